This is an optimization exercise on Yosys and OpenROAD, whose aim is small area, not a production implementation. Only simulation tests tie the RTL to the original design; equivalence was not proved. Runs are listed by start time; runs that overlapped did not see each other's results, and the first one shown may already differ from the original design. Some runs may be left out. An edit can pass the tests and still lose a function that they never use. In runs 5 to 7, 9 and 12 to 18 the design's own scripts or RTL, not TritonCTS, make the clock network. The clock port is modelled as an ideal driver, which makes a skipped or thinned clock tree look cheaper than it is; a real chip needs a root buffer or a tree. Power and IR drop assume default switching activity.

### flow/run.sh
#!/bin/bash
# synth_recipe.tcl (not shown) runs the flow's synth.tcl, then flattens the netlist and writes it again
# the make line also repeats each setting of config.mk as NAME=value (left out here)
make -C /OpenROAD-flow-scripts/flow DESIGN_CONFIG=/design/flow/config.mk WORK_HOME=/design/flow/orfs CLKGATE_MAP_FILE= SYNTH_SCRIPT=/design/flow/synth_recipe.tcl finish
### flow/config.mk
export PLATFORM = sky130hd
export DESIGN_NAME = led_show
export DESIGN_NICKNAME = led_show
export VERILOG_FILES = /design/flow/design.v
export SDC_FILE = /design/flow/constraint.sdc
export NUM_CORES = 4
export LEC_CHECK = 0
export CAP_MARGIN = 20
export CORE_MARGIN = 2
export CORE_UTILIZATION = 40
export SLEW_MARGIN = 20
### flow/constraint.sdc
create_clock -name core_clock -period 20.0 [get_ports {clk}]
set_input_delay 4.0000 -clock core_clock [delete_from_list [all_inputs] [get_ports {clk}]]
set_output_delay 4.0000 -clock core_clock [all_outputs]
set_load 0.01 [all_outputs]
### flow/design.v
`timescale 1ns / 1ps
module led_show(
    input clk,
    input rst,  
    output reg red,
    output reg green,
    output reg blue
);
reg [2:0] red_dir;
reg [2:0] green_dir;
reg [2:0] blue_dir;
reg [25:0] counter;
wire slow_clk;
assign slow_clk = counter[20];
reg [25:0] slow_counter;
reg [31:0] six_colors_counter;
wire change_dir_clk;
assign change_dir_clk = counter[25];
reg [18:0] pw_counter;
reg [7:0] pwm_percentage_red;  
reg [7:0] pwm_percentage_green;
reg [7:0] pwm_percentage_blue;
always@(posedge clk)
begin
    counter <= counter + 1;
end
always@(posedge clk)
begin
  if (rst) begin
    pw_counter <= 0;
    pwm_percentage_red <= 50;
    pwm_percentage_green <= 0;
    pwm_percentage_blue <= 0;
    slow_counter <= 0;
    six_colors_counter <= 0;
    red <= 0;
    green <= 0;
    blue <= 0;
  end
  else begin
    pw_counter <= pw_counter + 1;
    if (pwm_percentage_red == 0) begin          
        red <= 0;
    end
    else begin
        if (pw_counter >= (pwm_percentage_red * 1000)) begin
            red <= 0;
        end        
        else begin
            red <= 1;
        end
    end
    if (pwm_percentage_green == 0) begin          
        green <= 0;
    end
    else begin
        if (pw_counter >= (pwm_percentage_green * 1000)) begin
            green <= 0;
        end        
        else begin
            green <= 1;
        end
    end
    if (pwm_percentage_blue == 0) begin          
        blue <= 0;
    end
    else begin
        if (pw_counter >= (pwm_percentage_blue * 1000)) begin
            blue <= 0;
        end        
        else begin
            blue <= 1;
        end
    end
    if (pw_counter >= 100000) begin
        pw_counter <= 0;
    end
    slow_counter <= (slow_counter + 1) % 23277;
    six_colors_counter <= six_colors_counter + 1;
    if (six_colors_counter < 698322) begin
        if (slow_counter == 23275) begin
            pwm_percentage_red <= (pwm_percentage_red == 0) ? 0 : pwm_percentage_red - 1;  
            pwm_percentage_green <= (pwm_percentage_green == 50) ? 50 : pwm_percentage_green + 1;  
            pwm_percentage_blue <= 0;
        end
    end
    else if (six_colors_counter < 1396644) begin
        if (slow_counter == 23275) begin
            pwm_percentage_red <= 0;
            pwm_percentage_green <= (pwm_percentage_green == 0) ? 0 : pwm_percentage_green - 1;
            pwm_percentage_blue <= (pwm_percentage_blue == 50) ? 50 : pwm_percentage_blue + 1;
        end
    end
    else if (six_colors_counter < 2094966) begin
        if (slow_counter == 23275) begin
            pwm_percentage_red <= (pwm_percentage_red == 50) ? 50 : pwm_percentage_red + 1;
            pwm_percentage_green <= 0;
            pwm_percentage_blue <= (pwm_percentage_blue == 0) ? 0 : pwm_percentage_blue - 1;
        end
    end
    else begin
        six_colors_counter <= 0;
    end
  end
end
endmodule
==> impl_metrics.toml, run 1 <==
[critical_path]
cp-end-kind = "flip-flop"
r2r_end = "slow_counter[2]"
startpoint_type = "flip-flop"
worst-path-max-fanout = 16
timing.critical_path.slowest_cell_delay_ns = 0.63
signal_arrival_time_at_the_worst_endpoint_ns = 18.95
slowest_stage = "sky130_fd_sc_hd__or4_4"
worst_r2r_startpoint = "slow_counter[0]"
path_class = "flip-flop to flip-flop"
critPathMostFrequentCell = "sky130_fd_sc_hd__a21oi_2"
r2r_setup_slk_ns = 1.29
worst-r2r-cell-count = 55
worst_ep_required_time_ns = 20.24

[hold_path]
timing.hold.worst_endpoint = "six_colors_counter[0]"
timing.hold.worst_path_depth = 1
worst_hold_path_type = "flip-flop to flip-flop"
hold_path.startpoint = "six_colors_counter[0]"

[clock_tree]
postCtsSetupRepairBufs = 0
hold_buffers = 0
numClockSinks = 104
cts_root_buffer = "sky130_fd_sc_hd__clkbuf_16"
max-clock-path-buffers = 2
cts.htree.levels = 3
path_clk_slew_ns = 0.08
ctsResizeCount = 0
cts-buffers-inserted = 9
cts_tree = "yes"
insertion_delay_ns = 0.36

[synth]
most_used_flip_flop_cell_after_synthesis = "sky130_fd_sc_hd__dfxtp_1"
synth_compound_area_frac = 0.283
synth_cell_types = 132
synth_xor_area_frac = 0.111
yosys.area.top_type = "sky130_fd_sc_hd__ha_1"
ys_ff_latch = 104
avgSynthCellArea_sq_um = 7.68
synth_seq_area_share = 0.109
synth-simple-area-share = 0.232
synth_top_cell_area_share = 0.126
yosys.area_share.adder = 0.197
synthArstFlopShare = 0
synth_edf_count = 0
share_of_cell_area_taken_by_muxes_after_synthesis = 0.0189
ys.warnings.count = 1
synth_top_family_by_area = "compound AO/OA/AOI/OAI gates"
synthesis.instances = 2489
synth_top_cells_by_area = "sky130_fd_sc_hd__ha_1, sky130_fd_sc_hd__dfxtp_1, sky130_fd_sc_hd__fa_1"
post_synth_instance_area_sq_um = 19100

[die]
die_x_um = 223
floorplan.initialDensity = 0.403
die_h_um = 223
floorplan.rows = 80
top_level_ports = 5
core_sq_um = 47400
dieArea_sq_um = 49500

[timing]
relSlewSlack = 0.240
rsz0062_at_grt = "no"
finalSetupViolCount = 0
setup_total_negative_slack_ns = 0
timing_worst_slew_pin_value_ns = 1.13
finalHoldViolations = 0
finalWorstSetupSlack_ns = 1.29
final_max_slew_viol_count = 0
min_period_ns = 18.71
layout_worst_path_cycle_share = 0.936
fin_worst_skew_ns = 0.0166
clock.fmax_mhz = 53.4

[place]
post-place-cells = 3037
dp_hpwl_um = 42700
placement.setup.worst_slack_ns = 0.380
place.port_buffers = 4
place_congestion = 0.926

[cells_and_area]
layout.area.seq_sq_um = 2080
post_layout_nonfiller_instances = 3053
inserted_diodes = 0
area_growth_pct = 4.48
multi_input_area_sq_um = 16200
final_net_count = 2694
share_of_post_route_cells_with_drive_strength_above_1 = 0.0673
fill_cells = 4810

[global_route]
globalRouteTotalUtil = 0.215
gr-total-overflow = 0
vias_in_the_first_global_route = 17700
global_route_wire_length_before_repair_um = 90600
antenna_found_initial = 0
largest_net_degree_at_the_start_of_global_routing = 53

[status]
outcome = "timing/DRC/antenna clean"

[drt]
antenna_violating_nets_remaining = 0
vias_per_cell = 6.06
detail_route.wl_per_cell_um = 17.6
drt-total-wl_um = 53800
drc = 0
route.vias.total = 18500
detail_route.iter0.violations = 1528
first_pass_iters = 6

[flow_run]
cap_viol_max_count = 0
[critical path, delay by kind of cell, from the launching register on]
family,cells,cell delay (ns)
DFF,1,0.44
AOI/OAI and AO/OA,32,10.43
and+or+nand+nor,16,5.65
adders and majority gates,2,0.54
muxes,1,0.35
xor gates and xnor gates,4,1.12
[cells by family (layout without fill, tap and decap cells)]
logic type / Yosys count / after routing
mux: 34 / 34
flops: 104 / 104
fa+ha+maj: 261 / 261
other cells: 1 / 13
compound gates: 757 / 757
buf+inv: 227 / 164
xor+xnor: 234 / 234
simple gates: 871 / 871
[how the worst max path moves through the flow]
stage	endpoint	start
final	slow_counter[2]	slow_counter[0]
after global routing	slow_counter[2]	slow_counter[0]
after CTS	slow_counter[2]	slow_counter[2]
after detailed placement	slow_counter[2]	slow_counter[2]
after global placement	slow_counter[7]	slow_counter[2]
after floorplan	slow_counter[7]	slow_counter[0]
[state kept, by name (all words and copies together), names as in the netlist]
register,count
red,1
slow_counter,26
pw_counter,19
six_colors_counter,32
green,1
pwm_percentage_green,8
pwm_percentage_red,8
blue,1
pwm_percentage_blue,8
[cells in the mapped netlist, types with 35 or more instances]
cell type and count:
sky130_fd_sc_hd__nor2_1 231, sky130_fd_sc_hd__a21oi_1 165, sky130_fd_sc_hd__ha_1 193, sky130_fd_sc_hd__xnor2_1 147
sky130_fd_sc_hd__nand2_1 216, sky130_fd_sc_hd__o21ai_0 123, sky130_fd_sc_hd__inv_1 131, sky130_fd_sc_hd__a21o_1 38
sky130_fd_sc_hd__xor2_1 78, sky130_fd_sc_hd__a211oi_1 35, sky130_fd_sc_hd__nand3_1 80, sky130_fd_sc_hd__dfxtp_1 104
sky130_fd_sc_hd__fa_1 66, sky130_fd_sc_hd__nor3_1 74, sky130_fd_sc_hd__clkbuf_1 47
[per-stage QoR]
step,instance area (sq um),hold slack [ns],util
floorplan,19200,0.418,-
global placement,19600,0.431,0.413
detailed placement,19600,0.445,0.413
CTS,19900,0.457,0.419
global route,20000,0.480,0.421
finish,20000,0.457,0.421
[layer usage]
metal | vias up | routed length, um | GRT usage
met5 | - | 0 | 0
met4 | 0 | 780 | 0.0444
met3 | 69 | 2600 | 0.0229
met2 | 585 | 24200 | 0.346
met1 | 8808 | 26200 | 0.311
li1 | 9030 | - | -
[layout make-up]
cell class | instances | share of cell area
multi-input cells | 2170 | 0.812
flip-flops and latches | 104 | 0.104
well taps | 615 | 0.0385
inverters | 131 | 0.0246
clock buffers | 9 | 0.0113
repair buffers | 17 | 0.00664
clock inverters | 7 | 0.00276
[placed cells by master, fill, tap and decap left out, drive strengths merged, types with 22 or more instances in the layout]
cell    instances
a211oi         42
a21o           39
a21oi         173
a31oi          34
and2           30
and3           28
dfxtp         104
fa             66
ha            193
inv           133
mux2i          26
nand2         217
nand2b         34
nand3          83
nand4          38
nor2          234
nor2b          22
nor3           76
o211ai         34
o21ai         153
o22ai          24
o31ai          26
or2            23
xnor2         154
xor2           80
Power of run 1 is left out: the tool's default activity adds up to more than one toggle a clock period on the data nets, which glitch-free logic cannot reach.
==> run 2: changes to the inputs <==
==> flow/design.v (replaced) <==
module led_show(
    input clk,
    input rst,  
    output red,
    output green,
    output blue
);
reg [9:0]  r;
reg [6:0]  q;
reg [14:0] s;
reg [19:0] c;
reg [1:0]  ph;
reg        pend;
reg [4:0]  up;
reg        d0f;    
reg        d0b;    
wire r_tc  = r[9] & ~r[8] & ~r[7] & r[6] & r[5] & ~r[4] & r[3] & r[2] & r[1] & ~r[0];
wire q_top = q[6] & q[5] & q[2];    
wire s_tc  = s[14] & ~s[13] & ~s[12] & s[11] & ~s[9] & ~s[8] & ~s[6] & s[5] & s[4] & s[3] & s[2] & ~s[1] & ~s[0];
wire c_tc  = ~c[19] & c[17] & c[16] & ~c[15] & c[13] & ~c[12] & ~c[11] & ~c[10] & c[9] & ~c[8] & c[7] & c[6] & ~c[5] & ~c[4] & ~c[3] & ~c[2] & ~c[1] & c[0];
wire ph3   = ph[1] & ~ph[0];
wire ev    = s_tc & ~ph3;
wire r_ld = rst | r_tc | q_top;
wire s_ld = rst | s_tc;
wire c_ld = rst | c_tc | ph3;
always @(posedge clk) begin
    r <= ~({r[8:0], r[9] ^ r[6]} | {10{r_ld}});
    s <= ~({s[13:0], s[14] ^ s[13]} | {15{s_ld}});
    c <= ~({c[18:0], c[19] ^ c[16]} | {20{c_ld}});
    if (rst) q <= 7'd100;
    else if (q_top) q <= 7'd0;
    else if (r_tc) q <= q + 7'd1;
    if (rst) ph <= 2'b10;
    else if (c_tc | ph3) ph <= {ph[0], ~ph[1]};
    if (rst) pend <= 1'b0;
    else pend <= c_tc | (pend & ~ev);
    if (rst) begin
        up <= 5'd0;
        d0f <= 1'b1;
        d0b <= 1'b0;
    end else if (ev) begin
        if (pend) begin
            up <= 5'd1;
            d0f <= 1'b0;
            d0b <= up[0];
        end else begin
            up <= up + 5'd1;
        end
    end
end
wire p0 = ph == 2'b00, p1 = ph == 2'b01, p2 = ph == 2'b11;
wire r0 = pend ? p1 : p0;
wire r1 = pend ? p2 : p1;
wire r2 = pend ? (p0 | ph3) : (p2 | ph3);
wire [5:0] d0 = d0f ? 6'd50 : {5'b01111, d0b};
wire cu = q < {2'b00, up};
wire cd = ~q[6] & ({1'b0, q[5:0]} + {2'b00, up} < {1'b0, d0});
assign red   = (r0 & cd) | (r2 & cu);
assign green = (r0 & cu) | (r1 & cd);
assign blue  = (r1 & cu) | (r2 & cd);
endmodule
==> run 2 against run 1 <==
Still clean. Register-to-register slack better by 17 ns. Area after synthesis down 87%. Maximum frequency up 150%. Sequential cell count down 42. Final cell count down 89%. Critical path depth down 42. Cell area down 86%. Sequential share of layout area up 34 points. Global-route usage down 7.8 points. Routed wire length down 92%. Worst setup slack better by 11 ns. Non-clock buffer count down 12. Critical path type is now flip-flop to primary output.
==> impl_metrics.toml, run 2 <==
[power_and_ir_drop]
share_clk_of_total_power = 0.384
leakage_nw = 1.13
seq_power_share = 0.555
switching_power_uw = 64.1
p_per_area_nw_per_um2 = 89.6
power_switching_share = 0.258
power_report.internal_total_uw = 184
worst_ir_drop_vdd_mv = 0.0436
p_comb_frac = 0.061

[synth]
synthesis.instances = 261
synth_top_cells_by_area = "sky130_fd_sc_hd__dfxtp_1, sky130_fd_sc_hd__nor2_1, sky130_fd_sc_hd__ha_1"
synth.top_cells.by_count = "sky130_fd_sc_hd__dfxtp_1, sky130_fd_sc_hd__nor2_1, sky130_fd_sc_hd__ha_1"
synth_edf_count = 0
avgSynthCellArea_sq_um = 9.52
yosys.area.top_type = "sky130_fd_sc_hd__dfxtp_1"
synth_top_cell_area_share = 0.499
synthArstFlopShare = 0
most_used_flip_flop_cell_after_synthesis = "sky130_fd_sc_hd__dfxtp_1"
synth_seq_area_share = 0.499
post_synth_instance_area_sq_um = 2480
ys_ff_latch = 62
synth_cell_types = 46
ys.warnings.count = 1
yosys.cell_count.top_type = "sky130_fd_sc_hd__dfxtp_1"

[cells_and_area]
final_cell_mix = "sky130_fd_sc_hd__dfxtp_1, sky130_fd_sc_hd__nor2_1, sky130_fd_sc_hd__ha_1"
multi_input_area_sq_um = 1170
fill_cells = 593
most_flop_heavy_register = "c"
largest_register_ff_count = 20
final_net_count = 289
layout.area.seq_sq_um = 1240
mostFrequentLayoutCell = "sky130_fd_sc_hd__dfxtp_1"
inserted_diodes = 0
area_growth_pct = 11.5
biggestRegsByFlops = "c x20, s x15, r x10"
share_of_post_route_cells_with_drive_strength_above_1 = 0.0945

[clock_tree]
path_clk_slew_ns = 0.07
insertion_delay_ns = 0.34
cts-buffers-inserted = 9
postCtsSetupRepairBufs = 0
cts_tree = "yes"
cts_root_buffer = "sky130_fd_sc_hd__clkbuf_8"
max-clock-path-buffers = 2
hold_buffers = 0
ctsResizeCount = 0
numClockSinks = 62
cts.htree.levels = 3

[die]
floorplan.rows = 28
floorplan.initialDensity = 0.417
top_level_ports = 5
dieArea_sq_um = 6860
die_h_um = 82.8
die_x_um = 82.8
core_sq_um = 5960

[timing]
setup_total_negative_slack_ns = 0
rsz0062_at_grt = "no"
finalHoldViolations = 0
timing_worst_slew_pin_value_ns = 0.765
hold-worst-slack_ns = 0.385
layout_worst_path_cycle_share = 0.374
final_max_slew_viol_count = 0
clock.fmax_mhz = 134
fin_worst_skew_ns = 0.0105
finalSetupViolCount = 0
relSlewSlack = 0.477
min_period_ns = 7.49

[global_route]
gr-total-overflow = 0
globalRouteTotalUtil = 0.137
vias_in_the_first_global_route = 1689
largest_net_degree_at_the_start_of_global_routing = 21
global_route_wire_length_before_repair_um = 7590
antenna_found_initial = 0

[drt]
detail_route.wl_per_cell_um = 12.4
vias_per_cell = 4.98
first_pass_iters = 4
route.vias.total = 1743
antenna_violating_nets_remaining = 0
drc = 0
drt-total-wl_um = 4330
detail_route.iter0.violations = 96

[flow_run]
cap_viol_max_count = 0

[critical_path]
path_class = "flip-flop to primary output"
startpoint_type = "flip-flop"
signal_arrival_time_at_the_worst_endpoint_ns = 3.49
worst_ep_required_time_ns = 16.00
worst-path-max-fanout = 6
cp-end-kind = "primary output"

[place]
dp_hpwl_um = 3030
place_congestion = 0.787
place.port_buffers = 4

[hold_path]
worst_hold_path_type = "flip-flop to flip-flop"

[status]
outcome = "timing/DRC/antenna clean"
run 2: cell count changes after synthesis, moves of 37 or more:
cell	change
sky130_fd_sc_hd__nand2_1	-206
sky130_fd_sc_hd__dfxtp_1	-42
sky130_fd_sc_hd__nor3_1	-73
sky130_fd_sc_hd__a21o_1	-37
sky130_fd_sc_hd__fa_1	-65
sky130_fd_sc_hd__clkbuf_1	-41
sky130_fd_sc_hd__a21oi_1	-153
sky130_fd_sc_hd__xnor2_1	-143
sky130_fd_sc_hd__xor2_1	-73
sky130_fd_sc_hd__nor2_1	-171
sky130_fd_sc_hd__inv_1	-118
sky130_fd_sc_hd__ha_1	-177
sky130_fd_sc_hd__nand3_1	-73
sky130_fd_sc_hd__o21ai_0	-115
run 2: routing by layer:
layer | up-vias | global-route usage | wire (um)
li1 | 911 | - | -
met1 | 810 | 0.185 | 2230
met2 | 16 | 0.205 | 1910
met3 | 6 | 0.0427 | 126
met4 | 0 | 0.0581 | 62
met5 | - | 0 | 0
run 2: worst max-delay path: stages, from the launching register on:
cell,delay [ns]
sky130_fd_sc_hd__dfxtp_1,0.45
sky130_fd_sc_hd__inv_1,0.07
sky130_fd_sc_hd__ha_1,0.28
sky130_fd_sc_hd__nand2b_1,0.15
sky130_fd_sc_hd__a21oi_1,0.14
sky130_fd_sc_hd__nor2_1,0.08
sky130_fd_sc_hd__xor2_1,0.14
sky130_fd_sc_hd__ha_1,0.29
sky130_fd_sc_hd__a21o_1,0.17
sky130_fd_sc_hd__o21ai_0,0.26
sky130_fd_sc_hd__o2111ai_1,0.20
sky130_fd_sc_hd__o211ai_1,0.24
sky130_fd_sc_hd__a22o_1,0.15
sky130_fd_sc_hd__clkdlybuf4s50_1,0.53
run 2: area by class of cell:
| cell class | instances | area share |
|---|---|---|
| Clock buffer | 9 | 0.0447 |
| Tap cell | 75 | 0.0339 |
| Inverter | 13 | 0.0176 |
| Clock inverter | 7 | 0.0176 |
| Timing Repair Buffer | 5 | 0.0172 |
| Sequential cell | 62 | 0.448 |
| Multi-Input combinational cell | 179 | 0.421 |
run 2: cells by family after synthesis:
logic type	share of synthesized area
mux	0.00806
flops	0.499
simple gates	0.230
fa+ha+maj	0.0886
buf+inv	0.0307
compound gates	0.112
xor+xnor	0.0317
run 2: worst paths after layout:
check | startpoint | to | slack [ns] | cells past startpoint
min reg2reg | c[18] | c[19] | 0.38 | 1
min | c[18] | c[19] | 0.38 | 1
max reg2reg | s[12] | d0b | 18.24 | 6
max | up[1] | green | 12.51 | 13
run 2: power by group through the flow:
stage / combinational [mW] / sequential [mW] / clock [mW]
detailed placement: 0.0154 / 0.141 / 0
global placement: 0.0151 / 0.141 / 0
global route: 0.0176 / 0.139 / 0.104
CTS: 0.0155 / 0.138 / 0.0981
finish: 0.0151 / 0.138 / 0.0953
floorplan: 0.0124 / 0.139 / 0
run 2: metrics by stage:
step	utilization	area, sq um	power [mW]	setup slack, ns	instances
floorplan	-	2480	0.151	13.55	261
CTS	0.465	2770	0.251	12.51	350
detailed placement	0.436	2600	0.156	12.91	334
global placement	0.436	2600	0.156	12.94	334
finish	0.465	2770	0.248	12.51	350
global route	0.465	2770	0.260	12.27	350
==> run 3: changes to the inputs <==
==> flow/config.mk (replaced) <==
export PLATFORM = sky130hd
export DESIGN_NAME = led_show
export DESIGN_NICKNAME = led_show
export VERILOG_FILES = /design/flow/design.v
export SDC_FILE = /design/flow/constraint.sdc
export NUM_CORES = 4
export LEC_CHECK = 0
export CAP_MARGIN = 0
export CORE_MARGIN = 2
export CORE_UTILIZATION = 60
export CTS_BUF_LIST = sky130_fd_sc_hd__clkbuf_4
export CTS_CLUSTER_DIAMETER = 100
export CTS_CLUSTER_SIZE = 30
export SLEW_MARGIN = 0
==> run 3 against run 2 <==
Worst setup slack got worse by 0.074 ns. Combinational power about the same. Total power shrank 4.0%. Sequential share of layout area increased by 1.1 points. Critical path depth is 1 lower. Cell area is 2.4% lower. Synthesized cell count unchanged. Clock power shrank about 10%. Final cell count shrank 7.1%. Area after synthesis unchanged. Routed wire length shrank 3.6%. Via count hardly changed.
==> impl_metrics.toml, run 3 <==
[power_and_ir_drop]
total_power_uw = 238
worst_ir_drop_vdd_mv = 0.0733
leakage_nw = 1.12
p_per_area_nw_per_um2 = 88.1

[clock_tree]
cts-buffers-inserted = 9
postCtsSetupRepairBufs = 0
numClockSinks = 62
insertion_delay_ns = 0.41
ctsResizeCount = 0
cts_tree = "yes"
cts_root_buffer = "sky130_fd_sc_hd__clkbuf_4"
max-clock-path-buffers = 2
cts.htree.levels = 3
path_clk_slew_ns = 0.10
hold_buffers = 0

[critical_path]
slowest_stage = "sky130_fd_sc_hd__clkdlybuf4s50_1"
startpoint_type = "flip-flop"
timing.critical_path.slowest_cell_delay_ns = 0.60
timing.critical_path.cells = "inv_1 > ha_1 > nand2b_1 > a21oi_1 > nor2_1 > xor2_1 > ha_1 > a21o_1 > o21ai_0 > o211ai_1 > o31ai_1 > clkdlybuf4s50_1"
critPathMostFrequentCell = "sky130_fd_sc_hd__ha_1"
worst_path_depth = 12
critPathTopFamily = "compound AO/OA/AOI/OAI gates"
worst_ep_required_time_ns = 16.00
critical_path.n_buffers_inverters = 2
r2r_setup_slk_ns = 18.23
worst_r2r_startpoint = "s[12]"
path_class = "flip-flop to primary output"
r2r_end = "d0b"
worst-path-max-fanout = 6
crit_path_end = "red"
critPathLaunch = "up[1]"
cp-end-kind = "primary output"
worst-r2r-cell-count = 6
signal_arrival_time_at_the_worst_endpoint_ns = 3.56

[synth]
ys_ff_latch = 62
synth_edf_count = 0
yosys.cell_count.top_type = "sky130_fd_sc_hd__dfxtp_1"
avgSynthCellArea_sq_um = 9.52
synth_seq_area_share = 0.499
most_used_flip_flop_cell_after_synthesis = "sky130_fd_sc_hd__dfxtp_1"
synth_cell_types = 46
post_synth_instance_area_sq_um = 2480
yosys.area.top_type = "sky130_fd_sc_hd__dfxtp_1"
ys.warnings.count = 1
synthesis.instances = 261
synth_top_cells_by_area = "sky130_fd_sc_hd__dfxtp_1, sky130_fd_sc_hd__nor2_1, sky130_fd_sc_hd__ha_1"
synth_top_cell_area_share = 0.499
synth.top_cells.by_count = "sky130_fd_sc_hd__dfxtp_1, sky130_fd_sc_hd__nor2_1, sky130_fd_sc_hd__ha_1"
synthArstFlopShare = 0

[cells_and_area]
multi_input_area_sq_um = 1170
mostFrequentLayoutCell = "sky130_fd_sc_hd__dfxtp_1"
share_of_post_route_cells_with_drive_strength_above_1 = 0.0909
largest_register_ff_count = 20
layout.area.seq_sq_um = 1240
most_flop_heavy_register = "c"
inserted_diodes = 0
area_growth_pct = 8.81
final_net_count = 289
biggestRegsByFlops = "c x20, s x15, r x10"
fill_cells = 324
final_cell_mix = "sky130_fd_sc_hd__dfxtp_1, sky130_fd_sc_hd__nor2_1, sky130_fd_sc_hd__ha_1"
post_layout_nonfiller_instances = 325

[timing]
setup_total_negative_slack_ns = 0
rsz0062_at_grt = "no"
final_max_slew_viol_count = 0
hold-worst-slack_ns = 0.385
clock.fmax_mhz = 132
finalWorstSetupSlack_ns = 12.44
finalHoldViolations = 0
min_period_ns = 7.56
relSlewSlack = 0.429
layout_worst_path_cycle_share = 0.378
timing_worst_slew_pin_value_ns = 0.835
finalSetupViolCount = 0
fin_worst_skew_ns = 0.0139

[drt]
detail_route.iter0.violations = 112
drt-total-wl_um = 4170
first_pass_iters = 4
antenna_violating_nets_remaining = 0
route.vias.total = 1744
vias_per_cell = 5.37
drc = 0
detail_route.wl_per_cell_um = 12.8

[die]
die_x_um = 68.4
die_h_um = 68.4
floorplan.initialDensity = 0.621
floorplan.rows = 23
top_level_ports = 5
dieArea_sq_um = 4670
core_sq_um = 4000

[global_route]
gr-usage-met3 = 0.0543
antenna_found_initial = 0
global_route_wire_length_before_repair_um = 6740
vias_in_the_first_global_route = 1534
globalRouteTotalUtil = 0.203
grt_use_met1 = 0.262
gr-usage-met2 = 0.301
largest_net_degree_at_the_start_of_global_routing = 21
busiest_layer = "met2"
gr-total-overflow = 0

[flow_run]
cap_viol_max_count = 0

[place]
placement.setup.worst_slack_ns = 12.93
place.port_buffers = 4
place_congestion = 0.803
dp_hpwl_um = 2940
post-place-cells = 309

[status]
outcome = "timing/DRC/antenna clean"

[hold_path]
worst_hold_path_type = "flip-flop to flip-flop"
[run 3: cell families (layout without fill, tap and decap cells)]
family	count (synthesis)	after routing	share of synthesized area
AOI/OAI and AO/OA	41	41	0.112
xor gates and xnor gates	9	9	0.0317
adders and majority gates	17	17	0.0886
buffers and inverters	20	34	0.0307
DFF	62	62	0.499
muxes	2	2	0.00806
and+or+nand+nor	110	110	0.230
[run 3: worst min-delay path by stage]
stage                from  slack (ns)     to  cells past startpoint
global placement     s[7]        0.37   s[8]                      1
global route         s[7]        0.39   s[8]                      1
detailed placement  c[18]        0.37  c[19]                      1
CTS                  s[7]        0.38   s[8]                      1
floorplan           c[14]        0.37  c[15]                      1
finish               s[7]        0.39   s[8]                      1
[run 3: metal layers]
metal	part of all wire	up-vias
met5	0	-
met1	0.51	784
met2	0.44	25
met3	0.029	9
li1	-	926
met4	0.024	0
[run 3: report_power, final]
part / internal (mW) / leakage [nW] / switching [mW]
logic: 0.00693 / 0.525 / 0.00821
registers: 0.132 / 0.513 / 0.00580
clock network: 0.0394 / 0.0782 / 0.0461
[run 3: area by class of cell]
type,count,share of cell area
Clock inverter,6,0.0227
Timing Repair Buffer,5,0.0176
Multi-Input combinational cell,179,0.432
Clock buffer,10,0.0278
Tap cell,50,0.0231
Sequential cell,62,0.459
Inverter,13,0.0180
[run 3: stage by stage]
stage	util	area (sq um)
6_report	0.676	2700
5_1_grt	0.676	2700
4_1_cts	0.676	2700
3_5_place_dp	0.642	2570
3_3_place_gp	0.642	2570
2_1_floorplan	-	2480
==> run 4: changes to the inputs <==
--- a/flow/config.mk
+++ b/flow/config.mk
@@ -8,7 +8,7 @@
 export CAP_MARGIN = 0
 export CORE_MARGIN = 2
 export CORE_UTILIZATION = 60
-export CTS_BUF_LIST = sky130_fd_sc_hd__clkbuf_4
-export CTS_CLUSTER_DIAMETER = 100
-export CTS_CLUSTER_SIZE = 30
+export CTS_BUF_LIST = sky130_fd_sc_hd__clkbuf_8
+export CTS_CLUSTER_DIAMETER = 500
+export CTS_CLUSTER_SIZE = 64
 export SLEW_MARGIN = 0
==> run 4 against run 3 <==
Hold slack worse by 0.0044 ns. Worst setup slack improved by 0.084 ns. Sequential power hardly changed. Area after synthesis unchanged. Sequential cell count is the same. Critical endpoint is now blue. Combinational power is essentially flat. Core utilization grew 1.6 points.
==> impl_metrics.toml, run 4 <==
[drt]
drt-total-wl_um = 4220
detail_route.iter0.violations = 105
antenna_violating_nets_remaining = 0
drc = 0
detail_route.wl_per_cell_um = 13.0
first_pass_iters = 4
vias_per_cell = 5.39
route.vias.total = 1752

[synth]
synth_top_cells_by_area = "sky130_fd_sc_hd__dfxtp_1, sky130_fd_sc_hd__nor2_1, sky130_fd_sc_hd__ha_1"
synth.top_cells.by_count = "sky130_fd_sc_hd__dfxtp_1, sky130_fd_sc_hd__nor2_1, sky130_fd_sc_hd__ha_1"
synth_top_family_by_area = "simple AND/OR/NAND/NOR gates"
synth_edf_count = 0
synthesis.instances = 261
synthArstFlopShare = 0
yosys.area_share.adder = 0.0886
synth_seq_area_share = 0.499
yosys.area.top_type = "sky130_fd_sc_hd__dfxtp_1"
synth_cell_types = 46
post_synth_instance_area_sq_um = 2480
share_of_cell_area_taken_by_muxes_after_synthesis = 0.00806
synth-simple-area-share = 0.230
most_used_flip_flop_cell_after_synthesis = "sky130_fd_sc_hd__dfxtp_1"
ys_ff_latch = 62
yosys.cell_count.top_type = "sky130_fd_sc_hd__dfxtp_1"
avgSynthCellArea_sq_um = 9.52
ys.warnings.count = 1
synth_top_cell_area_share = 0.499
synth_compound_area_frac = 0.112
synth_xor_area_frac = 0.0317

[clock_tree]
hold_buffers = 0
cts-buffers-inserted = 9
max-clock-path-buffers = 2
cts.htree.levels = 3
cts_root_buffer = "sky130_fd_sc_hd__clkbuf_8"
postCtsSetupRepairBufs = 0
ctsResizeCount = 0
path_clk_slew_ns = 0.07
cts_tree = "yes"
numClockSinks = 62
insertion_delay_ns = 0.34

[power_and_ir_drop]
leakage_nw = 1.15
worst_ir_drop_vdd_mv = 0.0837
p_per_area_nw_per_um2 = 94.7
total_power_uw = 262

[die]
floorplan.rows = 23
core_sq_um = 4000
die_x_um = 68.4
die_h_um = 68.4
dieArea_sq_um = 4670
top_level_ports = 5
floorplan.initialDensity = 0.621

[place]
place_congestion = 0.803
place.port_buffers = 4
dp_hpwl_um = 2940

[flow_run]
cap_viol_max_count = 0

[timing]
relSlewSlack = 0.373
rsz0062_at_grt = "no"
finalSetupViolCount = 0
fin_worst_skew_ns = 0.00613
finalHoldViolations = 0
final_max_slew_viol_count = 0
min_period_ns = 7.48
timing_worst_slew_pin_value_ns = 0.917
clock.fmax_mhz = 134
setup_total_negative_slack_ns = 0
layout_worst_path_cycle_share = 0.374

[global_route]
gr-total-overflow = 0
vias_in_the_first_global_route = 1604
globalRouteTotalUtil = 0.210
global_route_wire_length_before_repair_um = 6930
largest_net_degree_at_the_start_of_global_routing = 21
antenna_found_initial = 0

[status]
outcome = "timing/DRC/antenna clean"

[cells_and_area]
biggestRegsByFlops = "c x20, s x15, r x10"
share_of_post_route_cells_with_drive_strength_above_1 = 0.0909
area_growth_pct = 11.3
largest_register_ff_count = 20
inserted_diodes = 0
utilization = 0.692
final_cell_mix = "sky130_fd_sc_hd__dfxtp_1, sky130_fd_sc_hd__nor2_1, sky130_fd_sc_hd__ha_1"
fill_cells = 311
final_net_count = 289
most_flop_heavy_register = "c"
mostFrequentLayoutCell = "sky130_fd_sc_hd__dfxtp_1"

[hold_path]
worst_hold_path_type = "flip-flop to flip-flop"

[critical_path]
path_class = "flip-flop to primary output"
signal_arrival_time_at_the_worst_endpoint_ns = 3.48
worst_ep_required_time_ns = 16.00
worst-path-max-fanout = 6
startpoint_type = "flip-flop"
cp-end-kind = "primary output"
[run 4: cell count changes in the layout (fill, tap and decap cells not counted)]
cell	previous run	this run
sky130_fd_sc_hd__clkinv_1	1	0
sky130_fd_sc_hd__inv_1	13	14
sky130_fd_sc_hd__clkbuf_4	10	0
sky130_fd_sc_hd__clkbuf_8	0	10
[run 4: final cells by class]
class | instances | area [sq um] | area share
multi-input cells | 179 | 1170 | 0.422
repair buffers | 5 | 47.5 | 0.0172
clock inverters | 6 | 61.3 | 0.0222
well taps | 50 | 62.6 | 0.0226
clock buffers | 10 | 138 | 0.0498
inverters | 13 | 48.8 | 0.0176
flip-flops and latches | 62 | 1240 | 0.449
[run 4: cells by family after synthesis]
family                     after synthesis
xor gates and xnor gates                 9
AOI/OAI and AO/OA                       41
adders and majority gates               17
muxes                                    2
buffers and inverters                   20
and+or+nand+nor                        110
DFF                                     62
[run 4: worst paths after layout]
kind              depth (start not counted)   from    end  slack, ns
setup reg to reg                          6  s[12]    d0b      18.24
hold reg to reg                           1  s[10]  s[11]       0.38
setup / recovery                         13  up[1]   blue      12.52
hold / removal                            1  s[10]  s[11]       0.38
[run 4: metal layers]
| layer | wire (um) | vias to the layer above | global-route usage | part of all wire |
|---|---|---|---|---|
| li1 | - | 919 | - | - |
| met4 | 131 | 0 | 0.145 | 0.031 |
| met1 | 2100 | 805 | 0.258 | 0.50 |
| met5 | 0 | - | 0 | 0 |
| met2 | 1900 | 16 | 0.318 | 0.45 |
| met3 | 84 | 12 | 0.0559 | 0.020 |
[run 4: power breakdown]
group | leakage (nW) | switching (mW) | internal [mW]
clock network | 0.108 | 0.0485 | 0.0607
logic | 0.525 | 0.00823 | 0.00693
registers | 0.513 | 0.00584 | 0.132
total | 1.15 | 0.0626 | 0.200
[run 4: worst max-delay path: stages, from the launching register on]
cell and delay (ns):
sky130_fd_sc_hd__dfxtp_1 0.45, sky130_fd_sc_hd__inv_1 0.08, sky130_fd_sc_hd__ha_1 0.28, sky130_fd_sc_hd__nand2b_1 0.14, sky130_fd_sc_hd__a21oi_1 0.14, sky130_fd_sc_hd__nor2_1 0.07, sky130_fd_sc_hd__xor2_1 0.14, sky130_fd_sc_hd__ha_1 0.29
sky130_fd_sc_hd__a21o_1 0.18, sky130_fd_sc_hd__o21ai_0 0.28, sky130_fd_sc_hd__o211ai_1 0.18, sky130_fd_sc_hd__o21a_1 0.20, sky130_fd_sc_hd__o221ai_1 0.15, sky130_fd_sc_hd__clkdlybuf4s50_1 0.56
[run 4: per-stage QoR]
step,instance area [sq um],worst slack (ns),hold WS [ns],instances
4_1_cts,2770,12.51,0.380,325
3_5_place_dp,2570,12.93,0.371,309
3_3_place_gp,2570,12.95,0.369,309
5_1_grt,2770,12.24,0.385,325
2_1_floorplan,2480,13.55,0.368,261
6_report,2770,12.52,0.381,325
==> run 5: changes to the inputs <==
==> flow/flow/run.sh (new file) <==
#!/bin/bash
# Own layout flow: the standard ORFS flow (standard.sh) with
#  - synthesis through flow/synth.tcl: synth_recipe.tcl unchanged, but ABC maps
#    with the area-oriented flow/abc_area.script, and adders are left to ABC
#    (no ha/fa extraction);
#  - port buffers of the smallest buffer (buf_1);
#  - a one-level clock tree built by flow/cts_pre.tcl (a few clkbuf cells fed
#    by the clock port, one per group of nearby flip-flops) in place of
#    TritonCTS's H-tree.
# Each tool's full output is in orfs/logs/ (ORFS's per-step logs) and make.log.
set -euo pipefail
W=$PWD
F=$W/flow
bash "$W/standard.sh" \
  "SYNTH_SCRIPT=$F/synth.tcl" \
  "ADDER_MAP_FILE=" \
  "BUFFER_PORTS_ARGS=-buffer_cell sky130_fd_sc_hd__buf_1" \
  "PRE_CTS_TCL=$F/cts_pre.tcl" \
  finish > "$W/make.log" 2>&1
==> flow/flow/abc_area.script (new file) <==
strash
&get -n
&st
&dch -f
&nf -R 1000
&put
topo
==> flow/flow/cts_pre.tcl (new file) <==
# Clock tree: split the clock port's flip-flops into NGROUP groups of
# neighbours (quarters: halves by x, then by y; else slices by x) and give each group one
# clock buffer at its centre, driven by the clock port. TritonCTS is then
# skipped; the rest of ORFS's CTS step (legalisation, timing repair) runs.
set own_buf sky130_fd_sc_hd__clkbuf_8
set own_ngroup 3
set block [ord::get_db_block]
set master [[ord::get_db] findMaster $own_buf]
set clknet [[$block findBTerm clk] getNet]
proc own_x {it} { return [lindex [[$it getInst] getLocation] 0] }
proc own_y {it} { return [lindex [[$it getInst] getLocation] 1] }
proc own_slices {items key n} {
  set s [lsort -command [list apply [list {k a b} {expr {[$k $a] - [$k $b]}}] $key] $items]
  set m [llength $s]
  set out {}
  for {set g 0} {$g < $n} {incr g} {
    lappend out [lrange $s [expr {$g * $m / $n}] [expr {($g + 1) * $m / $n - 1}]]
  }
  return $out
}
set sinks [$clknet getITerms]
if { $own_ngroup == 4 } {
  set groups {}
  foreach half [own_slices $sinks own_x 2] {
    lappend groups {*}[own_slices $half own_y 2]
  }
} else {
  set groups [own_slices $sinks own_x $own_ngroup]
}
set gi 0
foreach grp $groups {
  set inst [odb::dbInst_create $block $master "clkbuf_own_$gi"]
  set net [odb::dbNet_create $block "clknet_own_$gi"]
  $net setSigType CLOCK
  set sx 0
  set sy 0
  foreach it $grp {
    $it disconnect
    $it connect $net
    set sx [expr {$sx + [own_x $it]}]
    set sy [expr {$sy + [own_y $it]}]
  }
  set k [llength $grp]
  $inst setLocation [expr {$sx / $k}] [expr {$sy / $k}]
  $inst setPlacementStatus PLACED
  [$inst findITerm A] connect $clknet
  [$inst findITerm X] connect $net
  incr gi
}
puts "own clock tree: $gi x $own_buf for [llength $sinks] sinks"
set_propagated_clock [all_clocks]
proc clock_tree_synthesis {args} {
  puts "clock_tree_synthesis skipped: clock tree built by cts_pre.tcl"
}
==> flow/flow/synth.tcl (new file) <==
# synth_recipe.tcl (the standard synthesis) with ABC's mapping script swapped
# for flow/abc_area.script. Registers are mapped before ABC runs, so they
# are the standard synthesis's.
set ::own_abc_script [file join [file dirname [file normalize [info script]]] abc_area.script]
proc abc {args} {
  set i [lsearch -exact $args -script]
  if { $i >= 0 } {
    lset args [expr { $i + 1 }] $::own_abc_script
  }
  yosys abc {*}$args
}
source [file join [file dirname [file dirname $::own_abc_script]] synth_recipe.tcl]
==> flow/standard.sh (new file) <==
#!/bin/bash
# synth_recipe.tcl (not shown) runs the flow's synth.tcl, then flattens the netlist and writes it again
# the make line also repeats each setting of config.mk as NAME=value (left out here)
make -C /OpenROAD-flow-scripts/flow DESIGN_CONFIG=/design/flow/config.mk WORK_HOME=/design/flow/orfs CLKGATE_MAP_FILE= SYNTH_SCRIPT=/design/flow/synth_recipe.tcl "${@:-finish}"
==> flow/config.mk (replaced) <==
export PLATFORM = sky130hd
export DESIGN_NAME = led_show
export DESIGN_NICKNAME = led_show
export VERILOG_FILES = /design/flow/design.v
export SDC_FILE = /design/flow/constraint.sdc
export NUM_CORES = 4
export LEC_CHECK = 0
export CAP_MARGIN = 20
export CORE_MARGIN = 2
export CORE_UTILIZATION = 40
export SLEW_MARGIN = 20
removed: flow/run.sh
==> run 5 against run 4 <==
Maximum frequency increased by 15%. Global-route usage decreased by 9.2 points. Combinational power decreased by 5%. Largest cell class unchanged. Core utilization decreased by 24 points. Area after synthesis decreased by 13%. Critical path depth decreased by 3.
==> impl_metrics.toml, run 5 <==
[critical_path]
r2r_end = "q[6]"
worst_path_depth = 10
worst_r2r_startpoint = "r[8]"
path_class = "flip-flop to primary output"
critPathTopFamily = "compound AO/OA/AOI/OAI gates"
worst-r2r-cell-count = 7
startpoint_type = "flip-flop"
worst-path-max-fanout = 6
signal_arrival_time_at_the_worst_endpoint_ns = 2.49
r2r_setup_slk_ns = 17.53
timing.critical_path.slowest_cell_delay_ns = 0.42
timing.critical_path.cells = "xnor2_1 > o21ai_0 > maj3_1 > nand2b_1 > a21oi_1 > a221oi_1 > nor2_1 > a211o_1 > o22ai_1 > buf_1"
slowest_stage = "sky130_fd_sc_hd__maj3_1"
cp-end-kind = "primary output"
worst_ep_required_time_ns = 16.00
critical_path.n_buffers_inverters = 1

[timing]
relSlewSlack = 0.541
clock.fmax_mhz = 154
finalHoldViolations = 0
finalSetupViolCount = 0
timing_worst_slew_pin_value_ns = 0.679
setup_total_negative_slack_ns = 0
final_max_slew_viol_count = 0
hold-worst-slack_ns = 0.387
rsz0062_at_grt = "no"
min_period_ns = 6.49
fin_worst_skew_ns = 0.0149
layout_worst_path_cycle_share = 0.325

[die]
die_h_um = 77.4
floorplan.rows = 26
core_sq_um = 5140
dieArea_sq_um = 5990
top_level_ports = 5
die_x_um = 77.4
floorplan.initialDensity = 0.419

[synth]
synth_edf_count = 0
most_used_flip_flop_cell_after_synthesis = "sky130_fd_sc_hd__dfxtp_1"
ys_ff_latch = 62
ys.warnings.count = 1
synth_top_cell_area_share = 0.576
synthesis.instances = 236
synth.top_cells.by_count = "sky130_fd_sc_hd__dfxtp_1, sky130_fd_sc_hd__nor2_1, sky130_fd_sc_hd__nand2_1"
synthArstFlopShare = 0
synth_seq_area_share = 0.576
yosys.cell_count.top_type = "sky130_fd_sc_hd__dfxtp_1"
post_synth_instance_area_sq_um = 2160
synth_top_cells_by_area = "sky130_fd_sc_hd__dfxtp_1, sky130_fd_sc_hd__nor2_1, sky130_fd_sc_hd__nand2_1"
avgSynthCellArea_sq_um = 9.13
yosys.area.top_type = "sky130_fd_sc_hd__dfxtp_1"
synth_cell_types = 35

[flow_run]
cap_viol_max_count = 0

[hold_path]
hold_path.startpoint = "s[7]"
worst_hold_path_type = "flip-flop to flip-flop"
timing.hold.worst_endpoint = "s[8]"
timing.hold.worst_path_depth = 1

[clock_tree]
ctsResizeCount = 0
insertion_delay_ns = 0.17
path_clk_slew_ns = 0.11
postCtsSetupRepairBufs = 0
hold_buffers = 0

[power_and_ir_drop]
leakage_nw = 0.876
worst_ir_drop_vdd_mv = 0.0492
p_per_area_nw_per_um2 = 85.7

[cells_and_area]
final_net_count = 247
mostFrequentLayoutCell = "sky130_fd_sc_hd__dfxtp_1"
final_cell_mix = "sky130_fd_sc_hd__dfxtp_1, sky130_fd_sc_hd__nor2_1, sky130_fd_sc_hd__nand2_1"
most_flop_heavy_register = "c"
area_growth_pct = 6.67
inserted_diodes = 0
largest_register_ff_count = 20
post_layout_nonfiller_instances = 313
share_of_post_route_cells_with_drive_strength_above_1 = 0.0123
biggestRegsByFlops = "c x20, s x15, r x10"

[drt]
first_pass_iters = 4
detail_route.wl_per_cell_um = 11.1
dr_wl_met2_um = 1490
detail_route.iter0.violations = 47
antenna_violating_nets_remaining = 0
uppermost_signal_routing_layer_after_detailed_routing = "met4"
vias_per_cell = 4.81
route.vias.total = 1506
route.met3.wl_um = 68
drc = 0
m1WireLength_um = 1880
drt-total-wl_um = 3470

[global_route]
global_route_wire_length_before_repair_um = 6140
gr-total-overflow = 0
globalRouteTotalUtil = 0.118
antenna_found_initial = 0
largest_net_degree_at_the_start_of_global_routing = 22
vias_in_the_first_global_route = 1402

[status]
outcome = "timing/DRC/antenna clean"

[place]
place_congestion = 0.773
dp_hpwl_um = 2510
post-place-cells = 310
place.port_buffers = 4
## run 5: cell count changes after synthesis, sizes merged, moves of 4 or more
cell,delta
ha,-16
a21oi,-5
o211ai,-5
nor4b,+4
nor2b,+5
nor3,+8
inv,-13
clkinv,+7
nand2,+6
nor2,-4
clkbuf,-6
## run 5: layer usage
layer / GRT usage / up-vias
met3: 0.00930 / 2
met4: 0.0107 / 0
met5: 0 / -
met1: 0.173 / 671
li1: - / 823
met2: 0.199 / 10
## run 5: through the flow
| step | util | worst slack (ns) | area (sq um) | total power, mW |
|---|---|---|---|---|
| 6_report | 0.447 | 13.51 | 2300 | 0.197 |
| 4_1_cts | 0.447 | 13.51 | 2300 | 0.200 |
| 5_1_grt | 0.447 | 13.30 | 2300 | 0.207 |
| 2_1_floorplan | - | 13.91 | 2160 | 0.152 |
| 3_5_place_dp | 0.439 | 13.73 | 2260 | 0.157 |
| 3_3_place_gp | 0.439 | 13.76 | 2260 | 0.157 |
## run 5: power breakdown
part	leakage [nW]	switching, mW	internal (mW)
Clock	0.0216	0.0291	0.0141
Combinational	0.341	0.00810	0.00634
Sequential	0.513	0.00646	0.133
## run 5: area by class of cell
class                           count  area (sq um)
Buffer                              3          41.3
Timing Repair Buffer                4          15.0
Inverter                            7          26.3
Sequential cell                    62          1240
Fill cell                         546          2840
Multi-Input combinational cell    167           888
Tap cell                           70          87.6
## run 5: worst max path at each step
stage / startpoint / endpoint
final: up[1] / blue
after global routing: up[1] / blue
after CTS: up[1] / blue
after detailed placement: up[1] / blue
after global placement: up[1] / blue
after floorplan: up[1] / blue
## run 5: cell families after synthesis
group                    share of synthesized area
XOR/XNOR                                    0.0325
AO/OA/AOI/OAI                               0.0871
adder cells (fa/ha/maj)                    0.00464
AND/OR/NAND/NOR                              0.288
flip-flops                                   0.576
buffers and inverters                       0.0122
==> run 6: changes to the inputs <==
--- a/flow/flow/cts_pre.tcl
+++ b/flow/flow/cts_pre.tcl
@@ -3,7 +3,7 @@
 # clock buffer at its centre, driven by the clock port. TritonCTS is then
 # skipped; the rest of ORFS's CTS step (legalisation, timing repair) runs.
 set own_buf sky130_fd_sc_hd__clkbuf_8
-set own_ngroup 3
+set own_ngroup 4
 set block [ord::get_db_block]
 set master [[ord::get_db] findMaster $own_buf]
 set clknet [[$block findBTerm clk] getNet]
==> run 6 against run 5 <==
Still clean on timing, DRC and antenna. Sequential cell count is the same. Clock skew is essentially flat. Cell area grew 0.60%. Clock power grew 13%. Largest power group unchanged.
==> impl_metrics.toml, run 6 <==
[clock_tree]
ctsResizeCount = 0
insertion_delay_ns = 0.16
hold_buffers = 0
postCtsSetupRepairBufs = 0
path_clk_slew_ns = 0.09

[synth]
ys.warnings.count = 1
synthesis.instances = 236
synth_xor_area_frac = 0.0325
synth_top_cells_by_area = "sky130_fd_sc_hd__dfxtp_1, sky130_fd_sc_hd__nor2_1, sky130_fd_sc_hd__nand2_1"
synth_top_family_by_area = "simple AND/OR/NAND/NOR gates"
most_used_flip_flop_cell_after_synthesis = "sky130_fd_sc_hd__dfxtp_1"
synth.top_cells.by_count = "sky130_fd_sc_hd__dfxtp_1, sky130_fd_sc_hd__nor2_1, sky130_fd_sc_hd__nand2_1"
synth_compound_area_frac = 0.0871
synthArstFlopShare = 0
ys_ff_latch = 62
synth_cell_types = 35
post_synth_instance_area_sq_um = 2160
synth_seq_area_share = 0.576
avgSynthCellArea_sq_um = 9.13
synth-simple-area-share = 0.288
yosys.area_share.adder = 0.00464
synth_top_cell_area_share = 0.576
yosys.area.top_type = "sky130_fd_sc_hd__dfxtp_1"
yosys.cell_count.top_type = "sky130_fd_sc_hd__dfxtp_1"
share_of_cell_area_taken_by_muxes_after_synthesis = 0
synth_edf_count = 0

[place]
dp_hpwl_um = 2510
place.port_buffers = 4
place_congestion = 0.773
postPlaceCellArea_sq_um = 2260

[drt]
antenna_violating_nets_remaining = 0
detail_route.wl_per_cell_um = 11.3
first_pass_iters = 4
drc = 0
detail_route.iter0.violations = 49
drt-total-wl_um = 3560
vias_per_cell = 4.86
route.vias.total = 1525

[cells_and_area]
most_flop_heavy_register = "c"
final_net_count = 248
mostFrequentLayoutCell = "sky130_fd_sc_hd__dfxtp_1"
share_of_post_route_cells_with_drive_strength_above_1 = 0.0164
inserted_diodes = 0
biggestRegsByFlops = "c x20, s x15, r x10"
final_cell_mix = "sky130_fd_sc_hd__dfxtp_1, sky130_fd_sc_hd__nor2_1, sky130_fd_sc_hd__nand2_1"
utilization = 0.450
area_growth_pct = 7.31
design_area_sq_um = 2310
largest_register_ff_count = 20

[timing]
rsz0062_at_grt = "no"
clock.fmax_mhz = 155
finalSetupViolCount = 0
min_period_ns = 6.46
relSlewSlack = 0.550
fin_worst_skew_ns = 0.0147
setup_total_negative_slack_ns = 0
hold-worst-slack_ns = 0.385
final_max_slew_viol_count = 0
finalHoldViolations = 0
layout_worst_path_cycle_share = 0.323
timing_worst_slew_pin_value_ns = 0.665

[hold_path]
worst_hold_path_type = "flip-flop to flip-flop"
timing.hold.worst_path_depth = 1

[critical_path]
startpoint_type = "flip-flop"
cp-end-kind = "primary output"
worst-path-max-fanout = 6
critPathTopFamily = "compound AO/OA/AOI/OAI gates"
timing.critical_path.cells = "xnor2_1 > o21ai_0 > maj3_1 > nand2b_1 > a21oi_1 > a221oi_1 > nor2_1 > a211o_1 > o22ai_1 > buf_1"
timing.critical_path.slowest_cell_delay_ns = 0.42
critical_path.n_buffers_inverters = 1
path_class = "flip-flop to primary output"
signal_arrival_time_at_the_worst_endpoint_ns = 2.46
slowest_stage = "sky130_fd_sc_hd__maj3_1"
worst-r2r-cell-count = 7
worst_path_depth = 10
worst_ep_required_time_ns = 16.00

[power_and_ir_drop]
worst_ir_drop_vdd_mv = 0.0448
total_power_uw = 203
p_per_area_nw_per_um2 = 87.6
leakage_nw = 0.883

[global_route]
largest_net_degree_at_the_start_of_global_routing = 21
globalRouteTotalUtil = 0.120
global_route_wire_length_before_repair_um = 6240
vias_in_the_first_global_route = 1408
antenna_found_initial = 0
gr-total-overflow = 0

[die]
core_sq_um = 5140
top_level_ports = 5
dieArea_sq_um = 5990
die_h_um = 77.4
floorplan.rows = 26
floorplan.initialDensity = 0.419
die_x_um = 77.4

[flow_run]
cap_viol_max_count = 0

[status]
outcome = "timing/DRC/antenna clean"
[run 6: through the flow]
| stage | std cells | worst slack (ns) |
|---|---|---|
| after CTS | 314 | 13.55 |
| final | 314 | 13.54 |
| after global placement | 310 | 13.76 |
| after floorplan | 236 | 13.91 |
| after global routing | 314 | 13.34 |
| after detailed placement | 310 | 13.73 |
[run 6: cell type report]
class                      instances  area (sq um)
fill                             550          2830
tap                               70          87.6
timing repair buffer               4          15.0
sequential                        62          1240
multi-input combinational        167           888
inverter                           7          26.3
buffer                             4          55.1
[run 6: where the power goes]
| group | switching, mW | internal [mW] |
|---|---|---|
| registers | 0.00652 | 0.133 |
| logic | 0.00813 | 0.00634 |
| clock network | 0.0302 | 0.0185 |
[run 6: cell families after synthesis]
| logic type | Yosys count |
|---|---|
| DFF | 62 |
| buffers and inverters | 7 |
| and+or+nand+nor | 128 |
| adders and majority gates | 1 |
| xor gates and xnor gates | 8 |
| AOI/OAI and AO/OA | 30 |
[run 6: worst paths after layout]
check	start	slack [ns]	endpoint
setup / recovery	up[1]	13.54	blue
hold / removal	s[7]	0.39	s[8]
setup reg to reg	r[8]	17.53	q[6]
hold reg to reg	s[7]	0.39	s[8]
[run 6: per-layer routing]
metal  vias up  global-route usage  routed length (um)
met5         -                   0                   0
met4         0              0.0107                  42
met3         6              0.0140                  93
met2         8               0.196                1530
met1       686               0.179                1900
li1        825                   -                   -
==> run 7: changes to the inputs <==
--- a/flow/flow/cts_pre.tcl
+++ b/flow/flow/cts_pre.tcl
@@ -2,8 +2,8 @@
 # neighbours (quarters: halves by x, then by y; else slices by x) and give each group one
 # clock buffer at its centre, driven by the clock port. TritonCTS is then
 # skipped; the rest of ORFS's CTS step (legalisation, timing repair) runs.
-set own_buf sky130_fd_sc_hd__clkbuf_8
-set own_ngroup 4
+set own_buf sky130_fd_sc_hd__clkbuf_16
+set own_ngroup 2
 set block [ord::get_db_block]
 set master [[ord::get_db] findMaster $own_buf]
 set clknet [[$block findBTerm clk] getNet]
==> run 7 against run 6 <==
Combinational power is essentially flat. Sequential share of layout area grew 0.12 points. Worst setup slack got worse by 0.020 ns. Critical endpoint unchanged. Largest power group unchanged. Highest routed layer unchanged.
==> impl_metrics.toml, run 7 <==
[status]
outcome = "timing/DRC/antenna clean"

[global_route]
gr-total-overflow = 0
antenna_found_initial = 0
globalRouteTotalUtil = 0.118
global_route_wire_length_before_repair_um = 6150
busiest_layer = "met2"
gr-usage-met3 = 0.00698
gr-usage-met2 = 0.201
grt_use_met1 = 0.174
vias_in_the_first_global_route = 1400
largest_net_degree_at_the_start_of_global_routing = 32

[critical_path]
path_class = "flip-flop to primary output"
timing.critical_path.cells = "xnor2_1 > o21ai_0 > maj3_1 > nand2b_1 > a21oi_1 > a221oi_1 > nor2_1 > a211o_1 > o22ai_1 > buf_1"
critical_path.n_buffers_inverters = 1
critPathTopFamily = "compound AO/OA/AOI/OAI gates"
cp-end-kind = "primary output"
startpoint_type = "flip-flop"
signal_arrival_time_at_the_worst_endpoint_ns = 2.48
timing.critical_path.slowest_cell_delay_ns = 0.42
worst_ep_required_time_ns = 16.00
worst-path-max-fanout = 6
slowest_stage = "sky130_fd_sc_hd__maj3_1"

[synth]
synth.top_cells.by_count = "sky130_fd_sc_hd__dfxtp_1, sky130_fd_sc_hd__nor2_1, sky130_fd_sc_hd__nand2_1"
avgSynthCellArea_sq_um = 9.13
synth_top_cell_area_share = 0.576
yosys.area.top_type = "sky130_fd_sc_hd__dfxtp_1"
post_synth_instance_area_sq_um = 2160
synthArstFlopShare = 0
ys_ff_latch = 62
synth-simple-area-share = 0.288
synth_compound_area_frac = 0.0871
synth_seq_area_share = 0.576
synthesis.instances = 236
synth_cell_types = 35
share_of_cell_area_taken_by_muxes_after_synthesis = 0
yosys.cell_count.top_type = "sky130_fd_sc_hd__dfxtp_1"
synth_xor_area_frac = 0.0325
yosys.area_share.adder = 0.00464
synth_edf_count = 0
synth_top_family_by_area = "simple AND/OR/NAND/NOR gates"
ys.warnings.count = 1
most_used_flip_flop_cell_after_synthesis = "sky130_fd_sc_hd__dfxtp_1"
synth_top_cells_by_area = "sky130_fd_sc_hd__dfxtp_1, sky130_fd_sc_hd__nor2_1, sky130_fd_sc_hd__nand2_1"

[cells_and_area]
area_growth_pct = 7.08
share_of_post_route_cells_with_drive_strength_above_1 = 0.00826
post_layout_nonfiller_instances = 312
biggestRegsByFlops = "c x20, s x15, r x10"
multi_input_area_sq_um = 888
most_flop_heavy_register = "c"
layout.area.seq_sq_um = 1240
inserted_diodes = 0
utilization = 0.449
fill_cells = 551
largest_register_ff_count = 20
final_net_count = 246
final_cell_mix = "sky130_fd_sc_hd__dfxtp_1, sky130_fd_sc_hd__nor2_1, sky130_fd_sc_hd__nand2_1"
mostFrequentLayoutCell = "sky130_fd_sc_hd__dfxtp_1"

[timing]
final_max_slew_viol_count = 0
min_period_ns = 6.48
relSlewSlack = 0.540
fin_worst_skew_ns = 0.0105
layout_worst_path_cycle_share = 0.324
setup_total_negative_slack_ns = 0
timing_worst_slew_pin_value_ns = 0.680
finalWorstSetupSlack_ns = 13.52
rsz0062_at_grt = "no"
finalHoldViolations = 0
finalSetupViolCount = 0
clock.fmax_mhz = 154

[flow_run]
cap_viol_max_count = 0

[drt]
route.vias.total = 1509
detail_route.iter0.violations = 51
first_pass_iters = 4
antenna_violating_nets_remaining = 0
drc = 0
detail_route.wl_per_cell_um = 11.2
drt-total-wl_um = 3490
vias_per_cell = 4.84

[power_and_ir_drop]
worst_ir_drop_vdd_mv = 0.0506
leakage_nw = 0.879
p_per_area_nw_per_um2 = 87.7
total_power_uw = 202

[place]
placement.setup.worst_slack_ns = 13.73
place.port_buffers = 4
dp_hpwl_um = 2510
post-place-cells = 310
place_congestion = 0.773

[clock_tree]
postCtsSetupRepairBufs = 0
path_clk_slew_ns = 0.11
ctsResizeCount = 0
hold_buffers = 0
insertion_delay_ns = 0.17

[die]
dieArea_sq_um = 5990
core_sq_um = 5140
floorplan.rows = 26
floorplan.initialDensity = 0.419
die_x_um = 77.4
die_h_um = 77.4
top_level_ports = 5

[hold_path]
worst_hold_path_type = "flip-flop to flip-flop"
run 7: cell count changes in the layout (fill, tap and decap cells not counted), sizes merged:
cell | before | now
clkbuf | 4 | 2
run 7: cells by family after synthesis:
group | Yosys count
buffers and inverters | 7
adder cells (fa/ha/maj) | 1
flip-flops | 62
AND/OR/NAND/NOR | 128
AO/OA/AOI/OAI | 30
XOR/XNOR | 8
run 7: cell type report:
class                      count  area share
sequential                    62       0.538
inverter                       7      0.0114
multi-input combinational    167       0.385
buffer                         2      0.0217
tap                           70      0.0379
timing repair buffer           4     0.00650
run 7: worst register-to-register path: cells and delay by family (launching register included):
kind             cells  cell delay [ns]
flip-flops           1             0.32
AND/OR/NAND/NOR      6             2.02
AO/OA/AOI/OAI        1             0.06
run 7: where the power goes:
| group | internal, mW | leakage, nW | total (mW) | switching, mW |
|---|---|---|---|---|
| registers | 0.133 | 0.513 | 0.140 | 0.00652 |
| logic | 0.00634 | 0.341 | 0.0145 | 0.00812 |
| clock network | 0.0186 | 0.0246 | 0.0484 | 0.0298 |
run 7: layer usage:
metal / share of wire / routed length [um]
met4: 0.0092 / 32
met3: 0.019 / 66
met1: 0.55 / 1910
met2: 0.43 / 1490
met5: 0 / 0
run 7: path summary, 6_finish.rpt:
check | start | to | slack, ns | cells past startpoint
setup / recovery | up[1] | blue | 13.52 | 10
hold / removal | s[7] | s[8] | 0.39 | 1
setup reg to reg | r[8] | q[6] | 17.50 | 7
hold reg to reg | s[7] | s[8] | 0.39 | 1
run 7: per-stage QoR:
step                instance area, sq um  hold slack (ns)
global route                        2310            0.393
finish                              2310            0.387
detailed placement                  2260            0.371
global placement                    2260            0.369
CTS                                 2310            0.389
floorplan                           2160            0.368
==> run 8: changes to the inputs <==
--- a/flow/flow/run.sh
+++ b/flow/flow/run.sh
@@ -1,8 +1,8 @@
 #!/bin/bash
 # Own layout flow: the standard ORFS flow (standard.sh) with
 #  - synthesis through flow/synth.tcl: synth_recipe.tcl unchanged, but ABC maps
-#    with the area-oriented flow/abc_area.script, and adders are left to ABC
-#    (no ha/fa extraction);
+#    with several area-oriented scripts and the smallest result is kept, and
+#    adders are left to ABC (no ha/fa extraction);
 #  - port buffers of the smallest buffer (buf_1);
 #  - a one-level clock tree built by flow/cts_pre.tcl (a few clkbuf cells fed
 #    by the clock port, one per group of nearby flip-flops) in place of
==> flow/flow/synth.tcl (replaced) <==
# synth_recipe.tcl (the standard synthesis) with ABC's mapping changed: each
# ABC script below maps the same logic, and the smallest result (by the
# liberty cell area) is kept. Registers are mapped before ABC runs, so they
# are the standard synthesis's.
set ::own_dir [file dirname [file normalize [info script]]]
set ::own_abc_scripts {
  "strash; &get -n; &st; &dch -f; &nf -R 1000; &put; topo"
  "strash; &get -n; &st; &dch; &nf -R 1000; &put; topo"
  "strash; dch -f; amap; topo"
  "strash; dch -f; map -a; topo"
  "strash; dch -f; map -a; amap; topo"
  "strash; dc2; dch -f; amap; topo"
  "strash; dc2; dch -f; map -a; topo"
  "strash; ifraig; dch -f; map -a; topo"
  "strash; balance; rewrite; refactor; balance; rewrite -z; refactor -z; rewrite -z; balance; dch -f; map -a; topo"
  "strash; balance; rewrite; refactor; balance; rewrite -z; refactor -z; rewrite -z; balance; dch -f; amap; topo"
  "strash; dch -f; map -a; strash; dch -f; map -a; topo"
  "strash; &get -n; &st; &dch -f; &nf -R 1000 -E 100; &put; topo"
}
proc own_area {} {
  set st [tee -q -s result.string stat {*}$::lib_args]
  if { ![regexp {Chip area for module '[^']*': ([0-9.]+)} $st -> area] } {
    error "no area in stat output"
  }
  return $area
}
proc abc {args} {
  set i [lsearch -exact $args -script]
  if { $i < 0 } {
    yosys abc {*}$args
    return
  }
  yosys design -save own_pre_abc
  set best -1
  set best_area 0
  set n 0
  foreach body $::own_abc_scripts {
    set f [file join [pwd] "own_abc_$n.script"]
    set fh [open $f w]
    puts $fh [join [split $body ";"] "\n"]
    close $fh
    yosys design -load own_pre_abc
    lset args [expr { $i + 1 }] $f
    if { [catch { yosys abc {*}$args } err] } {
      puts "own abc script $n failed: $err"
    } else {
      yosys opt_clean -purge
      set area [own_area]
      puts "own abc script $n: area $area"
      if { $best < 0 || $area < $best_area } {
        set best $n
        set best_area $area
        yosys design -save own_best
      }
    }
    incr n
  }
  if { $best < 0 } {
    error "every ABC script failed"
  }
  yosys design -load own_best
  puts "own abc: kept script $best, area $best_area"
}
source [file join [file dirname $::own_dir] synth_recipe.tcl]
removed: flow/flow/abc_area.script
==> run 8 against run 7 <==
The flow now stops in synthesis (1_2_yosys).
==> impl_metrics.toml, run 8 <==
[status]
last_stage_reached = "synthesis (1_2_yosys)"
flow.first_error = "ERROR: TCL interpreter returned an error: couldn't open \"/OpenROAD-flow-scripts/flow/own_abc_0.script\": read-only file system"
outcome = "aborted with a tool error"

[synth]
ys.warnings.count = 1
==> run 9: changes to the inputs <==
--- a/flow/flow/synth.tcl
+++ b/flow/flow/synth.tcl
@@ -35,7 +35,7 @@
   set best_area 0
   set n 0
   foreach body $::own_abc_scripts {
-    set f [file join [pwd] "own_abc_$n.script"]
+    set f [file join $::env(OBJECTS_DIR) "own_abc_$n.script"]
     set fh [open $f w]
     puts $fh [join [split $body ";"] "\n"]
     close $fh
==> run 9 against run 8 <==
Now clean on timing, DRC and antenna.
==> impl_metrics.toml, run 9 <==
[synth]
ys.warnings.count = 1
post_synth_instance_area_sq_um = 2110
synth.top_cells.by_count = "sky130_fd_sc_hd__dfxtp_1, sky130_fd_sc_hd__nor2_1, sky130_fd_sc_hd__nand2_1"
yosys.cell_count.top_type = "sky130_fd_sc_hd__dfxtp_1"
yosys.area.top_type = "sky130_fd_sc_hd__dfxtp_1"
synth_cell_types = 32
most_used_flip_flop_cell_after_synthesis = "sky130_fd_sc_hd__dfxtp_1"
synth_top_cells_by_area = "sky130_fd_sc_hd__dfxtp_1, sky130_fd_sc_hd__nor2_1, sky130_fd_sc_hd__nand2_1"
ys_ff_latch = 62
synthesis.instances = 231
synth_top_cell_area_share = 0.587
synth_seq_area_share = 0.587
synthArstFlopShare = 0
avgSynthCellArea_sq_um = 9.15
synth_edf_count = 0

[die]
die_x_um = 76.7
dieArea_sq_um = 5880
top_level_ports = 5
die_h_um = 76.7
floorplan.rows = 26
floorplan.initialDensity = 0.414
core_sq_um = 5110

[global_route]
vias_in_the_first_global_route = 1366
gr-total-overflow = 0
global_route_wire_length_before_repair_um = 6090
globalRouteTotalUtil = 0.118
largest_net_degree_at_the_start_of_global_routing = 32
antenna_found_initial = 0

[timing]
setup_total_negative_slack_ns = 0
final_max_slew_viol_count = 0
hold-worst-slack_ns = 0.389
rsz0062_at_grt = "no"
timing_worst_slew_pin_value_ns = 0.878
finalWorstSetupSlack_ns = 13.50
fin_worst_skew_ns = 0.00634
relSlewSlack = 0.406
finalSetupViolCount = 0
finalHoldViolations = 0
layout_worst_path_cycle_share = 0.325
clock.fmax_mhz = 154
min_period_ns = 6.50

[drt]
route.vias.total = 1494
detail_route.wl_per_cell_um = 11.0
first_pass_iters = 4
vias_per_cell = 4.87
detail_route.iter0.violations = 71
antenna_violating_nets_remaining = 0
drc = 0
drt-total-wl_um = 3380

[critical_path]
worst-path-max-fanout = 5
cp-end-kind = "primary output"
timing.critical_path.cells = "xnor2_1 > o21ai_0 > maj3_1 > nand2b_1 > a21oi_1 > a221oi_1 > nor2_1 > a211o_1 > o22ai_1 > buf_1"
worst_ep_required_time_ns = 16.00
signal_arrival_time_at_the_worst_endpoint_ns = 2.50
slowest_stage = "sky130_fd_sc_hd__maj3_1"
path_class = "flip-flop to primary output"
timing.critical_path.slowest_cell_delay_ns = 0.41
startpoint_type = "flip-flop"

[flow_run]
cap_viol_max_count = 0

[cells_and_area]
largest_register_ff_count = 20
utilization = 0.444
mostFrequentLayoutCell = "sky130_fd_sc_hd__dfxtp_1"
biggestRegsByFlops = "c x20, s x15, r x10"
most_flop_heavy_register = "c"
area_growth_pct = 7.22
final_net_count = 241
share_of_post_route_cells_with_drive_strength_above_1 = 0.00844
final_cell_mix = "sky130_fd_sc_hd__dfxtp_1, sky130_fd_sc_hd__nor2_1, sky130_fd_sc_hd__nand2_1"
inserted_diodes = 0

[status]
outcome = "timing/DRC/antenna clean"

[place]
placement.setup.worst_slack_ns = 13.71
place.port_buffers = 4
place_congestion = 0.848
dp_hpwl_um = 2530

[clock_tree]
insertion_delay_ns = 0.17
postCtsSetupRepairBufs = 0
ctsResizeCount = 0
hold_buffers = 0
path_clk_slew_ns = 0.11

[hold_path]
worst_hold_path_type = "flip-flop to flip-flop"

[power_and_ir_drop]
worst_ir_drop_vdd_mv = 0.0532
total_power_uw = 201
leakage_nw = 0.870
p_per_area_nw_per_um2 = 88.6
## run 9: final cells by class
| cell class | instances | area [sq um] |
|---|---|---|
| plain buffers | 2 | 50.0 |
| fillers | 526 | 2840 |
| inverters | 6 | 22.5 |
| multi-input cells | 163 | 851 |
| flip-flops and latches | 62 | 1240 |
| well taps | 70 | 87.6 |
| repair buffers | 4 | 15.0 |
## run 9: kinds of logic (layout without fill, tap and decap cells)
family,count (synthesis),in the layout,synth area share
AND/OR/NAND/NOR,128,128,0.284
flip-flops,62,62,0.587
AO/OA/AOI/OAI,25,25,0.0763
XOR/XNOR,9,9,0.0373
buffers and inverters,6,12,0.0107
adder cells (fa/ha/maj),1,1,0.00473
## run 9: metrics by stage
| step | cell area [sq um] | instances |
|---|---|---|
| after floorplan | 2110 | 231 |
| after global placement | 2220 | 305 |
| after detailed placement | 2220 | 305 |
| after CTS | 2270 | 307 |
| after global routing | 2270 | 307 |
| final | 2270 | 307 |
## run 9: path summary, 6_finish.rpt
path / cells after the start / startpoint / slack (ns) / endpoint
setup / recovery: 10 / up[1] / 13.50 / blue
hold / removal: 1 / c[14] / 0.39 / c[15]
setup reg to reg: 8 / r[8] / 17.48 / q[5]
hold reg to reg: 1 / c[14] / 0.39 / c[15]
## run 9: layer usage
layer / part of all wire / vias to the layer above / wire [um] / global-route usage
met5: 0 / - / 0 / 0
met4: 0.0083 / 0 / 28 / 0.0109
met3: 0.034 / 4 / 114 / 0.00941
met2: 0.42 / 15 / 1430 / 0.192
met1: 0.54 / 687 / 1810 / 0.178
li1: - / 788 / - / -
## run 9: power breakdown
part,switching (mW),internal (mW),total (mW),leakage [nW]
combinational,0.00817,0.00605,0.0142,0.332
clock,0.0289,0.0186,0.0475,0.0246
sequential,0.00610,0.133,0.139,0.513
## run 9: critical path, delay by kind of cell, from the launching register on
kind / cells / cell delay (ns)
AO/OA/AOI/OAI: 5 / 0.95
adder cells (fa/ha/maj): 1 / 0.41
flip-flops: 1 / 0.36
XOR/XNOR: 1 / 0.27
AND/OR/NAND/NOR: 2 / 0.18
buffers and inverters: 1 / 0.17
==> run 10: changes to the inputs <==
==> flow/design.v (replaced) <==
module led_show(
    input clk,
    input rst,  
    output red,
    output green,
    output blue
);
reg [9:0]  r;
reg [6:0]  q;
reg [14:0] s;
reg [19:0] c;
reg [1:0]  ph;
reg        pend;
reg [4:0]  up;
reg        d0f;    
reg        d0b;    
wire r_tc  = r[9] & ~r[8] & r[7] & ~r[6] & r[5] & ~r[4] & ~r[2] & r[1];
wire q_top = q[6] & q[5] & q[2];    
wire s_tc  = ~s[14] & s[13] & ~s[12] & s[11] & ~s[10] & s[9] & ~s[8] & s[7] & s[5] & s[3] & s[1];
wire c_tc  = ~c[19] & ~c[18] & c[17] & c[16] & ~c[15] & c[14] & c[13] & ~c[12] & ~c[11] & ~c[10] & c[9] & ~c[8] & ~c[7] & c[5] & c[4] & c[3];
wire ph3   = ph[1] & ~ph[0];
wire ev    = s_tc & ~ph3;
always @(posedge clk) begin
    if (rst | r_tc | q_top) r <= 10'd691;
    else r <= ~{r[8:0], r[9] ^ r[6]};
    if (rst | s_tc) s <= 15'd9555;
    else s <= ~{s[13:0], s[14] ^ s[13]};
    if (rst | c_tc | ph3) c <= 20'd864461;
    else c <= ~{c[18:0], c[19] ^ c[16]};
    if (rst) q <= 7'd100;
    else if (q_top) q <= 7'd0;
    else if (r_tc) q <= q + 7'd1;
    if (rst) ph <= 2'b10;
    else if (c_tc | ph3) ph <= {ph[0], ~ph[1]};
    if (rst) pend <= 1'b0;
    else pend <= c_tc | (pend & ~ev);
    if (rst) begin
        up <= 5'd0;
        d0f <= 1'b1;
    end else if (ev) begin
        if (pend) begin
            up <= 5'd1;
            d0f <= 1'b0;
            d0b <= up[0];
        end else begin
            up <= up + 5'd1;
        end
    end
end
wire p0 = ph == 2'b00, p1 = ph == 2'b01, p2 = ph == 2'b11;
wire r0 = pend ? p1 : p0;
wire r1 = pend ? p2 : p1;
wire r2 = pend ? (p0 | ph3) : (p2 | ph3);
wire [7:0] qu = {1'b0, q} + {3'b000, up};
wire cu = q < {2'b00, up};
wire cd = d0f ? (qu < 8'd50) : (qu < {7'b0001111, d0b});
assign red   = (r0 & cd) | (r2 & cu);
assign green = (r0 & cu) | (r1 & cd);
assign blue  = (r1 & cu) | (r2 & cd);
endmodule
==> flow/flow/run.sh (replaced) <==
#!/bin/bash
# Own layout flow: the standard ORFS flow (standard.sh) with
#  - synthesis through flow/synth.tcl: synth_recipe.tcl unchanged, but ABC maps
#    with several area-oriented scripts and the smallest result is kept, and
#    adders are left to ABC (no ha/fa extraction);
#  - port buffers of the smallest buffer (buf_1);
#  - a one-level clock tree: flow/clock_pre.tcl gives each group of
#    flip-flops (by register) a clock buffer fed by the clock port, before
#    placement; flow/cts_pre.tcl then skips TritonCTS.
# Each tool's full output is in orfs/logs/ (ORFS's per-step logs) and make.log.
set -euo pipefail
W=$PWD
F=$W/flow
bash "$W/standard.sh" \
  "SYNTH_SCRIPT=$F/synth.tcl" \
  "ADDER_MAP_FILE=" \
  "BUFFER_PORTS_ARGS=-buffer_cell sky130_fd_sc_hd__buf_1" \
  "POST_FLOORPLAN_TCL=$F/clock_pre.tcl" \
  "PRE_CTS_TCL=$F/cts_pre.tcl" \
  finish > "$W/make.log" 2>&1
==> flow/flow/clock_pre.tcl (new file) <==
# Clock buffers, inserted after floorplanning so that placement pulls each
# group of flip-flops to its buffer. Each group (by register name) gets one
# clock buffer driven by the clock port; TritonCTS is skipped later
# (cts_pre.tcl). The buffers are marked dont-touch so that the placement
# step's buffer removal keeps them.
set own_groups {
  {sky130_fd_sc_hd__clkbuf_8 {c ph pend}}
  {sky130_fd_sc_hd__clkbuf_8 {s up d0f d0b}}
  {sky130_fd_sc_hd__clkbuf_8 {r q}}
}
set block [ord::get_db_block]
set clknet [[$block findBTerm clk] getNet]
set sinks [$clknet getITerms]
set gi 0
set placed 0
foreach grp $own_groups {
  lassign $grp cell names
  set master [[ord::get_db] findMaster $cell]
  set inst [odb::dbInst_create $block $master "clkbuf_own_$gi"]
  $inst setDoNotTouch 1
  set net [odb::dbNet_create $block "clknet_own_$gi"]
  $net setSigType CLOCK
  [$inst findITerm A] connect $clknet
  [$inst findITerm X] connect $net
  foreach it $sinks {
    set base [regsub {(\[[0-9]+\])?\$.*$} [[$it getInst] getName] ""]
    if { [lsearch -exact $names $base] >= 0 } {
      $it disconnect
      $it connect $net
      incr placed
    }
  }
  incr gi
}
if { $placed != [llength $sinks] } {
  error "clock_pre.tcl: grouped $placed of [llength $sinks] clock sinks"
}
puts "own clock tree: $gi buffers for $placed sinks"
==> flow/flow/cts_pre.tcl (replaced) <==
# The clock tree was built by clock_pre.tcl after floorplanning: skip
# TritonCTS; the rest of ORFS's CTS step (legalisation, timing repair) runs.
set_propagated_clock [all_clocks]
proc clock_tree_synthesis {args} {
  puts "clock_tree_synthesis skipped: clock tree built by clock_pre.tcl"
}
--- a/flow/flow/synth.tcl
+++ b/flow/flow/synth.tcl
@@ -16,6 +16,25 @@
   "strash; balance; rewrite; refactor; balance; rewrite -z; refactor -z; rewrite -z; balance; dch -f; amap; topo"
   "strash; dch -f; map -a; strash; dch -f; map -a; topo"
   "strash; &get -n; &st; &dch -f; &nf -R 1000 -E 100; &put; topo"
+  "strash; &get -n; &st; &dch -f; &nf -R 1000 -p; &put; topo"
+  "strash; &get -n; &st; &dch -f; &nf -R 1000 -F 8 -A 4; &put; topo"
+  "strash; &get -n; &st; &dch -f; &nf -R 1000 -Q 10; &put; topo"
+  "strash; &get -n; &st; &dch -f; &nf -R 1000 -C 32; &put; topo"
+  "strash; &get -n; &st; &dch -f; &nf -R 1000 -k; &put; topo"
+  "strash; &get -n; &st; &syn2; &dch -f; &nf -R 1000; &put; topo"
+  "strash; &get -n; &st; &synch2; &nf -R 1000; &put; topo"
+  "strash; &get -n; &st; &syn3; &dch -f; &nf -R 1000; &put; topo"
+  "strash; &get -n; &st; &b; &dch -f; &nf -R 1000; &put; topo"
+  "strash; dch; amap; topo"
+  "strash; dch; map -a; topo"
+  "strash; dc2; dc2; dch -f; map -a; topo"
+  "strash; dc2; dc2; dch -f; amap; topo"
+  "strash; rewrite; refactor; rewrite -z; dch -f; map -a; topo"
+  "strash; rewrite; refactor; rewrite -z; dch -f; amap; topo"
+  "strash; dch -f; map -a -B 0; topo"
+  "strash; &get -n; &st; &dch -f -r; &nf -R 1000; &put; topo"
+  "strash; &get -n; &st; &dc2; &dch -f; &nf -R 1000; &put; topo"
+  "strash; dc2; dch -f; map -a; strash; dch -f; amap; topo"
 }
 proc own_area {} {
   set st [tee -q -s result.string stat {*}$::lib_args]
==> run 10 against run 9 <==
The flow now stops in floorplan (2_1_floorplan). Synthesized cell count grew 4.3%. Area after synthesis shrank 0.24%.
==> impl_metrics.toml, run 10 <==
[status]
outcome = "aborted with a tool error"
last_stage_reached = "floorplan (2_1_floorplan)"
flow.first_error = "[ERROR ODB-0369] Attempt to connect iterm of dont_touch instance clkbuf_own_0"

[die]
die_x_um = 76.6
floorplan.rows = 26
die_h_um = 76.6
floorplan.initialDensity = 0.413

[synth]
synth_top_family_by_area = "simple AND/OR/NAND/NOR gates"
synth_top_cells_by_area = "sky130_fd_sc_hd__dfxtp_1, sky130_fd_sc_hd__nor2_1, sky130_fd_sc_hd__nand2_1"
yosys.area_share.adder = 0
synth_compound_area_frac = 0.135
yosys.cell_count.top_type = "sky130_fd_sc_hd__dfxtp_1"
ys_ff_latch = 62
synth_top_cell_area_share = 0.579
yosys.area.top_type = "sky130_fd_sc_hd__dfxtp_1"
avgSynthCellArea_sq_um = 8.75
synth.top_cells.by_count = "sky130_fd_sc_hd__dfxtp_1, sky130_fd_sc_hd__nor2_1, sky130_fd_sc_hd__nand2_1"
synth-simple-area-share = 0.234
synthArstFlopShare = 0
synth_xor_area_frac = 0.00415
share_of_cell_area_taken_by_muxes_after_synthesis = 0
most_used_flip_flop_cell_after_synthesis = "sky130_fd_sc_hd__dfxtp_1"
synthesis.instances = 241
synth_cell_types = 26
synth_edf_count = 1
synth_seq_area_share = 0.593
post_synth_instance_area_sq_um = 2110
ys.warnings.count = 1
[run 10: changes by cell type after synthesis, sizes merged, moves of 4 or more]
| cell | before | now |
|---|---|---|
| nand3 | 3 | 12 |
| nand2 | 21 | 28 |
| and3 | 4 | 0 |
| nor2 | 59 | 51 |
| and2 | 4 | 0 |
| nand2b | 4 | 0 |
| xor2 | 4 | 0 |
| xnor2 | 5 | 1 |
| nor2b | 7 | 1 |
| o21ai | 7 | 15 |
| clkinv | 6 | 19 |
| o22ai | 4 | 8 |
[run 10: kinds of logic after synthesis]
kind of cell           count (synthesis)
buffers and inverters                 19
AO/OA/AOI/OAI                         45
XOR/XNOR                               1
AND/OR/NAND/NOR                      114
flip-flops                            62
==> run 11: changes to the inputs <==
--- a/flow/flow/clock_pre.tcl
+++ b/flow/flow/clock_pre.tcl
@@ -17,7 +17,6 @@
   lassign $grp cell names
   set master [[ord::get_db] findMaster $cell]
   set inst [odb::dbInst_create $block $master "clkbuf_own_$gi"]
-  $inst setDoNotTouch 1
   set net [odb::dbNet_create $block "clknet_own_$gi"]
   $net setSigType CLOCK
   [$inst findITerm A] connect $clknet
@@ -30,6 +29,7 @@
       incr placed
     }
   }
+  $inst setDoNotTouch 1
   incr gi
 }
 if { $placed != [llength $sinks] } {
==> run 11 against run 10 <==
The flow again stops in floorplan (2_1_floorplan). Area after synthesis unchanged. Synthesized cell count unchanged.
==> impl_metrics.toml, run 11 <==
[synth]
synth_seq_area_share = 0.593
yosys.cell_count.top_type = "sky130_fd_sc_hd__dfxtp_1"
synth.top_cells.by_count = "sky130_fd_sc_hd__dfxtp_1, sky130_fd_sc_hd__nor2_1, sky130_fd_sc_hd__nand2_1"
avgSynthCellArea_sq_um = 8.75
synth_edf_count = 1
synth_top_cells_by_area = "sky130_fd_sc_hd__dfxtp_1, sky130_fd_sc_hd__nor2_1, sky130_fd_sc_hd__nand2_1"
synthesis.instances = 241
ys.warnings.count = 1
ys_ff_latch = 62
synth_cell_types = 26
yosys.area.top_type = "sky130_fd_sc_hd__dfxtp_1"
most_used_flip_flop_cell_after_synthesis = "sky130_fd_sc_hd__dfxtp_1"
synth_top_cell_area_share = 0.579
post_synth_instance_area_sq_um = 2110
synthArstFlopShare = 0

[die]
die_x_um = 76.6
die_h_um = 76.6
floorplan.initialDensity = 0.413
floorplan.rows = 26

[status]
last_stage_reached = "floorplan (2_1_floorplan)"
outcome = "aborted with a tool error"
flow.first_error = "Error: floorplan.tcl, 161 clock_pre.tcl: grouped 3 of 62 clock sinks"
[run 11: cell counts after synthesis]
Identical to the previous run, type by type.
[run 11: logic make-up after synthesis]
| family | synth area share |
|---|---|
| DFF | 0.593 |
| AOI/OAI and AO/OA | 0.135 |
| xor gates and xnor gates | 0.00415 |
| and+or+nand+nor | 0.234 |
| buffers and inverters | 0.0338 |
==> run 12: changes to the inputs <==
--- a/flow/flow/clock_pre.tcl
+++ b/flow/flow/clock_pre.tcl
@@ -22,7 +22,7 @@
   [$inst findITerm A] connect $clknet
   [$inst findITerm X] connect $net
   foreach it $sinks {
-    set base [regsub {(\[[0-9]+\])?\$.*$} [[$it getInst] getName] ""]
+    set base [regsub {[\\\[$].*$} [[$it getInst] getName] ""]
     if { [lsearch -exact $names $base] >= 0 } {
       $it disconnect
       $it connect $net
--- a/flow/config.mk
+++ b/flow/config.mk
@@ -8,4 +8,5 @@
 export CAP_MARGIN = 20
 export CORE_MARGIN = 2
 export CORE_UTILIZATION = 40
+export PLACE_DENSITY = 0.85
 export SLEW_MARGIN = 20
==> run 12 against run 11 <==
The run now finishes clean. Synthesized cell count stayed put. Area after synthesis did not move.
==> impl_metrics.toml, run 12 <==
[cells_and_area]
inserted_diodes = 0
final_net_count = 253
most_flop_heavy_register = "c"
final_cell_mix = "sky130_fd_sc_hd__dfxtp_1, sky130_fd_sc_hd__nor2_1, sky130_fd_sc_hd__nand2_1"
mostFrequentLayoutCell = "sky130_fd_sc_hd__dfxtp_1"
share_of_post_route_cells_with_drive_strength_above_1 = 0.0161
biggestRegsByFlops = "c x20, s x15, r x10"
area_growth_pct = 7.18
fill_cells = 529
largest_register_ff_count = 20

[drt]
route.vias.total = 1611
drt-total-wl_um = 3420
first_pass_iters = 4
antenna_violating_nets_remaining = 0
drc = 0
detail_route.wl_per_cell_um = 10.7
detail_route.iter0.violations = 66
vias_per_cell = 5.05

[synth]
synth.top_cells.by_count = "sky130_fd_sc_hd__dfxtp_1, sky130_fd_sc_hd__nor2_1, sky130_fd_sc_hd__nand2_1"
yosys.cell_count.top_type = "sky130_fd_sc_hd__dfxtp_1"
synthArstFlopShare = 0
ys_ff_latch = 62
yosys.area.top_type = "sky130_fd_sc_hd__dfxtp_1"
synth_top_cells_by_area = "sky130_fd_sc_hd__dfxtp_1, sky130_fd_sc_hd__nor2_1, sky130_fd_sc_hd__nand2_1"
avgSynthCellArea_sq_um = 8.75
synth_top_cell_area_share = 0.579
most_used_flip_flop_cell_after_synthesis = "sky130_fd_sc_hd__dfxtp_1"
synthesis.instances = 241
post_synth_instance_area_sq_um = 2110
synth_edf_count = 1
synth_seq_area_share = 0.593
synth_cell_types = 26
ys.warnings.count = 1

[timing]
fin_worst_skew_ns = 0.00508
setup_total_negative_slack_ns = 0
relSlewSlack = 0.465
finalHoldViolations = 0
timing_worst_slew_pin_value_ns = 0.795
layout_worst_path_cycle_share = 0.330
finalWorstSetupSlack_ns = 13.40
finalSetupViolCount = 0
hold-worst-slack_ns = 0.381
rsz0062_at_grt = "no"
min_period_ns = 6.60
clock.fmax_mhz = 152
final_max_slew_viol_count = 0

[hold_path]
worst_hold_path_type = "flip-flop to flip-flop"

[critical_path]
r2r_end = "q[5]"
critical_path.n_buffers_inverters = 2
cp-end-kind = "primary output"
worst-path-max-fanout = 6
startpoint_type = "flip-flop"
timing.critical_path.cells = "clkinv_1 > o2bb2ai_1 > a22oi_1 > o22ai_1 > a22oi_1 > nand2_1 > o21ai_0 > o311ai_0 > o22ai_1 > buf_1"
timing.critical_path.slowest_cell_delay_ns = 0.55
worst_path_depth = 10
r2r_setup_slk_ns = 17.56
critPathTopFamily = "compound AO/OA/AOI/OAI gates"
signal_arrival_time_at_the_worst_endpoint_ns = 2.60
worst_r2r_startpoint = "r[4]"
worst-r2r-cell-count = 11
critPathLaunch = "up[1]"
crit_path_end = "green"
slowest_stage = "sky130_fd_sc_hd__o311ai_0"
path_class = "flip-flop to primary output"
worst_ep_required_time_ns = 16.00

[die]
top_level_ports = 5
floorplan.rows = 26
core_sq_um = 5110
die_x_um = 76.6
floorplan.initialDensity = 0.413
die_h_um = 76.6
dieArea_sq_um = 5870

[power_and_ir_drop]
switching_power_uw = 42.0
p_comb_frac = 0.076
power_switching_share = 0.219
p_per_area_nw_per_um2 = 84.7
worst_ir_drop_vdd_mv = 0.0343
share_clk_of_total_power = 0.223
power_report.internal_total_uw = 150
seq_power_share = 0.700
leakage_nw = 0.792

[place]
place_congestion = 0.825
placement.setup.worst_slack_ns = 13.62
place.port_buffers = 4
dp_hpwl_um = 2770

[global_route]
largest_net_degree_at_the_start_of_global_routing = 24
globalRouteTotalUtil = 0.117
antenna_found_initial = 0
vias_in_the_first_global_route = 1492
gr-total-overflow = 0
global_route_wire_length_before_repair_um = 6040

[clock_tree]
postCtsSetupRepairBufs = 0
insertion_delay_ns = 0.17
path_clk_slew_ns = 0.12
hold_buffers = 0
ctsResizeCount = 0

[status]
outcome = "timing/DRC/antenna clean"

[flow_run]
cap_viol_max_count = 0
==> run 12: metrics by stage <==
step / cell area [sq um] / total power [mW] / std cells / util
after floorplan: 2110 / 0.147 / 241 / -
after global placement: 2260 / 0.184 / 319 / 0.443
after detailed placement: 2260 / 0.184 / 319 / 0.443
after CTS: 2260 / 0.193 / 319 / 0.443
after global routing: 2260 / 0.200 / 319 / 0.443
final: 2260 / 0.192 / 319 / 0.443
==> run 12: cells by family (layout without fill, tap and decap cells) <==
kind of cell    Yosys count  after routing  synth area share
simple gates            114            114             0.234
flops                    62             62             0.593
compound gates           45             45             0.135
buf+inv                  19             27            0.0338
xor+xnor                  1              1           0.00415
==> run 12: cell type report <==
| class | instances | area (sq um) | share of cell area |
|---|---|---|---|
| Tap cell | 70 | 87.6 | 0.0387 |
| Timing Repair Buffer | 5 | 22.5 | 0.00996 |
| Sequential cell | 62 | 1250 | 0.553 |
| Inverter | 19 | 71.3 | 0.0315 |
| Multi-Input combinational cell | 160 | 787 | 0.348 |
| Buffer | 3 | 41.3 | 0.0183 |
==> run 12: worst register-to-register path, cell delays in order, from the launching register on <==
cell,delay [ns]
sky130_fd_sc_hd__dfxtp_1,0.32
sky130_fd_sc_hd__or4b_1,0.50
sky130_fd_sc_hd__nor3_1,0.24
sky130_fd_sc_hd__clkinv_1,0.27
sky130_fd_sc_hd__nor2_1,0.21
sky130_fd_sc_hd__nand2_1,0.11
sky130_fd_sc_hd__nor2_1,0.16
sky130_fd_sc_hd__nand2_1,0.10
sky130_fd_sc_hd__nor2_1,0.16
sky130_fd_sc_hd__nand2_1,0.09
sky130_fd_sc_hd__o211ai_1,0.09
sky130_fd_sc_hd__nand2_1,0.07
==> run 12: metal layers <==
metal  share of wire  vias up  wire, um  global-route usage
met4          0.0050        0        17              0.0200
met5               0        -         0                   0
li1                -      855         -                   -
met3           0.014        2        48             0.00474
met2            0.50       16      1710               0.219
met1            0.48      738      1650               0.149
==> run 12: worst min path at each step <==
stage / slack, ns / startpoint / endpoint / depth (start not counted)
floorplan: 0.34 / c[1] / c[2] / 1
global placement: 0.35 / c[6] / c[7] / 1
detailed placement: 0.35 / c[6] / c[7] / 1
CTS: 0.39 / c[6] / c[7] / 1
global route: 0.39 / c[6] / c[7] / 1
finish: 0.38 / c[6] / c[7] / 1
==> run 12: power by group through the flow <==
stage,registers [mW],logic (mW),clock network [mW]
after floorplan,0.136,0.0114,0
after global placement,0.137,0.0142,0.0326
after detailed placement,0.137,0.0147,0.0326
after CTS,0.134,0.0148,0.0438
after global routing,0.135,0.0169,0.0484
final,0.134,0.0146,0.0428
==> run 13: changes to the inputs <==
==> flow/design.v (replaced) <==
module led_show(
    input clk,
    input rst,  
    output red,
    output green,
    output blue
);
reg [9:0]  r;
reg [6:0]  q;
reg [14:0] s;
reg [19:0] c;
reg [1:0]  ph;
reg        pend;
reg [4:0]  up;
reg        d0f;    
reg        d0b;    
wire r_tc  = r[9] & ~r[8] & ~r[7] & r[6] & r[5] & ~r[4] & r[3] & r[2] & r[1] & ~r[0];
wire q_top = q[6] & q[5] & q[2];    
wire s_tc  = s[14] & ~s[13] & ~s[12] & s[11] & ~s[9] & ~s[8] & ~s[6] & s[5] & s[4] & s[3] & s[2] & ~s[1] & ~s[0];
wire c_tc  = ~c[19] & c[17] & c[16] & ~c[15] & c[13] & ~c[12] & ~c[11] & ~c[10] & c[9] & ~c[8] & c[7] & c[6] & ~c[5] & ~c[4] & ~c[3] & ~c[2] & ~c[1] & c[0];
wire ph3   = ph[1] & ~ph[0];
wire ev    = s_tc & ~ph3;
wire r_ld = rst | r_tc | q_top;
wire s_ld = rst | s_tc;
wire c_ld = rst | c_tc | ph3;
always @(posedge clk) begin
    r <= ~({r[8:0], r[9] ^ r[6]} | {10{r_ld}});
    s <= ~({s[13:0], s[14] ^ s[13]} | {15{s_ld}});
    c <= ~({c[18:0], c[19] ^ c[16]} | {20{c_ld}});
    if (rst) q <= 7'd100;
    else if (q_top) q <= 7'd0;
    else if (r_tc) q <= q + 7'd1;
    if (rst) ph <= 2'b10;
    else if (c_tc | ph3) ph <= {ph[0], ~ph[1]};
    if (rst) pend <= 1'b0;
    else pend <= c_tc | (pend & ~ev);
    if (rst) begin
        up <= 5'd0;
        d0f <= 1'b1;
        d0b <= 1'b0;
    end else if (ev) begin
        if (pend) begin
            up <= 5'd1;
            d0f <= 1'b0;
            d0b <= up[0];
        end else begin
            up <= up + 5'd1;
        end
    end
end
wire p0 = ph == 2'b00, p1 = ph == 2'b01, p2 = ph == 2'b11;
wire r0 = pend ? p1 : p0;
wire r1 = pend ? p2 : p1;
wire r2 = pend ? (p0 | ph3) : (p2 | ph3);
wire [5:0] d0 = d0f ? 6'd50 : {5'b01111, d0b};
wire cu = q < {2'b00, up};
wire cd = ~q[6] & ({1'b0, q[5:0]} + {2'b00, up} < {1'b0, d0});
assign red   = (r0 & cd) | (r2 & cu);
assign green = (r0 & cu) | (r1 & cd);
assign blue  = (r1 & cu) | (r2 & cd);
endmodule
==> flow/flow/run.sh (replaced) <==
#!/bin/bash
# Own layout flow: the standard ORFS flow (standard.sh) with
#  - synthesis through flow/synth.tcl: synth_recipe.tcl unchanged, but ABC maps
#    with several area-oriented scripts and the smallest result is kept, and
#    adders are left to ABC (no ha/fa extraction);
#  - port buffers of the smallest buffer (buf_1);
#  - a one-level clock tree built by flow/cts_pre.tcl (a few clkbuf cells fed
#    by the clock port, one per group of nearby flip-flops) in place of
#    TritonCTS's H-tree.
# Each tool's full output is in orfs/logs/ (ORFS's per-step logs) and make.log.
set -euo pipefail
W=$PWD
F=$W/flow
bash "$W/standard.sh" \
  "SYNTH_SCRIPT=$F/synth.tcl" \
  "ADDER_MAP_FILE=" \
  "BUFFER_PORTS_ARGS=-buffer_cell sky130_fd_sc_hd__buf_1" \
  "PRE_CTS_TCL=$F/cts_pre.tcl" \
  finish > "$W/make.log" 2>&1
==> flow/flow/cts_pre.tcl (replaced) <==
# Clock tree: split the clock port's flip-flops into NGROUP groups of
# neighbours (quarters: halves by x, then by y; else slices by x) and give each group one
# clock buffer at its centre, driven by the clock port. TritonCTS is then
# skipped; the rest of ORFS's CTS step (legalisation, timing repair) runs.
set own_buf sky130_fd_sc_hd__clkbuf_8
set own_ngroup 3
set block [ord::get_db_block]
set master [[ord::get_db] findMaster $own_buf]
set clknet [[$block findBTerm clk] getNet]
proc own_x {it} { return [lindex [[$it getInst] getLocation] 0] }
proc own_y {it} { return [lindex [[$it getInst] getLocation] 1] }
proc own_slices {items key n} {
  set s [lsort -command [list apply [list {k a b} {expr {[$k $a] - [$k $b]}}] $key] $items]
  set m [llength $s]
  set out {}
  for {set g 0} {$g < $n} {incr g} {
    lappend out [lrange $s [expr {$g * $m / $n}] [expr {($g + 1) * $m / $n - 1}]]
  }
  return $out
}
set sinks [$clknet getITerms]
if { $own_ngroup == 4 } {
  set groups {}
  foreach half [own_slices $sinks own_x 2] {
    lappend groups {*}[own_slices $half own_y 2]
  }
} else {
  set groups [own_slices $sinks own_x $own_ngroup]
}
set gi 0
foreach grp $groups {
  set inst [odb::dbInst_create $block $master "clkbuf_own_$gi"]
  set net [odb::dbNet_create $block "clknet_own_$gi"]
  $net setSigType CLOCK
  set sx 0
  set sy 0
  foreach it $grp {
    $it disconnect
    $it connect $net
    set sx [expr {$sx + [own_x $it]}]
    set sy [expr {$sy + [own_y $it]}]
  }
  set k [llength $grp]
  $inst setLocation [expr {$sx / $k}] [expr {$sy / $k}]
  $inst setPlacementStatus PLACED
  [$inst findITerm A] connect $clknet
  [$inst findITerm X] connect $net
  incr gi
}
puts "own clock tree: $gi x $own_buf for [llength $sinks] sinks"
set_propagated_clock [all_clocks]
proc clock_tree_synthesis {args} {
  puts "clock_tree_synthesis skipped: clock tree built by cts_pre.tcl"
}
--- a/flow/flow/synth.tcl
+++ b/flow/flow/synth.tcl
@@ -16,25 +16,6 @@
   "strash; balance; rewrite; refactor; balance; rewrite -z; refactor -z; rewrite -z; balance; dch -f; amap; topo"
   "strash; dch -f; map -a; strash; dch -f; map -a; topo"
   "strash; &get -n; &st; &dch -f; &nf -R 1000 -E 100; &put; topo"
-  "strash; &get -n; &st; &dch -f; &nf -R 1000 -p; &put; topo"
-  "strash; &get -n; &st; &dch -f; &nf -R 1000 -F 8 -A 4; &put; topo"
-  "strash; &get -n; &st; &dch -f; &nf -R 1000 -Q 10; &put; topo"
-  "strash; &get -n; &st; &dch -f; &nf -R 1000 -C 32; &put; topo"
-  "strash; &get -n; &st; &dch -f; &nf -R 1000 -k; &put; topo"
-  "strash; &get -n; &st; &syn2; &dch -f; &nf -R 1000; &put; topo"
-  "strash; &get -n; &st; &synch2; &nf -R 1000; &put; topo"
-  "strash; &get -n; &st; &syn3; &dch -f; &nf -R 1000; &put; topo"
-  "strash; &get -n; &st; &b; &dch -f; &nf -R 1000; &put; topo"
-  "strash; dch; amap; topo"
-  "strash; dch; map -a; topo"
-  "strash; dc2; dc2; dch -f; map -a; topo"
-  "strash; dc2; dc2; dch -f; amap; topo"
-  "strash; rewrite; refactor; rewrite -z; dch -f; map -a; topo"
-  "strash; rewrite; refactor; rewrite -z; dch -f; amap; topo"
-  "strash; dch -f; map -a -B 0; topo"
-  "strash; &get -n; &st; &dch -f -r; &nf -R 1000; &put; topo"
-  "strash; &get -n; &st; &dc2; &dch -f; &nf -R 1000; &put; topo"
-  "strash; dc2; dch -f; map -a; strash; dch -f; amap; topo"
 }
 proc own_area {} {
   set st [tee -q -s result.string stat {*}$::lib_args]
removed: flow/flow/clock_pre.tcl
==> run 13 against run 12 <==
Maximum frequency grew 1.6%. Hold slack gained 0.010 ns. Total power grew 1.9%. Clock power shrank 2%. Routed wire length shrank 4.2%. Clock skew grew 0.0021 ns. Largest cell class unchanged. Via count shrank 6.3%. Still clean on timing, DRC and antenna. Register-to-register slack lost 0.05 ns. Largest power group unchanged. First-iteration DRC count grew 73%. Highest routed layer unchanged.
==> impl_metrics.toml, run 13 <==
[power_and_ir_drop]
p_per_area_nw_per_um2 = 86.5
leakage_nw = 0.867
worst_ir_drop_vdd_mv = 0.0532

[critical_path]
signal_arrival_time_at_the_worst_endpoint_ns = 2.49
worst_r2r_startpoint = "r[8]"
worst-path-max-fanout = 5
startpoint_type = "flip-flop"
worst_path_depth = 10
r2r_end = "q[5]"
critPathTopFamily = "compound AO/OA/AOI/OAI gates"
cp-end-kind = "primary output"
worst_ep_required_time_ns = 16.00
worst-r2r-cell-count = 8
slowest_stage = "sky130_fd_sc_hd__maj3_1"
path_class = "flip-flop to primary output"
timing.critical_path.cells = "xnor2_1 > o21ai_0 > maj3_1 > nand2b_1 > a21oi_1 > a221oi_1 > nor2_1 > a211o_1 > o22ai_1 > buf_1"
timing.critical_path.slowest_cell_delay_ns = 0.41
r2r_setup_slk_ns = 17.51
critical_path.n_buffers_inverters = 1

[drt]
drc = 0
detail_route.iter0.violations = 114
drt-total-wl_um = 3280
vias_per_cell = 4.90
detail_route.wl_per_cell_um = 10.6
first_pass_iters = 4
antenna_violating_nets_remaining = 0
route.vias.total = 1509

[global_route]
gr-total-overflow = 0
globalRouteTotalUtil = 0.116
vias_in_the_first_global_route = 1466
antenna_found_initial = 0
global_route_wire_length_before_repair_um = 6020
largest_net_degree_at_the_start_of_global_routing = 22

[timing]
min_period_ns = 6.49
rsz0062_at_grt = "no"
layout_worst_path_cycle_share = 0.325
clock.fmax_mhz = 154
relSlewSlack = 0.498
fin_worst_skew_ns = 0.00715
finalSetupViolCount = 0
final_max_slew_viol_count = 0
timing_worst_slew_pin_value_ns = 0.743
setup_total_negative_slack_ns = 0
finalWorstSetupSlack_ns = 13.51
finalHoldViolations = 0

[cells_and_area]
mostFrequentLayoutCell = "sky130_fd_sc_hd__dfxtp_1"
most_flop_heavy_register = "c"
share_of_post_route_cells_with_drive_strength_above_1 = 0.0126
area_growth_pct = 6.80
largest_register_ff_count = 20
final_cell_mix = "sky130_fd_sc_hd__dfxtp_1, sky130_fd_sc_hd__nor2_1, sky130_fd_sc_hd__nand2_1"
fill_cells = 494
inserted_diodes = 0
final_net_count = 242
design_area_sq_um = 2260
biggestRegsByFlops = "c x20, s x15, r x10"

[synth]
synth_top_cell_area_share = 0.587
synth_cell_types = 32
synth_top_cells_by_area = "sky130_fd_sc_hd__dfxtp_1, sky130_fd_sc_hd__nor2_1, sky130_fd_sc_hd__nand2_1"
yosys.cell_count.top_type = "sky130_fd_sc_hd__dfxtp_1"
synthesis.instances = 231
synth.top_cells.by_count = "sky130_fd_sc_hd__dfxtp_1, sky130_fd_sc_hd__nor2_1, sky130_fd_sc_hd__nand2_1"
avgSynthCellArea_sq_um = 9.15
ys.warnings.count = 1
most_used_flip_flop_cell_after_synthesis = "sky130_fd_sc_hd__dfxtp_1"
yosys.area.top_type = "sky130_fd_sc_hd__dfxtp_1"
synth_seq_area_share = 0.587
post_synth_instance_area_sq_um = 2110
synth_edf_count = 0
ys_ff_latch = 62
synthArstFlopShare = 0

[die]
die_x_um = 76.7
core_sq_um = 5110
floorplan.initialDensity = 0.414
die_h_um = 76.7
floorplan.rows = 26
dieArea_sq_um = 5880
top_level_ports = 5

[clock_tree]
postCtsSetupRepairBufs = 0
hold_buffers = 0
path_clk_slew_ns = 0.11
ctsResizeCount = 0
insertion_delay_ns = 0.17

[status]
outcome = "timing/DRC/antenna clean"

[flow_run]
cap_viol_max_count = 0

[place]
place_congestion = 0.747
placement.setup.worst_slack_ns = 13.72
place.port_buffers = 4
dp_hpwl_um = 2470
postPlaceCellArea_sq_um = 2220

[hold_path]
timing.hold.worst_path_depth = 1
timing.hold.worst_endpoint = "s[11]"
hold_path.startpoint = "s[10]"
worst_hold_path_type = "flip-flop to flip-flop"
## run 13: cell count changes after synthesis, sizes merged, moves of 6 or more
| cell | delta |
|---|---|
| nand2 | -7 |
| nor2b | +6 |
| o21ai | -8 |
| nor2 | +8 |
| nand3 | -9 |
| clkinv | -13 |
## run 13: cells by family (layout without fill, tap and decap cells)
family / after synthesis / after routing / synth area share
AND/OR/NAND/NOR: 128 / 128 / 0.284
buffers and inverters: 6 / 13 / 0.0107
adder cells (fa/ha/maj): 1 / 1 / 0.00473
flip-flops: 62 / 62 / 0.587
AO/OA/AOI/OAI: 25 / 25 / 0.0763
XOR/XNOR: 9 / 9 / 0.0373
## run 13: area by class of cell
cell class,count,area [sq um],share of cell area
flip-flops and latches,62,1240,0.550
repair buffers,4,15.0,0.00665
inverters,6,22.5,0.00997
plain buffers,3,41.3,0.0183
multi-input cells,163,851,0.377
well taps,70,87.6,0.0388
## run 13: per-layer routing
layer	up-vias	GRT usage	wire length, um
li1	789	-	-
met1	688	0.145	1510
met2	27	0.219	1580
met3	5	0.00941	140
met4	0	0.0200	46
met5	-	0	0
## run 13: how the worst max path moves through the flow
stage          startpoint  endpoint
3_3_place_gp        up[1]      blue
5_1_grt             up[1]      blue
2_1_floorplan       up[1]      blue
3_5_place_dp        up[1]      blue
6_report            up[1]       red
4_1_cts             up[1]      blue
## run 13: per-stage QoR
step                      total power [mW]  hold WS [ns]  instances  utilization
after floorplan                      0.152         0.368        231            -
after global placement               0.155         0.370        305        0.434
after detailed placement             0.156         0.373        305        0.434
after CTS                            0.197         0.391        308        0.442
after global routing                 0.205         0.409        308        0.442
final                                0.195         0.391        308        0.442
## run 13: power by group
part           switching, mW  leakage [nW]  internal, mW  total (mW)
Clock                 0.0279        0.0216        0.0140      0.0419
Sequential           0.00623         0.513         0.133       0.139
Combinational        0.00805         0.332       0.00603      0.0141
## run 13: worst reg2reg max path: stages, from the launching register on
cell	delay, ns
sky130_fd_sc_hd__dfxtp_1	0.32
sky130_fd_sc_hd__or4b_1	0.50
sky130_fd_sc_hd__nor4_1	0.57
sky130_fd_sc_hd__and3_1	0.31
sky130_fd_sc_hd__and3_1	0.22
sky130_fd_sc_hd__and2_0	0.23
sky130_fd_sc_hd__a21oi_1	0.09
sky130_fd_sc_hd__o21ai_0	0.08
sky130_fd_sc_hd__nand2_1	0.06
==> run 14: changes to the inputs <==
--- a/flow/config.mk
+++ b/flow/config.mk
@@ -8,5 +8,5 @@
 export CAP_MARGIN = 20
 export CORE_MARGIN = 2
 export CORE_UTILIZATION = 40
-export PLACE_DENSITY = 0.85
+export PLACE_DENSITY = 0.95
 export SLEW_MARGIN = 20
==> run 14 against run 13 <==
Still clean. Combinational power hardly changed. Critical path depth stayed put. Global-route usage is 0.11 points lower. Sequential cell count stayed put. Critical path type unchanged. Critical endpoint is now blue. Highest routed layer unchanged.
==> impl_metrics.toml, run 14 <==
[timing]
timing_worst_slew_pin_value_ns = 0.751
rsz0062_at_grt = "no"
min_period_ns = 6.57
fin_worst_skew_ns = 0.0123
layout_worst_path_cycle_share = 0.329
finalSetupViolCount = 0
relSlewSlack = 0.492
final_max_slew_viol_count = 0
setup_total_negative_slack_ns = 0
finalHoldViolations = 0
clock.fmax_mhz = 152

[critical_path]
signal_arrival_time_at_the_worst_endpoint_ns = 2.57
startpoint_type = "flip-flop"
worst_ep_required_time_ns = 16.00
path_class = "flip-flop to primary output"
critPathTopFamily = "compound AO/OA/AOI/OAI gates"
critical_path.n_buffers_inverters = 1
worst-path-max-fanout = 5
cp-end-kind = "primary output"
timing.critical_path.cells = "xnor2_1 > o21ai_0 > maj3_1 > nand2b_1 > a21oi_1 > a221oi_1 > nor2_1 > a211o_1 > o22ai_1 > buf_1"
timing.critical_path.slowest_cell_delay_ns = 0.41
slowest_stage = "sky130_fd_sc_hd__maj3_1"

[global_route]
antenna_found_initial = 0
gr-total-overflow = 0
globalRouteTotalUtil = 0.115
global_route_wire_length_before_repair_um = 5940
vias_in_the_first_global_route = 1461
largest_net_degree_at_the_start_of_global_routing = 22

[synth]
synthesis.instances = 231
avgSynthCellArea_sq_um = 9.15
ys.warnings.count = 1
synth.top_cells.by_count = "sky130_fd_sc_hd__dfxtp_1, sky130_fd_sc_hd__nor2_1, sky130_fd_sc_hd__nand2_1"
synth_top_cells_by_area = "sky130_fd_sc_hd__dfxtp_1, sky130_fd_sc_hd__nor2_1, sky130_fd_sc_hd__nand2_1"
synthArstFlopShare = 0
ys_ff_latch = 62
yosys.cell_count.top_type = "sky130_fd_sc_hd__dfxtp_1"
synth_top_cell_area_share = 0.587
synth_edf_count = 0
most_used_flip_flop_cell_after_synthesis = "sky130_fd_sc_hd__dfxtp_1"
synth_seq_area_share = 0.587
synth_cell_types = 32
yosys.area.top_type = "sky130_fd_sc_hd__dfxtp_1"
post_synth_instance_area_sq_um = 2110

[drt]
first_pass_iters = 4
drt-total-wl_um = 3420
drc = 0
detail_route.iter0.violations = 55
vias_per_cell = 4.96
detail_route.wl_per_cell_um = 11.1
route.vias.total = 1528
antenna_violating_nets_remaining = 0

[clock_tree]
insertion_delay_ns = 0.17
ctsResizeCount = 0
postCtsSetupRepairBufs = 0
hold_buffers = 0
path_clk_slew_ns = 0.12

[cells_and_area]
biggestRegsByFlops = "c x20, s x15, r x10"
utilization = 0.442
most_flop_heavy_register = "c"
final_net_count = 242
design_area_sq_um = 2260
largest_register_ff_count = 20
area_growth_pct = 6.80
final_cell_mix = "sky130_fd_sc_hd__dfxtp_1, sky130_fd_sc_hd__nor2_1, sky130_fd_sc_hd__nand2_1"
mostFrequentLayoutCell = "sky130_fd_sc_hd__dfxtp_1"
fill_cells = 488
inserted_diodes = 0
share_of_post_route_cells_with_drive_strength_above_1 = 0.0126

[power_and_ir_drop]
leakage_nw = 0.867
worst_ir_drop_vdd_mv = 0.0579
p_per_area_nw_per_um2 = 86.6

[status]
outcome = "timing/DRC/antenna clean"

[die]
dieArea_sq_um = 5880
core_sq_um = 5110
floorplan.rows = 26
top_level_ports = 5
die_h_um = 76.7
die_x_um = 76.7
floorplan.initialDensity = 0.414

[place]
place.port_buffers = 4
place_congestion = 0.775
dp_hpwl_um = 2550
postPlaceCellArea_sq_um = 2220

[hold_path]
worst_hold_path_type = "flip-flop to flip-flop"

[flow_run]
cap_viol_max_count = 0
run 14: cell counts after synthesis:
No cell type changed its count.
run 14: cell type report:
type / count / area (sq um) / share of cell area
plain buffers: 3 / 41.3 / 0.0183
inverters: 6 / 22.5 / 0.00997
multi-input cells: 163 / 851 / 0.377
repair buffers: 4 / 15.0 / 0.00665
flip-flops and latches: 62 / 1240 / 0.550
well taps: 70 / 87.6 / 0.0388
run 14: power breakdown:
group,internal (mW),switching [mW]
Clock,0.0140,0.0281
Combinational,0.00603,0.00798
Sequential,0.133,0.00638
run 14: kinds of logic after synthesis:
group	count (synthesis)	synth area share
xor+xnor	9	0.0373
compound gates	25	0.0763
buf+inv	6	0.0107
flops	62	0.587
simple gates	128	0.284
fa+ha+maj	1	0.00473
run 14: per-layer routing:
| layer | vias up | global-route usage | share of wire |
|---|---|---|---|
| met5 | - | 0 | 0 |
| met4 | 0 | 0.0236 | 0.012 |
| met3 | 7 | 0.00941 | 0.031 |
| met2 | 23 | 0.212 | 0.48 |
| met1 | 705 | 0.146 | 0.47 |
| li1 | 793 | - | - |
run 14: metrics by stage:
step	total power, mW	std cells	setup WS (ns)	hold WS, ns
global route	0.204	308	13.13	0.407
detailed placement	0.156	305	13.68	0.372
floorplan	0.152	231	13.92	0.368
global placement	0.155	305	13.80	0.369
CTS	0.197	308	13.47	0.392
finish	0.196	308	13.43	0.393
run 14: worst register-to-register path, stage by stage (launching register included):
cell and delay [ns]:
sky130_fd_sc_hd__dfxtp_1 0.33, sky130_fd_sc_hd__or4b_1 0.51, sky130_fd_sc_hd__nor4_1 0.52, sky130_fd_sc_hd__and3_1 0.31, sky130_fd_sc_hd__and3_1 0.21, sky130_fd_sc_hd__and2_0 0.21, sky130_fd_sc_hd__a21oi_1 0.08, sky130_fd_sc_hd__o21ai_0 0.08
sky130_fd_sc_hd__nand2_1 0.06
run 14: path summary, 6_finish.rpt:
check,start,depth (start not counted),slack (ns),end
worst min-delay path,c[18],1,0.39,c[19]
worst max-delay path,up[1],10,13.43,blue
worst min register to register,c[18],1,0.39,c[19]
worst max register to register,r[8],8,17.59,q[5]
==> run 15: changes to the inputs <==
==> flow/design.v (replaced) <==
module led_show(
    input clk,
    input rst,  
    output red,
    output green,
    output blue
);
reg [9:0]  r;
reg [6:0]  q;
reg [14:0] s;
reg [19:0] c;
reg [1:0]  ph;
reg        pend;
reg [4:0]  up;
reg        d0f;    
reg        d0b;    
wire r_tc  = r[9] & ~r[8] & r[7] & ~r[6] & r[5] & ~r[4] & ~r[2] & r[1];
wire q_top = q[6] & q[5] & q[2];    
wire s_tc  = ~s[14] & s[13] & ~s[12] & s[11] & ~s[10] & s[9] & ~s[8] & s[7] & s[5] & s[3] & s[1];
wire c_tc  = ~c[19] & ~c[18] & c[17] & c[16] & ~c[15] & c[14] & c[13] & ~c[12] & ~c[11] & ~c[10] & c[9] & ~c[8] & ~c[7] & c[5] & c[4] & c[3];
wire ph3   = ph[1] & ~ph[0];
wire ev    = s_tc & ~ph3;
always @(posedge clk) begin
    if (rst | r_tc | q_top) r <= 10'd691;
    else r <= ~{r[8:0], r[9] ^ r[6]};
    if (rst | s_tc) s <= 15'd9555;
    else s <= ~{s[13:0], s[14] ^ s[13]};
    if (rst | c_tc | ph3) c <= 20'd864461;
    else c <= ~{c[18:0], c[19] ^ c[16]};
    if (rst) q <= 7'd100;
    else if (q_top) q <= 7'd0;
    else if (r_tc) q <= q + 7'd1;
    if (rst) ph <= 2'b10;
    else if (c_tc | ph3) ph <= {ph[0], ~ph[1]};
    if (rst) pend <= 1'b0;
    else pend <= c_tc | (pend & ~ev);
    if (rst) begin
        up <= 5'd0;
        d0f <= 1'b1;
    end else if (ev) begin
        if (pend) begin
            up <= 5'd1;
            d0f <= 1'b0;
            d0b <= up[0];
        end else begin
            up <= up + 5'd1;
        end
    end
end
wire p0 = ph == 2'b00, p1 = ph == 2'b01, p2 = ph == 2'b11;
wire r0 = pend ? p1 : p0;
wire r1 = pend ? p2 : p1;
wire r2 = pend ? (p0 | ph3) : (p2 | ph3);
wire [7:0] qu = {1'b0, q} + {3'b000, up};
wire cu = q < {2'b00, up};
wire cd = d0f ? (qu < 8'd50) : (qu < {7'b0001111, d0b});
assign red   = (r0 & cd) | (r2 & cu);
assign green = (r0 & cu) | (r1 & cd);
assign blue  = (r1 & cu) | (r2 & cd);
endmodule
--- a/flow/flow/synth.tcl
+++ b/flow/flow/synth.tcl
@@ -16,6 +16,25 @@
   "strash; balance; rewrite; refactor; balance; rewrite -z; refactor -z; rewrite -z; balance; dch -f; amap; topo"
   "strash; dch -f; map -a; strash; dch -f; map -a; topo"
   "strash; &get -n; &st; &dch -f; &nf -R 1000 -E 100; &put; topo"
+  "strash; &get -n; &st; &dch -f; &nf -R 1000 -p; &put; topo"
+  "strash; &get -n; &st; &dch -f; &nf -R 1000 -F 8 -A 4; &put; topo"
+  "strash; &get -n; &st; &dch -f; &nf -R 1000 -Q 10; &put; topo"
+  "strash; &get -n; &st; &dch -f; &nf -R 1000 -C 32; &put; topo"
+  "strash; &get -n; &st; &dch -f; &nf -R 1000 -k; &put; topo"
+  "strash; &get -n; &st; &syn2; &dch -f; &nf -R 1000; &put; topo"
+  "strash; &get -n; &st; &synch2; &nf -R 1000; &put; topo"
+  "strash; &get -n; &st; &syn3; &dch -f; &nf -R 1000; &put; topo"
+  "strash; &get -n; &st; &b; &dch -f; &nf -R 1000; &put; topo"
+  "strash; dch; amap; topo"
+  "strash; dch; map -a; topo"
+  "strash; dc2; dc2; dch -f; map -a; topo"
+  "strash; dc2; dc2; dch -f; amap; topo"
+  "strash; rewrite; refactor; rewrite -z; dch -f; map -a; topo"
+  "strash; rewrite; refactor; rewrite -z; dch -f; amap; topo"
+  "strash; dch -f; map -a -B 0; topo"
+  "strash; &get -n; &st; &dch -f -r; &nf -R 1000; &put; topo"
+  "strash; &get -n; &st; &dc2; &dch -f; &nf -R 1000; &put; topo"
+  "strash; dc2; dch -f; map -a; strash; dch -f; amap; topo"
 }
 proc own_area {} {
   set st [tee -q -s result.string stat {*}$::lib_args]
--- a/flow/config.mk
+++ b/flow/config.mk
@@ -8,5 +8,5 @@
 export CAP_MARGIN = 20
 export CORE_MARGIN = 2
 export CORE_UTILIZATION = 40
-export PLACE_DENSITY = 0.95
+export PLACE_DENSITY = 0.85
 export SLEW_MARGIN = 20
==> run 15 against run 14 <==
First-iteration DRC count is 82% higher. Die area is 0.22% lower. Critical path depth stayed put. Largest cell class unchanged. Clock skew is 0.0068 ns higher. Global-route usage is 0.83 points higher. Core utilization hardly changed. Via count is 4.6% higher. Routed wire length is 3.3% higher. Total power is 2.1% lower. Hold slack worse by 0.018 ns. Area after synthesis is 0.24% lower. Synthesized cell count is 4.3% higher.
==> impl_metrics.toml, run 15 <==
[place]
placement.setup.worst_slack_ns = 13.65
dp_hpwl_um = 2680
post-place-cells = 316
postPlaceCellArea_sq_um = 2220
place.port_buffers = 4
place_congestion = 0.816

[cells_and_area]
design_area_sq_um = 2260
most_flop_heavy_register = "c"
final_net_count = 253
fill_cells = 507
mostFrequentLayoutCell = "sky130_fd_sc_hd__dfxtp_1"
inserted_diodes = 0
area_growth_pct = 7.18
multi_input_area_sq_um = 787
post_layout_nonfiller_instances = 319
layout.area.seq_sq_um = 1250
biggestRegsByFlops = "c x20, s x15, r x10"
share_of_post_route_cells_with_drive_strength_above_1 = 0.0161
final_cell_mix = "sky130_fd_sc_hd__dfxtp_1, sky130_fd_sc_hd__nor2_1, sky130_fd_sc_hd__nand2_1"
largest_register_ff_count = 20

[synth]
synth_compound_area_frac = 0.135
synth_top_cell_area_share = 0.579
synth-simple-area-share = 0.234
synth_top_family_by_area = "simple AND/OR/NAND/NOR gates"
synth_top_cells_by_area = "sky130_fd_sc_hd__dfxtp_1, sky130_fd_sc_hd__nor2_1, sky130_fd_sc_hd__nand2_1"
synth_cell_types = 26
synthesis.instances = 241
synth_edf_count = 1
yosys.cell_count.top_type = "sky130_fd_sc_hd__dfxtp_1"
yosys.area.top_type = "sky130_fd_sc_hd__dfxtp_1"
synth_seq_area_share = 0.593
share_of_cell_area_taken_by_muxes_after_synthesis = 0
synth.top_cells.by_count = "sky130_fd_sc_hd__dfxtp_1, sky130_fd_sc_hd__nor2_1, sky130_fd_sc_hd__nand2_1"
synth_xor_area_frac = 0.00415
synthArstFlopShare = 0
ys.warnings.count = 1
yosys.area_share.adder = 0
most_used_flip_flop_cell_after_synthesis = "sky130_fd_sc_hd__dfxtp_1"
avgSynthCellArea_sq_um = 8.75
post_synth_instance_area_sq_um = 2110
ys_ff_latch = 62

[global_route]
gr-total-overflow = 0
largest_net_degree_at_the_start_of_global_routing = 22
globalRouteTotalUtil = 0.123
global_route_wire_length_before_repair_um = 6300
vias_in_the_first_global_route = 1489
antenna_found_initial = 0

[timing]
clock.fmax_mhz = 151
finalSetupViolCount = 0
setup_total_negative_slack_ns = 0
min_period_ns = 6.60
final_max_slew_viol_count = 0
layout_worst_path_cycle_share = 0.330
relSlewSlack = 0.487
hold-worst-slack_ns = 0.375
fin_worst_skew_ns = 0.0191
finalWorstSetupSlack_ns = 13.40
finalHoldViolations = 0
rsz0062_at_grt = "no"
timing_worst_slew_pin_value_ns = 0.762

[flow_run]
cap_viol_max_count = 0

[die]
core_sq_um = 5110
floorplan.rows = 26
die_h_um = 76.6
dieArea_sq_um = 5870
die_x_um = 76.6
floorplan.initialDensity = 0.413
top_level_ports = 5

[power_and_ir_drop]
p_comb_frac = 0.076
switching_power_uw = 41.7
power_switching_share = 0.218
power_report.internal_total_uw = 150
worst_ir_drop_vdd_mv = 0.0890
share_clk_of_total_power = 0.223
p_per_area_nw_per_um2 = 84.6
leakage_nw = 0.792
seq_power_share = 0.701

[clock_tree]
hold_buffers = 0
insertion_delay_ns = 0.18
postCtsSetupRepairBufs = 0
path_clk_slew_ns = 0.12
ctsResizeCount = 0

[drt]
detail_route.wl_per_cell_um = 11.1
route.vias.total = 1598
first_pass_iters = 4
antenna_violating_nets_remaining = 0
detail_route.iter0.violations = 100
vias_per_cell = 5.01
drt-total-wl_um = 3530
drc = 0

[status]
outcome = "timing/DRC/antenna clean"

[hold_path]
worst_hold_path_type = "flip-flop to flip-flop"

[critical_path]
path_class = "flip-flop to primary output"
startpoint_type = "flip-flop"
cp-end-kind = "primary output"
worst_ep_required_time_ns = 16.00
signal_arrival_time_at_the_worst_endpoint_ns = 2.60
worst-path-max-fanout = 6
==> run 15: changes by cell type after synthesis, moves of 6 or more <==
cell and delta:
sky130_fd_sc_hd__o21ai_0 +8, sky130_fd_sc_hd__nor2_1 -8, sky130_fd_sc_hd__nand3_1 +9, sky130_fd_sc_hd__nor2b_1 -6
sky130_fd_sc_hd__nand2_1 +7, sky130_fd_sc_hd__clkinv_1 +13
==> run 15: through the flow <==
| step | total power [mW] | utilization |
|---|---|---|
| after CTS | 0.193 | 0.443 |
| after detailed placement | 0.152 | 0.435 |
| after global routing | 0.200 | 0.443 |
| final | 0.191 | 0.443 |
| after global placement | 0.151 | 0.435 |
| after floorplan | 0.147 | - |
==> run 15: path summary, 6_finish.rpt <==
kind | from | end | slack (ns) | cells past startpoint
setup / recovery | up[1] | green | 13.40 | 10
hold / removal | c[2] | c[3] | 0.37 | 1
setup reg to reg | r[4] | q[5] | 17.58 | 11
hold reg to reg | c[2] | c[3] | 0.37 | 1
==> run 15: power by group through the flow <==
stage | Combinational [mW] | Sequential (mW) | Clock [mW]
3_5_place_dp | 0.0147 | 0.137 | 0
3_3_place_gp | 0.0141 | 0.137 | 0
2_1_floorplan | 0.0114 | 0.136 | 0
5_1_grt | 0.0167 | 0.135 | 0.0481
6_report | 0.0145 | 0.134 | 0.0427
4_1_cts | 0.0147 | 0.134 | 0.0441
==> run 15: cell type report <==
| class | count | area share |
|---|---|---|
| multi-input combinational | 160 | 0.348 |
| sequential | 62 | 0.553 |
| buffer | 3 | 0.0183 |
| timing repair buffer | 5 | 0.00996 |
| tap | 70 | 0.0387 |
| inverter | 19 | 0.0315 |
==> run 15: kinds of logic (layout without fill, tap and decap cells) <==
| logic type | after synthesis | in the layout |
|---|---|---|
| buffers and inverters | 19 | 27 |
| DFF | 62 | 62 |
| xor gates and xnor gates | 1 | 1 |
| AOI/OAI and AO/OA | 45 | 45 |
| and+or+nand+nor | 114 | 114 |
==> run 15: critical path, cell delays in order (launching register included) <==
cell                        delay (ns)
sky130_fd_sc_hd__dfxtp_1          0.35
sky130_fd_sc_hd__clkinv_1         0.15
sky130_fd_sc_hd__o2bb2ai_1        0.29
sky130_fd_sc_hd__a22oi_1          0.18
sky130_fd_sc_hd__o22ai_1          0.27
sky130_fd_sc_hd__a22oi_1          0.13
sky130_fd_sc_hd__nand2_1          0.09
sky130_fd_sc_hd__o21ai_0          0.10
sky130_fd_sc_hd__o311ai_0         0.53
sky130_fd_sc_hd__o22ai_1          0.18
sky130_fd_sc_hd__buf_1            0.16
==> run 15: metal layers <==
layer,global-route usage,vias up,part of all wire
met5,0,-,0
met4,0.0127,0,0.012
met3,0.0118,5,0.027
met2,0.233,16,0.48
met1,0.157,723,0.48
li1,-,854,-
==> run 16: changes to the inputs <==
==> flow/flow/run.sh (replaced) <==
#!/bin/bash
# Own layout flow: the standard ORFS flow (standard.sh) with
#  - synthesis through flow/synth.tcl: synth_recipe.tcl unchanged, but ABC maps
#    with several area-oriented scripts (each in its own yosys process) and
#    the smallest result is kept, and adders are left to ABC (no ha/fa
#    extraction);
#  - port buffers of the smallest buffer (buf_1);
#  - a one-level clock tree built by flow/cts_pre.tcl (a few clkbuf cells fed
#    by the clock port, one per k-means cluster of placed flip-flops) in
#    place of TritonCTS's H-tree.
# Each tool's full output is in orfs/logs/ (ORFS's per-step logs) and make.log.
set -euo pipefail
W=$PWD
F=$W/flow
bash "$W/standard.sh" \
  "SYNTH_SCRIPT=$F/synth.tcl" \
  "ADDER_MAP_FILE=" \
  "BUFFER_PORTS_ARGS=-buffer_cell sky130_fd_sc_hd__buf_1" \
  "PRE_CTS_TCL=$F/cts_pre.tcl" \
  finish > "$W/make.log" 2>&1
==> flow/flow/cts_pre.tcl (replaced) <==
# Clock tree: split the clock port's flip-flops into own_ngroup clusters of
# neighbours (k-means on their placed positions, at most own_cap per
# cluster) and give each cluster one clock buffer at its centre, driven by
# the clock port. TritonCTS is then skipped; the rest of ORFS's CTS step
# (legalisation, timing repair) runs.
set own_buf sky130_fd_sc_hd__clkbuf_8
set own_ngroup 3
set own_cap 22
set block [ord::get_db_block]
set master [[ord::get_db] findMaster $own_buf]
set clknet [[$block findBTerm clk] getNet]
proc own_xy {it} {
  set b [[$it getInst] getBBox]
  return [list [expr {([$b xMin] + [$b xMax]) / 2.0}] [expr {([$b yMin] + [$b yMax]) / 2.0}]]
}
set sinks [$clknet getITerms]
set n [llength $sinks]
set pts {}
foreach it $sinks { lappend pts [own_xy $it] }
# start: centres of slices by x
set order [lsort -real -index 0 -indices $pts]
set cent {}
for {set g 0} {$g < $own_ngroup} {incr g} {
  set sx 0; set sy 0; set k 0
  foreach j [lrange $order [expr {$g * $n / $own_ngroup}] [expr {($g + 1) * $n / $own_ngroup - 1}]] {
    lassign [lindex $pts $j] x y
    set sx [expr {$sx + $x}]; set sy [expr {$sy + $y}]; incr k
  }
  lappend cent [list [expr {$sx / $k}] [expr {$sy / $k}]]
}
for {set iter 0} {$iter < 20} {incr iter} {
  # capacity-limited assignment: pairs (distance, sink, group) in order
  set pairs {}
  for {set j 0} {$j < $n} {incr j} {
    lassign [lindex $pts $j] x y
    for {set g 0} {$g < $own_ngroup} {incr g} {
      lassign [lindex $cent $g] cx cy
      lappend pairs [list [expr {hypot($x - $cx, $y - $cy)}] $j $g]
    }
  }
  set pairs [lsort -real -index 0 $pairs]
  set assign [lrepeat $n -1]
  set count [lrepeat $own_ngroup 0]
  foreach p $pairs {
    lassign $p d j g
    if { [lindex $assign $j] >= 0 || [lindex $count $g] >= $own_cap } { continue }
    lset assign $j $g
    lset count $g [expr {[lindex $count $g] + 1}]
  }
  set cent {}
  for {set g 0} {$g < $own_ngroup} {incr g} {
    set sx 0; set sy 0; set k 0
    for {set j 0} {$j < $n} {incr j} {
      if { [lindex $assign $j] != $g } { continue }
      lassign [lindex $pts $j] x y
      set sx [expr {$sx + $x}]; set sy [expr {$sy + $y}]; incr k
    }
    lappend cent [list [expr {$sx / max($k, 1)}] [expr {$sy / max($k, 1)}]]
  }
}
for {set g 0} {$g < $own_ngroup} {incr g} {
  set inst [odb::dbInst_create $block $master "clkbuf_own_$g"]
  set net [odb::dbNet_create $block "clknet_own_$g"]
  $net setSigType CLOCK
  for {set j 0} {$j < $n} {incr j} {
    if { [lindex $assign $j] != $g } { continue }
    set it [lindex $sinks $j]
    $it disconnect
    $it connect $net
  }
  lassign [lindex $cent $g] cx cy
  $inst setLocation [expr {int($cx)}] [expr {int($cy)}]
  $inst setPlacementStatus PLACED
  [$inst findITerm A] connect $clknet
  [$inst findITerm X] connect $net
}
puts "own clock tree: $own_ngroup x $own_buf for $n sinks, sizes $count"
set_propagated_clock [all_clocks]
proc clock_tree_synthesis {args} {
  puts "clock_tree_synthesis skipped: clock tree built by cts_pre.tcl"
}
--- a/flow/flow/synth.tcl
+++ b/flow/flow/synth.tcl
@@ -1,7 +1,8 @@
 # synth_recipe.tcl (the standard synthesis) with ABC's mapping changed: each
-# ABC script below maps the same logic, and the smallest result (by the
-# liberty cell area) is kept. Registers are mapped before ABC runs, so they
-# are the standard synthesis's.
+# ABC script below maps the same logic in a yosys process of its own (so a
+# crashing script is only skipped), and the smallest result by liberty cell
+# area is kept. Registers are mapped before ABC runs, so they are the
+# standard synthesis's.
 set ::own_dir [file dirname [file normalize [info script]]]
 set ::own_abc_scripts {
   "strash; &get -n; &st; &dch -f; &nf -R 1000; &put; topo"
@@ -35,11 +36,52 @@
   "strash; &get -n; &st; &dch -f -r; &nf -R 1000; &put; topo"
   "strash; &get -n; &st; &dc2; &dch -f; &nf -R 1000; &put; topo"
   "strash; dc2; dch -f; map -a; strash; dch -f; amap; topo"
+  "strash; &get -n; &st; &dch -f; &nf -R 1000; &put; mfs3 -a; topo"
+  "strash; &get -n; &st; &dch -f; &nf -R 1000; &put; mfs3 -a -R 4; topo"
+  "strash; &get -n; &st; &dch -f; &nf -R 1000; &put; mfs3 -a -R 4 -H 6 -K 8; topo"
+  "strash; &get -n; &st; &dch; &nf -R 1000; &put; mfs3 -a; topo"
+  "strash; &get -n; &st; &dch; &nf -R 1000; &put; mfs3 -a -R 4; topo"
+  "strash; &get -n; &st; &dch; &nf -R 1000; &put; mfs3 -a -R 4 -H 6 -K 8; topo"
+  "strash; &get -n; &st; &dch -f; &nf -R 1000 -E 100; &put; mfs3 -a; topo"
+  "strash; &get -n; &st; &dch -f; &nf -R 1000 -E 100; &put; mfs3 -a -R 4; topo"
+  "strash; &get -n; &st; &dch -f; &nf -R 1000 -E 100; &put; mfs3 -a -R 4 -H 6 -K 8; topo"
+  "strash; &get -n; &st; &dch -f; &nf -R 1000 -p; &put; mfs3 -a; topo"
+  "strash; &get -n; &st; &dch -f; &nf -R 1000 -p; &put; mfs3 -a -R 4; topo"
+  "strash; &get -n; &st; &dch -f; &nf -R 1000 -p; &put; mfs3 -a -R 4 -H 6 -K 8; topo"
+  "strash; &get -n; &st; &dch -f; &nf -R 1000 -F 8 -A 4; &put; mfs3 -a; topo"
+  "strash; &get -n; &st; &dch -f; &nf -R 1000 -F 8 -A 4; &put; mfs3 -a -R 4; topo"
+  "strash; &get -n; &st; &dch -f; &nf -R 1000 -F 8 -A 4; &put; mfs3 -a -R 4 -H 6 -K 8; topo"
+  "strash; &get -n; &st; &dch -f; &nf -R 1000 -Q 10; &put; mfs3 -a; topo"
+  "strash; &get -n; &st; &dch -f; &nf -R 1000 -Q 10; &put; mfs3 -a -R 4; topo"
+  "strash; &get -n; &st; &dch -f; &nf -R 1000 -Q 10; &put; mfs3 -a -R 4 -H 6 -K 8; topo"
+  "strash; &get -n; &st; &dch -f; &nf -R 1000 -C 32; &put; mfs3 -a; topo"
+  "strash; &get -n; &st; &dch -f; &nf -R 1000 -C 32; &put; mfs3 -a -R 4; topo"
+  "strash; &get -n; &st; &dch -f; &nf -R 1000 -C 32; &put; mfs3 -a -R 4 -H 6 -K 8; topo"
+  "strash; &get -n; &st; &dch -f; &nf -R 1000 -k; &put; mfs3 -a; topo"
+  "strash; &get -n; &st; &dch -f; &nf -R 1000 -k; &put; mfs3 -a -R 4; topo"
+  "strash; &get -n; &st; &dch -f; &nf -R 1000 -k; &put; mfs3 -a -R 4 -H 6 -K 8; topo"
+  "strash; &get -n; &st; &syn2; &dch -f; &nf -R 1000; &put; mfs3 -a; topo"
+  "strash; &get -n; &st; &syn2; &dch -f; &nf -R 1000; &put; mfs3 -a -R 4; topo"
+  "strash; &get -n; &st; &syn2; &dch -f; &nf -R 1000; &put; mfs3 -a -R 4 -H 6 -K 8; topo"
+  "strash; &get -n; &st; &syn3; &dch -f; &nf -R 1000; &put; mfs3 -a; topo"
+  "strash; &get -n; &st; &syn3; &dch -f; &nf -R 1000; &put; mfs3 -a -R 4; topo"
+  "strash; &get -n; &st; &syn3; &dch -f; &nf -R 1000; &put; mfs3 -a -R 4 -H 6 -K 8; topo"
+  "strash; &get -n; &st; &b; &dch -f; &nf -R 1000; &put; mfs3 -a; topo"
+  "strash; &get -n; &st; &b; &dch -f; &nf -R 1000; &put; mfs3 -a -R 4; topo"
+  "strash; &get -n; &st; &b; &dch -f; &nf -R 1000; &put; mfs3 -a -R 4 -H 6 -K 8; topo"
+  "strash; &get -n; &st; &dch -f -r; &nf -R 1000; &put; mfs3 -a; topo"
+  "strash; &get -n; &st; &dch -f -r; &nf -R 1000; &put; mfs3 -a -R 4; topo"
+  "strash; &get -n; &st; &dch -f -r; &nf -R 1000; &put; mfs3 -a -R 4 -H 6 -K 8; topo"
+  "strash; &get -n; &st; &dc2; &dch -f; &nf -R 1000; &put; mfs3 -a; topo"
+  "strash; &get -n; &st; &dc2; &dch -f; &nf -R 1000; &put; mfs3 -a -R 4; topo"
+  "strash; &get -n; &st; &dc2; &dch -f; &nf -R 1000; &put; mfs3 -a -R 4 -H 6 -K 8; topo"
 }
-proc own_area {} {
-  set st [tee -q -s result.string stat {*}$::lib_args]
+proc own_area_of {file} {
+  set fh [open $file r]
+  set st [read $fh]
+  close $fh
   if { ![regexp {Chip area for module '[^']*': ([0-9.]+)} $st -> area] } {
-    error "no area in stat output"
+    return -1
   }
   return $area
 }
@@ -49,27 +91,33 @@
     yosys abc {*}$args
     return
   }
-  yosys design -save own_pre_abc
+  set top $::env(DESIGN_NAME)
+  set dir $::env(OBJECTS_DIR)
+  set yosys_exe $::env(YOSYS_EXE)
+  set pre [file join $dir own_pre_abc.il]
+  yosys select -module $top
+  yosys write_rtlil -selected $pre
+  yosys select -clear
   set best -1
   set best_area 0
   set n 0
   foreach body $::own_abc_scripts {
-    set f [file join $::env(OBJECTS_DIR) "own_abc_$n.script"]
+    set f [file join $dir "own_abc_$n.script"]
     set fh [open $f w]
     puts $fh [join [split $body ";"] "\n"]
     close $fh
-    yosys design -load own_pre_abc
     lset args [expr { $i + 1 }] $f
-    if { [catch { yosys abc {*}$args } err] } {
-      puts "own abc script $n failed: $err"
+    set out [file join $dir "own_abc_$n.il"]
+    set rep [file join $dir "own_abc_$n.stat"]
+    set cmd "read_rtlil $pre; abc $args; opt_clean -purge; write_rtlil $out; tee -q -o $rep stat $::lib_args"
+    if { [catch { exec $yosys_exe -q -p $cmd >& [file join $dir "own_abc_$n.log"] } err] } {
+      puts "own abc script $n failed"
     } else {
-      yosys opt_clean -purge
-      set area [own_area]
+      set area [own_area_of $rep]
       puts "own abc script $n: area $area"
-      if { $best < 0 || $area < $best_area } {
+      if { $area > 0 && ($best < 0 || $area < $best_area) } {
         set best $n
         set best_area $area
-        yosys design -save own_best
       }
     }
     incr n
@@ -77,7 +125,8 @@
   if { $best < 0 } {
     error "every ABC script failed"
   }
-  yosys design -load own_best
+  yosys delete $top
+  yosys read_rtlil [file join $dir "own_abc_$best.il"]
   puts "own abc: kept script $best, area $best_area"
 }
 source [file join [file dirname $::own_dir] synth_recipe.tcl]
==> run 16 against run 15 <==
Still clean on timing, DRC and antenna. Cell area decreased by 1.9%. Clock power hardly changed. Final cell count shrank 5.6%. Global-route usage down 1.6 points. Sequential cell count unchanged. Hold slack worse by 0.013 ns. Clock skew fell by 0.0045 ns. First-iteration DRC count decreased by 68%. Sequential power hardly changed. Area after synthesis shrank 1.7%. Combinational power is 13% lower.
==> impl_metrics.toml, run 16 <==
[drt]
drt-total-wl_um = 3180
detail_route.iter0.violations = 32
drc = 0
route.vias.total = 1475
detail_route.wl_per_cell_um = 10.6
antenna_violating_nets_remaining = 0
vias_per_cell = 4.90
first_pass_iters = 4

[clock_tree]
postCtsSetupRepairBufs = 0
insertion_delay_ns = 0.17
hold_buffers = 0
path_clk_slew_ns = 0.12
ctsResizeCount = 0

[critical_path]
cp-end-kind = "primary output"
critPathTopFamily = "compound AO/OA/AOI/OAI gates"
startpoint_type = "flip-flop"
critPathMostFrequentCell = "sky130_fd_sc_hd__o21ai_0"
worst-path-max-fanout = 7
worst_path_depth = 12
worst_ep_required_time_ns = 16.00
signal_arrival_time_at_the_worst_endpoint_ns = 2.80
slowest_stage = "sky130_fd_sc_hd__dfxtp_1"
critical_path.n_buffers_inverters = 1
timing.critical_path.slowest_cell_delay_ns = 0.38
timing.critical_path.cells = "o21ai_0 > o21ai_0 > nand2_1 > nor2_1 > a211oi_1 > o21ai_0 > or2_0 > a31oi_1 > a21oi_1 > a211o_1 > o22ai_1 > buf_1"
path_class = "flip-flop to primary output"
worst-r2r-cell-count = 10

[die]
top_level_ports = 5
dieArea_sq_um = 5780
die_x_um = 76.0
floorplan.initialDensity = 0.411
die_h_um = 76.0
floorplan.rows = 26
core_sq_um = 5040

[timing]
relSlewSlack = 0.349
finalSetupViolCount = 0
finalHoldViolations = 0
hold-worst-slack_ns = 0.362
rsz0062_at_grt = "no"
final_max_slew_viol_count = 0
fin_worst_skew_ns = 0.0146
setup_total_negative_slack_ns = 0
layout_worst_path_cycle_share = 0.340
clock.fmax_mhz = 147
timing_worst_slew_pin_value_ns = 0.969
min_period_ns = 6.80

[cells_and_area]
layout.area.seq_sq_um = 1250
most_flop_heavy_register = "c"
final_cell_mix = "sky130_fd_sc_hd__dfxtp_1, sky130_fd_sc_hd__nor2_1, sky130_fd_sc_hd__nand2_1"
multi_input_area_sq_um = 801
final_net_count = 235
mostFrequentLayoutCell = "sky130_fd_sc_hd__dfxtp_1"
utilization = 0.440
fill_cells = 472
inserted_diodes = 0
largest_register_ff_count = 20
design_area_sq_um = 2220
biggestRegsByFlops = "c x20, s x15, r x10"
area_growth_pct = 6.94
share_of_post_route_cells_with_drive_strength_above_1 = 0.0130

[synth]
synthArstFlopShare = 0
ys.warnings.count = 1
post_synth_instance_area_sq_um = 2070
synth.top_cells.by_count = "sky130_fd_sc_hd__dfxtp_1, sky130_fd_sc_hd__nor2_1, sky130_fd_sc_hd__nand2_1"
avgSynthCellArea_sq_um = 9.26
synth_edf_count = 1
synth_cell_types = 33
most_used_flip_flop_cell_after_synthesis = "sky130_fd_sc_hd__dfxtp_1"
synth_seq_area_share = 0.603
synth_top_cells_by_area = "sky130_fd_sc_hd__dfxtp_1, sky130_fd_sc_hd__nor2_1, sky130_fd_sc_hd__nand2_1"
yosys.area.top_type = "sky130_fd_sc_hd__dfxtp_1"
synth_top_cell_area_share = 0.589
synthesis.instances = 224
yosys.cell_count.top_type = "sky130_fd_sc_hd__dfxtp_1"
ys_ff_latch = 62

[global_route]
largest_net_degree_at_the_start_of_global_routing = 23
global_route_wire_length_before_repair_um = 5550
gr-total-overflow = 0
vias_in_the_first_global_route = 1338
antenna_found_initial = 0
globalRouteTotalUtil = 0.107

[place]
dp_hpwl_um = 2330
place_congestion = 0.774
place.port_buffers = 4
postPlaceCellArea_sq_um = 2180

[flow_run]
cap_viol_max_count = 0

[hold_path]
timing.hold.worst_path_depth = 1
worst_hold_path_type = "flip-flop to flip-flop"

[power_and_ir_drop]
leakage_nw = 0.786
p_per_area_nw_per_um2 = 85.4
worst_ir_drop_vdd_mv = 0.0707

[status]
outcome = "timing/DRC/antenna clean"
run 16: where the power goes:
part | internal [mW] | total [mW] | switching, mW
clock network | 0.0141 | 0.0428 | 0.0287
registers | 0.130 | 0.134 | 0.00404
logic | 0.00488 | 0.0126 | 0.00768
total | 0.149 | 0.190 | 0.0404
run 16: per-layer routing:
| layer | track usage | part of all wire |
|---|---|---|
| met5 | 0 | 0 |
| met4 | 0.0145 | 0.014 |
| met3 | 0.00592 | 0.015 |
| met2 | 0.197 | 0.46 |
| met1 | 0.142 | 0.51 |
run 16: final cells by class:
class,count,share of cell area
inverters,6,0.0102
well taps,70,0.0395
multi-input cells,156,0.361
repair buffers,4,0.00677
plain buffers,3,0.0186
flip-flops and latches,62,0.564
run 16: metrics by stage:
stage               worst slack, ns  cells  power (mW)
floorplan                     13.78    224       0.146
global placement              13.59    298       0.149
detailed placement            13.48    298       0.149
CTS                           13.23    301       0.191
global route                  12.99    301       0.197
finish                        13.20    301       0.190
run 16: cell families (layout without fill, tap and decap cells):
kind of cell | count (synthesis) | in the layout | synth area share
xor+xnor | 8 | 8 | 0.0338
buf+inv | 6 | 13 | 0.0109
simple gates | 108 | 108 | 0.233
flops | 62 | 62 | 0.603
compound gates | 40 | 40 | 0.119
run 16: worst reg2reg max path, delay by kind of cell, from the launching register on:
family	cells	cell delay (ns)
and+or+nand+nor	8	1.37
DFF	1	0.37
xor gates and xnor gates	1	0.19
buffers and inverters	1	0.13
run 16: path summary, 6_finish.rpt:
check	from	endpoint	slack, ns
worst max-delay path	up[1]	blue	13.20
worst min-delay path	c[2]	c[3]	0.36
worst max register to register	s[14]	up[4]	17.84
worst min register to register	c[2]	c[3]	0.36
==> run 17: changes to the inputs <==
--- a/flow/flow/cts_pre.tcl
+++ b/flow/flow/cts_pre.tcl
@@ -5,7 +5,7 @@
 # (legalisation, timing repair) runs.
 set own_buf sky130_fd_sc_hd__clkbuf_8
 set own_ngroup 3
-set own_cap 22
+set own_cap 21
 set block [ord::get_db_block]
 set master [[ord::get_db] findMaster $own_buf]
 set clknet [[$block findBTerm clk] getNet]
==> run 17 against run 16 <==
Still clean. Critical path depth unchanged. Maximum frequency up 0.30%. First-iteration DRC count down 31%. Via count about the same. Hold slack better by 0.012 ns. Total power about the same. Sequential power about the same. Area after synthesis unchanged. Largest cell class unchanged. Largest power group unchanged.
==> impl_metrics.toml, run 17 <==
[clock_tree]
hold_buffers = 0
postCtsSetupRepairBufs = 0
ctsResizeCount = 0
path_clk_slew_ns = 0.12
insertion_delay_ns = 0.17

[cells_and_area]
largest_register_ff_count = 20
share_of_post_route_cells_with_drive_strength_above_1 = 0.0130
layout.area.seq_sq_um = 1250
multi_input_area_sq_um = 801
most_flop_heavy_register = "c"
mostFrequentLayoutCell = "sky130_fd_sc_hd__dfxtp_1"
final_net_count = 235
fill_cells = 474
biggestRegsByFlops = "c x20, s x15, r x10"
final_cell_mix = "sky130_fd_sc_hd__dfxtp_1, sky130_fd_sc_hd__nor2_1, sky130_fd_sc_hd__nand2_1"
area_growth_pct = 6.94
inserted_diodes = 0

[drt]
route.vias.total = 1476
antenna_violating_nets_remaining = 0
detail_route.iter0.violations = 22
drt-total-wl_um = 3190
first_pass_iters = 4
drc = 0
detail_route.wl_per_cell_um = 10.6
vias_per_cell = 4.90

[timing]
setup_total_negative_slack_ns = 0
fin_worst_skew_ns = 0.00600
finalSetupViolCount = 0
finalWorstSetupSlack_ns = 13.22
min_period_ns = 6.78
clock.fmax_mhz = 147
layout_worst_path_cycle_share = 0.339
rsz0062_at_grt = "no"
finalHoldViolations = 0
timing_worst_slew_pin_value_ns = 0.990
relSlewSlack = 0.335
final_max_slew_viol_count = 0

[global_route]
globalRouteTotalUtil = 0.106
antenna_found_initial = 0
global_route_wire_length_before_repair_um = 5530
vias_in_the_first_global_route = 1337
largest_net_degree_at_the_start_of_global_routing = 22
gr-total-overflow = 0

[synth]
ys.warnings.count = 1
post_synth_instance_area_sq_um = 2070
share_of_cell_area_taken_by_muxes_after_synthesis = 0
synth_edf_count = 1
synth_seq_area_share = 0.603
synth_compound_area_frac = 0.119
yosys.area_share.adder = 0
most_used_flip_flop_cell_after_synthesis = "sky130_fd_sc_hd__dfxtp_1"
ys_ff_latch = 62
avgSynthCellArea_sq_um = 9.26
synth-simple-area-share = 0.233
synth_top_family_by_area = "simple AND/OR/NAND/NOR gates"
yosys.cell_count.top_type = "sky130_fd_sc_hd__dfxtp_1"
synth_top_cell_area_share = 0.589
synth_xor_area_frac = 0.0338
synth_top_cells_by_area = "sky130_fd_sc_hd__dfxtp_1, sky130_fd_sc_hd__nor2_1, sky130_fd_sc_hd__nand2_1"
synthArstFlopShare = 0
yosys.area.top_type = "sky130_fd_sc_hd__dfxtp_1"
synth.top_cells.by_count = "sky130_fd_sc_hd__dfxtp_1, sky130_fd_sc_hd__nor2_1, sky130_fd_sc_hd__nand2_1"
synthesis.instances = 224
synth_cell_types = 33

[flow_run]
cap_viol_max_count = 0

[die]
core_sq_um = 5040
die_x_um = 76.0
dieArea_sq_um = 5780
top_level_ports = 5
floorplan.rows = 26
floorplan.initialDensity = 0.411
die_h_um = 76.0

[place]
place_congestion = 0.774
place.port_buffers = 4
dp_hpwl_um = 2330
placement.setup.worst_slack_ns = 13.48

[critical_path]
r2r_setup_slk_ns = 17.85
path_class = "flip-flop to primary output"
startpoint_type = "flip-flop"
worst_ep_required_time_ns = 16.00
signal_arrival_time_at_the_worst_endpoint_ns = 2.78
cp-end-kind = "primary output"
worst-path-max-fanout = 7

[hold_path]
worst_hold_path_type = "flip-flop to flip-flop"

[power_and_ir_drop]
p_per_area_nw_per_um2 = 85.4
worst_ir_drop_vdd_mv = 0.0741
leakage_nw = 0.786

[status]
outcome = "timing/DRC/antenna clean"
-- run 17: area by class of cell --
class / count / area share
Tap cell: 70 / 0.0395
Timing Repair Buffer: 4 / 0.00677
Multi-Input combinational cell: 156 / 0.361
Buffer: 3 / 0.0186
Inverter: 6 / 0.0102
Sequential cell: 62 / 0.564
-- run 17: cells by family (layout without fill, tap and decap cells) --
group | Yosys count | in the layout
DFF | 62 | 62
xor gates and xnor gates | 8 | 8
AOI/OAI and AO/OA | 40 | 40
buffers and inverters | 6 | 13
and+or+nand+nor | 108 | 108
-- run 17: power breakdown --
part           internal (mW)  total [mW]  switching, mW  leakage, nW
Combinational        0.00488      0.0126        0.00767        0.254
Clock                 0.0141      0.0428         0.0288       0.0216
Sequential             0.130       0.134        0.00400        0.510
Total                  0.149       0.190         0.0404        0.786
-- run 17: worst max-delay path, stage by stage (launching register included) --
cell and delay [ns]:
sky130_fd_sc_hd__dfxtp_1 0.38, sky130_fd_sc_hd__o21ai_0 0.30, sky130_fd_sc_hd__o21ai_0 0.17, sky130_fd_sc_hd__nand2_1 0.12, sky130_fd_sc_hd__nor2_1 0.06, sky130_fd_sc_hd__a211oi_1 0.32, sky130_fd_sc_hd__o21ai_0 0.19, sky130_fd_sc_hd__or2_0 0.25
sky130_fd_sc_hd__a31oi_1 0.16, sky130_fd_sc_hd__a21oi_1 0.06, sky130_fd_sc_hd__a211o_1 0.29, sky130_fd_sc_hd__o22ai_1 0.15, sky130_fd_sc_hd__buf_1 0.16
-- run 17: per-stage QoR --
stage          power (mW)   util  cell area, sq um  hold WS [ns]  cells
3_5_place_dp        0.149  0.432              2180         0.350    298
2_1_floorplan       0.146      -              2070         0.343    224
5_1_grt             0.197  0.440              2220         0.388    301
3_3_place_gp        0.149  0.432              2180         0.346    298
4_1_cts             0.191  0.440              2220         0.382    301
6_report            0.190  0.440              2220         0.374    301
-- run 17: final timing paths --
path,startpoint,to,cells after the start
setup / recovery,up[1],blue,12
hold / removal,s[0],s[1],1
setup reg to reg,s[14],up[4],10
hold reg to reg,s[0],s[1],1
-- run 17: per-layer routing --
layer	up-vias	GRT usage	wire length, um
li1	776	-	-
met1	683	0.141	1610
met2	12	0.196	1470
met3	5	0.00711	57
met4	0	0.0145	51
met5	-	0	0
==> run 18: changes to the inputs <==
--- a/flow/flow/synth.tcl
+++ b/flow/flow/synth.tcl
@@ -75,6 +75,34 @@
   "strash; &get -n; &st; &dc2; &dch -f; &nf -R 1000; &put; mfs3 -a; topo"
   "strash; &get -n; &st; &dc2; &dch -f; &nf -R 1000; &put; mfs3 -a -R 4; topo"
   "strash; &get -n; &st; &dc2; &dch -f; &nf -R 1000; &put; mfs3 -a -R 4 -H 6 -K 8; topo"
+  "strash; &get -n; &st; &dch -f; &nf -R 1000; &put; mfs3 -a -R 4 -e; topo"
+  "strash; &get -n; &st; &dch -f; &nf -R 1000; &put; mfs3 -a -e; topo"
+  "strash; &get -n; &st; &dch; &nf -R 1000; &put; mfs3 -a -R 4 -e; topo"
+  "strash; &get -n; &st; &dch; &nf -R 1000; &put; mfs3 -a -e; topo"
+  "strash; &get -n; &st; &dch -f; &nf -R 1000 -E 100; &put; mfs3 -a -R 4 -e; topo"
+  "strash; &get -n; &st; &dch -f; &nf -R 1000 -E 100; &put; mfs3 -a -e; topo"
+  "strash; &get -n; &st; &dch -f; &nf -R 1000 -p; &put; mfs3 -a -R 4 -e; topo"
+  "strash; &get -n; &st; &dch -f; &nf -R 1000 -p; &put; mfs3 -a -e; topo"
+  "strash; &get -n; &st; &dch -f; &nf -R 1000 -F 8 -A 4; &put; mfs3 -a -R 4 -e; topo"
+  "strash; &get -n; &st; &dch -f; &nf -R 1000 -F 8 -A 4; &put; mfs3 -a -e; topo"
+  "strash; &get -n; &st; &dch -f; &nf -R 1000 -Q 10; &put; mfs3 -a -R 4 -e; topo"
+  "strash; &get -n; &st; &dch -f; &nf -R 1000 -Q 10; &put; mfs3 -a -e; topo"
+  "strash; &get -n; &st; &dch -f; &nf -R 1000 -C 32; &put; mfs3 -a -R 4 -e; topo"
+  "strash; &get -n; &st; &dch -f; &nf -R 1000 -C 32; &put; mfs3 -a -e; topo"
+  "strash; &get -n; &st; &dch -f; &nf -R 1000 -k; &put; mfs3 -a -R 4 -e; topo"
+  "strash; &get -n; &st; &dch -f; &nf -R 1000 -k; &put; mfs3 -a -e; topo"
+  "strash; &get -n; &st; &syn2; &dch -f; &nf -R 1000; &put; mfs3 -a -R 4 -e; topo"
+  "strash; &get -n; &st; &syn2; &dch -f; &nf -R 1000; &put; mfs3 -a -e; topo"
+  "strash; &get -n; &st; &synch2; &nf -R 1000; &put; mfs3 -a -R 4 -e; topo"
+  "strash; &get -n; &st; &synch2; &nf -R 1000; &put; mfs3 -a -e; topo"
+  "strash; &get -n; &st; &syn3; &dch -f; &nf -R 1000; &put; mfs3 -a -R 4 -e; topo"
+  "strash; &get -n; &st; &syn3; &dch -f; &nf -R 1000; &put; mfs3 -a -e; topo"
+  "strash; &get -n; &st; &b; &dch -f; &nf -R 1000; &put; mfs3 -a -R 4 -e; topo"
+  "strash; &get -n; &st; &b; &dch -f; &nf -R 1000; &put; mfs3 -a -e; topo"
+  "strash; &get -n; &st; &dch -f -r; &nf -R 1000; &put; mfs3 -a -R 4 -e; topo"
+  "strash; &get -n; &st; &dch -f -r; &nf -R 1000; &put; mfs3 -a -e; topo"
+  "strash; &get -n; &st; &dc2; &dch -f; &nf -R 1000; &put; mfs3 -a -R 4 -e; topo"
+  "strash; &get -n; &st; &dc2; &dch -f; &nf -R 1000; &put; mfs3 -a -e; topo"
 }
 proc own_area_of {file} {
   set fh [open $file r]
==> run 18 against run 17 <==
Critical path depth is the same. Area after synthesis about the same. Global-route usage grew 0.72 points. Worst setup slack better by 0.18 ns. Final cell count fell by 0.33%. Die area barely moved. Sequential power hardly changed. Sequential share of layout area hardly changed. Critical endpoint unchanged.
==> impl_metrics.toml, run 18 <==
[critical_path]
startpoint_type = "flip-flop"
signal_arrival_time_at_the_worst_endpoint_ns = 2.61
cp-end-kind = "primary output"
critPathMostFrequentCell = "sky130_fd_sc_hd__o21ai_0"
timing.critical_path.cells = "o21ai_0 > o21ai_0 > nand2_1 > nand2_1 > mux2i_1 > o21ai_0 > or2_0 > a31oi_1 > a21oi_1 > a211o_1 > o22ai_1 > buf_1"
timing.critical_path.slowest_cell_delay_ns = 0.39
worst_ep_required_time_ns = 16.00
path_class = "flip-flop to primary output"
slowest_stage = "sky130_fd_sc_hd__dfxtp_1"
worst-path-max-fanout = 7

[drt]
detail_route.iter0.violations = 43
route.vias.total = 1471
first_pass_iters = 4
vias_per_cell = 4.90
drt-total-wl_um = 3250
detail_route.wl_per_cell_um = 10.8
antenna_violating_nets_remaining = 0
drc = 0

[synth]
post_synth_instance_area_sq_um = 2070
synth_edf_count = 1
ys_ff_latch = 62
synth.top_cells.by_count = "sky130_fd_sc_hd__dfxtp_1, sky130_fd_sc_hd__nor2_1, sky130_fd_sc_hd__nand2_1"
synth_cell_types = 33
yosys.area.top_type = "sky130_fd_sc_hd__dfxtp_1"
yosys.cell_count.top_type = "sky130_fd_sc_hd__dfxtp_1"
synth_top_cells_by_area = "sky130_fd_sc_hd__dfxtp_1, sky130_fd_sc_hd__nor2_1, sky130_fd_sc_hd__nand2_1"
synth_seq_area_share = 0.604
synthesis.instances = 223
avgSynthCellArea_sq_um = 9.30
ys.warnings.count = 1
synthArstFlopShare = 0
most_used_flip_flop_cell_after_synthesis = "sky130_fd_sc_hd__dfxtp_1"
synth_top_cell_area_share = 0.589

[clock_tree]
path_clk_slew_ns = 0.12
ctsResizeCount = 0
postCtsSetupRepairBufs = 0
insertion_delay_ns = 0.17
hold_buffers = 0

[power_and_ir_drop]
p_per_area_nw_per_um2 = 85.4
worst_ir_drop_vdd_mv = 0.0528
leakage_nw = 0.801
total_power_uw = 189

[global_route]
gr-total-overflow = 0
largest_net_degree_at_the_start_of_global_routing = 22
global_route_wire_length_before_repair_um = 5870
vias_in_the_first_global_route = 1446
antenna_found_initial = 0
globalRouteTotalUtil = 0.114

[cells_and_area]
largest_register_ff_count = 20
inserted_diodes = 0
share_of_post_route_cells_with_drive_strength_above_1 = 0.0130
final_net_count = 234
fill_cells = 500
area_growth_pct = 6.94
mostFrequentLayoutCell = "sky130_fd_sc_hd__dfxtp_1"
most_flop_heavy_register = "c"
final_cell_mix = "sky130_fd_sc_hd__dfxtp_1, sky130_fd_sc_hd__nor2_1, sky130_fd_sc_hd__nand2_1"
biggestRegsByFlops = "c x20, s x15, r x10"

[timing]
clock.fmax_mhz = 151
timing_worst_slew_pin_value_ns = 0.963
hold-worst-slack_ns = 0.378
min_period_ns = 6.61
finalHoldViolations = 0
final_max_slew_viol_count = 0
finalSetupViolCount = 0
finalWorstSetupSlack_ns = 13.39
fin_worst_skew_ns = 0.0110
relSlewSlack = 0.353
rsz0062_at_grt = "no"
layout_worst_path_cycle_share = 0.330
setup_total_negative_slack_ns = 0

[die]
core_sq_um = 5040
floorplan.rows = 26
dieArea_sq_um = 5780
die_x_um = 76.0
die_h_um = 76.0
top_level_ports = 5
floorplan.initialDensity = 0.411

[place]
place.port_buffers = 4
placement.setup.worst_slack_ns = 13.64
place_congestion = 0.799
dp_hpwl_um = 2410

[hold_path]
worst_hold_path_type = "flip-flop to flip-flop"

[status]
outcome = "timing/DRC/antenna clean"

[flow_run]
cap_viol_max_count = 0
run 18: metal layers:
layer	track usage	part of all wire	wire length, um	vias up
li1	-	-	-	771
met1	0.140	0.48	1570	689
met2	0.221	0.48	1560	8
met3	0.00829	0.022	73	3
met4	0.0164	0.013	41	0
met5	0	0	0	-
run 18: kinds of logic after synthesis:
family,after synthesis,synth area share
AO/OA/AOI/OAI,38,0.111
flip-flops,62,0.604
XOR/XNOR,9,0.0380
multiplexers,1,0.00483
AND/OR/NAND/NOR,107,0.232
buffers and inverters,6,0.0109
run 18: path summary, 6_finish.rpt:
check,start,endpoint,slack (ns),cells after the start
min reg2reg,r[3],r[4],0.38,1
max,up[1],blue,13.39,12
min,r[3],r[4],0.38,1
max reg2reg,s[14],up[4],17.85,10
run 18: report_power, final:
group          leakage, nW  internal, mW  switching (mW)
sequential           0.510         0.130         0.00402
combinational        0.270       0.00488         0.00788
clock               0.0216        0.0140          0.0284
run 18: worst max-delay path, delay by kind of cell (launching register included):
kind	cells	cell delay (ns)
compound gates	7	1.28
buf+inv	1	0.17
flops	1	0.39
mux	1	0.20
simple gates	3	0.40
run 18: cell type report:
cell class | count | area (sq um) | share of cell area
repair buffers | 4 | 15.0 | 0.00677
plain buffers | 3 | 41.3 | 0.0186
flip-flops and latches | 62 | 1250 | 0.564
inverters | 6 | 22.5 | 0.0102
multi-input cells | 155 | 800 | 0.361
well taps | 70 | 87.6 | 0.0395
run 18: per-stage QoR:
stage / instances / utilization / instance area, sq um
floorplan: 223 / - / 2070
global placement: 297 / 0.432 / 2180
detailed placement: 297 / 0.432 / 2180
CTS: 300 / 0.440 / 2220
global route: 300 / 0.440 / 2220
finish: 300 / 0.440 / 2220

-- afterwards: timing with drivers on the ports --
How much do the figures lean on ideal ports? The routed layouts below were timed once more, with nothing changed but the port constraints.
Step 1, drivers: a clkbuf_16 drives clk and a buf_2 each remaining input, both assumed.
Step 2 also shifts input and output timing later by t, the mid clock arrival at the registers, as if the neighbouring blocks saw the same clock.
Slacks: no drivers / after step 1 / after step 2; pairs: no drivers / after step 1.
| run | t, ns | setup WS [ns] | worst register clock-pin slew, ns | worst slew at a driven data input, ns | pins driven straight from the clock port |
|---|---|---|---|---|---|
| run 1 | 0.412 | 1.289 / 1.289 / 1.289 | 0.08 / 0.08 | 0.03 | 1 |
| run 2 | 0.357 | 12.513 / 12.486 / 12.843 | 0.07 / 0.07 | 0.03 | 1 |
| run 3 | 0.424 | 12.439 / 12.414 / 12.838 | 0.11 / 0.11 | 0.03 | 1 |
| run 4 | 0.360 | 12.523 / 12.495 / 12.855 | 0.07 / 0.07 | 0.03 | 1 |
| run 5 | 0.213 | 13.509 / 13.463 / 13.677 | 0.12 / 0.12 | 0.03 | 3 |
| run 6 | 0.205 | 13.540 / 13.486 / 13.690 | 0.10 / 0.10 | 0.03 | 4 |
| run 7 | 0.213 | 13.520 / 13.473 / 13.687 | 0.11 / 0.11 | 0.03 | 2 |
| run 9 | 0.212 | 13.503 / 13.456 / 13.669 | 0.11 / 0.11 | 0.03 | 2 |
| run 12 | 0.196 | 13.403 / 13.372 / 13.568 | 0.12 / 0.12 | 0.03 | 3 |
| run 13 | 0.207 | 13.506 / 13.463 / 13.669 | 0.11 / 0.11 | 0.03 | 3 |
| run 14 | 0.205 | 13.428 / 13.387 / 13.592 | 0.12 / 0.12 | 0.03 | 3 |
| run 15 | 0.208 | 13.398 / 13.355 / 13.563 | 0.12 / 0.12 | 0.03 | 3 |
| run 16 | 0.205 | 13.196 / 13.156 / 13.360 | 0.12 / 0.12 | 0.03 | 3 |
| run 17 | 0.208 | 13.217 / 13.174 / 13.382 | 0.12 / 0.12 | 0.03 | 3 |
| run 18 | 0.210 | 13.395 / 13.350 / 13.560 | 0.12 / 0.12 | 0.03 | 3 |
After both steps setup and hold are still met in every run listed.
